Background: an optimization exercise with open tools, aiming at small area. Do not read the settings as production practice.
At most, simulation tests tie the RTL to the original design; equivalence was not proved.
Order is by start time. A run may have started before the one above it ended, and the first run may already hold edits.
Some runs may be left out. An edit can pass the tests and still lose a function that they never use.
Only the layout flow was run in run 12; the RTL was not checked for function there.
Power figures rest on the tool's default switching activity, not on a simulated workload.

## design/flow/design.v

```verilog
`timescale 1ns / 1ps
module t_ff(
    input  logic clk, reset,
    input  logic t,
    output logic q
    );
    always_ff@(posedge clk, posedge reset)
    begin
        if(reset)
            q <= 1'b0;
        else if(t)
            q <= ~q;
    end
endmodule
`timescale 1ns / 1ps
module timerMs_input
    #(parameter bits = 16)(
    input logic clk, reset,
    input logic [bits - 1:0] finalValue,
    output logic done
    );
    logic [2*bits-1:0] r_reg, r_next;
    always_ff@(posedge clk, posedge reset)
    begin
        if(reset)
            r_reg <= 0;
        else
            r_reg <= r_next;
    end
    assign r_next = (r_reg == finalValue * 1_000_000)? 1 : r_reg + 1;
    assign done = (r_reg == finalValue * 1_000_000);
endmodule
`timescale 1ns / 1ps
module singleLedBlink
    #(parameter bits = 16)(
    input logic clk, reset,
    input logic [bits - 1:0] finalValue,
    output logic led
    );
    logic timerOut;
    timerMs_input #(.bits(bits)) timer (
        .clk(clk),
        .reset(reset),
        .finalValue(finalValue),
        .done(timerOut)
    );
    t_ff TFF (
        .clk(clk),
        .reset(reset),
        .t(timerOut),
        .q(led)
    );
endmodule
`timescale 1ns / 1ps
module blinkingLeds
    #(parameter W = 4)(  
    input logic clk, reset,
    input  logic cs,
    input  logic read,
    input  logic write,
    input  logic [4:0] addr,
    input  logic [31:0] wr_data,
    output logic [31:0] rd_data,
    output logic [W-1:0] LED
    );
    logic [15:0] led_reg [3:0]; 
    logic wr_en;
    generate
        genvar i;
        for(i=0; i<4; i=i+1)
        begin: blinkingCircuit
            singleLedBlink #(.bits(16)) blink (
                .clk(clk),
                .reset(reset),
                .finalValue(led_reg[i]),
                .led(LED[i])
            );
        end
    endgenerate
    always_ff@(posedge clk, posedge reset)
    begin
        if(reset)
        begin
            led_reg[0] <= 0;
            led_reg[1] <= 0;
            led_reg[2] <= 0;
            led_reg[3] <= 0;
        end
        else
        begin
            if(wr_en)
            begin
                if(addr[1:0] == 2'b00)
                    led_reg[0] <= wr_data[15:0];   
                if(addr[1:0] == 2'b01)
                    led_reg[1] <= wr_data[15:0];   
                if(addr[1:0] == 2'b10)
                    led_reg[2] <= wr_data[15:0];   
                if(addr[1:0] == 2'b11)
                    led_reg[3] <= wr_data[15:0];   
            end
        end
    end
    assign wr_en = write && cs && (addr <= 3);
    assign rd_data = 0;
endmodule
```

## design/flow/run.sh

```bash
#!/bin/bash
# synth_recipe.tcl (not shown) runs the flow's synth.tcl, then flattens the netlist and writes it again
# the make line also repeats each setting of config.mk as NAME=value (left out here)
make -C /OpenROAD-flow-scripts/flow DESIGN_CONFIG=/design/flow/config.mk WORK_HOME=/design/flow/orfs CLKGATE_MAP_FILE= SYNTH_SCRIPT=/design/flow/synth_recipe.tcl finish
```

## design/flow/constraint.sdc

```tcl
create_clock -name core_clock -period 10.0 [get_ports {clk}]
set_input_delay 2.0000 -clock core_clock [delete_from_list [all_inputs] [get_ports {clk}]]
set_output_delay 2.0000 -clock core_clock [all_outputs]
set_load 0.01 [all_outputs]
```

## design/flow/config.mk

```make
export PLATFORM = sky130hd
export DESIGN_NAME = blinkingLeds
export DESIGN_NICKNAME = blinkingLeds
export VERILOG_FILES = /design/flow/design.v
export SDC_FILE = /design/flow/constraint.sdc
export NUM_CORES = 4
export LEC_CHECK = 0
export CAP_MARGIN = 20
export CORE_MARGIN = 2
export CORE_UTILIZATION = 40
export SLEW_MARGIN = 20
```

==> run_results.csv, run 1 <==
group,metric,value,unit
synth,syn_area,23400,µm²
grt,grt_use_met1,24.3,%
sta,setup_tns,0,ns
grt,grt_antenna_before_repair,1,
floorplan,die_h,246,µm
flow_run,max_cap_violations,0,
layout,num_antenna_cells,0,
sta,drv_slew,0,
synth,synth_edf_count,0,
clocking,cts-root-buf,"clkbuf_16",
sta,max_freq,0.140,GHz
critical_path,cp_max_fo,30,
layout,syn2layout_area_growth,6.91,%
critical_path,critical_path_class,"flip-flop to flip-flop",
synth,ys_seq_area_share,20.9,%
grt,grt.total_usage,18.1,%
placement,io_buffers,28,
synth,avgSynthCellArea,9.34,µm²
clocking,cts_tree,"yes",
placement,hpwl,42000,µm
synth,synth_cell_types,71,
layout,nets,3100,
floorplan,io_pins,78,
grt,gr-usage-met2,30.6,%
critical_path,critPathLaunchType,"flip-flop",
clocking,clk_path_buf_depth,2,
clocking,cts.repair.resized,0,
grt,grt_pass1_wl,87800,µm
grt,grt_max_degree,121,
clocking,numCtsBuffers,17,
critical_path,cp.arrival,7.57,ns
synth,synth_cells,2509,
route,drc,0,
clocking,insertion_delay,0.50,ns
critical_path,timing.rr.start,"led_reg[3][1]$_DFFE_PP0P_",
sta,rsz0062_at_grt,"false",
sta,min_period_over_period,71.4,%
clocking,postCtsSetupRepairBufs,0,
critical_path,endpoint,"blinkingCircuit[3].blink.TFF.q$_DFFE_PP0N_",
critical_path,startpoint,"led_reg[3][1]$_DFFE_PP0P_",
route,vias,16600,
route,finalWirelength,51600,µm
critical_path,reg2reg_setup_slack,2.86,ns
sta,tightest_slew,0.850,ns
synth,yosys_warnings,5,
sta,setup_violations,0,
critical_path,cp.required,10.43,ns
floorplan,start_util,40.5,%
sta,hold_ws,0.467,ns
sta,max-slew-margin-rel,43.3,%
status,status,"timing/DRC/antenna clean",
synth,ys_ff_latch,196,
min_path,hold_class,"flip-flop to flip-flop",
route,drtPass1Iterations,5,
placement,gp_congestion,0.891,
critical_path,ff2ff_path_depth,19,
floorplan,die-area,60500,µm²
grt,grt_pass1_vias,17200,
clocking,clk_pin_slew,0.08,ns
floorplan,coreArea,57800,µm²
clocking,cts_sinks,196,
layout,drive_above_1_share,4.85,%
grt,met3_usage,2.34,%
route,wl_per_cell,15.6,µm
sta,period_minus_slack,7.14,ns
critical_path,r2r_end,"blinkingCircuit[3].blink.TFF.q$_DFFE_PP0N_",
layout,largest_reg_flops,128,
floorplan,rows,88,
clocking,hold_buffers,0,
route,drtIter0Drc,784,
synth,async_flop_share,100,%
layout,n_fill_cell,5633,
floorplan,die_w,246,µm
grt,grt_remaining_overflow,0,
route,vias_per_cell,5.05,
route,postRouteAntennaNets,0,
sta,final-hold-violation-count,0,
clocking,htree_levels,4,
synth,ys.flop_type,"dfrtp_1",
sta,timing.clock.skew,0.0183,ns
min_path,worstHoldPathCells,1,
grt,grt-busiest-layer,"met2",
critical_path,end_kind,"flip-flop",
==> metrics by stage <==
| stage | utilization (%) | worst slack, ns | instances | instance area [µm²] |
|---|---|---|---|---|
| floorplan | - | 2.66 | 2540 | 23500 |
| global placement | 42.3 | 2.71 | 3267 | 24400 |
| detailed placement | 42.3 | 2.66 | 3267 | 24400 |
| CTS | 43.3 | 2.65 | 3299 | 25000 |
| global route | 43.3 | 2.50 | 3300 | 25000 |
| finish | 43.3 | 2.86 | 3300 | 25000 |
==> worst max-delay path, cell delays in order (launching register included) <==
cell       delay, ns
dfrtp_1         0.53
fa_1            0.58
inv_1           0.05
fa_1            0.49
fa_1            0.44
fa_1            0.49
inv_1           0.04
ha_1            0.28
fa_1            0.44
ha_1            0.37
xnor2_1         0.41
nor3_1          0.13
or4_1           0.50
nor4_1          0.33
o2111ai_1       0.15
or4_1           0.42
or4b_1          0.55
a2111oi_4       0.29
buf_4           0.37
xor2_1          0.18
==> cell families after synthesis <==
family,Yosys count,share of synthesized area (%)
adders and majority gates,536,35.2
DFF,196,20.9
xor gates and xnor gates,292,11.0
and+or+nand+nor,593,12.3
other,1,0.0160
buffers and inverters,529,9.10
muxes,71,3.35
AOI/OAI and AO/OA,291,8.16
==> placed cells by master, fill, tap and decap left out, types with 62 or more instances in the layout <==
cell | synthesis | routed
a21oi_1 | 75 | 75
dfrtp_1 | 196 | 196
fa_1 | 204 | 204
ha_1 | 332 | 332
inv_1 | 458 | 457
nand2_1 | 113 | 113
nand3_1 | 67 | 67
nor2_1 | 195 | 195
o21ai_0 | 62 | 62
xnor2_1 | 184 | 184
xor2_1 | 107 | 107
==> cell type report <==
cell class	instances	area, µm²	area share, %
clock inverters	15	161	0.644
multi-input cells	1815	16500	66.0
inverters	458	1730	6.89
clock buffers	17	425	1.70
repair buffers	34	345	1.38
well taps	765	957	3.82
flip-flops and latches	196	4900	19.6
==> cell usage after synthesis, types with 7 or more instances <==
master,count,area share (%)
a31oi_1,15,0.40
nor4_1,14,0.37
xor2_1,107,4.0
inv_1,458,7.3
mux2_2,60,2.9
nor2_1,195,3.1
and2_1,7,0.19
or2_2,13,0.35
buf_4,36,1.2
nor2b_1,17,0.45
fa_1,204,17
nor3_1,30,0.64
a2111oi_0,7,0.26
a21o_1,20,0.64
nand3_1,67,1.4
o21ai_0,62,1.3
dfrtp_1,196,21
nand2b_1,23,0.61
and3_1,35,0.93
o21a_1,16,0.51
ha_1,332,18
o211ai_1,19,0.61
clkbuf_1,31,0.50
a21oi_1,75,1.6
or4_1,7,0.22
nand4_1,40,1.1
nand2_1,113,1.8
xnor2_1,184,6.9
a211oi_1,11,0.35
and4_1,12,0.45
mux2i_1,11,0.47
==> routing by layer <==
layer / wire (µm) / part of all wire, %
met1: 24500 / 48
met2: 24600 / 48
met3: 1630 / 3.2
met4: 824 / 1.6
met5: 8 / 0.016
==> worst min path at each step <==
stage,from,to
2_1_floorplan,blinkingCircuit[3].blink.timer.r_reg[0]$_DFF_PP0_,blinkingCircuit[3].blink.timer.r_reg[0]$_DFF_PP0_
3_3_place_gp,blinkingCircuit[1].blink.TFF.q$_DFFE_PP0N_,blinkingCircuit[1].blink.TFF.q$_DFFE_PP0N_
3_5_place_dp,blinkingCircuit[2].blink.TFF.q$_DFFE_PP0N_,blinkingCircuit[2].blink.TFF.q$_DFFE_PP0N_
4_1_cts,blinkingCircuit[2].blink.TFF.q$_DFFE_PP0N_,blinkingCircuit[2].blink.TFF.q$_DFFE_PP0N_
5_1_grt,blinkingCircuit[2].blink.TFF.q$_DFFE_PP0N_,blinkingCircuit[2].blink.TFF.q$_DFFE_PP0N_
6_report,blinkingCircuit[2].blink.TFF.q$_DFFE_PP0N_,blinkingCircuit[2].blink.TFF.q$_DFFE_PP0N_
Power of run 1 is not shown: the default activity estimate is doubtful for this run.
==> run 2: changes to the inputs <==
--- a/design/flow/design.v
+++ b/design/flow/design.v
@@ -20,14 +20,14 @@
     output logic done
     );
-    logic [2*bits-1:0] r_reg, r_next;
+    localparam logic [31:0] INV = 32'h68c26139;  
+    logic [31:0] s_reg;
+    assign done = (s_reg == {{(26-bits){1'b0}}, finalValue, 6'b0});
     always_ff@(posedge clk, posedge reset)
     begin
         if(reset)
-            r_reg <= 0;
+            s_reg <= 0;
         else
-            r_reg <= r_next;
+            s_reg <= (done ? 32'd0 : s_reg) + INV;
     end
-    assign r_next = (r_reg == finalValue * 1_000_000)? 1 : r_reg + 1;
-    assign done = (r_reg == finalValue * 1_000_000);
 endmodule
 `timescale 1ns / 1ps
==> run_results.csv, run 2 <==
group,metric,value,unit
status,status,"timing/DRC/antenna clean",
sta,min_period_over_period,38.6,%
route,vias,6813,
power,finalPower,0.00162,W
sta,setup_violations,0,
critical_path,timing.rr.start,"blinkingCircuit[3].blink.timer.s_reg[0]$_DFF_PP0_",
floorplan,start_util,40.3,%
layout,largest_reg_flops,128,
sta,final-hold-violation-count,0,
synth,ys_ff_latch,196,
layout,syn2layout_area_growth,9.68,%
power,pwr-share-clk,41.0,%
critical_path,crit_buf_inv,2,
critical_path,cp.required,10.32,ns
sta,tightest_slew,0.947,ns
layout,n_fill_cell,2407,
layout,final_cell_mix,"dfrtp_1 (196), xnor2_1 (90), nor2_1 (86)",
synth,avgSynthCellArea,10.5,µm²
power,p_sw,0.000409,W
grt,grt_max_degree,133,
power,p_leak,4.61,nW
synth,synth_top_area_share,48.7,%
critical_path,crit_chain,"clkdlybuf4s50_1 > or4_1 > inv_1 > nand3_1 > mux2_2",
layout,final_common_cell,"dfrtp_1",
power,switching_share,25.2,%
clocking,insertion_delay,0.44,ns
clocking,numCtsBuffers,17,
sta,max_freq,0.259,GHz
power,cellInternalPower,0.00121,W
grt,grt_pass1_wl,33800,µm
synth,synth_commonest_cells,"dfrtp_1 (196), xnor2_1 (90), nor2_1 (86)",
clocking,cts_sinks,196,
critical_path,critPathLaunchType,"input port",
floorplan,rows,58,
route,drtIter0Drc,529,
floorplan,die_h,163,µm
clocking,cts-root-buf,"clkbuf_16",
critical_path,slowest_stage,"nand3_1",
synth,yosys_warnings,5,
synth,synthTopCellsByArea,"dfrtp_1 (49%), xnor2_1 (7.8%), mux2_2 (7.2%), xor2_1 (6.3%), nor2_1 (3.2%)",
layout,multi_input_area,4790,µm²
grt,grt.total_usage,16.0,%
route,wl_per_cell,15.4,µm
floorplan,coreArea,25000,µm²
min_path,hp-start,"blinkingCircuit[3].blink.TFF.q$_DFFE_PP0P_",
sta,rsz0062_at_grt,"false",
placement,gp_congestion,0.768,
clocking,hold_buffers,0,
critical_path,startpoint,"addr[3]",
grt,grt_antenna_before_repair,0,
route,drtPass1Iterations,4,
floorplan,die-area,26500,µm²
synth,synth_most_common_cell,"dfrtp_1",
min_path,hold_class,"flip-flop to flip-flop",
power,pwr-share-seq,52.6,%
grt,grt_remaining_overflow,0,
placement,io_buffers,28,
synth,synth_cells,957,
clocking,htree_levels,4,
synth,synth_cell_types,62,
synth,ys.flop_type,"dfrtp_1",
critical_path,cp_max_fo,16,
route,drc,0,
layout,nets,1005,
flow_run,max_cap_violations,0,
critical_path,max_stage_delay,0.60,ns
placement,hpwl,13800,µm
clocking,cts.repair.resized,0,
power,powerDensity,147,nW/µm²
clocking,postCtsSetupRepairBufs,0,
synth,synth_edf_count,0,
layout,finalInstanceArea,11000,µm²
critical_path,path_delay_family,"simple AND/OR/NAND/NOR gates",
synth,async_flop_share,100,%
sta,setup_tns,0,ns
layout,register_area,4900,µm²
clocking,clk_pin_slew,0.08,ns
power,p_comb_share,6.4,%
floorplan,die_w,163,µm
synth,syn_area,10100,µm²
sta,period_minus_slack,3.86,ns
critical_path,critical_path_class,"input port to flip-flop",
sta,drv_slew,0,
synth,ys_seq_area_share,48.7,%
layout,drive_above_1_share,12.3,%
critical_path,cp.arrival,4.19,ns
critical_path,end_kind,"flip-flop",
layout,num_antenna_cells,0,
clocking,clk_path_buf_depth,2,
sta,max-slew-margin-rel,36.7,%
power,irDropWorstVdd,118,µV
grt,grt_pass1_vias,6474,
synth,yosysTopAreaCell,"dfrtp_1",
placement,placed_area,10500,µm²
route,postRouteAntennaNets,0,
floorplan,io_pins,78,
clocking,cts_tree,"yes",
route,finalWirelength,20100,µm
route,vias_per_cell,5.23,
sta,timing.clock.skew,0.0113,ns
## run 2: worst reg2reg max path, delay by kind of cell, from the launching register on
kind | cells | cell delay [ns]
compound gates | 5 | 1.88
fa+ha+maj | 1 | 0.26
simple gates | 1 | 0.09
flops | 1 | 0.41
## run 2: final timing paths
check,endpoint,slack [ns],depth (start not counted)
setup / recovery,led_reg[3][7]$_DFFE_PP0P_,6.14,5
hold / removal,blinkingCircuit[3].blink.TFF.q$_DFFE_PP0P_,0.47,1
setup reg to reg,blinkingCircuit[3].blink.timer.s_reg[30]$_DFF_PP0_,7.24,7
hold reg to reg,blinkingCircuit[3].blink.TFF.q$_DFFE_PP0P_,0.47,1
max in group asynchronous,blinkingCircuit[0].blink.timer.s_reg[1]$_DFF_PP0_,6.49,3
min in group asynchronous,blinkingCircuit[3].blink.timer.s_reg[9]$_DFF_PP0_,2.18,2
## run 2: final cells by class
type                            count  share of cell area, %
Multi-Input combinational cell    699                   43.4
Sequential cell                   196                   44.4
Timing Repair Buffer               32                   2.88
Tap cell                          330                   3.74
Clock inverter                     15                   1.20
Clock buffer                       17                   3.85
Inverter                           13                  0.510
## run 2: per-layer routing
metal | GRT usage, % | up-vias | share of wire [%]
met4 | 4.63 | 0 | 1.1
met3 | 2.88 | 14 | 3.0
met2 | 24.8 | 126 | 47
met1 | 23.0 | 3380 | 49
li1 | - | 3293 | -
met5 | 0 | - | 0
## run 2: power groups by stage
| stage | logic [W] | registers [W] | clock network (W) |
|---|---|---|---|
| final | 0.000104 | 0.000853 | 0.000665 |
| after detailed placement | 0.000106 | 0.000869 | 0 |
| after global placement | 0.000104 | 0.000868 | 0 |
| after floorplan | 0.0000863 | 0.000861 | 0 |
| after global routing | 0.000116 | 0.000858 | 0.000717 |
| after CTS | 0.000106 | 0.000854 | 0.000682 |
## run 2: cells by family after synthesis
| kind of cell | count (synthesis) | share of synthesized area, % |
|---|---|---|
| mux | 64 | 7.16 |
| other cells | 1 | 0.0372 |
| fa+ha+maj | 4 | 0.497 |
| flops | 196 | 48.7 |
| simple gates | 295 | 14.5 |
| buf+inv | 93 | 4.95 |
| xor+xnor | 162 | 14.1 |
| compound gates | 142 | 10.1 |
## run 2: stage by stage
stage	worst slack, ns	utilization [%]	instances	hold slack (ns)
after floorplan	2.66	-	988	0.428
after global placement	5.66	41.9	1269	0.458
after detailed placement	5.67	41.9	1269	0.463
after CTS	6.14	44.2	1301	0.478
after global routing	6.02	44.2	1302	0.500
final	6.14	44.2	1302	0.471
==> run 3: changes to the inputs <==
--- a/design/flow/design.v
+++ b/design/flow/design.v
@@ -17,16 +17,19 @@
     #(parameter bits = 16)(
     input logic clk, reset,
+    input logic phase_zero, phase_wrap,
     input logic [bits - 1:0] finalValue,
     output logic done
     );
-    localparam logic [31:0] INV = 32'h68c26139;  
-    logic [31:0] s_reg;
-    assign done = (s_reg == {{(26-bits){1'b0}}, finalValue, 6'b0});
+    localparam logic [25:0] INV = 26'h0c26139;  
+    logic [25:0] w_reg;
+    assign done = phase_zero && (w_reg == {{(26-bits){1'b0}}, finalValue});
     always_ff@(posedge clk, posedge reset)
     begin
         if(reset)
-            s_reg <= 0;
-        else
-            s_reg <= (done ? 32'd0 : s_reg) + INV;
+            w_reg <= 0;
+        else if(done)
+            w_reg <= 0;
+        else if(phase_wrap)
+            w_reg <= w_reg + INV;
     end
 endmodule
@@ -35,4 +38,5 @@
     #(parameter bits = 16)(
     input logic clk, reset,
+    input logic phase_zero, phase_wrap,
     input logic [bits - 1:0] finalValue,
     output logic led
@@ -42,4 +46,6 @@
         .clk(clk),
         .reset(reset),
+        .phase_zero(phase_zero),
+        .phase_wrap(phase_wrap),
         .finalValue(finalValue),
         .done(timerOut)
@@ -64,6 +70,17 @@
     output logic [W-1:0] LED
     );
-    logic [15:0] led_reg [3:0]; 
+    logic [15:0] led_reg [3:0];
     logic wr_en;
+    logic [5:0] phase;
+    logic phase_zero, phase_wrap;
+    always_ff@(posedge clk, posedge reset)
+    begin
+        if(reset)
+            phase <= 0;
+        else
+            phase <= phase + 1;
+    end
+    assign phase_zero = (phase == 6'd0);
+    assign phase_wrap = (phase == 6'd63);
     generate
         genvar i;
@@ -73,4 +90,6 @@
                 .clk(clk),
                 .reset(reset),
+                .phase_zero(phase_zero),
+                .phase_wrap(phase_wrap),
                 .finalValue(led_reg[i]),
                 .led(LED[i])
@@ -92,11 +111,11 @@
             begin
                 if(addr[1:0] == 2'b00)
-                    led_reg[0] <= wr_data[15:0];   
+                    led_reg[0] <= wr_data[15:0];
                 if(addr[1:0] == 2'b01)
-                    led_reg[1] <= wr_data[15:0];   
+                    led_reg[1] <= wr_data[15:0];
                 if(addr[1:0] == 2'b10)
-                    led_reg[2] <= wr_data[15:0];   
+                    led_reg[2] <= wr_data[15:0];
                 if(addr[1:0] == 2'b11)
-                    led_reg[3] <= wr_data[15:0];   
+                    led_reg[3] <= wr_data[15:0];
             end
         end
==> run_results.csv, run 3 <==
group,metric,value,unit
floorplan,rows,55,
clocking,htree_levels,4,
floorplan,coreArea,22400,µm²
critical_path,critPathLaunchType,"input port",
synth,syn_area,9050,µm²
synth,synth_cell_types,46,
layout,final_cell_mix,"dfrtp_1 (178), nor2_1 (92), xnor2_1 (86)",
layout,finalInstanceArea,10100,µm²
floorplan,die_w,154,µm
power,powerDensity,164,nW/µm²
grt,grt.total_usage,16.4,%
clocking,cts.repair.resized,0,
layout,nets,898,
critical_path,timing.rr.start,"phase[5]$_DFF_PP0_",
synth,synthTopCellsByArea,"dfrtp_1 (49%), xnor2_1 (8.3%), xor2_1 (8.1%), mux2_2 (8.0%), nor2_1 (3.8%)",
placement,post-place-ws,5.82,ns
critical_path,max_stage_delay,0.65,ns
critical_path,r2r_end,"blinkingCircuit[1].blink.timer.w_reg[9]$_DFFE_PP0P_",
synth,synth_commonest_cells,"dfrtp_1 (178), nor2_1 (92), xnor2_1 (86)",
sta,min_period_over_period,37.5,%
synth,ys_seq_area_share,49.2,%
sta,setup_tns,0,ns
route,vias,5914,
route,finalWirelength,18400,µm
critical_path,crit_chain,"clkdlybuf4s50_1 > nand2_1 > nor4_1 > nand3_1 > mux2_2",
min_path,worstHoldPathCells,1,
synth,synth_most_common_cell,"dfrtp_1",
sta,timing.clock.skew,0.0106,ns
sta,period_minus_slack,3.75,ns
min_path,holdPathEnd,"blinkingCircuit[0].blink.TFF.q$_DFFE_PP0P_",
clocking,cts_tree,"yes",
flow_run,max_cap_violations,0,
critical_path,reg2reg_setup_slack,7.57,ns
sta,setup_violations,0,
route,drc,0,
clocking,hold_buffers,0,
synth,synth_top_area_share,49.2,%
sta,max_freq,0.267,GHz
synth,yosysTopAreaCell,"dfrtp_1",
sta,rsz0062_at_grt,"false",
synth,ys.flop_type,"dfrtp_1",
status,status,"timing/DRC/antenna clean",
layout,n_fill_cell,2110,
clocking,numCtsBuffers,17,
sta,fin_ws,6.25,ns
critical_path,path_delay_family,"simple AND/OR/NAND/NOR gates",
layout,final_common_cell,"dfrtp_1",
layout,largest_reg_flops,104,
layout,num_antenna_cells,0,
power,p_leak,4.69,nW
layout,instances_no_fill,1148,
route,vias_per_cell,5.15,
layout,multi_input_area,4240,µm²
sta,final-hold-violation-count,0,
synth,ys_ff_latch,178,
grt,grt_pass1_wl,30800,µm
placement,dp_cells,1116,
critical_path,cp_max_fo,16,
floorplan,start_util,40.3,%
placement,placed_area,9400,µm²
layout,drive_above_1_share,13.8,%
floorplan,io_pins,78,
route,drtPass1Iterations,4,
clocking,insertion_delay,0.43,ns
sta,max-slew-margin-rel,47.2,%
synth,async_flop_share,100,%
critical_path,critical_path_class,"input port to flip-flop",
clocking,clk_path_buf_depth,2,
critical_path,cp.arrival,4.06,ns
power,irDropWorstVdd,102,µV
layout,syn2layout_area_growth,11.1,%
clocking,cts_sinks,178,
synth,yosys_warnings,5,
min_path,hp-start,"blinkingCircuit[0].blink.TFF.q$_DFFE_PP0P_",
grt,grt_remaining_overflow,0,
critical_path,end_kind,"flip-flop",
critical_path,cp.required,10.31,ns
grt,grt_max_degree,64,
power,finalPower,0.00165,W
grt,grt_pass1_vias,5887,
sta,drv_slew,0,
synth,synth_cells,841,
layout,register_area,4450,µm²
critical_path,crit_buf_inv,1,
critical_path,ff2ff_path_depth,6,
grt,grt_antenna_before_repair,1,
sta,tightest_slew,0.793,ns
clocking,clk_pin_slew,0.06,ns
route,wl_per_cell,16.0,µm
synth,avgSynthCellArea,10.8,µm²
placement,gp_congestion,0.763,
placement,io_buffers,28,
synth,synth_edf_count,0,
critical_path,slowest_stage,"nand3_1",
placement,hpwl,12400,µm
min_path,hold_class,"flip-flop to flip-flop",
clocking,postCtsSetupRepairBufs,0,
clocking,cts-root-buf,"clkbuf_16",
floorplan,die-area,23800,µm²
floorplan,die_h,154,µm
route,drtIter0Drc,320,
route,postRouteAntennaNets,0,
-- run 3: cell count changes in the layout (fill, tap and decap cells not counted), sizes merged, moves of 7 or more --
| cell | change |
|---|---|
| nand2b | -13 |
| o311ai | -11 |
| dfrtp | -18 |
| xor2 | +12 |
| nand2 | -10 |
| nor3 | -12 |
| o21ai | -8 |
| a2111oi | -7 |
| o31ai | -11 |
| inv | -19 |
| or3 | -9 |
| nand3 | +7 |
-- run 3: report_power, final --
group          total [W]  switching [W]  internal, W
sequential      0.000780      0.0000248     0.000755
clock           0.000746       0.000287     0.000459
combinational   0.000120      0.0000594    0.0000602
-- run 3: kinds of logic (layout without fill, tap and decap cells) --
group	count (synthesis)	count (layout)	synth area share, %
AND/OR/NAND/NOR	257	257	14.0
flip-flops	178	178	49.2
XOR/XNOR	170	170	16.5
AO/OA/AOI/OAI	86	86	6.22
buffers and inverters	79	70	5.24
multiplexers	64	64	7.96
adder cells (fa/ha/maj)	6	6	0.830
other	1	32	0.0414
-- run 3: routing by layer --
metal,global-route usage [%],share of wire [%],vias to the layer above
met1,23.8,51,2961
met2,24.9,44,111
met4,4.50,0.97,0
met5,0,0,-
li1,-,-,2829
met3,3.39,3.9,13
-- run 3: worst max path at each step --
stage,startpoint,end,slack (ns),cells past startpoint
floorplan,reset,blinkingCircuit[0].blink.TFF.q$_DFFE_PP0P_,3.17,1
global placement,write,led_reg[3][4]$_DFFE_PP0P_,5.83,5
detailed placement,write,led_reg[3][4]$_DFFE_PP0P_,5.82,5
CTS,write,led_reg[3][10]$_DFFE_PP0P_,6.26,5
global route,write,led_reg[3][0]$_DFFE_PP0P_,5.99,5
finish,write,led_reg[3][12]$_DFFE_PP0P_,6.25,5
-- run 3: layout make-up --
type | instances | area share (%)
clock buffer | 20 | 4.54
clock inverter | 12 | 2.02
inverter | 4 | 0.199
multi-input combinational | 615 | 42.2
sequential | 178 | 44.3
tap | 285 | 3.55
timing repair buffer | 34 | 3.24
-- run 3: metrics by stage --
stage                     hold WS [ns]  util [%]
final                            0.463      44.8
after global routing             0.485      44.8
after CTS                        0.469      44.8
after detailed placement         0.457      41.9
after global placement           0.456      41.9
after floorplan                  0.443         -
-- run 3: worst reg2reg max path, cell delays in order, from the launching register on --
cell     delay [ns]
dfrtp_1        0.41
nor4_1         0.28
and2_2         0.31
nand4_1        0.13
or4_4          0.46
nor3_4         0.55
nor2_1         0.13
==> run 4: changes to the inputs <==
--- a/design/flow/config.mk
+++ b/design/flow/config.mk
@@ -8,4 +8,6 @@
 export CAP_MARGIN = 20
 export CORE_MARGIN = 2
-export CORE_UTILIZATION = 40
+export CORE_UTILIZATION = 70
+export CTS_BUF_LIST = sky130_fd_sc_hd__clkbuf_8
+export PLACE_DENSITY = 0.8
 export SLEW_MARGIN = 20
==> run_results.csv, run 4 <==
group,metric,value,unit
grt,grt_remaining_overflow,0,
sta,tightest_slew,0.849,ns
power,pwr-share-clk,37.8,%
layout,n_fill_cell,871,
route,vias,6091,
floorplan,die_h,118,µm
clocking,htree_levels,4,
route,vias_per_cell,5.90,
critical_path,critPathLaunchType,"input port",
layout,instances_no_fill,1032,
sta,timing.clock.skew,0.0113,ns
route,finalWirelength,18100,µm
sta,max_freq,0.269,GHz
layout,final_common_cell,"dfrtp_1",
clocking,cts-root-buf,"clkbuf_8",
placement,io_buffers,28,
route,drtIter0Drc,455,
synth,yosysTopAreaCell,"dfrtp_1",
floorplan,die_w,118,µm
synth,syn_area,9050,µm²
synth,synth_cells,841,
critical_path,max_stage_delay,0.66,ns
layout,drive_above_1_share,13.6,%
min_path,hold_class,"flip-flop to flip-flop",
clocking,cts_sinks,178,
clocking,clk_pin_slew,0.09,ns
placement,gp_congestion,0.855,
synth,async_flop_share,100,%
sta,max-slew-margin-rel,43.3,%
floorplan,coreArea,12600,µm²
power,cellInternalPower,0.00110,W
sta,hold_ws,0.467,ns
sta,rsz0062_at_grt,"false",
synth,avgSynthCellArea,10.8,µm²
floorplan,die-area,13900,µm²
power,p_sw,0.000350,W
synth,ys.flop_type,"dfrtp_1",
clocking,hold_buffers,0,
layout,final_cell_mix,"dfrtp_1 (178), nor2_1 (92), xnor2_1 (86)",
grt,grt_max_degree,116,
route,drc,0,
power,irDropWorstVdd,129,µV
grt,grt.total_usage,27.6,%
critical_path,slowest_stage,"nand3_1",
clocking,cts_tree,"yes",
power,powerDensity,150,nW/µm²
floorplan,rows,41,
sta,min_period_over_period,37.2,%
synth,synth_edf_count,0,
sta,setup_tns,0,ns
clocking,clk_path_buf_depth,2,
sta,final-hold-violation-count,0,
critical_path,cp_max_fo,16,
layout,largest_reg_flops,104,
synth,synthTopCellsByArea,"dfrtp_1 (49%), xnor2_1 (8.3%), xor2_1 (8.1%), mux2_2 (8.0%), nor2_1 (3.8%)",
placement,hpwl,12200,µm
synth,synth_most_common_cell,"dfrtp_1",
route,postRouteAntennaNets,0,
grt,grt_pass1_wl,30500,µm
power,p_leak,4.58,nW
synth,synth_top_area_share,49.2,%
power,pwr-share-seq,53.9,%
layout,nets,895,
floorplan,io_pins,78,
sta,drv_slew,0,
grt,grt_pass1_vias,6172,
synth,synth_cell_types,46,
critical_path,cp.arrival,4.08,ns
layout,num_antenna_cells,0,
status,status,"timing/DRC/antenna clean",
clocking,numCtsBuffers,17,
layout,register_area,4450,µm²
clocking,cts.repair.resized,0,
power,finalPower,0.00145,W
clocking,insertion_delay,0.48,ns
layout,syn2layout_area_growth,7.08,%
synth,synth_commonest_cells,"dfrtp_1 (178), nor2_1 (92), xnor2_1 (86)",
placement,dp_cells,1000,
clocking,postCtsSetupRepairBufs,0,
layout,post-route-util,76.8,%
critical_path,end_kind,"flip-flop",
synth,yosys_warnings,5,
flow_run,max_cap_violations,0,
synth,ys_ff_latch,178,
sta,setup_violations,0,
grt,grt_antenna_before_repair,0,
sta,period_minus_slack,3.72,ns
layout,multi_input_area,4250,µm²
floorplan,start_util,71.7,%
critical_path,crit_chain,"clkdlybuf4s50_1 > nand2_1 > nor4_1 > nand3_1 > mux2_2",
critical_path,cp.required,10.36,ns
critical_path,critical_path_class,"input port to flip-flop",
route,wl_per_cell,17.5,µm
power,switching_share,24.1,%
route,drtPass1Iterations,7,
synth,ys_seq_area_share,49.2,%
power,p_comb_share,8.3,%
==> run 4: cell types whose count changed in the layout (fill, tap and decap cells not counted), sizes merged <==
cell / change
buf: -3
clkbuf: -1
clkinv: +1
bufinv: -1
clkinvlp: +1
==> run 4: final timing paths <==
check                                                      startpoint                                                   end  slack [ns]  cells after the start
max in group asynchronous                                       reset  blinkingCircuit[2].blink.timer.w_reg[23]$_DFFE_PP0P_        6.67                      3
hold reg to reg            blinkingCircuit[1].blink.TFF.q$_DFFE_PP0P_            blinkingCircuit[1].blink.TFF.q$_DFFE_PP0P_        0.47                      1
hold / removal             blinkingCircuit[1].blink.TFF.q$_DFFE_PP0P_            blinkingCircuit[1].blink.TFF.q$_DFFE_PP0P_        0.47                      1
setup / recovery                                                write                             led_reg[3][1]$_DFFE_PP0P_        6.28                      5
min in group asynchronous                                       reset  blinkingCircuit[1].blink.timer.w_reg[16]$_DFFE_PP0P_        2.05                      2
setup reg to reg                                   phase[5]$_DFF_PP0_            blinkingCircuit[0].blink.TFF.q$_DFFE_PP0P_        7.56                      6
==> run 4: worst max-delay path, delay by kind of cell <==
family / cells / cell delay (ns)
multiplexers: 1 / 0.51
AND/OR/NAND/NOR: 3 / 1.11
buffers and inverters: 1 / 0.46
==> run 4: final cells by class <==
| cell class | count | area share (%) |
|---|---|---|
| Clock buffer | 19 | 2.70 |
| Clock inverter | 13 | 1.90 |
| Inverter | 4 | 0.232 |
| Multi-Input combinational cell | 615 | 43.9 |
| Sequential cell | 178 | 46.0 |
| Tap cell | 172 | 2.22 |
| Timing Repair Buffer | 31 | 3.12 |
==> run 4: metal layers <==
layer / part of all wire, % / routed length, µm / GRT usage, % / up-vias
met5: 0 / 0 / 0 / -
met4: 1.8 / 323 / 10.2 / 0
met3: 4.3 / 779 / 5.14 / 32
met2: 50 / 9000 / 44.7 / 171
met1: 44 / 8000 / 37.6 / 3065
li1: - / - / - / 2823
==> run 4: logic make-up after synthesis <==
kind of cell	share of synthesized area [%]
compound gates	6.22
xor+xnor	16.5
fa+ha+maj	0.830
buf+inv	5.24
flops	49.2
mux	7.96
other cells	0.0414
simple gates	14.0
==> run 4: stage by stage <==
stage	setup slack (ns)	cell area, µm²
3_5_place_dp	5.79	9240
5_1_grt	6.06	9690
3_3_place_gp	5.56	9240
4_1_cts	6.28	9690
2_1_floorplan	3.17	9170
6_report	6.28	9690
==> run 4: power groups by stage <==
stage	Sequential, W	Clock (W)	Combinational (W)
2_1_floorplan	0.000787	0	0.0000975
3_3_place_gp	0.000794	0	0.000115
3_5_place_dp	0.000796	0	0.000119
4_1_cts	0.000781	0.000552	0.000122
5_1_grt	0.000786	0.000585	0.000132
6_report	0.000781	0.000548	0.000121
==> run 5: changes to the inputs <==
--- a/design/flow/design.v
+++ b/design/flow/design.v
@@ -22,14 +22,31 @@
     );
     localparam logic [25:0] INV = 26'h0c26139;  
-    logic [25:0] w_reg;
+    logic [25:0] w_reg, w_keep, w_next;
+    logic [26:0] carry;   
     assign done = phase_zero && (w_reg == {{(26-bits){1'b0}}, finalValue});
+    assign w_keep = done ? 26'd0 : w_reg;
+    always_comb
+    begin
+        carry[0] = 1'b0;
+        for (int k = 0; k < 26; k++)
+        begin
+            if (INV[k])
+            begin
+                w_next[k]  = w_keep[k] ^ (phase_wrap & ~carry[k]);
+                carry[k+1] = carry[k] | (phase_wrap & w_reg[k]);
+            end
+            else
+            begin
+                w_next[k]  = w_keep[k] ^ carry[k];
+                carry[k+1] = carry[k] & w_reg[k];
+            end
+        end
+    end
     always_ff@(posedge clk, posedge reset)
     begin
         if(reset)
             w_reg <= 0;
-        else if(done)
-            w_reg <= 0;
-        else if(phase_wrap)
-            w_reg <= w_reg + INV;
+        else
+            w_reg <= w_next;
     end
 endmodule
==> design/flow/flow/run.sh (new file) <==
#!/bin/bash
# Own layout flow: the standard ORFS flow (standard.sh) with
#  - synthesis through synth_area.tcl (area-oriented ABC mapping),
#  - port buffers of the smallest buffer cell,
#  - CTS without dummy loads,
#  - power/area recovery (downsizing of non-critical gates) after global routing.
set -euo pipefail
here=$(cd "$(dirname "$0")" && pwd)
bash standard.sh \
  SYNTH_SCRIPT="$here/synth_area.tcl" \
  BUFFER_PORTS_ARGS="-buffer_cell sky130_fd_sc_hd__buf_1" \
  CTS_ARGS="-sink_clustering_enable -repair_clock_nets -dont_use_dummy_load -buf_list sky130_fd_sc_hd__clkbuf_8" \
  RECOVER_POWER=100 \
  finish > make_flow.log 2>&1
==> design/flow/flow/area.abc (new file) <==
strash
&get -n
&fraig -x
&put
dc2
strash
&get -n
&dch -f
&nf -R 1000 -p
&put
strash
&get -n
&dch -f
&nf -R 1000 -p
&put
==> design/flow/flow/synth_area.tcl (new file) <==
# The standard synthesis script (synth_recipe.tcl), with one change: ABC
# maps the combinational logic with an area-oriented script (area.abc)
# instead of ORFS's delay-oriented one. Registers are mapped before ABC runs,
# so they come out exactly as in the standard synthesis.
set area_abc_script [file join [file dirname [file normalize [info script]]] area.abc]
proc synth {args} { yosys synth -nofsm -noshare {*}$args }
proc abc {args} {
  set i [lsearch -exact $args -script]
  lset args [expr {$i + 1}] $::area_abc_script
  yosys abc {*}$args
}
source $::env(SCRIPTS_DIR)/synth.tcl
# left out here: clear keep_hierarchy, flatten, clean up, hide names made inside functions, write 1_2_yosys.v
==> design/flow/standard.sh (new file) <==
#!/bin/bash
# synth_recipe.tcl (not shown) runs the flow's synth.tcl, then flattens the netlist and writes it again
# the make line also repeats each setting of config.mk as NAME=value (left out here)
make -C /OpenROAD-flow-scripts/flow DESIGN_CONFIG=/design/flow/config.mk WORK_HOME=/design/flow/orfs CLKGATE_MAP_FILE= SYNTH_SCRIPT=/design/flow/synth_recipe.tcl "${@:-finish}"
--- a/design/flow/config.mk
+++ b/design/flow/config.mk
@@ -9,5 +9,4 @@
 export CORE_MARGIN = 2
 export CORE_UTILIZATION = 70
-export CTS_BUF_LIST = sky130_fd_sc_hd__clkbuf_8
 export PLACE_DENSITY = 0.8
 export SLEW_MARGIN = 20
removed: design/flow/run.sh
==> run_results.csv, run 5 <==
group,metric,value,unit
sta,period_minus_slack,4.99,ns
synth,synthTopCellsByArea,"dfrtp_1 (55%), mux2_1 (6.4%), xnor2_1 (5.1%), xor2_1 (5.0%), nand2_1 (4.1%)",
sta,drv_slew,90,
layout,drive_above_1_share,2.51,%
sta,rsz0062_at_grt,"false",
critical_path,cp_max_fo,18,
route,vias_per_cell,5.93,
synth,ys_seq_area_share,54.9,%
layout,nets,843,
clocking,cts_sinks,178,
grt,grt.total_usage,27.6,%
floorplan,die_w,112,µm
synth,synth-compound-area-share,10.7,%
synth,async_flop_share,100,%
critical_path,r2r_end,"blinkingCircuit[0].blink.timer.w_reg[23]$_DFF_PP0_",
synth,synth_cell_types,38,
sta,timing.clock.skew,0.0180,ns
sta,min_period_over_period,49.9,%
placement,hpwl,11200,µm
placement,gp_congestion,0.844,
layout,num_antenna_cells,0,
synth,synth_most_common_cell,"dfrtp_1",
critical_path,timing.rr.start,"phase[0]$_DFF_PP0_",
power,irDropWorstVdd,110,µV
critical_path,endpoint,"blinkingCircuit[0].blink.timer.w_reg[23]$_DFF_PP0_",
status,status,"complete, but fails checks",
grt,grt_remaining_overflow,0,
layout,n_fill_cell,811,
clocking,cts_tree,"yes",
critical_path,end_kind,"flip-flop",
synth,syn_area,8110,µm²
synth,yosys.area_share.simple,12.5,%
route,wl_met3,670,µm
critical_path,ff2ff_path_depth,22,
route,wl_met1,7060,µm
synth,yosys_warnings,5,
clocking,postCtsSetupRepairBufs,0,
clocking,cts.repair.resized,0,
sta,max-slew-margin-rel,-152,%
layout,multi_input_area,3360,µm²
power,finalPower,0.00125,W
route,drtPass1Iterations,4,
route,drc,0,
grt,grt_pass1_wl,27200,µm
status,so.violations,"capacitance limit, slew limit",
route,vias,5570,
synth,synth_commonest_cells,"dfrtp_1 (178), nand2_1 (89), a21oi_1 (57)",
floorplan,rows,39,
grt,grt_max_degree,91,
grt,grt_antenna_before_repair,0,
sta,final-hold-violation-count,0,
synth,avgSynthCellArea,10.8,µm²
floorplan,coreArea,11400,µm²
sta,setup_violations,0,
synth,synth_edf_count,0,
clocking,htree_levels,4,
route,finalWirelength,15800,µm
floorplan,start_util,71.3,%
floorplan,die_h,112,µm
sta,max_freq,0.200,GHz
route,wl_met2,7740,µm
synth,ys.flop_type,"dfrtp_1",
route,postRouteAntennaNets,0,
critical_path,cp.arrival,5.36,ns
clocking,insertion_delay,0.45,ns
critical_path,startpoint,"phase[0]$_DFF_PP0_",
synth,synth-xor-area-share,10.0,%
clocking,clk_path_buf_depth,2,
clocking,cts-root-buf,"clkbuf_8",
power,powerDensity,147,nW/µm²
sta,tightest_slew,3.76,ns
min_path,hold_class,"flip-flop to flip-flop",
clocking,clk_pin_slew,0.07,ns
route,wl_per_cell,16.8,µm
synth,synthMuxAreaShare,6.39,%
flow_run,max_cap_violations,1,
synth,synth_top_area_share,54.9,%
critical_path,reg2reg_setup_slack,5.01,ns
power,p_leak,4.02,nW
route,routed.top_layer,"met4",
clocking,numCtsBuffers,17,
critical_path,critPathLaunchType,"flip-flop",
critical_path,critical_path_class,"flip-flop to flip-flop",
floorplan,die-area,12500,µm²
clocking,hold_buffers,0,
layout,final_common_cell,"dfrtp_1",
layout,register_area,4450,µm²
grt,grt_pass1_vias,5643,
synth,synth_cells,753,
synth,synthAdderAreaFrac,0.309,%
synth,yosysTopAreaCell,"dfrtp_1",
floorplan,io_pins,78,
sta,setup_tns,0,ns
layout,largest_reg_flops,104,
layout,final_cell_mix,"dfrtp_1 (178), nand2_1 (89), a21oi_1 (57)",
synth,synth_top_family_by_area,"simple AND/OR/NAND/NOR gates",
layout,syn2layout_area_growth,4.83,%
placement,io_buffers,28,
critical_path,cp.required,10.37,ns
synth,ys_ff_latch,178,
route,drtIter0Drc,413,
==> run 5: cell count changes after synthesis, moves of 12 or more <==
cell	before	now
nor2b_1	1	13
mux2_2	64	0
buf_2	13	0
xor2_1	84	46
nand2_1	54	89
mux2_1	0	46
nand3_1	28	16
xnor2_1	86	47
nand4_1	23	10
a21oi_1	26	57
clkbuf_1	22	0
clkinv_1	0	37
nor2_1	92	45
==> run 5: worst min path at each step <==
| stage | from | to | slack, ns | cells after the start |
|---|---|---|---|---|
| 2_1_floorplan | blinkingCircuit[2].blink.timer.w_reg[25]$_DFF_PP0_ | blinkingCircuit[2].blink.timer.w_reg[25]$_DFF_PP0_ | 0.44 | 1 |
| 3_3_place_gp | blinkingCircuit[3].blink.timer.w_reg[25]$_DFF_PP0_ | blinkingCircuit[3].blink.timer.w_reg[25]$_DFF_PP0_ | 0.45 | 1 |
| 3_5_place_dp | blinkingCircuit[1].blink.timer.w_reg[23]$_DFF_PP0_ | blinkingCircuit[1].blink.timer.w_reg[23]$_DFF_PP0_ | 0.46 | 1 |
| 4_1_cts | blinkingCircuit[1].blink.TFF.q$_DFFE_PP0P_ | blinkingCircuit[1].blink.TFF.q$_DFFE_PP0P_ | 0.47 | 1 |
| 5_1_grt | blinkingCircuit[1].blink.TFF.q$_DFFE_PP0P_ | blinkingCircuit[1].blink.TFF.q$_DFFE_PP0P_ | 0.49 | 1 |
| 6_report | blinkingCircuit[1].blink.TFF.q$_DFFE_PP0P_ | blinkingCircuit[1].blink.TFF.q$_DFFE_PP0P_ | 0.47 | 1 |
==> run 5: area by class of cell <==
type                            count  area share [%]
Multi-Input combinational cell    533            39.5
Sequential cell                   178            52.4
Tap cell                          143            2.10
Timing Repair Buffer               32            1.55
Inverter                           37            1.65
Clock buffer                       17            2.75
==> run 5: logic make-up after synthesis <==
kind of cell | count (synthesis)
adder cells (fa/ha/maj) | 2
flip-flops | 178
buffers and inverters | 73
other | 1
XOR/XNOR | 93
multiplexers | 46
AO/OA/AOI/OAI | 141
AND/OR/NAND/NOR | 219
==> run 5: report_power, final <==
part	switching, W	internal, W
registers	0.0000235	0.000757
logic	0.0000622	0.0000436
clock network	0.000214	0.000150
==> run 5: worst max-delay path: stages, from the launching register on <==
cell and delay [ns]:
dfrtp_1 0.40, clkinv_1 0.07, ha_1 0.14, nand3_1 0.27, a2111oi_0 0.47, nand4_1 0.72, nand2_1 0.35, nor2_1 0.09
a21oi_1 0.17, nor2b_1 0.11, nand2_1 0.12, a21boi_0 0.19, and3_1 0.30, nand2_1 0.08, nand2_1 0.09, and3_1 0.23
a21o_1 0.16, and2_0 0.20, and3_1 0.24, nand2_1 0.10, nand2_1 0.09, nor2_1 0.17, xor2_1 0.17
==> run 5: per-stage QoR <==
stage	setup slack, ns	hold slack, ns	util, %	cell area [µm²]	instances
after floorplan	4.80	0.438	-	8230	784
after global placement	5.22	0.454	72.8	8270	923
after detailed placement	5.14	0.458	72.8	8270	923
after CTS	5.09	0.474	74.8	8510	940
after global routing	4.51	0.495	74.8	8500	940
final	5.01	0.470	74.8	8500	940
==> run 5: per-layer routing <==
layer  vias up  track usage [%]
met5         -                0
met3        29             5.33
met1      2787             38.8
met2       140             43.8
li1       2614                -
met4         0             9.79
==> run 6: changes to the inputs <==
==> design/flow/flow/run.sh (replaced) <==
#!/bin/bash
# Own layout flow: the standard ORFS flow (standard.sh) with
#  - synthesis through synth_area.tcl (area-oriented ABC mapping),
#  - port buffers of the smallest buffer cell,
#  - CTS without dummy loads,
set -euo pipefail
here=$(cd "$(dirname "$0")" && pwd)
bash standard.sh \
  SYNTH_SCRIPT="$here/synth_area.tcl" \
  BUFFER_PORTS_ARGS="-buffer_cell sky130_fd_sc_hd__buf_1" \
  CTS_ARGS="-sink_clustering_enable -repair_clock_nets -dont_use_dummy_load -buf_list sky130_fd_sc_hd__clkbuf_8" \
  finish > make_flow.log 2>&1
==> run_results.csv, run 6 <==
group,metric,value,unit
power,irDropWorstVdd,111,µV
sta,hold_ws,0.470,ns
clocking,cts.repair.resized,0,
route,vias,5564,
grt,grt_antenna_before_repair,0,
sta,drv_slew,0,
clocking,insertion_delay,0.45,ns
power,pwr-share-seq,62.4,%
status,status,"timing/DRC/antenna clean",
power,switching_share,24.0,%
synth,synth_top_area_share,54.9,%
route,postRouteAntennaNets,0,
flow_run,max_cap_violations,0,
placement,gp_congestion,0.844,
sta,max_freq,0.201,GHz
power,p_sw,0.000300,W
clocking,htree_levels,4,
layout,finalInstanceArea,8510,µm²
grt,grt_remaining_overflow,0,
sta,final-hold-violation-count,0,
floorplan,die-area,12500,µm²
placement,hpwl,11200,µm
floorplan,die_h,112,µm
layout,num_antenna_cells,0,
floorplan,start_util,71.3,%
power,p_comb_share,8.5,%
synth,synth_edf_count,0,
grt,grt_pass1_wl,27200,µm
min_path,hold_class,"flip-flop to flip-flop",
layout,syn2layout_area_growth,4.97,%
critical_path,cp.required,10.37,ns
layout,nets,843,
floorplan,io_pins,78,
route,drtIter0Drc,405,
power,finalPower,0.00125,W
synth,synthTopCellsByArea,"dfrtp_1 (55%), mux2_1 (6.4%), xnor2_1 (5.1%), xor2_1 (5.0%), nand2_1 (4.1%)",
synth,async_flop_share,100,%
route,finalWirelength,15800,µm
route,wl_per_cell,16.9,µm
layout,largest_reg_flops,104,
grt,grt.total_usage,27.6,%
synth,yosysTopAreaCell,"dfrtp_1",
power,p_leak,4.03,nW
placement,placed_area,8270,µm²
floorplan,rows,39,
sta,rsz0062_at_grt,"false",
synth,synth_commonest_cells,"dfrtp_1 (178), nand2_1 (89), a21oi_1 (57)",
clocking,clk_path_buf_depth,2,
sta,max-slew-margin-rel,46.9,%
placement,io_buffers,28,
synth,ys_ff_latch,178,
sta,timing.clock.skew,0.0178,ns
synth,avgSynthCellArea,10.8,µm²
placement,post-place-ws,5.14,ns
sta,setup_tns,0,ns
critical_path,critPathLaunchType,"flip-flop",
route,vias_per_cell,5.92,
clocking,cts_tree,"yes",
clocking,cts_sinks,178,
synth,ys_seq_area_share,54.9,%
power,cellInternalPower,0.000951,W
clocking,cts-root-buf,"clkbuf_8",
clocking,postCtsSetupRepairBufs,0,
layout,drive_above_1_share,2.76,%
synth,synth_cells,753,
clocking,hold_buffers,0,
grt,grt_max_degree,91,
sta,period_minus_slack,4.98,ns
critical_path,critical_path_class,"flip-flop to flip-flop",
route,drtPass1Iterations,4,
power,powerDensity,147,nW/µm²
synth,ys.flop_type,"dfrtp_1",
route,drc,0,
floorplan,coreArea,11400,µm²
grt,grt_pass1_vias,5643,
synth,synth_most_common_cell,"dfrtp_1",
critical_path,end_kind,"flip-flop",
power,pwr-share-clk,29.1,%
synth,synth_cell_types,38,
floorplan,die_w,112,µm
sta,tightest_slew,0.795,ns
critical_path,cp_max_fo,18,
clocking,numCtsBuffers,17,
sta,min_period_over_period,49.8,%
critical_path,cp.arrival,5.35,ns
synth,yosys_warnings,5,
synth,syn_area,8110,µm²
layout,final_cell_mix,"dfrtp_1 (178), nand2_1 (89), a21oi_1 (57)",
sta,fin_ws,5.02,ns
layout,final_common_cell,"dfrtp_1",
sta,setup_violations,0,
clocking,clk_pin_slew,0.07,ns
## run 6: cell counts after synthesis
No cell type changed its count.
## run 6: path summary, 6_finish.rpt
path	start	endpoint	slack (ns)	cells past startpoint
worst max-delay path	phase[0]$_DFF_PP0_	blinkingCircuit[0].blink.timer.w_reg[23]$_DFF_PP0_	5.02	22
worst min-delay path	blinkingCircuit[1].blink.TFF.q$_DFFE_PP0P_	blinkingCircuit[1].blink.TFF.q$_DFFE_PP0P_	0.47	1
worst max register to register	phase[0]$_DFF_PP0_	blinkingCircuit[0].blink.timer.w_reg[23]$_DFF_PP0_	5.02	22
worst min register to register	blinkingCircuit[1].blink.TFF.q$_DFFE_PP0P_	blinkingCircuit[1].blink.TFF.q$_DFFE_PP0P_	0.47	1
max in group asynchronous	reset	blinkingCircuit[3].blink.timer.w_reg[16]$_DFF_PP0_	7.00	3
min in group asynchronous	reset	blinkingCircuit[0].blink.timer.w_reg[17]$_DFF_PP0_	1.70	2
## run 6: through the flow
| step | utilization [%] | std cells |
|---|---|---|
| 2_1_floorplan | - | 784 |
| 3_3_place_gp | 72.8 | 923 |
| 3_5_place_dp | 72.8 | 923 |
| 4_1_cts | 74.8 | 940 |
| 5_1_grt | 74.9 | 940 |
| 6_report | 74.9 | 940 |
## run 6: cell families after synthesis
logic type               synth area share [%]
AND/OR/NAND/NOR                          12.5
flip-flops                               54.9
AO/OA/AOI/OAI                            10.7
XOR/XNOR                                 10.0
buffers and inverters                    5.05
multiplexers                             6.39
adder cells (fa/ha/maj)                 0.309
other                                  0.0462
## run 6: area by class of cell
cell class                      count  area, µm²
Multi-Input combinational cell    533       3360
Sequential cell                   178       4450
Tap cell                          143        179
Clock buffer                       17        234
Fill cell                         805       2860
Timing Repair Buffer               32        139
Inverter                           37        144
## run 6: power groups by stage
| stage | logic [W] | clock network (W) | registers (W) |
|---|---|---|---|
| finish | 0.000106 | 0.000364 | 0.000781 |
| global route | 0.000120 | 0.000398 | 0.000785 |
| CTS | 0.000107 | 0.000367 | 0.000781 |
| detailed placement | 0.000106 | 0 | 0.000795 |
| global placement | 0.000102 | 0 | 0.000793 |
| floorplan | 0.0000884 | 0 | 0.000788 |
## run 6: layer usage
layer	vias up	track usage, %	routed length [µm]	share of wire [%]
met4	0	9.79	314	2.0
met1	2783	38.8	7140	45
met5	-	0	0	0
li1	2616	-	-	-
met2	136	43.8	7780	49
met3	29	5.33	612	3.9
## run 6: critical path: stages, from the launching register on
cell and delay, ns:
dfrtp_1 0.40, clkinv_1 0.07, ha_1 0.14, nand3_1 0.27
a2111oi_0 0.46, nand4_1 0.71, nand2_1 0.35, nor2_1 0.09
a21oi_1 0.17, nor2b_1 0.11, nand2_1 0.12, a21boi_0 0.19
and3_1 0.30, nand2_1 0.08, nand2_1 0.09, and3_1 0.23
a21o_1 0.16, and2_0 0.20, and3_1 0.24, nand2_1 0.10
nand2_1 0.09, nor2_1 0.17, xor2_1 0.17
==> run 7: changes to the inputs <==
--- a/design/flow/flow/run.sh
+++ b/design/flow/flow/run.sh
@@ -10,3 +10,4 @@
   BUFFER_PORTS_ARGS="-buffer_cell sky130_fd_sc_hd__buf_1" \
   CTS_ARGS="-sink_clustering_enable -repair_clock_nets -dont_use_dummy_load -buf_list sky130_fd_sc_hd__clkbuf_8" \
+  SKIP_REPAIR_TIE_FANOUT=1 \
   finish > make_flow.log 2>&1
==> run_results.csv, run 7 <==
group,metric,value,unit
synth,synth_cell_types,38,
grt,grt_remaining_overflow,0,
power,p_leak,3.93,nW
critical_path,cp_max_fo,18,
grt,grt_pass1_wl,27200,µm
clocking,clk_pin_slew,0.08,ns
clocking,numCtsBuffers,17,
power,powerDensity,149,nW/µm²
power,irDropWorstVdd,110,µV
synth,syn_area,8110,µm²
sta,drv_slew,0,
sta,timing.clock.skew,0.0189,ns
clocking,cts-root-buf,"clkbuf_8",
sta,tightest_slew,0.873,ns
min_path,worstHoldPathCells,1,
clocking,clk_path_buf_depth,2,
sta,max-slew-margin-rel,41.7,%
layout,final_common_cell,"dfrtp_1",
synth,ys_ff_latch,178,
clocking,cts_tree,"yes",
floorplan,start_util,71.3,%
synth,async_flop_share,100,%
route,vias,5528,
sta,max_freq,0.198,GHz
clocking,cts_sinks,178,
floorplan,rows,39,
synth,synth_cells,753,
sta,final-hold-violation-count,0,
layout,final_cell_mix,"dfrtp_1 (178), nand2_1 (89), a21oi_1 (57)",
grt,grt_max_degree,94,
grt,grt_antenna_before_repair,0,
min_path,hold_class,"flip-flop to flip-flop",
placement,io_buffers,28,
synth,ys.flop_type,"dfrtp_1",
placement,hpwl,11500,µm
layout,instances_no_fill,909,
flow_run,max_cap_violations,0,
layout,num_antenna_cells,0,
clocking,htree_levels,4,
route,wl_per_cell,18.0,µm
synth,avgSynthCellArea,10.8,µm²
status,status,"timing/DRC/antenna clean",
route,vias_per_cell,6.08,
placement,gp_congestion,0.871,
route,drc,0,
layout,n_fill_cell,802,
floorplan,die_w,112,µm
synth,ys_seq_area_share,54.9,%
critical_path,end_kind,"flip-flop",
clocking,postCtsSetupRepairBufs,0,
sta,setup_tns,0,ns
route,drtPass1Iterations,5,
synth,synth_top_area_share,54.9,%
critical_path,critPathLaunchType,"flip-flop",
placement,dp_cells,892,
floorplan,die-area,12500,µm²
clocking,cts.repair.resized,0,
layout,nets,812,
layout,drive_above_1_share,2.87,%
critical_path,cp.arrival,5.43,ns
floorplan,die_h,112,µm
critical_path,critical_path_class,"flip-flop to flip-flop",
layout,syn2layout_area_growth,3.53,%
sta,rsz0062_at_grt,"false",
grt,grt.total_usage,27.8,%
sta,min_period_over_period,50.6,%
floorplan,coreArea,11400,µm²
route,postRouteAntennaNets,0,
critical_path,ff2ff_path_depth,22,
synth,synthTopCellsByArea,"dfrtp_1 (55%), mux2_1 (6.4%), xnor2_1 (5.1%), xor2_1 (5.0%), nand2_1 (4.1%)",
synth,synth_edf_count,0,
synth,synth_commonest_cells,"dfrtp_1 (178), nand2_1 (89), a21oi_1 (57)",
critical_path,cp.required,10.37,ns
sta,setup_violations,0,
synth,yosysTopAreaCell,"dfrtp_1",
floorplan,io_pins,78,
layout,largest_reg_flops,104,
route,drtIter0Drc,374,
synth,synth_most_common_cell,"dfrtp_1",
clocking,hold_buffers,0,
route,finalWirelength,16300,µm
sta,period_minus_slack,5.06,ns
clocking,insertion_delay,0.46,ns
grt,grt_pass1_vias,5688,
synth,yosys_warnings,5,
-- run 7: critical path: stages, from the launching register on --
cell and delay [ns]:
dfrtp_1 0.40, clkinv_1 0.07, ha_1 0.14, nand3_1 0.28, a2111oi_0 0.47, nand4_1 0.71
nand2_1 0.34, nor2_1 0.10, a21oi_1 0.19, nor2b_1 0.12, nand2_1 0.12, a21boi_0 0.20
and3_1 0.30, nand2_1 0.08, nand2_1 0.09, and3_1 0.24, a21o_1 0.17, and2_0 0.21
and3_1 0.24, nand2_1 0.09, nand2_1 0.09, nor2_1 0.16, xor2_1 0.17
-- run 7: area by class of cell --
cell class / instances / area (µm²) / area share, %
clock buffers: 17 / 234 / 2.79
inverters: 37 / 144 / 1.71
multi-input cells: 502 / 3250 / 38.7
flip-flops and latches: 178 / 4450 / 53.1
well taps: 143 / 179 / 2.13
repair buffers: 32 / 139 / 1.65
-- run 7: layer usage --
layer / up-vias / wire, µm / part of all wire [%] / global-route usage [%]
li1: 2580 / - / - / -
met1: 2763 / 6910 / 42 / 36.6
met2: 141 / 8150 / 50 / 45.1
met3: 44 / 844 / 5.2 / 6.75
met4: 0 / 434 / 2.7 / 11.3
met5: - / 0 / 0 / 0
-- run 7: path summary, 6_finish.rpt --
path	start	endpoint	slack, ns
max	phase[0]$_DFF_PP0_	blinkingCircuit[0].blink.timer.w_reg[23]$_DFF_PP0_	4.94
min	blinkingCircuit[2].blink.timer.w_reg[25]$_DFF_PP0_	blinkingCircuit[2].blink.timer.w_reg[25]$_DFF_PP0_	0.47
max reg2reg	phase[0]$_DFF_PP0_	blinkingCircuit[0].blink.timer.w_reg[23]$_DFF_PP0_	4.94
min reg2reg	blinkingCircuit[2].blink.timer.w_reg[25]$_DFF_PP0_	blinkingCircuit[2].blink.timer.w_reg[25]$_DFF_PP0_	0.47
max in group asynchronous	reset	blinkingCircuit[3].blink.timer.w_reg[22]$_DFF_PP0_	7.04
min in group asynchronous	reset	blinkingCircuit[2].blink.timer.w_reg[24]$_DFF_PP0_	1.71
-- run 7: metrics by stage --
stage / total power [W] / util [%] / setup slack [ns] / hold slack, ns / instance area [µm²]
detailed placement: 0.000902 / 71.8 / 5.04 / 0.455 / 8160
finish: 0.00125 / 73.8 / 4.94 / 0.469 / 8400
floorplan: 0.000876 / - / 4.80 / 0.438 / 8110
global route: 0.00131 / 73.8 / 4.48 / 0.490 / 8400
global placement: 0.000896 / 71.8 / 5.22 / 0.453 / 8160
CTS: 0.00126 / 73.8 / 5.00 / 0.470 / 8390
-- run 7: report_power, final --
| part | leakage [nW] | internal, W | switching, W |
|---|---|---|---|
| Combinational | 1.44 | 0.0000437 | 0.0000638 |
| Clock | 0.122 | 0.000150 | 0.000215 |
| Sequential | 2.38 | 0.000757 | 0.0000236 |
| Total | 3.93 | 0.000951 | 0.000303 |
-- run 7: kinds of logic after synthesis --
logic type / share of synthesized area [%]
AND/OR/NAND/NOR: 12.5
AO/OA/AOI/OAI: 10.7
other: 0.0462
buffers and inverters: 5.05
adder cells (fa/ha/maj): 0.309
multiplexers: 6.39
XOR/XNOR: 10.0
flip-flops: 54.9
==> run 8: changes to the inputs <==
--- a/design/flow/flow/run.sh
+++ b/design/flow/flow/run.sh
@@ -9,5 +9,4 @@
   SYNTH_SCRIPT="$here/synth_area.tcl" \
   BUFFER_PORTS_ARGS="-buffer_cell sky130_fd_sc_hd__buf_1" \
-  CTS_ARGS="-sink_clustering_enable -repair_clock_nets -dont_use_dummy_load -buf_list sky130_fd_sc_hd__clkbuf_8" \
-  SKIP_REPAIR_TIE_FANOUT=1 \
+  CTS_ARGS="-sink_clustering_enable -repair_clock_nets -dont_use_dummy_load -buf_list sky130_fd_sc_hd__clkbuf_8 -sink_clustering_size 24 -sink_clustering_max_diameter 80" \
   finish > make_flow.log 2>&1
==> run_results.csv, run 8 <==
group,metric,value,unit
status,status,"timing/DRC/antenna clean",
layout,largest_reg_flops,104,
sta,timing.clock.skew,0.0178,ns
placement,hpwl,11200,µm
synth,synth_most_common_cell,"dfrtp_1",
synth,syn_area,8110,µm²
sta,tightest_slew,0.795,ns
route,drc,0,
route,postRouteAntennaNets,0,
clocking,cts_tree,"yes",
critical_path,cp_max_fo,18,
synth,synth_top_area_share,54.9,%
grt,grt_pass1_vias,5643,
route,drtIter0Drc,405,
power,powerDensity,147,nW/µm²
layout,nets,843,
placement,dp_cells,923,
layout,post-route-util,74.9,%
route,drtPass1Iterations,4,
critical_path,critPathLaunchType,"flip-flop",
sta,drv_slew,0,
sta,hold_ws,0.470,ns
clocking,numCtsBuffers,17,
clocking,cts_sinks,178,
critical_path,ff2ff_path_depth,22,
sta,final-hold-violation-count,0,
layout,n_fill_cell,805,
min_path,holdPathEnd,"blinkingCircuit[1].blink.TFF.q$_DFFE_PP0P_",
critical_path,end_kind,"flip-flop",
clocking,clk_path_buf_depth,2,
critical_path,cp.required,10.37,ns
min_path,hold_class,"flip-flop to flip-flop",
route,wl_per_cell,16.9,µm
layout,num_antenna_cells,0,
layout,final_cell_mix,"dfrtp_1 (178), nand2_1 (89), a21oi_1 (57)",
sta,max-slew-margin-rel,46.9,%
grt,grt_pass1_wl,27200,µm
clocking,cts.repair.resized,0,
critical_path,timing.rr.start,"phase[0]$_DFF_PP0_",
sta,max_freq,0.201,GHz
sta,period_minus_slack,4.98,ns
grt,grt_remaining_overflow,0,
synth,ys_ff_latch,178,
grt,grt_max_degree,91,
min_path,hp-start,"blinkingCircuit[1].blink.TFF.q$_DFFE_PP0P_",
floorplan,io_pins,78,
synth,synth_commonest_cells,"dfrtp_1 (178), nand2_1 (89), a21oi_1 (57)",
critical_path,critical_path_class,"flip-flop to flip-flop",
sta,min_period_over_period,49.8,%
power,p_leak,4.03,nW
grt,grt.total_usage,27.6,%
clocking,postCtsSetupRepairBufs,0,
clocking,htree_levels,4,
route,finalWirelength,15800,µm
floorplan,die_w,112,µm
floorplan,start_util,71.3,%
flow_run,max_cap_violations,0,
sta,rsz0062_at_grt,"false",
layout,instances_no_fill,940,
layout,final_common_cell,"dfrtp_1",
clocking,hold_buffers,0,
synth,ys_seq_area_share,54.9,%
grt,grt_antenna_before_repair,0,
floorplan,die_h,112,µm
synth,synth_cells,753,
clocking,clk_pin_slew,0.07,ns
power,irDropWorstVdd,111,µV
synth,ys.flop_type,"dfrtp_1",
critical_path,cp.arrival,5.35,ns
synth,yosysTopAreaCell,"dfrtp_1",
critical_path,r2r_end,"blinkingCircuit[0].blink.timer.w_reg[23]$_DFF_PP0_",
placement,gp_congestion,0.844,
placement,placed_area,8270,µm²
sta,setup_violations,0,
route,vias_per_cell,5.92,
sta,setup_tns,0,ns
floorplan,rows,39,
route,vias,5564,
floorplan,coreArea,11400,µm²
layout,drive_above_1_share,2.76,%
synth,avgSynthCellArea,10.8,µm²
floorplan,die-area,12500,µm²
layout,finalInstanceArea,8510,µm²
min_path,worstHoldPathCells,1,
clocking,insertion_delay,0.45,ns
synth,synth_edf_count,0,
synth,synth_cell_types,38,
critical_path,reg2reg_setup_slack,5.02,ns
clocking,cts-root-buf,"clkbuf_8",
synth,yosys_warnings,5,
placement,io_buffers,28,
layout,syn2layout_area_growth,4.97,%
synth,async_flop_share,100,%
synth,synthTopCellsByArea,"dfrtp_1 (55%), mux2_1 (6.4%), xnor2_1 (5.1%), xor2_1 (5.0%), nand2_1 (4.1%)",
-- run 8: cell counts after synthesis --
Identical to the previous run, type by type.
-- run 8: power breakdown --
part           total, W  switching [W]  internal (W)  leakage [nW]
clock          0.000364       0.000214      0.000150         0.122
sequential     0.000781      0.0000235      0.000757          2.38
combinational  0.000106      0.0000624     0.0000437          1.54
-- run 8: cell type report --
class	count	area [µm²]	share of cell area, %
inverters	37	144	1.69
flip-flops and latches	178	4450	52.3
repair buffers	32	139	1.63
well taps	143	179	2.10
multi-input cells	533	3360	39.5
clock buffers	17	234	2.75
-- run 8: layer usage --
layer	up-vias	routed length [µm]	track usage [%]
met3	29	612	5.33
met5	-	0	0
met2	136	7780	43.8
li1	2616	-	-
met4	0	314	9.79
met1	2783	7140	38.8
-- run 8: cells by family (layout without fill, tap and decap cells) --
group | Yosys count | after routing | synth area share (%)
compound gates | 141 | 141 | 10.7
other cells | 1 | 32 | 0.0462
buf+inv | 73 | 86 | 5.05
flops | 178 | 178 | 54.9
mux | 46 | 46 | 6.39
simple gates | 219 | 219 | 12.5
xor+xnor | 93 | 93 | 10.0
fa+ha+maj | 2 | 2 | 0.309
-- run 8: worst max-delay path, cell delays in order (launching register included) --
cell	delay [ns]
dfrtp_1	0.40
clkinv_1	0.07
ha_1	0.14
nand3_1	0.27
a2111oi_0	0.46
nand4_1	0.71
nand2_1	0.35
nor2_1	0.09
a21oi_1	0.17
nor2b_1	0.11
nand2_1	0.12
a21boi_0	0.19
and3_1	0.30
nand2_1	0.08
nand2_1	0.09
and3_1	0.23
a21o_1	0.16
and2_0	0.20
and3_1	0.24
nand2_1	0.10
nand2_1	0.09
nor2_1	0.17
xor2_1	0.17
-- run 8: worst max path at each step --
stage / slack [ns] / cells after the start / from / end
global route: 4.51 / 22 / phase[0]$_DFF_PP0_ / blinkingCircuit[0].blink.timer.w_reg[23]$_DFF_PP0_
finish: 5.02 / 22 / phase[0]$_DFF_PP0_ / blinkingCircuit[0].blink.timer.w_reg[23]$_DFF_PP0_
CTS: 5.09 / 22 / phase[0]$_DFF_PP0_ / blinkingCircuit[0].blink.timer.w_reg[23]$_DFF_PP0_
global placement: 5.22 / 22 / phase[0]$_DFF_PP0_ / blinkingCircuit[0].blink.timer.w_reg[23]$_DFF_PP0_
detailed placement: 5.14 / 22 / phase[0]$_DFF_PP0_ / blinkingCircuit[0].blink.timer.w_reg[23]$_DFF_PP0_
floorplan: 4.80 / 1 / reset / blinkingCircuit[0].blink.TFF.q$_DFFE_PP0P_
-- run 8: metrics by stage --
step | power [W] | worst slack, ns
final | 0.00125 | 5.02
after detailed placement | 0.000901 | 5.14
after floorplan | 0.000876 | 4.80
after global placement | 0.000895 | 5.22
after global routing | 0.00130 | 4.51
after CTS | 0.00125 | 5.09
==> run 9: changes to the inputs <==
--- a/design/flow/flow/run.sh
+++ b/design/flow/flow/run.sh
@@ -9,4 +9,5 @@
   SYNTH_SCRIPT="$here/synth_area.tcl" \
   BUFFER_PORTS_ARGS="-buffer_cell sky130_fd_sc_hd__buf_1" \
-  CTS_ARGS="-sink_clustering_enable -repair_clock_nets -dont_use_dummy_load -buf_list sky130_fd_sc_hd__clkbuf_8 -sink_clustering_size 24 -sink_clustering_max_diameter 80" \
+  CTS_ARGS="-sink_clustering_enable -repair_clock_nets -dont_use_dummy_load -buf_list sky130_fd_sc_hd__clkbuf_8 -sink_clustering_size 30 -sink_clustering_max_diameter 100 -sink_clustering_levels 1" \
+  SKIP_REPAIR_TIE_FANOUT=1 \
   finish > make_flow.log 2>&1
==> run_results.csv, run 9 <==
group,metric,value,unit
status,status,"timing/DRC/antenna clean",
critical_path,cp_max_fo,18,
critical_path,critical_path_class,"flip-flop to flip-flop",
power,pwr-share-seq,62.3,%
grt,grt_remaining_overflow,0,
route,drtPass1Iterations,5,
power,p_sw,0.000303,W
clocking,postCtsSetupRepairBufs,0,
min_path,hold_class,"flip-flop to flip-flop",
grt,grt.total_usage,27.8,%
sta,rsz0062_at_grt,"false",
grt,grt_pass1_vias,5688,
floorplan,die-area,12500,µm²
synth,synthTopCellsByArea,"dfrtp_1 (55%), mux2_1 (6.4%), xnor2_1 (5.1%), xor2_1 (5.0%), nand2_1 (4.1%)",
grt,grt_antenna_before_repair,0,
sta,fin_ws,4.94,ns
sta,period_minus_slack,5.06,ns
sta,tightest_slew,0.873,ns
critical_path,crit_chain,"clkinv_1 > ha_1 > nand3_1 > a2111oi_0 > nand4_1 > nand2_1 > nor2_1 > a21oi_1 > nor2b_1 > nand2_1 > a21boi_0 > and3_1 > nand2_1 > nand2_1 > and3_1 > a21o_1 > and2_0 > and3_1 > nand2_1 > nand2_1 > nor2_1 > xor2_1",
synth,async_flop_share,100,%
clocking,htree_levels,4,
critical_path,end_kind,"flip-flop",
clocking,cts-root-buf,"clkbuf_8",
critical_path,crit_path_frequent_cell,"nand2_1",
sta,max-slew-margin-rel,41.7,%
synth,ys_seq_area_share,54.9,%
floorplan,rows,39,
placement,io_buffers,28,
critical_path,critPathLaunchType,"flip-flop",
synth,synth_edf_count,0,
layout,nets,812,
sta,setup_tns,0,ns
route,vias_per_cell,6.08,
clocking,clk_path_buf_depth,2,
critical_path,slowest_stage,"nand4_1",
placement,hpwl,11500,µm
layout,largest_reg_flops,104,
route,drc,0,
sta,timing.clock.skew,0.0189,ns
placement,gp_congestion,0.871,
sta,min_period_over_period,50.6,%
power,p_leak,3.93,nW
power,cellInternalPower,0.000951,W
layout,syn2layout_area_growth,3.53,%
clocking,clk_pin_slew,0.08,ns
clocking,cts_tree,"yes",
synth,yosys_warnings,5,
sta,drv_slew,0,
layout,n_fill_cell,802,
route,vias,5528,
floorplan,io_pins,78,
sta,setup_violations,0,
layout,post-route-util,73.8,%
power,irDropWorstVdd,110,µV
layout,register_area,4450,µm²
placement,placed_area,8160,µm²
layout,finalInstanceArea,8400,µm²
clocking,cts_sinks,178,
synth,synth_most_common_cell,"dfrtp_1",
clocking,hold_buffers,0,
layout,final_cell_mix,"dfrtp_1 (178), nand2_1 (89), a21oi_1 (57)",
synth,synth_top_area_share,54.9,%
floorplan,die_w,112,µm
route,wl_per_cell,18.0,µm
synth,yosysTopAreaCell,"dfrtp_1",
floorplan,start_util,71.3,%
route,postRouteAntennaNets,0,
power,finalPower,0.00125,W
synth,synth_cell_types,38,
synth,syn_area,8110,µm²
flow_run,max_cap_violations,0,
power,powerDensity,149,nW/µm²
layout,multi_input_area,3250,µm²
synth,synth_cells,753,
critical_path,cp.arrival,5.43,ns
floorplan,coreArea,11400,µm²
placement,post-place-ws,5.04,ns
power,pwr-share-clk,29.2,%
clocking,insertion_delay,0.46,ns
layout,num_antenna_cells,0,
power,p_comb_share,8.6,%
power,switching_share,24.1,%
route,finalWirelength,16300,µm
synth,synth_commonest_cells,"dfrtp_1 (178), nand2_1 (89), a21oi_1 (57)",
synth,ys.flop_type,"dfrtp_1",
synth,ys_ff_latch,178,
clocking,numCtsBuffers,17,
grt,grt_max_degree,94,
grt,grt_pass1_wl,27200,µm
critical_path,max_stage_delay,0.71,ns
sta,max_freq,0.198,GHz
sta,final-hold-violation-count,0,
layout,drive_above_1_share,2.87,%
critical_path,cp.required,10.37,ns
floorplan,die_h,112,µm
route,drtIter0Drc,374,
layout,final_common_cell,"dfrtp_1",
clocking,cts.repair.resized,0,
synth,avgSynthCellArea,10.8,µm²
## run 9: cell counts after synthesis
Identical to the previous run, type by type.
## run 9: critical path, delay by kind of cell, from the launching register on
family	cells	cell delay, ns
compound gates	4	1.03
xor+xnor	1	0.17
fa+ha+maj	1	0.14
buf+inv	1	0.07
flops	1	0.40
simple gates	15	3.17
## run 9: final cells by class
type | count | area share [%]
Multi-Input combinational cell | 502 | 38.7
Timing Repair Buffer | 32 | 1.65
Sequential cell | 178 | 53.1
Inverter | 37 | 1.71
Clock buffer | 17 | 2.79
Tap cell | 143 | 2.13
## run 9: logic make-up (layout without fill, tap and decap cells)
kind of cell	count (synthesis)	in the layout	share of synthesized area, %
AOI/OAI and AO/OA	141	141	10.7
DFF	178	178	54.9
adders and majority gates	2	2	0.309
other	1	1	0.0462
xor gates and xnor gates	93	93	10.0
buffers and inverters	73	86	5.05
and+or+nand+nor	219	219	12.5
muxes	46	46	6.39
## run 9: stage by stage
| stage | hold WS (ns) | instances |
|---|---|---|
| 4_1_cts | 0.470 | 909 |
| 3_5_place_dp | 0.455 | 892 |
| 6_report | 0.469 | 909 |
| 3_3_place_gp | 0.453 | 892 |
| 5_1_grt | 0.490 | 909 |
| 2_1_floorplan | 0.438 | 753 |
## run 9: power groups by stage
stage	clock network, W	registers [W]	logic [W]
detailed placement	0	0.000794	0.000108
finish	0.000365	0.000781	0.000107
floorplan	0	0.000788	0.0000884
CTS	0.000372	0.000780	0.000108
global placement	0	0.000793	0.000103
global route	0.000400	0.000784	0.000121
## run 9: layer usage
metal	track usage, %	wire (µm)	vias up
met3	6.75	844	44
li1	-	-	2580
met1	36.6	6910	2763
met2	45.1	8150	141
met5	0	0	-
met4	11.3	434	0
## run 9: path summary, 6_finish.rpt
path | start | to | slack (ns) | cells past startpoint
hold / removal | blinkingCircuit[2].blink.timer.w_reg[25]$_DFF_PP0_ | blinkingCircuit[2].blink.timer.w_reg[25]$_DFF_PP0_ | 0.47 | 1
setup reg to reg | phase[0]$_DFF_PP0_ | blinkingCircuit[0].blink.timer.w_reg[23]$_DFF_PP0_ | 4.94 | 22
setup / recovery | phase[0]$_DFF_PP0_ | blinkingCircuit[0].blink.timer.w_reg[23]$_DFF_PP0_ | 4.94 | 22
max in group asynchronous | reset | blinkingCircuit[3].blink.timer.w_reg[22]$_DFF_PP0_ | 7.04 | 3
hold reg to reg | blinkingCircuit[2].blink.timer.w_reg[25]$_DFF_PP0_ | blinkingCircuit[2].blink.timer.w_reg[25]$_DFF_PP0_ | 0.47 | 1
min in group asynchronous | reset | blinkingCircuit[2].blink.timer.w_reg[24]$_DFF_PP0_ | 1.71 | 2
==> run 10: changes to the inputs <==
--- a/design/flow/flow/run.sh
+++ b/design/flow/flow/run.sh
@@ -9,5 +9,5 @@
   SYNTH_SCRIPT="$here/synth_area.tcl" \
   BUFFER_PORTS_ARGS="-buffer_cell sky130_fd_sc_hd__buf_1" \
-  CTS_ARGS="-sink_clustering_enable -repair_clock_nets -dont_use_dummy_load -buf_list sky130_fd_sc_hd__clkbuf_8 -sink_clustering_size 30 -sink_clustering_max_diameter 100 -sink_clustering_levels 1" \
+  CTS_ARGS="-sink_clustering_enable -repair_clock_nets -dont_use_dummy_load -buf_list {sky130_fd_sc_hd__clkbuf_4 sky130_fd_sc_hd__clkbuf_8 sky130_fd_sc_hd__clkbuf_16}" \
   SKIP_REPAIR_TIE_FANOUT=1 \
   finish > make_flow.log 2>&1
==> run_results.csv, run 10 <==
group,metric,value,unit
status,status,"timing/DRC/antenna clean",
clocking,clk_pin_slew,0.06,ns
synth,synthTopCellsByArea,"dfrtp_1 (55%), mux2_1 (6.4%), xnor2_1 (5.1%), xor2_1 (5.0%), nand2_1 (4.1%)",
sta,hold_ws,0.465,ns
floorplan,start_util,71.3,%
synth,async_flop_share,100,%
clocking,numCtsBuffers,17,
route,finalWirelength,16800,µm
synth,syn_area,8110,µm²
critical_path,critical_path_class,"flip-flop to flip-flop",
sta,final-hold-violation-count,0,
layout,n_fill_cell,766,
grt,grt_max_degree,94,
power,finalPower,0.00142,W
clocking,htree_levels,4,
flow_run,max_cap_violations,0,
synth,synth_cells,753,
synth,yosys_warnings,5,
critical_path,r2r_end,"blinkingCircuit[0].blink.timer.w_reg[23]$_DFF_PP0_",
sta,min_period_over_period,54.1,%
sta,rsz0062_at_grt,"false",
sta,fin_ws,4.59,ns
sta,tightest_slew,0.905,ns
placement,hpwl,11500,µm
grt,grt.total_usage,28.5,%
layout,final_cell_mix,"dfrtp_1 (178), nand2_1 (89), a21oi_1 (57)",
critical_path,cp_max_fo,18,
layout,syn2layout_area_growth,5.89,%
clocking,insertion_delay,0.42,ns
floorplan,rows,39,
sta,period_minus_slack,5.41,ns
grt,grt_antenna_before_repair,0,
critical_path,end_kind,"flip-flop",
synth,ys_seq_area_share,54.9,%
critical_path,ff2ff_path_depth,22,
grt,grt_pass1_wl,27900,µm
placement,io_buffers,28,
layout,nets,812,
clocking,cts_tree,"yes",
sta,setup_violations,0,
synth,synth_commonest_cells,"dfrtp_1 (178), nand2_1 (89), a21oi_1 (57)",
synth,synth_top_area_share,54.9,%
sta,drv_slew,0,
power,p_leak,4.02,nW
route,drtPass1Iterations,5,
sta,timing.clock.skew,0.0110,ns
route,vias,5556,
clocking,hold_buffers,0,
power,irDropWorstVdd,143,µV
critical_path,reg2reg_setup_slack,4.59,ns
floorplan,coreArea,11400,µm²
synth,yosysTopAreaCell,"dfrtp_1",
power,powerDensity,166,nW/µm²
critical_path,timing.rr.start,"phase[0]$_DFF_PP0_",
grt,grt_remaining_overflow,0,
synth,synth_edf_count,0,
synth,synth_most_common_cell,"dfrtp_1",
critical_path,critPathLaunchType,"flip-flop",
synth,avgSynthCellArea,10.8,µm²
route,postRouteAntennaNets,0,
placement,post-place-ws,5.04,ns
synth,ys.flop_type,"dfrtp_1",
clocking,cts-root-buf,"clkbuf_16",
floorplan,die-area,12500,µm²
route,vias_per_cell,6.11,
placement,gp_congestion,0.871,
floorplan,die_h,112,µm
min_path,hp-start,"blinkingCircuit[2].blink.timer.w_reg[25]$_DFF_PP0_",
clocking,cts.repair.resized,0,
synth,synth_cell_types,38,
route,drc,0,
synth,ys_ff_latch,178,
sta,max-slew-margin-rel,39.5,%
sta,max_freq,0.185,GHz
min_path,worstHoldPathCells,1,
critical_path,cp.required,10.34,ns
sta,setup_tns,0,ns
floorplan,io_pins,78,
floorplan,die_w,112,µm
grt,grt_pass1_vias,5765,
critical_path,cp.arrival,5.75,ns
layout,largest_reg_flops,104,
min_path,holdPathEnd,"blinkingCircuit[2].blink.timer.w_reg[25]$_DFF_PP0_",
layout,drive_above_1_share,2.87,%
clocking,postCtsSetupRepairBufs,0,
clocking,clk_path_buf_depth,2,
layout,num_antenna_cells,0,
min_path,hold_class,"flip-flop to flip-flop",
clocking,cts_sinks,178,
route,drtIter0Drc,425,
layout,final_common_cell,"dfrtp_1",
layout,post-route-util,75.5,%
route,wl_per_cell,18.5,µm
==> run 10: worst max path at each step <==
stage                  startpoint                                            endpoint  slack, ns  cells past startpoint
2_1_floorplan               reset          blinkingCircuit[0].blink.TFF.q$_DFFE_PP0P_       4.80                      1
4_1_cts        phase[0]$_DFF_PP0_  blinkingCircuit[0].blink.timer.w_reg[23]$_DFF_PP0_       4.70                     22
3_3_place_gp   phase[0]$_DFF_PP0_  blinkingCircuit[0].blink.timer.w_reg[23]$_DFF_PP0_       5.22                     22
6_report       phase[0]$_DFF_PP0_  blinkingCircuit[0].blink.timer.w_reg[23]$_DFF_PP0_       4.59                     22
3_5_place_dp   phase[0]$_DFF_PP0_  blinkingCircuit[0].blink.timer.w_reg[23]$_DFF_PP0_       5.04                     22
5_1_grt        phase[0]$_DFF_PP0_  blinkingCircuit[0].blink.timer.w_reg[23]$_DFF_PP0_       4.29                     22
==> run 10: logic make-up after synthesis <==
group | synth area share [%]
AO/OA/AOI/OAI | 10.7
XOR/XNOR | 10.0
adder cells (fa/ha/maj) | 0.309
buffers and inverters | 5.05
flip-flops | 54.9
multiplexers | 6.39
other | 0.0462
AND/OR/NAND/NOR | 12.5
==> run 10: area by class of cell <==
class	instances	area (µm²)	area share, %
timing repair buffer	32	139	1.62
tap	143	179	2.08
clock buffer	17	425	4.95
multi-input combinational	502	3250	37.8
sequential	178	4450	51.9
inverter	37	144	1.68
==> run 10: through the flow <==
step                      cell area (µm²)  cells
after floorplan                      8110    753
after global placement               8160    892
after detailed placement             8160    892
after CTS                            8580    909
after global routing                 8590    909
final                                8590    909
==> run 10: critical path, cell delays in order, from the launching register on <==
cell	delay [ns]
dfrtp_1	0.40
clkinv_1	0.07
ha_1	0.14
nand3_1	0.29
a2111oi_0	0.67
nand4_1	0.82
nand2_1	0.35
nor2_1	0.10
a21oi_1	0.18
nor2b_1	0.11
nand2_1	0.12
a21boi_0	0.20
and3_1	0.30
nand2_1	0.08
nand2_1	0.09
and3_1	0.23
a21o_1	0.17
and2_0	0.21
and3_1	0.24
nand2_1	0.10
nand2_1	0.09
nor2_1	0.18
xor2_1	0.18
==> run 10: per-layer routing <==
layer,global-route usage (%),vias to the layer above,wire [µm]
met2,47.9,145,8550
met3,6.26,35,809
met5,0,-,0
li1,-,2583,-
met1,37.4,2793,7110
met4,9.63,0,343
==> run 10: report_power, final <==
group,internal (W),switching (W)
combinational,0.0000437,0.0000654
sequential,0.000758,0.0000237
clock,0.000295,0.000235
total,0.00110,0.000324
==> run 11: changes to the inputs <==
==> design/flow/flow/run.sh (replaced) <==
#!/bin/bash
# Own layout flow: the standard ORFS flow (standard.sh) with
#  - synthesis through synth_area.tcl (area-oriented ABC mapping),
#  - port buffers of the smallest buffer cell,
#  - CTS without dummy loads,
#  - one tie cell for all constant outputs (no tie fanout repair),
set -euo pipefail
here=$(cd "$(dirname "$0")" && pwd)
bash standard.sh \
  SYNTH_SCRIPT="$here/synth_area.tcl" \
  BUFFER_PORTS_ARGS="-buffer_cell sky130_fd_sc_hd__buf_1" \
  CTS_ARGS="-sink_clustering_enable -repair_clock_nets -dont_use_dummy_load -buf_list sky130_fd_sc_hd__clkbuf_8" \
  SKIP_REPAIR_TIE_FANOUT=1 \
  finish > make_flow.log 2>&1
==> design/flow/flow/mux_a22o.v (new file) <==
module sky130_fd_sc_hd__mux2_1 (input A0, input A1, input S, output X);
  wire s_n;
  sky130_fd_sc_hd__inv_1 sel_inv (.A(S), .Y(s_n));
  sky130_fd_sc_hd__a22o_1 _TECHMAP_REPLACE_ (.A1(S), .A2(A1), .B1(s_n), .B2(A0), .X(X));
endmodule
==> design/flow/flow/synth_area.tcl (replaced) <==
# The standard synthesis script (synth_recipe.tcl), with one change: ABC
# maps the combinational logic with an area-oriented script (area.abc)
# instead of ORFS's delay-oriented one, and mux2 cells become a22o cells
# (mux_a22o.v). Registers are mapped before ABC runs,
# so they come out exactly as in the standard synthesis.
set flow_dir [file dirname [file normalize [info script]]]
set area_abc_script [file join $flow_dir area.abc]
set mux_map [file join $flow_dir mux_a22o.v]
proc synth {args} { yosys synth -nofsm -noshare {*}$args }
proc abc {args} {
  set i [lsearch -exact $args -script]
  lset args [expr {$i + 1}] $::area_abc_script
  yosys abc {*}$args
  # 2:1 muxes on a shared select: a22o plus one shared inverter per select
  yosys techmap -map $::mux_map t:sky130_fd_sc_hd__mux2_1
  yosys opt_merge -share_all t:sky130_fd_sc_hd__inv_1
  yosys opt_clean
}
source $::env(SCRIPTS_DIR)/synth.tcl
# left out here: clear keep_hierarchy, flatten, clean up, hide names made inside functions, write 1_2_yosys.v
==> run_results.csv, run 11 <==
group,metric,value,unit
layout,final_cell_mix,"dfrtp_1 (178), nand2_1 (89), a21oi_1 (57)",
route,postRouteAntennaNets,0,
sta,max_freq,0.203,GHz
grt,grt_pass1_wl,27600,µm
grt,grt_max_degree,74,
synth,yosys_warnings,5,
synth,ys.flop_type,"dfrtp_1",
critical_path,timing.rr.start,"phase[2]$_DFF_PP0_",
synth,synth_edf_count,0,
sta,max-slew-margin-rel,39.6,%
clocking,hold_buffers,0,
floorplan,io_pins,78,
clocking,cts_tree,"yes",
layout,syn2layout_area_growth,3.66,%
clocking,numCtsBuffers,17,
grt,grt_pass1_vias,5617,
route,finalWirelength,16600,µm
synth,synth_commonest_cells,"dfrtp_1 (178), nand2_1 (89), a21oi_1 (57)",
floorplan,rows,39,
power,cellInternalPower,0.000955,W
synth,ys_ff_latch,178,
synth,synth_most_common_cell,"dfrtp_1",
sta,period_minus_slack,4.92,ns
critical_path,ff2ff_path_depth,21,
synth,synthTopCellsByArea,"dfrtp_1 (56%), a22o_1 (5.2%), xnor2_1 (5.1%), xor2_1 (5.0%), nand2_1 (4.2%)",
power,p_sw,0.000308,W
placement,io_buffers,28,
critical_path,critPathLaunchType,"flip-flop",
layout,register_area,4450,µm²
synth,ys_seq_area_share,55.6,%
status,status,"timing/DRC/antenna clean",
power,p_leak,3.86,nW
sta,final-hold-violation-count,0,
sta,drv_slew,0,
critical_path,critical_path_class,"flip-flop to flip-flop",
clocking,htree_levels,4,
synth,synth_cells,757,
power,irDropWorstVdd,116,µV
floorplan,coreArea,11300,µm²
placement,hpwl,11500,µm
floorplan,die-area,12300,µm²
floorplan,die_h,111,µm
layout,nets,817,
route,wl_per_cell,18.1,µm
route,vias,5659,
critical_path,cp_max_fo,18,
sta,timing.clock.skew,0.0150,ns
synth,synth_cell_types,38,
critical_path,end_kind,"flip-flop",
clocking,insertion_delay,0.45,ns
sta,tightest_slew,0.906,ns
min_path,hp-start,"blinkingCircuit[1].blink.TFF.q$_DFFE_PP0P_",
min_path,holdPathEnd,"blinkingCircuit[1].blink.TFF.q$_DFFE_PP0P_",
sta,setup_tns,0,ns
layout,largest_reg_flops,104,
layout,drive_above_1_share,3.11,%
critical_path,reg2reg_setup_slack,5.08,ns
flow_run,max_cap_violations,0,
layout,multi_input_area,3130,µm²
placement,gp_congestion,0.829,
floorplan,die_w,111,µm
synth,yosysTopAreaCell,"dfrtp_1",
placement,dp_cells,897,
critical_path,cp.required,10.36,ns
clocking,cts.repair.resized,0,
layout,num_antenna_cells,0,
route,vias_per_cell,6.19,
synth,async_flop_share,100,%
power,pwr-share-seq,61.9,%
layout,n_fill_cell,768,
clocking,clk_path_buf_depth,2,
grt,grt_remaining_overflow,0,
sta,hold_ws,0.471,ns
critical_path,r2r_end,"blinkingCircuit[0].blink.timer.w_reg[23]$_DFF_PP0_",
route,drtPass1Iterations,5,
min_path,worstHoldPathCells,1,
clocking,cts_sinks,178,
clocking,clk_pin_slew,0.08,ns
critical_path,cp.arrival,5.28,ns
route,drtIter0Drc,432,
floorplan,start_util,71.1,%
clocking,postCtsSetupRepairBufs,0,
sta,fin_ws,5.08,ns
sta,setup_violations,0,
sta,rsz0062_at_grt,"false",
power,powerDensity,152,nW/µm²
synth,synth_top_area_share,55.6,%
power,p_comb_share,8.9,%
route,drc,0,
min_path,hold_class,"flip-flop to flip-flop",
layout,instances_no_fill,914,
layout,final_common_cell,"dfrtp_1",
sta,min_period_over_period,49.2,%
grt,grt_antenna_before_repair,0,
grt,grt.total_usage,28.4,%
synth,syn_area,8010,µm²
placement,post-place-ws,5.14,ns
synth,avgSynthCellArea,10.6,µm²
power,switching_share,24.4,%
clocking,cts-root-buf,"clkbuf_8",
power,pwr-share-clk,29.2,%
[run 11: per-stage QoR]
| stage | power, W | instance area (µm²) | util, % |
|---|---|---|---|
| after global routing | 0.00131 | 8300 | 73.6 |
| after global placement | 0.000902 | 8070 | 71.6 |
| after floorplan | 0.000881 | 8010 | - |
| final | 0.00126 | 8300 | 73.6 |
| after detailed placement | 0.000907 | 8070 | 71.6 |
| after CTS | 0.00126 | 8300 | 73.6 |
[run 11: critical path: stages, from the launching register on]
cell and delay (ns):
dfrtp_1 0.43, nor2_1 0.13, nand3_1 0.28, a2111oi_0 0.49
nand4_1 0.69, nand2_1 0.33, nor2_1 0.09, a21oi_1 0.19
nor2b_1 0.11, nand2_1 0.12, a21boi_0 0.19, and3_1 0.29
nand2_1 0.08, nand2_1 0.09, and3_1 0.22, a21o_1 0.16
and2_0 0.22, and3_1 0.25, nand2_1 0.09, nand2_1 0.08
nor2_1 0.15, xor2_1 0.16
[run 11: logic make-up after synthesis]
kind of cell / count (synthesis) / share of synthesized area (%)
adders and majority gates: 2 / 0.312
other: 1 / 0.0468
and+or+nand+nor: 219 / 12.7
AOI/OAI and AO/OA: 187 / 15.9
xor gates and xnor gates: 93 / 10.2
DFF: 178 / 55.6
buffers and inverters: 77 / 5.30
[run 11: final cells by class]
type | count | area share [%]
Clock buffer | 17 | 2.82
Inverter | 41 | 1.91
Multi-Input combinational cell | 502 | 37.7
Sequential cell | 178 | 53.7
Tap cell | 143 | 2.16
Timing Repair Buffer | 33 | 1.72
[run 11: how the worst max path moves through the flow]
| stage | from | endpoint | cells after the start | slack [ns] |
|---|---|---|---|---|
| after CTS | phase[0]$_DFF_PP0_ | blinkingCircuit[0].blink.timer.w_reg[23]$_DFF_PP0_ | 22 | 5.11 |
| after detailed placement | phase[0]$_DFF_PP0_ | blinkingCircuit[0].blink.timer.w_reg[23]$_DFF_PP0_ | 22 | 5.14 |
| after global placement | phase[0]$_DFF_PP0_ | blinkingCircuit[0].blink.timer.w_reg[23]$_DFF_PP0_ | 22 | 5.29 |
| after global routing | phase[0]$_DFF_PP0_ | blinkingCircuit[0].blink.timer.w_reg[23]$_DFF_PP0_ | 22 | 4.62 |
| after floorplan | reset | blinkingCircuit[0].blink.TFF.q$_DFFE_PP0P_ | 1 | 4.80 |
| final | phase[2]$_DFF_PP0_ | blinkingCircuit[0].blink.timer.w_reg[23]$_DFF_PP0_ | 21 | 5.08 |
[run 11: power groups by stage]
| stage | clock network, W | registers (W) | logic (W) |
|---|---|---|---|
| 6_report | 0.000369 | 0.000782 | 0.000112 |
| 5_1_grt | 0.000396 | 0.000786 | 0.000127 |
| 4_1_cts | 0.000370 | 0.000782 | 0.000113 |
| 3_5_place_dp | 0 | 0.000796 | 0.000112 |
| 3_3_place_gp | 0 | 0.000795 | 0.000107 |
| 2_1_floorplan | 0 | 0.000788 | 0.0000931 |
[run 11: per-layer routing]
layer  wire length [µm]  share of wire (%)  track usage [%]  up-vias
li1                   -                  -                -     2633
met1               7290                 44             39.4     2819
met2               8000                 48             45.8      188
met3               1070                6.5             6.72       19
met4                209                1.3             7.50        0
met5                  0                  0                0        -
==> run 12: changes to the inputs <==
--- a/design/flow/design.v
+++ b/design/flow/design.v
@@ -22,8 +22,7 @@
     );
     localparam logic [25:0] INV = 26'h0c26139;  
-    logic [25:0] w_reg, w_keep, w_next;
+    logic [25:0] w_reg, w_next, toggle;
     logic [26:0] carry;   
     assign done = phase_zero && (w_reg == {{(26-bits){1'b0}}, finalValue});
-    assign w_keep = done ? 26'd0 : w_reg;
     always_comb
     begin
@@ -33,12 +32,13 @@
             if (INV[k])
             begin
-                w_next[k]  = w_keep[k] ^ (phase_wrap & ~carry[k]);
+                toggle[k]  = (phase_wrap & ~carry[k]) | (done & w_reg[k]);
                 carry[k+1] = carry[k] | (phase_wrap & w_reg[k]);
             end
             else
             begin
-                w_next[k]  = w_keep[k] ^ carry[k];
+                toggle[k]  = carry[k] | (done & w_reg[k]);
                 carry[k+1] = carry[k] & w_reg[k];
             end
+            w_next[k] = w_reg[k] ^ toggle[k];
         end
     end
==> run_results.csv, run 12 <==
group,metric,value,unit
floorplan,io_pins,78,
sta,rsz0062_at_grt,"false",
synth,syn_area,7960,µm²
clocking,clk_pin_slew,0.08,ns
sta,hold_ws,0.471,ns
clocking,cts_sinks,178,
floorplan,coreArea,11000,µm²
synth,avgSynthCellArea,10.7,µm²
clocking,clk_path_buf_depth,2,
flow_run,max_cap_violations,0,
sta,setup_tns,0,ns
synth,synth_top_area_share,55.9,%
route,drc,0,
floorplan,die-area,12200,µm²
sta,period_minus_slack,4.50,ns
synth,synth_commonest_cells,"dfrtp_1 (178), nand2_1 (68), nor2_1 (50)",
placement,gp_congestion,0.867,
grt,grt_max_degree,118,
clocking,cts_tree,"yes",
clocking,cts.repair.resized,0,
synth,synthTopCellsByArea,"dfrtp_1 (56%), a22o_1 (5.4%), xnor2_1 (4.6%), xor2_1 (3.5%), buf_4 (3.4%)",
sta,max_freq,0.222,GHz
synth,ys_seq_area_share,55.9,%
power,p_leak,3.80,nW
placement,io_buffers,28,
critical_path,cp_max_fo,53,
clocking,insertion_delay,0.45,ns
min_path,hold_class,"flip-flop to flip-flop",
synth,ys_ff_latch,178,
sta,fin_ws,5.50,ns
layout,final_common_cell,"dfrtp_1",
route,finalWirelength,16400,µm
critical_path,end_kind,"flip-flop",
synth,yosys_warnings,5,
synth,synth_cells,747,
clocking,hold_buffers,0,
critical_path,critical_path_class,"flip-flop to flip-flop",
synth,synth_most_common_cell,"dfrtp_1",
status,status,"timing/DRC/antenna clean",
synth,ys.flop_type,"dfrtp_1",
clocking,htree_levels,4,
critical_path,cp.arrival,4.84,ns
sta,tightest_slew,0.763,ns
placement,hpwl,11400,µm
grt,grt_pass1_wl,27700,µm
synth,async_flop_share,100,%
synth,yosysTopAreaCell,"dfrtp_1",
layout,post-route-util,75.2,%
floorplan,die_h,111,µm
critical_path,critPathLaunchType,"flip-flop",
route,wl_per_cell,18.2,µm
route,vias,5725,
route,drtIter0Drc,434,
grt,grt_remaining_overflow,0,
grt,grt.total_usage,28.4,%
power,powerDensity,151,nW/µm²
layout,drive_above_1_share,3.28,%
route,drtPass1Iterations,5,
floorplan,start_util,72.5,%
synth,synth_cell_types,41,
sta,drv_slew,0,
power,irDropWorstVdd,114,µV
route,postRouteAntennaNets,0,
grt,grt_pass1_vias,5678,
placement,post-place-ws,5.55,ns
route,vias_per_cell,6.35,
clocking,postCtsSetupRepairBufs,0,
layout,nets,808,
critical_path,cp.required,10.34,ns
layout,syn2layout_area_growth,3.74,%
clocking,numCtsBuffers,17,
synth,synth_edf_count,0,
sta,min_period_over_period,45.0,%
layout,num_antenna_cells,0,
sta,setup_violations,0,
sta,timing.clock.skew,0.0165,ns
sta,max-slew-margin-rel,49.1,%
sta,final-hold-violation-count,0,
layout,final_cell_mix,"dfrtp_1 (178), nand2_1 (68), nor2_1 (50)",
clocking,cts-root-buf,"clkbuf_8",
floorplan,die_w,111,µm
grt,grt_antenna_before_repair,0,
layout,largest_reg_flops,104,
floorplan,rows,38,
run 12: path summary, 6_finish.rpt:
kind                                                                    start  depth (start not counted)  slack, ns                                                 end
min in group asynchronous                                               reset                          2       1.74  blinkingCircuit[2].blink.timer.w_reg[18]$_DFF_PP0_
hold / removal             blinkingCircuit[3].blink.timer.w_reg[23]$_DFF_PP0_                          1       0.47  blinkingCircuit[3].blink.timer.w_reg[23]$_DFF_PP0_
setup / recovery                                           phase[0]$_DFF_PP0_                         18       5.50  blinkingCircuit[2].blink.timer.w_reg[25]$_DFF_PP0_
max in group asynchronous                                               reset                          3       7.01                          led_reg[1][12]$_DFFE_PP0P_
setup reg to reg                                           phase[0]$_DFF_PP0_                         18       5.50  blinkingCircuit[2].blink.timer.w_reg[25]$_DFF_PP0_
hold reg to reg            blinkingCircuit[3].blink.timer.w_reg[23]$_DFF_PP0_                          1       0.47  blinkingCircuit[3].blink.timer.w_reg[23]$_DFF_PP0_
run 12: cell type report:
cell class / instances / area, µm²
fillers: 748 / 2720
multi-input cells: 495 / 3100
clock buffers: 17 / 234
inverters: 38 / 150
well taps: 140 / 175
flip-flops and latches: 178 / 4450
repair buffers: 34 / 150
run 12: cells by family after synthesis:
| kind of cell | synth area share (%) |
|---|---|
| buffers and inverters | 5.19 |
| AOI/OAI and AO/OA | 17.7 |
| other | 0.0471 |
| adders and majority gates | 0.314 |
| DFF | 55.9 |
| xor gates and xnor gates | 8.14 |
| and+or+nand+nor | 12.7 |
run 12: stage by stage:
step	std cells	power [W]	area (µm²)
3_3_place_gp	885	0.000898	8020
6_report	902	0.00125	8260
5_1_grt	902	0.00130	8260
3_5_place_dp	885	0.000904	8020
4_1_cts	902	0.00126	8260
2_1_floorplan	747	0.000880	7960
run 12: report_power, final:
part           switching, W  total (W)  internal, W
Sequential        0.0000266   0.000783     0.000756
Clock              0.000210   0.000360     0.000150
Combinational     0.0000600   0.000108    0.0000484
Total              0.000297    0.00125     0.000954
run 12: layer usage:
layer | routed length (µm) | global-route usage (%)
met1 | 7330 | 39.4
met2 | 7770 | 44.5
met3 | 826 | 5.49
met4 | 475 | 11.8
met5 | 0 | 0
run 12: worst max-delay path, cell delays in order (launching register included):
cell and delay (ns):
dfrtp_1 0.38, ha_1 0.19, and3_1 0.23, and3_2 0.18
buf_4 0.49, o21ai_0 0.22, nand2b_1 0.22, nand2b_1 0.23
a21boi_0 0.53, and4_1 0.29, o21ai_0 0.17, nand2b_1 0.20
nand2_1 0.08, and2_0 0.23, and3_1 0.24, nand2_1 0.08
o21ai_0 0.14, nand2_1 0.11, xnor2_1 0.13
==> run 13: changes to the inputs <==
--- a/design/flow/design.v
+++ b/design/flow/design.v
@@ -90,5 +90,6 @@
     logic wr_en;
     logic [5:0] phase;
-    logic phase_zero, phase_wrap;
+    logic phase_low_zero, phase_zero, phase_wrap;
+    assign phase_low_zero = (phase[4:0] == 5'd0);
     always_ff@(posedge clk, posedge reset)
     begin
@@ -96,8 +97,8 @@
             phase <= 0;
         else
-            phase <= phase + 1;
+            phase <= {phase[4:0], phase[5] ^ phase[4] ^ phase_low_zero};
     end
-    assign phase_zero = (phase == 6'd0);
-    assign phase_wrap = (phase == 6'd63);
+    assign phase_zero = phase_low_zero & ~phase[5];
+    assign phase_wrap = phase_low_zero & phase[5];
     generate
         genvar i;
==> run_results.csv, run 13 <==
group,metric,value,unit
clocking,clk_path_buf_depth,2,
layout,finalInstanceArea,8190,µm²
synth,synth_cell_types,37,
sta,tightest_slew,0.818,ns
critical_path,cp_max_fo,18,
synth,synth_top_area_share,56.4,%
critical_path,cp.required,10.34,ns
grt,grt_remaining_overflow,0,
sta,max-slew-margin-rel,45.4,%
grt,grt.total_usage,29.9,%
floorplan,io_pins,78,
clocking,htree_levels,4,
route,drc,0,
placement,io_buffers,28,
sta,hold_ws,0.368,ns
layout,syn2layout_area_growth,3.77,%
synth,avgSynthCellArea,10.5,µm²
layout,num_antenna_cells,0,
synth,synth_most_common_cell,"dfrtp_1",
power,powerDensity,154,nW/µm²
sta,final-hold-violation-count,0,
route,postRouteAntennaNets,0,
flow_run,max_cap_violations,0,
sta,setup_violations,0,
layout,largest_reg_flops,104,
route,vias,5702,
synth,synthTopCellsByArea,"dfrtp_1 (56%), a22o_1 (5.2%), a21oi_1 (3.5%), xor2_1 (3.4%), buf_4 (3.4%)",
clocking,hold_buffers,0,
power,irDropWorstVdd,107,µV
floorplan,die_w,110,µm
sta,rsz0062_at_grt,"false",
placement,hpwl,11600,µm
grt,grt_antenna_before_repair,0,
clocking,cts-root-buf,"clkbuf_8",
clocking,cts_sinks,178,
min_path,hold_class,"flip-flop to flip-flop",
critical_path,critPathLaunchType,"flip-flop",
sta,setup_tns,0,ns
route,finalWirelength,16400,µm
clocking,cts_tree,"yes",
layout,post-route-util,74.9,%
synth,yosys_warnings,5,
sta,drv_slew,0,
route,drtIter0Drc,346,
clocking,numCtsBuffers,17,
layout,final_common_cell,"dfrtp_1",
power,p_leak,3.74,nW
synth,synth_commonest_cells,"dfrtp_1 (178), nand2_1 (70), nor2_1 (57)",
synth,synth_cells,753,
grt,grt_pass1_vias,5677,
layout,drive_above_1_share,3.13,%
floorplan,rows,38,
layout,nets,812,
grt,grt_max_degree,93,
placement,gp_congestion,0.934,
sta,timing.clock.skew,0.0200,ns
status,status,"timing/DRC/antenna clean",
critical_path,end_kind,"flip-flop",
floorplan,coreArea,10900,µm²
synth,synth_edf_count,0,
synth,syn_area,7890,µm²
route,drtPass1Iterations,5,
clocking,clk_pin_slew,0.08,ns
critical_path,reg2reg_setup_slack,5.35,ns
synth,ys.flop_type,"dfrtp_1",
clocking,postCtsSetupRepairBufs,0,
synth,ys_seq_area_share,56.4,%
critical_path,critical_path_class,"flip-flop to flip-flop",
grt,grt_pass1_wl,27300,µm
placement,placed_area,7950,µm²
critical_path,cp.arrival,4.99,ns
clocking,insertion_delay,0.47,ns
sta,max_freq,0.215,GHz
floorplan,start_util,72.2,%
synth,ys_ff_latch,178,
clocking,cts.repair.resized,0,
route,wl_per_cell,18.1,µm
route,vias_per_cell,6.28,
synth,yosysTopAreaCell,"dfrtp_1",
layout,final_cell_mix,"dfrtp_1 (178), nand2_1 (70), nor2_1 (57)",
synth,async_flop_share,100,%
floorplan,die-area,12100,µm²
floorplan,die_h,110,µm
sta,period_minus_slack,4.65,ns
sta,min_period_over_period,46.5,%
-- run 13: cell types whose count changed after synthesis, moves of 5 or more --
cell       previous run  this run
nor3_1                4        12
nor2_1               50        57
a21oi_1              43        55
xnor2_1              42        28
and3_1               13         5
a211oi_1              5         0
o2111ai_1             2         9
nor2b_1              10        21
-- run 13: layer usage --
metal | vias to the layer above | track usage [%] | part of all wire (%)
met2 | 185 | 47.1 | 48
li1 | 2687 | - | -
met4 | 0 | 11.9 | 2.3
met1 | 2797 | 39.6 | 43
met3 | 33 | 8.41 | 6.3
met5 | - | 0 | 0
-- run 13: layout make-up --
class	instances	area, µm²
Tap cell	140	175
Clock buffer	17	234
Sequential cell	178	4450
Timing Repair Buffer	34	154
Multi-Input combinational cell	501	3020
Inverter	38	148
Fill cell	786	2750
-- run 13: per-stage QoR --
step / cells / worst slack, ns / power, W
2_1_floorplan: 753 / 4.80 / 0.000879
3_3_place_gp: 891 / 5.58 / 0.000897
3_5_place_dp: 891 / 5.38 / 0.000904
4_1_cts: 908 / 5.36 / 0.00126
5_1_grt: 908 / 4.89 / 0.00131
6_report: 908 / 5.35 / 0.00126
-- run 13: worst max-delay path: stages, from the launching register on --
cell and delay (ns):
dfrtp_1 0.37, or4_1 0.56, nor2_1 0.14, and2_1 0.57, o31ai_1 0.19, a21boi_0 0.51, a22oi_1 0.23, nor3_1 0.40
nor2_1 0.11, nor2b_1 0.24, nand2_1 0.11, nand2_1 0.08, and2_0 0.24, nand3_1 0.16, nor2b_1 0.24, o21ai_0 0.17
nor2b_1 0.18
-- run 13: cell families (layout without fill, tap and decap cells) --
| kind of cell | Yosys count | after routing | share of synthesized area, % |
|---|---|---|---|
| AND/OR/NAND/NOR | 239 | 239 | 14.3 |
| other | 1 | 1 | 0.0475 |
| buffers and inverters | 74 | 89 | 5.23 |
| XOR/XNOR | 59 | 59 | 6.55 |
| flip-flops | 178 | 178 | 56.4 |
| AO/OA/AOI/OAI | 202 | 202 | 17.4 |
-- run 13: worst paths after layout --
check,from,endpoint,cells after the start
min in group asynchronous,reset,blinkingCircuit[0].blink.timer.w_reg[13]$_DFF_PP0_,2
max in group asynchronous,reset,led_reg[1][5]$_DFFE_PP0P_,3
max,phase[1]$_DFF_PP0_,blinkingCircuit[3].blink.timer.w_reg[24]$_DFF_PP0_,16
min reg2reg,phase[1]$_DFF_PP0_,phase[2]$_DFF_PP0_,0
min,phase[1]$_DFF_PP0_,phase[2]$_DFF_PP0_,0
max reg2reg,phase[1]$_DFF_PP0_,blinkingCircuit[3].blink.timer.w_reg[24]$_DFF_PP0_,16
-- run 13: power by group --
group / internal (W) / switching, W
Combinational: 0.0000473 / 0.0000614
Sequential: 0.000756 / 0.0000256
Clock: 0.000150 / 0.000218
Total: 0.000954 / 0.000305
==> run 14: changes to the inputs <==
--- a/design/flow/flow/run.sh
+++ b/design/flow/flow/run.sh
@@ -10,5 +10,5 @@
   SYNTH_SCRIPT="$here/synth_area.tcl" \
   BUFFER_PORTS_ARGS="-buffer_cell sky130_fd_sc_hd__buf_1" \
-  CTS_ARGS="-sink_clustering_enable -repair_clock_nets -dont_use_dummy_load -buf_list sky130_fd_sc_hd__clkbuf_8" \
+  CTS_ARGS="-repair_clock_nets -dont_use_dummy_load -buf_list sky130_fd_sc_hd__clkbuf_8" \
   SKIP_REPAIR_TIE_FANOUT=1 \
   finish > make_flow.log 2>&1
==> run_results.csv, run 14 <==
group,metric,value,unit
critical_path,cp.required,10.34,ns
sta,max_freq,0.215,GHz
placement,hpwl,11600,µm
layout,instances_no_fill,908,
critical_path,end_kind,"flip-flop",
synth,synth_top_family_by_area,"compound AO/OA/AOI/OAI gates",
route,vias_per_cell,6.28,
synth,synth_cell_types,37,
synth,yosys.area_share.simple,14.3,%
layout,num_antenna_cells,0,
layout,post-route-util,74.9,%
synth,synth_cells,753,
sta,timing.clock.skew,0.0200,ns
sta,final-hold-violation-count,0,
sta,tightest_slew,0.818,ns
min_path,hp-start,"phase[1]$_DFF_PP0_",
floorplan,io_pins,78,
placement,gp_congestion,0.934,
status,status,"timing/DRC/antenna clean",
sta,drv_slew,0,
critical_path,critical_path_class,"flip-flop to flip-flop",
clocking,cts_sinks,178,
grt,grt_antenna_before_repair,0,
floorplan,start_util,72.2,%
clocking,htree_levels,4,
clocking,cts.repair.resized,0,
layout,nets,812,
clocking,numCtsBuffers,17,
grt,grt.total_usage,29.9,%
flow_run,max_cap_violations,0,
layout,drive_above_1_share,3.13,%
critical_path,timing.rr.start,"phase[1]$_DFF_PP0_",
route,drtPass1Iterations,5,
clocking,clk_path_buf_depth,2,
layout,final_cell_mix,"dfrtp_1 (178), nand2_1 (70), nor2_1 (57)",
route,wl_met2,7900,µm
synth,ys_ff_latch,178,
synth,avgSynthCellArea,10.5,µm²
floorplan,die_h,110,µm
synth,synthMuxAreaShare,0,%
grt,grt_pass1_vias,5677,
route,finalWirelength,16400,µm
route,wl_per_cell,18.1,µm
power,powerDensity,154,nW/µm²
sta,max-slew-margin-rel,45.4,%
clocking,insertion_delay,0.47,ns
synth,synth-xor-area-share,6.55,%
grt,grt_remaining_overflow,0,
clocking,hold_buffers,0,
clocking,clk_pin_slew,0.08,ns
synth,synth_edf_count,0,
synth,synth-compound-area-share,17.4,%
placement,io_buffers,28,
sta,setup_tns,0,ns
critical_path,r2r_end,"blinkingCircuit[3].blink.timer.w_reg[24]$_DFF_PP0_",
synth,synthTopCellsByArea,"dfrtp_1 (56%), a22o_1 (5.2%), a21oi_1 (3.5%), xor2_1 (3.4%), buf_4 (3.4%)",
route,wl_met1,7130,µm
synth,ys_seq_area_share,56.4,%
route,vias,5702,
clocking,postCtsSetupRepairBufs,0,
sta,period_minus_slack,4.65,ns
min_path,hold_class,"flip-flop to flip-flop",
synth,synth_most_common_cell,"dfrtp_1",
critical_path,cp_max_fo,18,
sta,min_period_over_period,46.5,%
placement,dp_cells,891,
floorplan,die-area,12100,µm²
clocking,cts-root-buf,"clkbuf_8",
critical_path,critPathLaunchType,"flip-flop",
route,drtIter0Drc,346,
critical_path,ff2ff_path_depth,16,
critical_path,startpoint,"phase[1]$_DFF_PP0_",
synth,yosys_warnings,5,
critical_path,reg2reg_setup_slack,5.35,ns
route,wl_met3,1040,µm
synth,syn_area,7890,µm²
sta,setup_violations,0,
layout,final_common_cell,"dfrtp_1",
synth,yosysTopAreaCell,"dfrtp_1",
synth,async_flop_share,100,%
critical_path,endpoint,"blinkingCircuit[3].blink.timer.w_reg[24]$_DFF_PP0_",
floorplan,rows,38,
route,drc,0,
grt,grt_max_degree,93,
route,postRouteAntennaNets,0,
clocking,cts_tree,"yes",
power,irDropWorstVdd,107,µV
grt,grt_pass1_wl,27300,µm
layout,largest_reg_flops,104,
route,routed.top_layer,"met4",
synth,synthAdderAreaFrac,0,%
floorplan,coreArea,10900,µm²
synth,synth_commonest_cells,"dfrtp_1 (178), nand2_1 (70), nor2_1 (57)",
sta,rsz0062_at_grt,"false",
power,p_leak,3.74,nW
layout,syn2layout_area_growth,3.77,%
critical_path,cp.arrival,4.99,ns
floorplan,die_w,110,µm
synth,synth_top_area_share,56.4,%
synth,ys.flop_type,"dfrtp_1",
## run 14: cell counts after synthesis
No cell type changed its count.
## run 14: logic make-up after synthesis
group | Yosys count
flip-flops | 178
AND/OR/NAND/NOR | 239
XOR/XNOR | 59
other | 1
buffers and inverters | 74
AO/OA/AOI/OAI | 202
## run 14: worst max-delay path, cell delays in order, from the launching register on
cell	delay (ns)
dfrtp_1	0.37
or4_1	0.56
nor2_1	0.14
and2_1	0.57
o31ai_1	0.19
a21boi_0	0.51
a22oi_1	0.23
nor3_1	0.40
nor2_1	0.11
nor2b_1	0.24
nand2_1	0.11
nand2_1	0.08
and2_0	0.24
nand3_1	0.16
nor2b_1	0.24
o21ai_0	0.17
nor2b_1	0.18
## run 14: through the flow
step / power, W / setup WS (ns) / area [µm²] / hold WS (ns)
floorplan: 0.000879 / 4.80 / 7890 / 0.346
finish: 0.00126 / 5.35 / 8190 / 0.368
global placement: 0.000897 / 5.58 / 7950 / 0.353
global route: 0.00131 / 4.89 / 8190 / 0.381
CTS: 0.00126 / 5.36 / 8190 / 0.372
detailed placement: 0.000904 / 5.38 / 7950 / 0.355
## run 14: cell type report
cell class              instances  area (µm²)
well taps                     140         175
fillers                       786        2750
multi-input cells             501        3020
repair buffers                 34         154
inverters                      38         148
flip-flops and latches        178        4450
clock buffers                  17         234
## run 14: worst min path at each step
stage / slack, ns / cells after the start / endpoint
after floorplan: 0.35 / 0 / phase[3]$_DFF_PP0_
after global placement: 0.35 / 0 / phase[4]$_DFF_PP0_
after detailed placement: 0.36 / 0 / phase[3]$_DFF_PP0_
after CTS: 0.37 / 0 / phase[2]$_DFF_PP0_
after global routing: 0.38 / 0 / phase[2]$_DFF_PP0_
final: 0.37 / 0 / phase[2]$_DFF_PP0_
## run 14: report_power, final
part | switching [W] | internal [W]
Combinational | 0.0000614 | 0.0000473
Sequential | 0.0000256 | 0.000756
Clock | 0.000218 | 0.000150
## run 14: per-layer routing
| layer | track usage, % | up-vias |
|---|---|---|
| li1 | - | 2687 |
| met1 | 39.6 | 2797 |
| met2 | 47.1 | 185 |
| met4 | 11.9 | 0 |
| met3 | 8.41 | 33 |
| met5 | 0 | - |
==> run 15: changes to the inputs <==
--- a/design/flow/flow/run.sh
+++ b/design/flow/flow/run.sh
@@ -10,5 +10,5 @@
   SYNTH_SCRIPT="$here/synth_area.tcl" \
   BUFFER_PORTS_ARGS="-buffer_cell sky130_fd_sc_hd__buf_1" \
-  CTS_ARGS="-repair_clock_nets -dont_use_dummy_load -buf_list sky130_fd_sc_hd__clkbuf_8" \
+  CTS_ARGS="-sink_clustering_enable -sink_clustering_buffer sky130_fd_sc_hd__clkbuf_8 -sink_clustering_size 30 -sink_clustering_max_diameter 200 -repair_clock_nets -dont_use_dummy_load -buf_list sky130_fd_sc_hd__clkbuf_8" \
   SKIP_REPAIR_TIE_FANOUT=1 \
   finish > make_flow.log 2>&1
==> run_results.csv, run 15 <==
group,metric,value,unit
clocking,cts_sinks,178,
layout,syn2layout_area_growth,3.77,%
synth,synth_top_area_share,56.4,%
status,status,"timing/DRC/antenna clean",
critical_path,crit_path_frequent_cell,"nor2b_1",
clocking,cts-root-buf,"clkbuf_8",
layout,post-route-util,74.9,%
synth,syn_area,7890,µm²
synth,yosysTopAreaCell,"dfrtp_1",
route,vias_per_cell,6.28,
route,drc,0,
synth,synth-xor-area-share,6.55,%
clocking,cts.repair.resized,0,
synth,yosys_warnings,5,
floorplan,die_w,110,µm
sta,rsz0062_at_grt,"false",
critical_path,crit_chain,"or4_1 > nor2_1 > and2_1 > o31ai_1 > a21boi_0 > a22oi_1 > nor3_1 > nor2_1 > nor2b_1 > nand2_1 > nand2_1 > and2_0 > nand3_1 > nor2b_1 > o21ai_0 > nor2b_1",
sta,final-hold-violation-count,0,
floorplan,start_util,72.2,%
synth,yosys.area_share.simple,14.3,%
synth,synth_cells,753,
critical_path,cp_max_fo,18,
min_path,holdPathEnd,"phase[2]$_DFF_PP0_",
layout,n_fill_cell,786,
clocking,hold_buffers,0,
route,wl_per_cell,18.1,µm
critical_path,cp.required,10.34,ns
layout,drive_above_1_share,3.13,%
critical_path,cp.arrival,4.99,ns
layout,final_common_cell,"dfrtp_1",
power,powerDensity,154,nW/µm²
synth,ys.flop_type,"dfrtp_1",
synth,synthTopCellsByArea,"dfrtp_1 (56%), a22o_1 (5.2%), a21oi_1 (3.5%), xor2_1 (3.4%), buf_4 (3.4%)",
critical_path,critical_path_class,"flip-flop to flip-flop",
sta,drv_slew,0,
placement,io_buffers,28,
synth,ys_seq_area_share,56.4,%
floorplan,die_h,110,µm
min_path,hp-start,"phase[1]$_DFF_PP0_",
sta,setup_violations,0,
grt,grt_antenna_before_repair,0,
route,vias,5702,
synth,async_flop_share,100,%
route,finalWirelength,16400,µm
critical_path,r2r_end,"blinkingCircuit[3].blink.timer.w_reg[24]$_DFF_PP0_",
synth,synth_cell_types,37,
min_path,worstHoldPathCells,0,
sta,timing.clock.skew,0.0200,ns
layout,multi_input_area,3020,µm²
layout,largest_reg_flops,104,
placement,hpwl,11600,µm
floorplan,rows,38,
flow_run,max_cap_violations,0,
layout,register_area,4450,µm²
placement,gp_congestion,0.934,
synth,synth_most_common_cell,"dfrtp_1",
synth,synth_commonest_cells,"dfrtp_1 (178), nand2_1 (70), nor2_1 (57)",
sta,tightest_slew,0.818,ns
layout,final_cell_mix,"dfrtp_1 (178), nand2_1 (70), nor2_1 (57)",
grt,grt_max_degree,93,
sta,max-slew-margin-rel,45.4,%
grt,grt_pass1_wl,27300,µm
sta,min_period_over_period,46.5,%
layout,nets,812,
grt,grt_remaining_overflow,0,
layout,num_antenna_cells,0,
synth,synth-compound-area-share,17.4,%
route,drtIter0Drc,346,
floorplan,io_pins,78,
synth,synth_edf_count,0,
clocking,clk_path_buf_depth,2,
synth,ys_ff_latch,178,
clocking,cts_tree,"yes",
critical_path,timing.rr.start,"phase[1]$_DFF_PP0_",
synth,synthAdderAreaFrac,0,%
clocking,insertion_delay,0.47,ns
critical_path,max_stage_delay,0.57,ns
clocking,numCtsBuffers,17,
route,drtPass1Iterations,5,
synth,synth_top_family_by_area,"compound AO/OA/AOI/OAI gates",
clocking,postCtsSetupRepairBufs,0,
grt,grt.total_usage,29.9,%
critical_path,critPathLaunchType,"flip-flop",
critical_path,slowest_stage,"and2_1",
power,irDropWorstVdd,107,µV
floorplan,die-area,12100,µm²
route,postRouteAntennaNets,0,
clocking,htree_levels,4,
grt,grt_pass1_vias,5677,
critical_path,ff2ff_path_depth,16,
critical_path,end_kind,"flip-flop",
synth,avgSynthCellArea,10.5,µm²
sta,max_freq,0.215,GHz
sta,setup_tns,0,ns
min_path,hold_class,"flip-flop to flip-flop",
floorplan,coreArea,10900,µm²
power,p_leak,3.74,nW
clocking,clk_pin_slew,0.08,ns
synth,synthMuxAreaShare,0,%
critical_path,reg2reg_setup_slack,5.35,ns
sta,period_minus_slack,4.65,ns
## run 15: cell counts after synthesis
No cell type changed its count.
## run 15: area by class of cell
type / count / share of cell area [%]
Sequential cell: 178 / 54.4
Inverter: 38 / 1.80
Clock buffer: 17 / 2.86
Tap cell: 140 / 2.14
Timing Repair Buffer: 34 / 1.88
Multi-Input combinational cell: 501 / 36.9
## run 15: worst max-delay path: cells and delay by family, from the launching register on
| family | cells | cell delay [ns] |
|---|---|---|
| flip-flops | 1 | 0.37 |
| AO/OA/AOI/OAI | 4 | 1.10 |
| AND/OR/NAND/NOR | 12 | 3.03 |
## run 15: report_power, final
| group | switching [W] | leakage (nW) | total [W] | internal [W] |
|---|---|---|---|---|
| Clock | 0.000218 | 0.122 | 0.000368 | 0.000150 |
| Combinational | 0.0000614 | 1.23 | 0.000109 | 0.0000473 |
| Sequential | 0.0000256 | 2.38 | 0.000782 | 0.000756 |
| Total | 0.000305 | 3.74 | 0.00126 | 0.000954 |
## run 15: metal layers
layer | part of all wire, % | vias to the layer above | global-route usage [%]
met5 | 0 | - | 0
met4 | 2.3 | 0 | 11.9
met3 | 6.3 | 33 | 8.41
met2 | 48 | 185 | 47.1
met1 | 43 | 2797 | 39.6
li1 | - | 2687 | -
## run 15: kinds of logic after synthesis
family | after synthesis
flops | 178
compound gates | 202
xor+xnor | 59
simple gates | 239
buf+inv | 74
other cells | 1
## run 15: worst max-delay path by stage
| stage | slack (ns) | endpoint | cells after the start | start |
|---|---|---|---|---|
| global placement | 5.58 | blinkingCircuit[3].blink.timer.w_reg[24]$_DFF_PP0_ | 16 | phase[1]$_DFF_PP0_ |
| floorplan | 4.80 | blinkingCircuit[0].blink.TFF.q$_DFFE_PP0P_ | 1 | reset |
| CTS | 5.36 | blinkingCircuit[3].blink.timer.w_reg[24]$_DFF_PP0_ | 16 | phase[1]$_DFF_PP0_ |
| global route | 4.89 | blinkingCircuit[3].blink.timer.w_reg[24]$_DFF_PP0_ | 16 | phase[1]$_DFF_PP0_ |
| finish | 5.35 | blinkingCircuit[3].blink.timer.w_reg[24]$_DFF_PP0_ | 16 | phase[1]$_DFF_PP0_ |
| detailed placement | 5.38 | blinkingCircuit[3].blink.timer.w_reg[24]$_DFF_PP0_ | 16 | phase[1]$_DFF_PP0_ |
## run 15: stage by stage
| stage | power [W] | cells | setup slack [ns] | area [µm²] | hold slack (ns) |
|---|---|---|---|---|---|
| floorplan | 0.000879 | 753 | 4.80 | 7890 | 0.346 |
| global placement | 0.000897 | 891 | 5.58 | 7950 | 0.353 |
| detailed placement | 0.000904 | 891 | 5.38 | 7950 | 0.355 |
| CTS | 0.00126 | 908 | 5.36 | 8190 | 0.372 |
| global route | 0.00131 | 908 | 4.89 | 8190 | 0.381 |
| finish | 0.00126 | 908 | 5.35 | 8190 | 0.368 |
==> run 16: changes to the inputs <==
--- a/design/flow/design.v
+++ b/design/flow/design.v
@@ -32,10 +32,10 @@
             if (INV[k])
             begin
-                toggle[k]  = (phase_wrap & ~carry[k]) | (done & w_reg[k]);
+                toggle[k]  = (phase_wrap & ~carry[k]) | (done & w_reg[k] & (k < bits));
                 carry[k+1] = carry[k] | (phase_wrap & w_reg[k]);
             end
             else
             begin
-                toggle[k]  = carry[k] | (done & w_reg[k]);
+                toggle[k]  = carry[k] | (done & w_reg[k] & (k < bits));
                 carry[k+1] = carry[k] & w_reg[k];
             end
--- a/design/flow/flow/run.sh
+++ b/design/flow/flow/run.sh
@@ -10,5 +10,5 @@
   SYNTH_SCRIPT="$here/synth_area.tcl" \
   BUFFER_PORTS_ARGS="-buffer_cell sky130_fd_sc_hd__buf_1" \
-  CTS_ARGS="-sink_clustering_enable -sink_clustering_buffer sky130_fd_sc_hd__clkbuf_8 -sink_clustering_size 30 -sink_clustering_max_diameter 200 -repair_clock_nets -dont_use_dummy_load -buf_list sky130_fd_sc_hd__clkbuf_8" \
+  CTS_ARGS="-sink_clustering_enable -repair_clock_nets -dont_use_dummy_load -buf_list sky130_fd_sc_hd__clkbuf_8" \
   SKIP_REPAIR_TIE_FANOUT=1 \
   finish > make_flow.log 2>&1
==> design/flow/flow/area_s12.abc (new file) <==
strash
&get -n
&fraig -x
&put
dc2
strash
&get -n
&dch -f
&nf -R 1000 -p
&put
strash
&get -n
&dch -f
&nf -R 1000 -p
&put
strash
&get -n
&dch -f
&nf -R 1000 -p
&put
==> design/flow/flow/area_s13.abc (new file) <==
strash
&get -n
&fraig -x
&put
dc2
strash
&get -n
&dch -f
&nf -R 1000 -p -F 10 -A 10
&put
strash
&get -n
&dch -f
&nf -R 1000 -p -F 10 -A 10
&put
==> design/flow/flow/area_s23.abc (new file) <==
strash
&get -n
&fraig -x
&put
dc2
strash
&get -n
&if -K 4
&mfs -W 8
&st
&syn2
&dch -f
&nf -R 1000 -p
&put
strash
&get -n
&dch -f
&nf -R 1000 -p
&put
==> design/flow/flow/area_s5.abc (new file) <==
strash
&get -n
&fraig -x
&put
scorr
dc2
dretime
strash
&get -n
&dch -f
&nf -R 1000 -p
&put
==> design/flow/flow/area_s6.abc (new file) <==
&get -n
&st
&dch -f
&nf -R 1000 -p
&put
==> design/flow/flow/area_s8.abc (new file) <==
strash
&get -n
&fraig -x
&put
dc2
strash
&get -n
&dch -f
&nf -R 1000 -p
&put
strash
&get -n
&dch -f
&nf -R 1000 -p
&put
==> design/flow/flow/synth_area.tcl (replaced) <==
# The standard synthesis script (synth_recipe.tcl), with one change in how
# ABC maps the combinational logic: instead of ORFS's delay-oriented script it
# tries several area-oriented scripts (area_*.abc) and keeps the netlist with
# the smallest cell area; mux2 cells then become a22o cells with a shared
# select inverter (mux_a22o.v). Registers are mapped before ABC runs, so they
# come out exactly as in the standard synthesis.
set flow_dir [file dirname [file normalize [info script]]]
set area_abc_scripts [lsort [glob [file join $flow_dir area_*.abc]]]
set mux_map [file join $flow_dir mux_a22o.v]
proc synth {args} { yosys synth -nofsm -noshare {*}$args }

proc area_abc_map {args script} {
  set i [lsearch -exact $args -script]
  lset args [expr {$i + 1}] $script
  yosys abc {*}$args
  # 2:1 muxes on a shared select: a22o plus one shared inverter per select
  yosys techmap -map $::mux_map t:sky130_fd_sc_hd__mux2_1
  yosys opt_merge -share_all t:sky130_fd_sc_hd__inv_1
  yosys opt_clean
}

proc netlist_area {liberty} {
  set f [file join $::env(OBJECTS_DIR) area_abc_stat.txt]
  yosys tee -q -o $f stat -liberty $liberty
  set fh [open $f r]
  set text [read $fh]
  close $fh
  if { ![regexp {Chip area for module [^:]*:\s*([0-9.eE+-]+)} $text -> area] } {
    error "no chip area in stat output"
  }
  return $area
}

proc abc {args} {
  set liberty [lindex $args [expr {[lsearch -exact $args -liberty] + 1}]]
  yosys design -save before_abc
  set best_area ""
  set best_script ""
  foreach script $::area_abc_scripts {
    yosys design -load before_abc
    area_abc_map $args $script
    set area [netlist_area $liberty]
    puts "area ABC script [file tail $script]: $area"
    if { $best_area eq "" || $area < $best_area } {
      set best_area $area
      set best_script $script
    }
  }
  puts "area ABC script chosen: [file tail $best_script] ($best_area)"
  yosys design -load before_abc
  area_abc_map $args $best_script
}
source $::env(SCRIPTS_DIR)/synth.tcl
# left out here: clear keep_hierarchy, flatten, clean up, hide names made inside functions, write 1_2_yosys.v
removed: design/flow/flow/area.abc
==> run_results.csv, run 16 <==
group,metric,value,unit
grt,grt_max_degree,93,
sta,setup_tns,0,ns
route,postRouteAntennaNets,0,
power,powerDensity,154,nW/µm²
power,finalPower,0.00126,W
placement,post-place-ws,4.97,ns
synth,synth_most_common_cell,"dfrtp_1",
critical_path,cp.required,10.37,ns
synth,synth_top_area_share,56.7,%
route,drc,0,
sta,max-slew-margin-rel,46.4,%
clocking,htree_levels,4,
floorplan,die_w,110,µm
layout,syn2layout_area_growth,3.60,%
clocking,clk_pin_slew,0.07,ns
power,irDropWorstVdd,150,µV
flow_run,max_cap_violations,0,
power,pwr-share-seq,62.1,%
floorplan,rows,38,
synth,yosysTopAreaCell,"dfrtp_1",
synth,synth_commonest_cells,"dfrtp_1 (178), xor2_1 (76), a22o_1 (64)",
floorplan,die_h,110,µm
synth,syn_area,7860,µm²
route,finalWirelength,15500,µm
floorplan,coreArea,10900,µm²
clocking,cts_sinks,178,
placement,hpwl,10300,µm
power,pwr-share-clk,29.1,%
layout,final_common_cell,"dfrtp_1",
critical_path,end_kind,"flip-flop",
clocking,postCtsSetupRepairBufs,0,
status,status,"timing/DRC/antenna clean",
power,p_leak,4.25,nW
clocking,numCtsBuffers,17,
synth,ys.flop_type,"dfrtp_1",
sta,min_period_over_period,50.9,%
critical_path,critical_path_class,"flip-flop to flip-flop",
layout,drive_above_1_share,3.19,%
clocking,cts_tree,"yes",
route,wl_per_cell,18.6,µm
placement,gp_congestion,0.800,
sta,timing.clock.skew,0.0255,ns
synth,synth_edf_count,0,
clocking,cts.repair.resized,0,
clocking,cts-root-buf,"clkbuf_8",
clocking,hold_buffers,0,
layout,post-route-util,74.8,%
synth,ys_seq_area_share,56.7,%
placement,io_buffers,28,
clocking,clk_path_buf_depth,2,
layout,nets,758,
sta,tightest_slew,0.804,ns
route,drtIter0Drc,356,
floorplan,die-area,12100,µm²
sta,fin_ws,4.91,ns
critical_path,cp_max_fo,25,
sta,max_freq,0.197,GHz
grt,grt_remaining_overflow,0,
layout,final_cell_mix,"dfrtp_1 (178), xor2_1 (76), a22o_1 (64)",
critical_path,critPathLaunchType,"flip-flop",
critical_path,cp.arrival,5.45,ns
floorplan,start_util,72.2,%
route,vias_per_cell,6.16,
power,cellInternalPower,0.000958,W
synth,synthTopCellsByArea,"dfrtp_1 (57%), xor2_1 (8.5%), a22o_1 (7.1%), ha_1 (3.8%), buf_4 (3.4%)",
power,p_sw,0.000299,W
route,vias,5114,
power,switching_share,23.8,%
route,drtPass1Iterations,4,
layout,largest_reg_flops,104,
grt,grt_pass1_vias,5224,
floorplan,io_pins,78,
synth,avgSynthCellArea,11.6,µm²
sta,setup_violations,0,
grt,grt.total_usage,28.7,%
sta,period_minus_slack,5.09,ns
min_path,hold_class,"flip-flop to flip-flop",
sta,final-hold-violation-count,0,
clocking,insertion_delay,0.46,ns
synth,synth_cell_types,29,
synth,async_flop_share,100,%
sta,drv_slew,0,
synth,ys_ff_latch,178,
sta,rsz0062_at_grt,"false",
power,p_comb_share,8.8,%
synth,synth_cells,677,
synth,yosys_warnings,5,
grt,grt_pass1_wl,25800,µm
grt,grt_antenna_before_repair,0,
layout,num_antenna_cells,0,
[run 16: changes by cell type after synthesis, sizes merged, moves of 17 or more]
cell	change
xor2	+45
nand2	-41
a21oi	-29
clkinv	-29
nor2	-27
ha	+24
xnor2	-23
a22o	+17
nand2b	+17
[run 16: critical path: stages (launching register included)]
cell	delay, ns
dfrtp_1	0.38
nor4_1	0.35
nor2b_1	0.24
and2_0	0.16
buf_4	0.32
nand3_1	0.17
o22a_1	0.24
nand2b_1	0.16
nor2b_1	0.25
a21oi_1	0.12
nand2b_1	0.20
nand2b_1	0.19
nand2b_1	0.17
nor2b_1	0.24
nor2_1	0.10
nor2b_1	0.29
ha_1	0.23
a21o_1	0.09
ha_1	0.14
ha_1	0.14
ha_1	0.14
ha_1	0.18
o21bai_1	0.13
ha_1	0.18
xor2_1	0.16
[run 16: stage by stage]
stage	cells	hold WS [ns]	area, µm²
after detailed placement	813	0.370	7900
after floorplan	677	0.354	7860
after global routing	830	0.392	8140
final	830	0.377	8140
after global placement	813	0.360	7900
after CTS	830	0.385	8140
[run 16: routing by layer]
| metal | routed length, µm | global-route usage, % |
|---|---|---|
| met1 | 6660 | 39.4 |
| met2 | 7620 | 46.3 |
| met3 | 911 | 6.28 |
| met4 | 266 | 8.32 |
| met5 | 0 | 0 |
[run 16: kinds of logic (layout without fill, tap and decap cells)]
logic type,count (synthesis),count (layout),synth area share [%]
buffers and inverters,45,58,3.87
other,1,1,0.0477
adder cells (fa/ha/maj),24,24,3.82
XOR/XNOR,81,81,9.03
AND/OR/NAND/NOR,189,189,12.4
AO/OA/AOI/OAI,159,159,14.1
flip-flops,178,178,56.7
[run 16: final timing paths]
path                                     from                                            endpoint  slack [ns]  cells past startpoint
hold / removal             phase[1]$_DFF_PP0_                                  phase[2]$_DFF_PP0_        0.38                      0
setup / recovery           phase[3]$_DFF_PP0_  blinkingCircuit[0].blink.timer.w_reg[25]$_DFF_PP0_        4.91                     24
min in group asynchronous               reset  blinkingCircuit[3].blink.timer.w_reg[13]$_DFF_PP0_        1.69                      2
setup reg to reg           phase[3]$_DFF_PP0_  blinkingCircuit[0].blink.timer.w_reg[25]$_DFF_PP0_        4.91                     24
hold reg to reg            phase[1]$_DFF_PP0_                                  phase[2]$_DFF_PP0_        0.38                      0
max in group asynchronous               reset  blinkingCircuit[2].blink.timer.w_reg[18]$_DFF_PP0_        7.06                      3
[run 16: final cells by class]
class                   count  area (µm²)
flip-flops and latches    178        4450
multi-input cells         454        3100
fillers                   746        2750
clock buffers              17         234
well taps                 140         175
repair buffers             32         139
inverters                   9        38.8
[run 16: power by group through the flow]
stage / Clock (W) / Sequential (W) / Combinational (W)
2_1_floorplan: 0 / 0.000788 / 0.0000944
3_3_place_gp: 0 / 0.000793 / 0.000106
3_5_place_dp: 0 / 0.000795 / 0.000110
4_1_cts: 0.000372 / 0.000781 / 0.000112
5_1_grt: 0.000402 / 0.000785 / 0.000123
6_report: 0.000366 / 0.000781 / 0.000110
==> run 17: changes to the inputs <==
--- a/design/flow/config.mk
+++ b/design/flow/config.mk
@@ -8,5 +8,5 @@
 export CAP_MARGIN = 20
 export CORE_MARGIN = 2
-export CORE_UTILIZATION = 70
-export PLACE_DENSITY = 0.8
+export CORE_UTILIZATION = 80
+export PLACE_DENSITY = 0.88
 export SLEW_MARGIN = 20
==> run_results.csv, run 17 <==
group,metric,value,unit
power,cellInternalPower,0.000958,W
sta,tightest_slew,0.919,ns
grt,grt.total_usage,32.4,%
floorplan,io_pins,78,
power,pwr-share-clk,29.1,%
critical_path,critPathLaunchType,"flip-flop",
synth,yosys_warnings,5,
placement,gp_congestion,0.853,
clocking,cts.repair.resized,0,
grt,grt_pass1_wl,25500,µm
min_path,hold_class,"flip-flop to flip-flop",
clocking,postCtsSetupRepairBufs,0,
layout,drive_above_1_share,3.05,%
layout,n_fill_cell,554,
layout,nets,757,
synth,synth_top_area_share,56.7,%
critical_path,cp.arrival,5.67,ns
floorplan,start_util,81.5,%
route,wl_per_cell,19.5,µm
clocking,hold_buffers,0,
sta,setup_violations,0,
synth,ys_ff_latch,178,
sta,max-slew-margin-rel,38.7,%
synth,ys_seq_area_share,56.7,%
floorplan,die_h,103,µm
clocking,cts-root-buf,"clkbuf_8",
route,drtPass1Iterations,5,
clocking,cts_sinks,178,
sta,max_freq,0.189,GHz
layout,num_antenna_cells,0,
grt,grt_max_degree,105,
route,drtIter0Drc,258,
placement,hpwl,10600,µm
synth,syn_area,7860,µm²
floorplan,rows,36,
clocking,insertion_delay,0.47,ns
synth,synth_cell_types,29,
layout,syn2layout_area_growth,3.34,%
clocking,cts_tree,"yes",
sta,timing.clock.skew,0.0192,ns
route,postRouteAntennaNets,0,
sta,final-hold-violation-count,0,
floorplan,die-area,10600,µm²
synth,synthTopCellsByArea,"dfrtp_1 (57%), xor2_1 (8.5%), a22o_1 (7.1%), ha_1 (3.8%), buf_4 (3.4%)",
power,p_comb_share,8.9,%
critical_path,cp.required,10.39,ns
synth,ys.flop_type,"dfrtp_1",
synth,yosysTopAreaCell,"dfrtp_1",
floorplan,coreArea,9640,µm²
power,irDropWorstVdd,128,µV
clocking,clk_path_buf_depth,2,
route,vias,5344,
critical_path,cp_max_fo,25,
sta,setup_tns,0,ns
floorplan,die_w,103,µm
power,pwr-share-seq,61.9,%
clocking,clk_pin_slew,0.08,ns
sta,min_period_over_period,52.8,%
power,powerDensity,155,nW/µm²
grt,grt_remaining_overflow,0,
layout,register_area,4450,µm²
status,status,"timing/DRC/antenna clean",
layout,final_common_cell,"dfrtp_1",
critical_path,end_kind,"flip-flop",
route,vias_per_cell,6.50,
synth,synth_most_common_cell,"dfrtp_1",
clocking,htree_levels,4,
power,finalPower,0.00126,W
synth,synth_edf_count,0,
power,p_sw,0.000302,W
layout,final_cell_mix,"dfrtp_1 (178), xor2_1 (76), a22o_1 (64)",
power,p_leak,4.25,nW
synth,async_flop_share,100,%
layout,multi_input_area,3100,µm²
grt,grt_pass1_vias,5267,
layout,largest_reg_flops,104,
route,finalWirelength,16000,µm
sta,drv_slew,0,
synth,avgSynthCellArea,11.6,µm²
power,switching_share,24.0,%
min_path,worstHoldPathCells,0,
route,drc,0,
placement,io_buffers,28,
synth,synth_cells,677,
grt,grt_antenna_before_repair,0,
sta,period_minus_slack,5.28,ns
flow_run,max_cap_violations,0,
critical_path,critical_path_class,"flip-flop to flip-flop",
clocking,numCtsBuffers,17,
synth,synth_commonest_cells,"dfrtp_1 (178), xor2_1 (76), a22o_1 (64)",
sta,rsz0062_at_grt,"false",
critical_path,ff2ff_path_depth,23,
==> run 17: cell counts after synthesis <==
No cell type changed its count.
==> run 17: final timing paths <==
| kind | startpoint | to | slack [ns] |
|---|---|---|---|
| setup / recovery | phase[3]$_DFF_PP0_ | blinkingCircuit[0].blink.timer.w_reg[25]$_DFF_PP0_ | 4.72 |
| min in group asynchronous | reset | blinkingCircuit[2].blink.timer.w_reg[25]$_DFF_PP0_ | 1.73 |
| setup reg to reg | phase[3]$_DFF_PP0_ | blinkingCircuit[0].blink.timer.w_reg[25]$_DFF_PP0_ | 4.72 |
| max in group asynchronous | reset | blinkingCircuit[2].blink.timer.w_reg[22]$_DFF_PP0_ | 6.77 |
| hold / removal | phase[1]$_DFF_PP0_ | phase[2]$_DFF_PP0_ | 0.38 |
| hold reg to reg | phase[1]$_DFF_PP0_ | phase[2]$_DFF_PP0_ | 0.38 |
==> run 17: power by group through the flow <==
stage / sequential (W) / clock (W) / combinational, W
after global placement: 0.000792 / 0 / 0.000107
after detailed placement: 0.000794 / 0 / 0.000112
after CTS: 0.000780 / 0.000365 / 0.000113
after global routing: 0.000784 / 0.000396 / 0.000124
after floorplan: 0.000788 / 0 / 0.0000944
final: 0.000780 / 0.000367 / 0.000112
==> run 17: worst max-delay path: stages, from the launching register on <==
cell and delay [ns]:
dfrtp_1 0.39, nor4_1 0.32, nor2b_1 0.24, nand2_1 0.43, buf_4 0.42, o22a_1 0.24, nand2b_1 0.17, nor2b_1 0.27
a21oi_1 0.12, nand2b_1 0.20, nand2b_1 0.18, nand2b_1 0.17, nor2b_1 0.26, nor2_1 0.11, nor2b_1 0.26, ha_1 0.23
a21o_1 0.10, ha_1 0.17, ha_1 0.16, ha_1 0.14, ha_1 0.18, o21bai_1 0.12, ha_1 0.18, xor2_1 0.14
==> run 17: kinds of logic (layout without fill, tap and decap cells) <==
group	after synthesis	after routing	synth area share [%]
AO/OA/AOI/OAI	159	159	14.1
XOR/XNOR	81	81	9.03
adder cells (fa/ha/maj)	24	24	3.82
buffers and inverters	45	57	3.87
flip-flops	178	178	56.7
other	1	1	0.0477
AND/OR/NAND/NOR	189	189	12.4
==> run 17: cell type report <==
type                            count  area share (%)
Clock buffer                       17            2.88
Multi-Input combinational cell    454            38.2
Timing Repair Buffer               31            1.57
Inverter                            9           0.478
Tap cell                          133            2.05
Sequential cell                   178            54.8
==> run 17: layer usage <==
| layer | GRT usage [%] | share of wire [%] | up-vias | wire, µm |
|---|---|---|---|---|
| li1 | - | - | 2421 | - |
| met1 | 43.4 | 43 | 2698 | 6810 |
| met2 | 50.2 | 47 | 169 | 7530 |
| met3 | 8.27 | 6.5 | 56 | 1040 |
| met4 | 15.8 | 4.0 | 0 | 643 |
| met5 | 0 | 0 | - | 0 |
==> run 17: metrics by stage <==
| stage | instances | hold slack (ns) | utilization, % | worst slack, ns | area [µm²] |
|---|---|---|---|---|---|
| 3_5_place_dp | 805 | 0.367 | 81.8 | 4.79 | 7890 |
| 3_3_place_gp | 805 | 0.360 | 81.8 | 5.07 | 7890 |
| 2_1_floorplan | 677 | 0.354 | - | 4.80 | 7860 |
| 4_1_cts | 822 | 0.384 | 84.3 | 4.74 | 8120 |
| 5_1_grt | 822 | 0.402 | 84.3 | 4.30 | 8120 |
| 6_report | 822 | 0.382 | 84.3 | 4.72 | 8120 |
==> run 18: changes to the inputs <==
--- a/design/flow/config.mk
+++ b/design/flow/config.mk
@@ -8,5 +8,5 @@
 export CAP_MARGIN = 20
 export CORE_MARGIN = 2
-export CORE_UTILIZATION = 80
-export PLACE_DENSITY = 0.88
+export CORE_UTILIZATION = 55
+export PLACE_DENSITY = 0.7
 export SLEW_MARGIN = 20
==> run_results.csv, run 18 <==
group,metric,value,unit
clocking,clk_pin_slew,0.08,ns
clocking,numCtsBuffers,17,
sta,timing.clock.skew,0.0154,ns
layout,final_cell_mix,"dfrtp_1 (178), xor2_1 (76), a22o_1 (64)",
power,pwr-share-seq,62.0,%
floorplan,die-area,15300,µm²
grt,grt_max_degree,96,
clocking,hold_buffers,0,
layout,post-route-util,58.8,%
sta,period_minus_slack,5.09,ns
placement,gp_congestion,0.789,
layout,final_common_cell,"dfrtp_1",
grt,grt_remaining_overflow,0,
grt,grt_pass1_vias,5045,
sta,tightest_slew,0.855,ns
synth,async_flop_share,100,%
status,status,"timing/DRC/antenna clean",
flow_run,max_cap_violations,0,
clocking,clk_path_buf_depth,2,
critical_path,slowest_stage,"dfrtp_1",
critical_path,crit_buf_inv,1,
critical_path,crit_chain,"nor4_1 > nor2b_1 > and2_0 > buf_4 > nand3_1 > o22a_1 > nand2b_1 > nor2b_1 > a21oi_1 > nand2b_1 > nand2b_1 > nand2b_1 > nor2b_1 > nor2_1 > nor2b_1 > ha_1 > a21o_1 > ha_1 > ha_1 > ha_1 > ha_1 > o21bai_1 > ha_1 > xor2_1",
power,cellInternalPower,0.000958,W
sta,max-slew-margin-rel,43.0,%
power,p_sw,0.000300,W
synth,synthTopCellsByArea,"dfrtp_1 (57%), xor2_1 (8.5%), a22o_1 (7.1%), ha_1 (3.8%), buf_4 (3.4%)",
power,irDropWorstVdd,80.5,µV
power,powerDensity,154,nW/µm²
critical_path,timing.rr.start,"phase[2]$_DFF_PP0_",
synth,synth_commonest_cells,"dfrtp_1 (178), xor2_1 (76), a22o_1 (64)",
route,drtPass1Iterations,4,
route,finalWirelength,15600,µm
layout,finalInstanceArea,8190,µm²
route,wl_per_cell,17.9,µm
clocking,insertion_delay,0.46,ns
synth,ys_seq_area_share,56.7,%
power,switching_share,23.8,%
critical_path,path_delay_family,"simple AND/OR/NAND/NOR gates",
floorplan,rows,43,
critical_path,r2r_end,"blinkingCircuit[1].blink.timer.w_reg[25]$_DFF_PP0_",
placement,placed_area,7950,µm²
critical_path,critical_path_class,"flip-flop to flip-flop",
synth,synth_most_common_cell,"dfrtp_1",
route,drc,0,
min_path,worstHoldPathCells,0,
route,vias,5197,
synth,yosysTopAreaCell,"dfrtp_1",
route,postRouteAntennaNets,0,
clocking,cts.repair.resized,0,
critical_path,critPathLaunchType,"flip-flop",
placement,dp_cells,853,
critical_path,max_stage_delay,0.39,ns
floorplan,coreArea,13900,µm²
min_path,hold_class,"flip-flop to flip-flop",
grt,grt_antenna_before_repair,0,
layout,drive_above_1_share,3.19,%
synth,yosys_warnings,5,
floorplan,io_pins,78,
layout,largest_reg_flops,104,
critical_path,cp_max_fo,24,
floorplan,start_util,56.4,%
synth,synth_top_area_share,56.7,%
critical_path,end_kind,"flip-flop",
min_path,hp-start,"phase[0]$_DFF_PP0_",
synth,synth_cell_types,29,
sta,rsz0062_at_grt,"false",
floorplan,die_h,124,µm
clocking,htree_levels,4,
power,pwr-share-clk,29.2,%
clocking,postCtsSetupRepairBufs,0,
clocking,cts_sinks,178,
sta,max_freq,0.197,GHz
min_path,holdPathEnd,"phase[1]$_DFF_PP0_",
placement,hpwl,10100,µm
route,drtIter0Drc,395,
grt,grt.total_usage,22.6,%
sta,setup_tns,0,ns
placement,io_buffers,28,
floorplan,die_w,124,µm
layout,syn2layout_area_growth,4.24,%
layout,instances_no_fill,870,
power,p_leak,4.25,nW
layout,num_antenna_cells,0,
route,vias_per_cell,5.97,
sta,drv_slew,0,
clocking,cts-root-buf,"clkbuf_8",
critical_path,startpoint,"phase[2]$_DFF_PP0_",
critical_path,crit_path_frequent_cell,"ha_1",
layout,nets,758,
critical_path,ff2ff_path_depth,24,
synth,ys_ff_latch,178,
synth,synth_edf_count,0,
synth,syn_area,7860,µm²
synth,synth_cells,677,
clocking,cts_tree,"yes",
sta,hold_ws,0.380,ns
synth,ys.flop_type,"dfrtp_1",
sta,setup_violations,0,
critical_path,cp.arrival,5.47,ns
sta,final-hold-violation-count,0,
critical_path,cp.required,10.38,ns
grt,grt_pass1_wl,25800,µm
sta,min_period_over_period,50.9,%
synth,avgSynthCellArea,11.6,µm²
critical_path,reg2reg_setup_slack,4.91,ns
power,p_comb_share,8.8,%
[run 18: per-layer routing]
metal | share of wire, % | up-vias | GRT usage [%]
met5 | 0 | - | 0
met4 | 1.8 | 0 | 8.81
met3 | 4.9 | 23 | 4.34
met2 | 46 | 111 | 33.4
met1 | 47 | 2640 | 33.2
li1 | - | 2423 | -
[run 18: power by group through the flow]
stage | clock, W | combinational [W] | sequential [W]
after global routing | 0.000402 | 0.000125 | 0.000784
after floorplan | 0 | 0.0000944 | 0.000788
after global placement | 0 | 0.000108 | 0.000793
after CTS | 0.000378 | 0.000112 | 0.000780
after detailed placement | 0 | 0.000112 | 0.000794
final | 0.000367 | 0.000111 | 0.000780
[run 18: how the worst max path moves through the flow]
stage / cells past startpoint / endpoint
6_report: 24 / blinkingCircuit[1].blink.timer.w_reg[25]$_DFF_PP0_
5_1_grt: 24 / blinkingCircuit[1].blink.timer.w_reg[25]$_DFF_PP0_
4_1_cts: 24 / blinkingCircuit[1].blink.timer.w_reg[25]$_DFF_PP0_
3_5_place_dp: 24 / blinkingCircuit[1].blink.timer.w_reg[25]$_DFF_PP0_
3_3_place_gp: 24 / blinkingCircuit[1].blink.timer.w_reg[25]$_DFF_PP0_
2_1_floorplan: 1 / blinkingCircuit[0].blink.TFF.q$_DFFE_PP0P_
[run 18: cells by family after synthesis]
group	Yosys count	synth area share, %
AND/OR/NAND/NOR	189	12.4
XOR/XNOR	81	9.03
buffers and inverters	45	3.87
flip-flops	178	56.7
other	1	0.0477
AO/OA/AOI/OAI	159	14.1
adder cells (fa/ha/maj)	24	3.82
[run 18: final cells by class]
| cell class | count | area (µm²) |
|---|---|---|
| tap | 180 | 225 |
| sequential | 178 | 4450 |
| fill | 1121 | 5740 |
| multi-input combinational | 454 | 3100 |
| timing repair buffer | 32 | 139 |
| inverter | 9 | 38.8 |
| clock buffer | 17 | 234 |
[run 18: per-stage QoR]
stage,setup slack [ns],total power [W]
global placement,5.15,0.000901
floorplan,4.80,0.000882
global route,4.42,0.00131
detailed placement,4.96,0.000906
CTS,4.92,0.00127
finish,4.91,0.00126
==> run 19: changes to the inputs <==
--- a/design/flow/flow/run.sh
+++ b/design/flow/flow/run.sh
@@ -10,5 +10,5 @@
   SYNTH_SCRIPT="$here/synth_area.tcl" \
   BUFFER_PORTS_ARGS="-buffer_cell sky130_fd_sc_hd__buf_1" \
-  CTS_ARGS="-sink_clustering_enable -repair_clock_nets -dont_use_dummy_load -buf_list sky130_fd_sc_hd__clkbuf_8" \
+  CTS_ARGS="-sink_clustering_enable -repair_clock_nets -dont_use_dummy_load -buf_list sky130_fd_sc_hd__buf_6" \
   SKIP_REPAIR_TIE_FANOUT=1 \
   finish > make_flow.log 2>&1
--- a/design/flow/config.mk
+++ b/design/flow/config.mk
@@ -8,5 +8,5 @@
 export CAP_MARGIN = 20
 export CORE_MARGIN = 2
-export CORE_UTILIZATION = 55
-export PLACE_DENSITY = 0.7
+export CORE_UTILIZATION = 70
+export PLACE_DENSITY = 0.8
 export SLEW_MARGIN = 20
==> run_results.csv, run 19 <==
group,metric,value,unit
clocking,cts-root-buf,"buf_6",
power,p_leak,4.24,nW
layout,largest_reg_flops,104,
critical_path,cp.arrival,5.42,ns
layout,final_common_cell,"dfrtp_1",
grt,grt_remaining_overflow,0,
route,routed.top_layer,"met4",
synth,synth_cells,677,
synth,ys_ff_latch,178,
layout,final_cell_mix,"dfrtp_1 (178), xor2_1 (76), a22o_1 (64)",
sta,max-slew-margin-rel,46.3,%
floorplan,die_w,110,µm
synth,synth_top_area_share,56.7,%
route,vias_per_cell,6.22,
floorplan,coreArea,10900,µm²
min_path,worstHoldPathCells,0,
route,vias,5162,
sta,setup_violations,0,
critical_path,reg2reg_setup_slack,4.93,ns
sta,setup_tns,0,ns
clocking,hold_buffers,0,
min_path,hold_class,"flip-flop to flip-flop",
route,finalWirelength,15300,µm
route,drtPass1Iterations,5,
critical_path,r2r_end,"blinkingCircuit[0].blink.timer.w_reg[25]$_DFF_PP0_",
route,postRouteAntennaNets,0,
floorplan,io_pins,78,
placement,hpwl,10300,µm
critical_path,startpoint,"phase[3]$_DFF_PP0_",
critical_path,ff2ff_path_depth,24,
placement,gp_congestion,0.800,
grt,grt_max_degree,93,
floorplan,die-area,12100,µm²
synth,async_flop_share,100,%
placement,dp_cells,813,
critical_path,cp.required,10.35,ns
clocking,cts_sinks,178,
layout,finalInstanceArea,8100,µm²
grt,grt.total_usage,28.5,%
power,pwr-share-clk,28.2,%
floorplan,rows,38,
sta,rsz0062_at_grt,"false",
sta,min_period_over_period,50.7,%
route,wl_per_cell,18.4,µm
critical_path,critical_path_class,"flip-flop to flip-flop",
synth,synth_cell_types,29,
sta,max_freq,0.197,GHz
layout,nets,758,
clocking,cts.repair.resized,0,
layout,syn2layout_area_growth,3.06,%
critical_path,cp_max_fo,25,
grt,grt_antenna_before_repair,0,
power,irDropWorstVdd,131,µV
layout,instances_no_fill,830,
floorplan,die_h,110,µm
flow_run,max_cap_violations,0,
layout,drive_above_1_share,3.19,%
route,drc,0,
power,finalPower,0.00124,W
route,drtIter0Drc,340,
power,powerDensity,153,nW/µm²
synth,ys.flop_type,"dfrtp_1",
clocking,htree_levels,4,
floorplan,start_util,72.2,%
critical_path,critPathLaunchType,"flip-flop",
synth,synthTopCellsByArea,"dfrtp_1 (57%), xor2_1 (8.5%), a22o_1 (7.1%), ha_1 (3.8%), buf_4 (3.4%)",
clocking,cts_tree,"yes",
grt,grt_pass1_vias,5188,
sta,tightest_slew,0.806,ns
power,p_comb_share,8.9,%
sta,drv_slew,0,
sta,period_minus_slack,5.07,ns
power,pwr-share-seq,62.9,%
power,p_sw,0.000304,W
grt,grt_pass1_wl,25500,µm
route,wl_met3,829,µm
clocking,numCtsBuffers,17,
clocking,clk_path_buf_depth,2,
status,status,"timing/DRC/antenna clean",
sta,timing.clock.skew,0.0285,ns
critical_path,endpoint,"blinkingCircuit[0].blink.timer.w_reg[25]$_DFF_PP0_",
synth,yosys_warnings,5,
synth,syn_area,7860,µm²
layout,n_fill_cell,757,
synth,avgSynthCellArea,11.6,µm²
clocking,clk_pin_slew,0.08,ns
clocking,insertion_delay,0.44,ns
synth,synth_commonest_cells,"dfrtp_1 (178), xor2_1 (76), a22o_1 (64)",
route,wl_met1,6720,µm
synth,ys_seq_area_share,56.7,%
clocking,postCtsSetupRepairBufs,0,
power,switching_share,24.5,%
synth,synth_most_common_cell,"dfrtp_1",
route,wl_met2,7490,µm
layout,post-route-util,74.4,%
synth,synth_edf_count,0,
sta,final-hold-violation-count,0,
placement,placed_area,7900,µm²
layout,num_antenna_cells,0,
critical_path,timing.rr.start,"phase[3]$_DFF_PP0_",
critical_path,end_kind,"flip-flop",
power,cellInternalPower,0.000938,W
synth,yosysTopAreaCell,"dfrtp_1",
placement,io_buffers,28,
-- run 19: cell counts after synthesis --
Identical to the previous run, type by type.
-- run 19: worst min path at each step --
stage | startpoint | end | slack, ns
2_1_floorplan | phase[3]$_DFF_PP0_ | phase[4]$_DFF_PP0_ | 0.35
6_report | phase[0]$_DFF_PP0_ | phase[1]$_DFF_PP0_ | 0.38
3_3_place_gp | phase[0]$_DFF_PP0_ | phase[1]$_DFF_PP0_ | 0.36
4_1_cts | phase[1]$_DFF_PP0_ | phase[2]$_DFF_PP0_ | 0.38
5_1_grt | phase[0]$_DFF_PP0_ | phase[1]$_DFF_PP0_ | 0.39
3_5_place_dp | phase[0]$_DFF_PP0_ | phase[1]$_DFF_PP0_ | 0.37
-- run 19: routing by layer --
layer | global-route usage (%) | vias to the layer above
met1 | 39.0 | 2588
met2 | 45.5 | 129
met3 | 6.64 | 20
met4 | 9.49 | 0
met5 | 0 | -
li1 | - | 2425
-- run 19: power by group through the flow --
stage / clock network [W] / registers, W / logic [W]
5_1_grt: 0.000384 / 0.000786 / 0.000124
3_3_place_gp: 0 / 0.000793 / 0.000106
2_1_floorplan: 0 / 0.000788 / 0.0000944
6_report: 0.000350 / 0.000782 / 0.000110
3_5_place_dp: 0 / 0.000795 / 0.000110
4_1_cts: 0.000355 / 0.000782 / 0.000112
-- run 19: kinds of logic (layout without fill, tap and decap cells) --
family          after synthesis  count (layout)  share of synthesized area, %
compound gates              159             159                          14.1
xor+xnor                     81              81                          9.03
fa+ha+maj                    24              24                          3.82
buf+inv                      45              58                          3.87
flops                       178             178                          56.7
other cells                   1               1                        0.0477
simple gates                189             189                          12.4
-- run 19: worst max-delay path: stages (launching register included) --
cell and delay, ns:
dfrtp_1 0.39, nor4_1 0.35, nor2b_1 0.24, and2_0 0.16, buf_4 0.32, nand3_1 0.17, o22a_1 0.24, nand2b_1 0.16
nor2b_1 0.24, a21oi_1 0.12, nand2b_1 0.20, nand2b_1 0.19, nand2b_1 0.17, nor2b_1 0.24, nor2_1 0.11, nor2b_1 0.29
ha_1 0.23, a21o_1 0.09, ha_1 0.14, ha_1 0.14, ha_1 0.14, ha_1 0.18, o21bai_1 0.12, ha_1 0.18
xor2_1 0.16
-- run 19: final cells by class --
cell class	count	area [µm²]	area share, %
Tap cell	140	175	2.16
Sequential cell	178	4450	55.0
Clock buffer	17	191	2.36
Inverter	9	38.8	0.479
Multi-Input combinational cell	454	3100	38.3
Timing Repair Buffer	32	139	1.71
-- run 19: through the flow --
| stage | hold WS, ns | worst slack, ns |
|---|---|---|
| 3_3_place_gp | 0.360 | 5.18 |
| 2_1_floorplan | 0.354 | 4.80 |
| 4_1_cts | 0.384 | 4.92 |
| 3_5_place_dp | 0.370 | 4.97 |
| 5_1_grt | 0.393 | 4.48 |
| 6_report | 0.381 | 4.93 |
==> run 20: changes to the inputs <==
==> design/flow/run.sh (new file) <==
#!/bin/bash
# synth_recipe.tcl (not shown) runs the flow's synth.tcl, then flattens the netlist and writes it again
# the make line also repeats each setting of config.mk as NAME=value (left out here)
make -C /OpenROAD-flow-scripts/flow DESIGN_CONFIG=/design/flow/config.mk WORK_HOME=/design/flow/orfs CLKGATE_MAP_FILE= SYNTH_SCRIPT=/design/flow/synth_recipe.tcl finish
--- a/design/flow/config.mk
+++ b/design/flow/config.mk
@@ -9,4 +9,5 @@
 export CORE_MARGIN = 2
 export CORE_UTILIZATION = 70
+export CTS_BUF_LIST = sky130_fd_sc_hd__clkbuf_8
 export PLACE_DENSITY = 0.8
 export SLEW_MARGIN = 20
removed: design/flow/flow/run.sh
removed: design/flow/flow/area_s12.abc
removed: design/flow/flow/area_s13.abc
removed: design/flow/flow/area_s23.abc
removed: design/flow/flow/area_s5.abc
removed: design/flow/flow/area_s6.abc
removed: design/flow/flow/area_s8.abc
removed: design/flow/flow/mux_a22o.v
removed: design/flow/flow/synth_area.tcl
removed: design/flow/standard.sh
==> run_results.csv, run 20 <==
group,metric,value,unit
status,status,"timing/DRC/antenna clean",
sta,rsz0062_at_grt,"false",
floorplan,io_pins,78,
sta,max-slew-margin-rel,42.6,%
grt,grt_pass1_vias,5752,
route,postRouteAntennaNets,0,
critical_path,end_kind,"flip-flop",
floorplan,rows,40,
floorplan,start_util,71.6,%
sta,setup_violations,0,
floorplan,die_h,115,µm
clocking,clk_pin_slew,0.08,ns
critical_path,cp_max_fo,16,
synth,yosys_warnings,5,
layout,drive_above_1_share,14.7,%
synth,synth_top_area_share,52.0,%
sta,period_minus_slack,3.69,ns
clocking,htree_levels,4,
sta,setup_tns,0,ns
clocking,cts-root-buf,"clkbuf_8",
synth,synth_most_common_cell,"dfrtp_1",
synth,ys_ff_latch,178,
critical_path,cp.arrival,4.06,ns
clocking,cts.repair.resized,0,
synth,synth_commonest_cells,"dfrtp_1 (178), o21ai_0 (85), xor2_1 (72)",
sta,max_freq,0.271,GHz
route,drc,0,
sta,drv_slew,0,
synth,ys.flop_type,"dfrtp_1",
placement,io_buffers,28,
synth,async_flop_share,100,%
min_path,hold_class,"flip-flop to flip-flop",
layout,num_antenna_cells,0,
clocking,cts_tree,"yes",
clocking,hold_buffers,0,
sta,fin_ws,6.31,ns
grt,grt_antenna_before_repair,0,
synth,synth_cells,736,
layout,final_cell_mix,"dfrtp_1 (178), o21ai_0 (85), xor2_1 (72)",
critical_path,critical_path_class,"input port to flip-flop",
critical_path,cp.required,10.37,ns
synth,synth_edf_count,0,
sta,final-hold-violation-count,0,
power,irDropWorstVdd,127,µV
critical_path,slowest_stage,"or4_1",
synth,synth_cell_types,51,
clocking,numCtsBuffers,17,
layout,nets,831,
grt,grt_max_degree,98,
route,vias,5718,
route,finalWirelength,17500,µm
sta,tightest_slew,0.859,ns
sta,timing.clock.skew,0.00962,ns
route,wl_per_cell,18.9,µm
synth,syn_area,8570,µm²
layout,n_fill_cell,730,
critical_path,crit_buf_inv,1,
synth,ys_seq_area_share,52.0,%
synth,avgSynthCellArea,11.6,µm²
clocking,insertion_delay,0.48,ns
critical_path,max_stage_delay,0.61,ns
placement,post-place-ws,5.53,ns
route,vias_per_cell,6.19,
clocking,postCtsSetupRepairBufs,0,
grt,grt_pass1_wl,28800,µm
power,p_leak,4.76,nW
floorplan,coreArea,12000,µm²
critical_path,critPathLaunchType,"input port",
sta,min_period_over_period,36.9,%
layout,syn2layout_area_growth,8.16,%
flow_run,max_cap_violations,0,
grt,grt_remaining_overflow,0,
route,drtPass1Iterations,4,
floorplan,die-area,13100,µm²
synth,yosysTopAreaCell,"dfrtp_1",
route,drtIter0Drc,411,
synth,synthTopCellsByArea,"dfrtp_1 (52%), mux2_2 (8.3%), xor2_1 (7.4%), o21ai_0 (5.0%), ha_1 (3.5%)",
layout,final_common_cell,"dfrtp_1",
floorplan,die_w,115,µm
clocking,clk_path_buf_depth,2,
clocking,cts_sinks,178,
layout,largest_reg_flops,104,
power,powerDensity,154,nW/µm²
placement,hpwl,12000,µm
placement,gp_congestion,0.802,
critical_path,path_delay_family,"simple AND/OR/NAND/NOR gates",
critical_path,crit_chain,"clkdlybuf4s50_1 > or4_1 > nor3_4 > mux2_2",
grt,grt.total_usage,29.1,%
run 20: cell count changes after synthesis, sizes merged, moves of 7 or more:
cell | before | now
o21ai | 40 | 85
or4 | 0 | 20
nand2b | 25 | 1
buf | 36 | 43
or3 | 8 | 17
nor3b | 0 | 8
clkbuf | 0 | 12
mux2 | 0 | 63
nand3 | 39 | 13
mux2i | 0 | 21
nor3 | 9 | 18
a21oi | 26 | 6
a22o | 64 | 0
nor2b | 14 | 1
run 20: final timing paths:
| check | from | end | slack, ns | cells past startpoint |
|---|---|---|---|---|
| hold reg to reg | phase[2]$_DFF_PP0_ | phase[3]$_DFF_PP0_ | 0.43 | 0 |
| min in group asynchronous | reset | blinkingCircuit[2].blink.timer.w_reg[20]$_DFF_PP0_ | 2.05 | 2 |
| hold / removal | phase[2]$_DFF_PP0_ | phase[3]$_DFF_PP0_ | 0.43 | 0 |
| setup / recovery | addr[2] | led_reg[0][8]$_DFFE_PP0P_ | 6.31 | 4 |
| setup reg to reg | blinkingCircuit[2].blink.timer.w_reg[1]$_DFF_PP0_ | blinkingCircuit[2].blink.timer.w_reg[25]$_DFF_PP0_ | 6.48 | 13 |
| max in group asynchronous | reset | blinkingCircuit[3].blink.timer.w_reg[8]$_DFF_PP0_ | 6.69 | 3 |
run 20: report_power, final:
group	internal (W)	total, W	switching [W]
clock	0.000273	0.000522	0.000249
sequential	0.000754	0.000781	0.0000266
combinational	0.0000591	0.000127	0.0000678
run 20: cell families after synthesis:
logic type / count (synthesis) / synth area share, %
fa+ha+maj: 24 / 3.50
xor+xnor: 82 / 8.38
other cells: 1 / 0.0438
mux: 84 / 10.7
simple gates: 175 / 12.0
compound gates: 130 / 8.86
flops: 178 / 52.0
buf+inv: 62 / 4.53
run 20: layout make-up:
class                   count  area [µm²]  area share [%]
flip-flops and latches    178        4450            48.1
multi-input cells         527        3850            41.6
repair buffers             34         329            3.55
clock buffers              18         248            2.67
well taps                 147         184            1.98
clock inverters            13         168            1.81
inverters                   7        31.3           0.338
run 20: per-stage QoR:
| stage | power (W) | util, % | area [µm²] | hold slack [ns] | instances |
|---|---|---|---|---|---|
| CTS | 0.00144 | 77.4 | 9260 | 0.436 | 924 |
| finish | 0.00143 | 77.5 | 9270 | 0.431 | 924 |
| floorplan | 0.000890 | - | 8680 | 0.393 | 767 |
| global placement | 0.000914 | 73.9 | 8840 | 0.405 | 893 |
| detailed placement | 0.000920 | 73.9 | 8840 | 0.408 | 893 |
| global route | 0.00148 | 77.5 | 9270 | 0.437 | 924 |
run 20: worst reg2reg max path, cell delays in order (launching register included):
cell	delay, ns
dfrtp_1	0.43
and3_1	0.24
or4_1	0.52
a211oi_1	0.39
nor3b_1	0.10
ha_1	0.24
a21o_1	0.16
ha_1	0.19
ha_1	0.20
ha_1	0.19
ha_1	0.22
o21bai_1	0.17
ha_1	0.23
xor2_1	0.14
run 20: per-layer routing:
layer	up-vias	global-route usage (%)	part of all wire (%)
li1	2657	-	-
met5	-	0	0
met1	2880	37.5	43
met4	0	10.9	1.9
met3	29	5.56	4.1
met2	152	49.1	51
==> run 21: changes to the inputs <==
==> design/flow/flow/run.sh (new file) <==
#!/bin/bash
# Own layout flow: the standard ORFS flow (standard.sh) with
#  - synthesis through synth_area.tcl (area-oriented ABC mapping),
#  - port buffers of the smallest buffer cell,
#  - CTS without dummy loads, built from buf_6 cells (smaller than clkbuf_8
#    at a similar drive; the clock-pin slew stays well under the limit),
#  - one tie cell for all constant outputs (no tie fanout repair),
set -euo pipefail
here=$(cd "$(dirname "$0")" && pwd)
bash standard.sh \
  SYNTH_SCRIPT="$here/synth_area.tcl" \
  BUFFER_PORTS_ARGS="-buffer_cell sky130_fd_sc_hd__buf_1" \
  CTS_ARGS="-sink_clustering_enable -repair_clock_nets -dont_use_dummy_load -buf_list sky130_fd_sc_hd__buf_6" \
  SKIP_REPAIR_TIE_FANOUT=1 \
  finish > make_flow.log 2>&1
==> design/flow/flow/area_s12.abc (new file) <==
strash
&get -n
&fraig -x
&put
dc2
strash
&get -n
&dch -f
&nf -R 1000 -p
&put
strash
&get -n
&dch -f
&nf -R 1000 -p
&put
strash
&get -n
&dch -f
&nf -R 1000 -p
&put
==> design/flow/flow/area_s13.abc (new file) <==
strash
&get -n
&fraig -x
&put
dc2
strash
&get -n
&dch -f
&nf -R 1000 -p -F 10 -A 10
&put
strash
&get -n
&dch -f
&nf -R 1000 -p -F 10 -A 10
&put
==> design/flow/flow/area_s23.abc (new file) <==
strash
&get -n
&fraig -x
&put
dc2
strash
&get -n
&if -K 4
&mfs -W 8
&st
&syn2
&dch -f
&nf -R 1000 -p
&put
strash
&get -n
&dch -f
&nf -R 1000 -p
&put
==> design/flow/flow/area_s5.abc (new file) <==
strash
&get -n
&fraig -x
&put
scorr
dc2
dretime
strash
&get -n
&dch -f
&nf -R 1000 -p
&put
==> design/flow/flow/area_s6.abc (new file) <==
&get -n
&st
&dch -f
&nf -R 1000 -p
&put
==> design/flow/flow/area_s8.abc (new file) <==
strash
&get -n
&fraig -x
&put
dc2
strash
&get -n
&dch -f
&nf -R 1000 -p
&put
strash
&get -n
&dch -f
&nf -R 1000 -p
&put
==> design/flow/flow/mux_a22o.v (new file) <==
module sky130_fd_sc_hd__mux2_1 (input A0, input A1, input S, output X);
  wire s_n;
  sky130_fd_sc_hd__inv_1 sel_inv (.A(S), .Y(s_n));
  sky130_fd_sc_hd__a22o_1 _TECHMAP_REPLACE_ (.A1(S), .A2(A1), .B1(s_n), .B2(A0), .X(X));
endmodule
==> design/flow/flow/synth_area.tcl (new file) <==
# The standard synthesis script (synth_recipe.tcl), with one change in how
# ABC maps the combinational logic: instead of ORFS's delay-oriented script it
# tries several area-oriented scripts (area_*.abc) and keeps the netlist with
# the smallest cell area; mux2 cells then become a22o cells with a shared
# select inverter (mux_a22o.v). Registers are mapped before ABC runs, so they
# come out exactly as in the standard synthesis.
set flow_dir [file dirname [file normalize [info script]]]
set area_abc_scripts [lsort [glob [file join $flow_dir area_*.abc]]]
set mux_map [file join $flow_dir mux_a22o.v]
proc synth {args} { yosys synth -nofsm -noshare {*}$args }

proc area_abc_map {args script} {
  set i [lsearch -exact $args -script]
  lset args [expr {$i + 1}] $script
  yosys abc {*}$args
  # 2:1 muxes on a shared select: a22o plus one shared inverter per select
  yosys techmap -map $::mux_map t:sky130_fd_sc_hd__mux2_1
  yosys opt_merge -share_all t:sky130_fd_sc_hd__inv_1
  yosys opt_clean
}

proc netlist_area {liberty} {
  set f [file join $::env(OBJECTS_DIR) area_abc_stat.txt]
  yosys tee -q -o $f stat -liberty $liberty
  set fh [open $f r]
  set text [read $fh]
  close $fh
  if { ![regexp {Chip area for module [^:]*:\s*([0-9.eE+-]+)} $text -> area] } {
    error "no chip area in stat output"
  }
  return $area
}

proc abc {args} {
  set liberty [lindex $args [expr {[lsearch -exact $args -liberty] + 1}]]
  yosys design -save before_abc
  set best_area ""
  set best_script ""
  foreach script $::area_abc_scripts {
    yosys design -load before_abc
    area_abc_map $args $script
    set area [netlist_area $liberty]
    puts "area ABC script [file tail $script]: $area"
    if { $best_area eq "" || $area < $best_area } {
      set best_area $area
      set best_script $script
    }
  }
  puts "area ABC script chosen: [file tail $best_script] ($best_area)"
  yosys design -load before_abc
  area_abc_map $args $best_script
}
source $::env(SCRIPTS_DIR)/synth.tcl
# left out here: clear keep_hierarchy, flatten, clean up, hide names made inside functions, write 1_2_yosys.v
==> design/flow/standard.sh (new file) <==
#!/bin/bash
# synth_recipe.tcl (not shown) runs the flow's synth.tcl, then flattens the netlist and writes it again
# the make line also repeats each setting of config.mk as NAME=value (left out here)
make -C /OpenROAD-flow-scripts/flow DESIGN_CONFIG=/design/flow/config.mk WORK_HOME=/design/flow/orfs CLKGATE_MAP_FILE= SYNTH_SCRIPT=/design/flow/synth_recipe.tcl "${@:-finish}"
--- a/design/flow/config.mk
+++ b/design/flow/config.mk
@@ -9,5 +9,4 @@
 export CORE_MARGIN = 2
 export CORE_UTILIZATION = 70
-export CTS_BUF_LIST = sky130_fd_sc_hd__clkbuf_8
 export PLACE_DENSITY = 0.8
 export SLEW_MARGIN = 20
removed: design/flow/run.sh
==> run_results.csv, run 21 <==
group,metric,value,unit
layout,largest_reg_flops,104,
floorplan,io_pins,78,
power,p_leak,4.24,nW
sta,setup_violations,0,
floorplan,die_w,110,µm
layout,nets,758,
layout,register_area,4450,µm²
placement,gp_congestion,0.800,
synth,ys_ff_latch,178,
clocking,htree_levels,4,
synth,ys.flop_type,"dfrtp_1",
grt,grt_max_degree,93,
synth,synth_cell_types,29,
synth,async_flop_share,100,%
flow_run,max_cap_violations,0,
critical_path,critPathLaunchType,"flip-flop",
sta,final-hold-violation-count,0,
min_path,hold_class,"flip-flop to flip-flop",
grt,grt_use_met1,39.0,%
clocking,numCtsBuffers,17,
grt,met3_usage,6.64,%
synth,syn_area,7860,µm²
grt,grt_pass1_wl,25500,µm
grt,grt.total_usage,28.5,%
route,drtPass1Iterations,5,
sta,timing.clock.skew,0.0285,ns
synth,synth_top_area_share,56.7,%
route,postRouteAntennaNets,0,
grt,gr-usage-met2,45.5,%
layout,n_fill_cell,757,
placement,io_buffers,28,
clocking,hold_buffers,0,
clocking,cts_sinks,178,
synth,yosys_warnings,5,
power,irDropWorstVdd,131,µV
power,powerDensity,153,nW/µm²
clocking,insertion_delay,0.44,ns
synth,ys_seq_area_share,56.7,%
clocking,cts-root-buf,"buf_6",
sta,period_minus_slack,5.07,ns
route,drc,0,
route,vias,5162,
critical_path,cp.required,10.35,ns
floorplan,rows,38,
critical_path,end_kind,"flip-flop",
placement,hpwl,10300,µm
floorplan,start_util,72.2,%
floorplan,coreArea,10900,µm²
critical_path,cp.arrival,5.42,ns
layout,final_common_cell,"dfrtp_1",
clocking,postCtsSetupRepairBufs,0,
synth,synth_commonest_cells,"dfrtp_1 (178), xor2_1 (76), a22o_1 (64)",
layout,num_antenna_cells,0,
sta,drv_slew,0,
clocking,clk_pin_slew,0.08,ns
sta,max-slew-margin-rel,46.3,%
layout,final_cell_mix,"dfrtp_1 (178), xor2_1 (76), a22o_1 (64)",
floorplan,die-area,12100,µm²
synth,synth_cells,677,
sta,max_freq,0.197,GHz
layout,post-route-util,74.4,%
critical_path,cp_max_fo,25,
synth,avgSynthCellArea,11.6,µm²
synth,synth_most_common_cell,"dfrtp_1",
clocking,clk_path_buf_depth,2,
layout,drive_above_1_share,3.19,%
grt,grt_antenna_before_repair,0,
synth,yosysTopAreaCell,"dfrtp_1",
sta,setup_tns,0,ns
synth,synth_edf_count,0,
sta,min_period_over_period,50.7,%
grt,grt_pass1_vias,5188,
floorplan,die_h,110,µm
route,wl_per_cell,18.4,µm
sta,rsz0062_at_grt,"false",
route,finalWirelength,15300,µm
layout,multi_input_area,3100,µm²
clocking,cts.repair.resized,0,
route,drtIter0Drc,340,
grt,grt-busiest-layer,"met2",
critical_path,critical_path_class,"flip-flop to flip-flop",
sta,tightest_slew,0.806,ns
synth,synthTopCellsByArea,"dfrtp_1 (57%), xor2_1 (8.5%), a22o_1 (7.1%), ha_1 (3.8%), buf_4 (3.4%)",
status,status,"timing/DRC/antenna clean",
layout,syn2layout_area_growth,3.06,%
route,vias_per_cell,6.22,
grt,grt_remaining_overflow,0,
clocking,cts_tree,"yes",
run 21: layout make-up:
class	count	share of cell area (%)
clock buffers	17	2.36
inverters	9	0.479
multi-input cells	454	38.3
flip-flops and latches	178	55.0
well taps	140	2.16
repair buffers	32	1.71
run 21: metrics by stage:
stage	area, µm²	power, W	instances	hold slack [ns]	worst slack (ns)
floorplan	7860	0.000882	677	0.354	4.80
global placement	7900	0.000899	813	0.360	5.18
detailed placement	7900	0.000905	813	0.370	4.97
CTS	8100	0.00125	830	0.384	4.92
global route	8100	0.00129	830	0.393	4.48
finish	8100	0.00124	830	0.381	4.93
run 21: routing by layer:
metal / wire, µm / part of all wire [%]
met2: 7490 / 49
met5: 0 / 0
met4: 265 / 1.7
met1: 6720 / 44
met3: 829 / 5.4
run 21: worst max-delay path, cell delays in order, from the launching register on:
cell and delay (ns):
dfrtp_1 0.39, nor4_1 0.35, nor2b_1 0.24, and2_0 0.16
buf_4 0.32, nand3_1 0.17, o22a_1 0.24, nand2b_1 0.16
nor2b_1 0.24, a21oi_1 0.12, nand2b_1 0.20, nand2b_1 0.19
nand2b_1 0.17, nor2b_1 0.24, nor2_1 0.11, nor2b_1 0.29
ha_1 0.23, a21o_1 0.09, ha_1 0.14, ha_1 0.14
ha_1 0.14, ha_1 0.18, o21bai_1 0.12, ha_1 0.18
xor2_1 0.16
run 21: cell families (layout without fill, tap and decap cells):
kind of cell             after synthesis  count (layout)  synth area share (%)
AND/OR/NAND/NOR                      189             189                  12.4
XOR/XNOR                              81              81                  9.03
adder cells (fa/ha/maj)               24              24                  3.82
other                                  1               1                0.0477
buffers and inverters                 45              58                  3.87
flip-flops                           178             178                  56.7
AO/OA/AOI/OAI                        159             159                  14.1
run 21: power by group:
group          internal [W]  switching, W  total, W
Sequential         0.000755     0.0000271  0.000782
Clock              0.000129      0.000221  0.000350
Combinational     0.0000540     0.0000563  0.000110
Total              0.000938      0.000304   0.00124
run 21: path summary, 6_finish.rpt:
kind                                                                      endpoint  depth (start not counted)  slack [ns]                from
worst max-delay path            blinkingCircuit[0].blink.timer.w_reg[25]$_DFF_PP0_                         24        4.93  phase[3]$_DFF_PP0_
worst max register to register  blinkingCircuit[0].blink.timer.w_reg[25]$_DFF_PP0_                         24        4.93  phase[3]$_DFF_PP0_
worst min register to register                                  phase[1]$_DFF_PP0_                          0        0.38  phase[0]$_DFF_PP0_
min in group asynchronous                                led_reg[3][5]$_DFFE_PP0P_                          2        1.72               reset
worst min-delay path                                            phase[1]$_DFF_PP0_                          0        0.38  phase[0]$_DFF_PP0_
max in group asynchronous                                led_reg[1][9]$_DFFE_PP0P_                          3        7.03               reset
==> run 22: changes to the inputs <==
==> design/flow/flow/area_s31.abc (new file) <==
&get -n
&st
&synch2
&dch -f
&nf -R 1000 -p
&put
==> design/flow/flow/area_s37.abc (new file) <==
&get -n
&st
&dch -f -r
&nf -R 1000 -p
&put
==> run_results.csv, run 22 <==
group,metric,value,unit
placement,dp_cells,813,
synth,ys.flop_type,"dfrtp_1",
power,pwr-share-seq,63.2,%
floorplan,start_util,71.8,%
critical_path,crit_path_frequent_cell,"ha_1",
route,finalWirelength,15200,µm
layout,syn2layout_area_growth,2.98,%
floorplan,coreArea,10900,µm²
layout,register_area,4450,µm²
clocking,clk_path_buf_depth,2,
critical_path,critical_path_class,"flip-flop to flip-flop",
floorplan,die_w,110,µm
route,vias_per_cell,6.22,
synth,synth_edf_count,0,
grt,grt_remaining_overflow,0,
synth,synth_cells,678,
power,irDropWorstVdd,121,µV
layout,n_fill_cell,733,
synth,async_flop_share,100,%
power,p_sw,0.000299,W
route,drtIter0Drc,293,
grt,grt.total_usage,27.7,%
critical_path,end_kind,"flip-flop",
clocking,numCtsBuffers,17,
synth,ys_seq_area_share,57.0,%
route,wl_per_cell,18.3,µm
placement,io_buffers,28,
layout,final_cell_mix,"dfrtp_1 (178), xor2_1 (76), a22o_1 (64)",
grt,grt_antenna_before_repair,0,
sta,period_minus_slack,4.97,ns
sta,final-hold-violation-count,0,
clocking,hold_buffers,0,
sta,setup_tns,0,ns
power,switching_share,24.1,%
synth,avgSynthCellArea,11.5,µm²
sta,tightest_slew,0.844,ns
sta,setup_violations,0,
sta,timing.clock.skew,0.0328,ns
critical_path,cp.arrival,5.32,ns
critical_path,cp.required,10.35,ns
synth,synthTopCellsByArea,"dfrtp_1 (57%), xor2_1 (8.5%), a22o_1 (7.2%), ha_1 (3.8%), buf_4 (3.5%)",
synth,synth_most_common_cell,"dfrtp_1",
grt,grt_pass1_wl,24700,µm
critical_path,crit_chain,"nor4_1 > nor2b_1 > and2_0 > buf_4 > nand3_1 > o22a_1 > nor2b_1 > a22oi_1 > nor2b_1 > nand3_1 > nor2b_1 > nor2_1 > nor2b_1 > ha_1 > a21o_1 > ha_1 > ha_1 > ha_1 > ha_1 > o21bai_1 > ha_1 > xor2_1",
flow_run,max_cap_violations,0,
sta,drv_slew,0,
status,status,"timing/DRC/antenna clean",
clocking,postCtsSetupRepairBufs,0,
layout,drive_above_1_share,3.04,%
placement,hpwl,10400,µm
synth,synth_commonest_cells,"dfrtp_1 (178), xor2_1 (76), a22o_1 (64)",
floorplan,die-area,12000,µm²
layout,nets,758,
layout,largest_reg_flops,104,
synth,synth_top_area_share,57.0,%
power,powerDensity,154,nW/µm²
synth,synth_cell_types,28,
power,p_leak,4.22,nW
layout,instances_no_fill,830,
grt,grt_pass1_vias,5016,
power,pwr-share-clk,27.9,%
sta,max_freq,0.201,GHz
route,drtPass1Iterations,5,
floorplan,io_pins,78,
sta,rsz0062_at_grt,"false",
clocking,clk_pin_slew,0.10,ns
clocking,cts_sinks,178,
critical_path,slowest_stage,"dfrtp_1",
floorplan,die_h,110,µm
layout,multi_input_area,3060,µm²
synth,syn_area,7820,µm²
route,vias,5160,
critical_path,critPathLaunchType,"flip-flop",
layout,num_antenna_cells,0,
clocking,cts.repair.resized,0,
clocking,cts-root-buf,"buf_6",
synth,yosysTopAreaCell,"dfrtp_1",
synth,ys_ff_latch,178,
clocking,htree_levels,4,
grt,grt_max_degree,98,
sta,min_period_over_period,49.7,%
clocking,cts_tree,"yes",
critical_path,cp_max_fo,31,
power,finalPower,0.00124,W
clocking,insertion_delay,0.43,ns
critical_path,max_stage_delay,0.40,ns
floorplan,rows,38,
min_path,hold_class,"flip-flop to flip-flop",
synth,yosys_warnings,5,
placement,gp_congestion,0.817,
sta,max-slew-margin-rel,43.7,%
power,cellInternalPower,0.000939,W
layout,final_common_cell,"dfrtp_1",
power,p_comb_share,8.9,%
route,postRouteAntennaNets,0,
route,drc,0,
==> run 22: cells by family (layout without fill, tap and decap cells) <==
logic type,Yosys count,count (layout),synth area share (%)
buf+inv,45,57,3.89
other cells,1,1,0.0480
compound gates,164,164,14.4
xor+xnor,81,81,9.07
fa+ha+maj,24,24,3.84
simple gates,185,185,11.8
flops,178,178,57.0
==> run 22: stage by stage <==
step	cell area [µm²]	util [%]	setup slack, ns	hold WS (ns)
after floorplan	7820	-	4.80	0.354
after global placement	7860	72.2	5.22	0.362
after detailed placement	7860	72.2	5.12	0.373
after CTS	8050	73.9	5.07	0.376
after global routing	8050	73.9	4.48	0.395
final	8050	73.9	5.03	0.364
==> run 22: critical path: cells and delay by family (launching register included) <==
kind / cells / cell delay (ns)
and+or+nand+nor: 10 / 2.36
buffers and inverters: 1 / 0.37
AOI/OAI and AO/OA: 4 / 0.62
xor gates and xnor gates: 1 / 0.15
adders and majority gates: 6 / 0.97
DFF: 1 / 0.40
==> run 22: power by group through the flow <==
stage | clock network (W) | logic [W] | registers [W]
6_report | 0.000345 | 0.000110 | 0.000782
4_1_cts | 0.000351 | 0.000111 | 0.000782
2_1_floorplan | 0 | 0.0000944 | 0.000788
5_1_grt | 0.000380 | 0.000123 | 0.000786
3_5_place_dp | 0 | 0.000111 | 0.000794
3_3_place_gp | 0 | 0.000107 | 0.000793
==> run 22: layout make-up <==
type                            count  area share [%]
Timing Repair Buffer               31            1.63
Sequential cell                   178            55.3
Multi-Input combinational cell    455            38.0
Clock buffer                       17            2.38
Inverter                            9           0.482
Tap cell                          140            2.18
==> run 22: final timing paths <==
kind,start,cells past startpoint,to,slack [ns]
min in group asynchronous,reset,2,blinkingCircuit[1].blink.timer.w_reg[18]$_DFF_PP0_,1.77
setup reg to reg,phase[2]$_DFF_PP0_,22,blinkingCircuit[0].blink.timer.w_reg[25]$_DFF_PP0_,5.03
hold / removal,phase[3]$_DFF_PP0_,0,phase[4]$_DFF_PP0_,0.36
max in group asynchronous,reset,3,blinkingCircuit[2].blink.timer.w_reg[16]$_DFF_PP0_,7.00
hold reg to reg,phase[3]$_DFF_PP0_,0,phase[4]$_DFF_PP0_,0.36
setup / recovery,phase[2]$_DFF_PP0_,22,blinkingCircuit[0].blink.timer.w_reg[25]$_DFF_PP0_,5.03
==> run 22: metal layers <==
| layer | wire (µm) | share of wire (%) | up-vias | track usage, % |
|---|---|---|---|---|
| li1 | - | - | 2431 | - |
| met1 | 6780 | 45 | 2580 | 37.9 |
| met2 | 7320 | 48 | 118 | 44.2 |
| met3 | 734 | 4.8 | 31 | 5.99 |
| met4 | 398 | 2.6 | 0 | 9.86 |
| met5 | 0 | 0 | - | 0 |

-- afterwards: timing with drivers on the ports --
The results above use ideal ports. As a check the final layouts listed here were re-extracted and re-timed, cells and wires unchanged.
Step 1, drivers: a clkbuf_16 drives clk and a buf_2 each remaining input, both assumed.
Step 2 moves the port delays by t, midway between the first and last clock arrival at a register: inputs arrive t later, outputs are due t later. That takes back most of the time a late clock gives input paths.
a / b / c = no drivers / after step 1 / after step 2; a / b = the first two.
run | t (ns) | setup slack, ns | worst setup path after step 2 | worst data-port slew with drivers (ns) | cell pins on the clock port's net
run 1 | 0.548 | 2.862 / 2.862 / 2.862 | register to register | 0.09 | 1
run 2 | 0.485 | 6.136 / 6.161 / 5.676 | input to register | 0.03 | 1
run 3 | 0.473 | 6.254 / 6.271 / 5.798 | input to register | 0.03 | 1
run 4 | 0.513 | 6.279 / 6.288 / 5.775 | input to register | 0.04 | 1
run 5 | 0.481 | 5.012 / 5.012 / 4.955 | input, reset recovery | 0.03 | 1
run 6 | 0.481 | 5.021 / 5.021 / 5.021 | register to register | 0.03 | 1
run 7 | 0.480 | 4.941 / 4.941 / 4.941 | register to register | 0.05 | 1
run 8 | 0.481 | 5.021 / 5.021 / 5.021 | register to register | 0.03 | 1
run 9 | 0.480 | 4.941 / 4.941 / 4.941 | register to register | 0.05 | 1
run 10 | 0.454 | 4.591 / 4.591 / 4.591 | register to register | 0.05 | 1
run 11 | 0.480 | 5.080 / 5.080 / 5.080 | register to register | 0.04 | 1
run 12 | 0.481 | 5.503 / 5.503 / 5.503 | register to register | 0.03 | 1
run 13 | 0.492 | 5.352 / 5.352 / 5.352 | register to register | 0.04 | 1
run 14 | 0.492 | 5.352 / 5.352 / 5.352 | register to register | 0.04 | 1
run 15 | 0.492 | 5.352 / 5.352 / 5.352 | register to register | 0.04 | 1
run 16 | 0.486 | 4.913 / 4.913 / 4.913 | register to register | 0.04 | 1
run 17 | 0.492 | 4.723 / 4.723 / 4.723 | register to register | 0.05 | 1
run 18 | 0.490 | 4.913 / 4.913 / 4.913 | register to register | 0.03 | 1
run 19 | 0.467 | 4.930 / 4.930 / 4.930 | register to register | 0.03 | 1
run 20 | 0.515 | 6.309 / 6.309 / 5.794 | input to register | 0.04 | 1
run 21 | 0.467 | 4.930 / 4.930 / 4.930 | register to register | 0.03 | 1
run 22 | 0.447 | 5.034 / 5.034 / 5.034 | register to register | 0.03 | 1
The setup slack of run 20, which loses most, moves by 0.000 ns with the drivers and by -0.515 ns with both steps. The worst setup slack also covers recovery checks on asynchronous resets.
